This is an optimization exercise on Yosys and OpenROAD, whose aim is small area, a short achievable clock period and few clock cycles per item, not a production implementation.
At most, simulation tests tie the RTL to the original design; equivalence was not proved.
Runs are listed by start time; runs that overlapped did not see each other's results, and the first one shown may already differ from the original design.
The series may have gaps, and a smaller design here may also do less where the tests do not look.
Function not checked in runs 3 to 11 and 21: the RTL went through the layout flow alone.
Power and IR drop assume default switching activity.

### flow/run.sh
#!/bin/bash
# synth_recipe.tcl (not shown) runs the flow's synth.tcl, then flattens the netlist and writes it again
# the make line also repeats each setting of config.mk as NAME=value (left out here)
make -C /OpenROAD-flow-scripts/flow DESIGN_CONFIG=/design/flow/config.mk WORK_HOME=/design/flow/orfs CLKGATE_MAP_FILE= SYNTH_SCRIPT=/design/flow/synth_recipe.tcl finish
### flow/config.mk
export PLATFORM = sky130hd
export DESIGN_NAME = rsa
export DESIGN_NICKNAME = rsa
export VERILOG_FILES = /design/flow/design.v
export SDC_FILE = /design/flow/constraint.sdc
export NUM_CORES = 4
export LEC_CHECK = 0
export ABC_CLOCK_PERIOD_IN_PS = 4000
export CAP_MARGIN = 20
export CORE_MARGIN = 2
export CORE_UTILIZATION = 40
export PLACE_DENSITY = 0.6
export SLEW_MARGIN = 20
### flow/constraint.sdc
create_clock -name core_clock -period 15.0 [get_ports {clk}]
set_input_delay 3.0000 -clock core_clock [delete_from_list [all_inputs] [get_ports {clk}]]
set_output_delay 3.0000 -clock core_clock [all_outputs]
set_load 0.01 [all_outputs]
### flow/design.v
module rsa #(
    parameter WIDTH = 32,
    parameter E_BITS = 32
)(
    input  wire                   clk,
    input  wire                   rst,
    input  wire                   start,
    input  wire [WIDTH-1:0]       M,
    input  wire [E_BITS-1:0]      E,
    input  wire [WIDTH-1:0]       N,
    input  wire [WIDTH-1:0]       N_INV,
    input  wire [WIDTH-1:0]       R2_MOD_N,
    output wire [WIDTH-1:0]       C,
    output reg                    done
);
    localparam K  = 4;           
    localparam W  = 38;          
    localparam AW = 34;          
    localparam PH_IDLE = 3'd0, PH_C1 = 3'd1, PH_C2 = 3'd2, PH_WAIT = 3'd3,
               PH_SQ = 3'd4, PH_MUL = 3'd5, PH_FIN = 3'd6;
    reg  [2:0]    ph;
    reg           it;          
    reg  [3:0]    j;           
    reg  [32:0]   res;         
    reg  [32:0]   mr;          
    reg  [AW-1:0] s, c;        
    reg           cin;         
    reg  [K-1:0]  a;           
    reg  [31:0]   er;          
    reg  [4:0]    cnt;         
    reg  [31:0]   nr;          
    reg           ez;          
    reg           isn;         
    assign C = res[31:0];
    reg  [3:0] np, npr;
    always @(*) begin
        case (N[3:1])
            3'd0: np = 4'd15;
            3'd1: np = 4'd5;
            3'd2: np = 4'd3;
            3'd3: np = 4'd9;
            3'd4: np = 4'd7;
            3'd5: np = 4'd13;
            3'd6: np = 4'd11;
            default: np = 4'd1;
        endcase
    end
    wire [3:0] u = s[3:0] + c[3:0] + {3'b0, cin} + (a * res[3:0]);
    wire [7:0] qm = u * npr;
    wire [3:0] q = qm[3:0];
    wire [W-1:0] b0 = a[0] ? {5'b0, res}        : {W{1'b0}};
    wire [W-1:0] b1 = a[1] ? {4'b0, res, cin}   : {{(W-1){1'b0}}, cin};
    wire [W-1:0] b2 = a[2] ? {3'b0, res, 2'b0}  : {W{1'b0}};
    wire [W-1:0] b3 = a[3] ? {2'b0, res, 3'b0}  : {W{1'b0}};
    wire [W-1:0] n0 = q[0] ? {6'b0, nr}         : {W{1'b0}};
    wire [W-1:0] n1 = q[1] ? {5'b0, nr, 1'b0}   : {W{1'b0}};
    wire [W-1:0] n2 = q[2] ? {4'b0, nr, 2'b0}   : {W{1'b0}};
    wire [W-1:0] n3 = q[3] ? {3'b0, nr, 3'b0}   : {W{1'b0}};
    wire [W-1:0] s0 = {4'b0, s};
    wire [W-1:0] c0 = {4'b0, c};
    wire [W-1:0] l1a_s = s0 ^ c0 ^ b0;
    wire [W-1:0] l1a_c = ((s0 & c0) | (s0 & b0) | (c0 & b0)) << 1;
    wire [W-1:0] l1b_s = b1 ^ b2 ^ b3;
    wire [W-1:0] l1b_c = ((b1 & b2) | (b1 & b3) | (b2 & b3)) << 1;
    wire [W-1:0] l2_s  = l1a_s ^ l1a_c ^ l1b_s;
    wire [W-1:0] l2_c  = ((l1a_s & l1a_c) | (l1a_s & l1b_s) | (l1a_c & l1b_s)) << 1;
    wire [W-1:0] l3_s  = l2_s ^ l2_c ^ l1b_c;
    wire [W-1:0] l3_c  = ((l2_s & l2_c) | (l2_s & l1b_c) | (l2_c & l1b_c)) << 1;
    wire [W-1:0] l4a_s = l3_s ^ l3_c ^ n0;
    wire [W-1:0] l4a_c = ((l3_s & l3_c) | (l3_s & n0) | (l3_c & n0)) << 1;
    wire [W-1:0] l4b_s = n1 ^ n2 ^ n3;
    wire [W-1:0] l4b_c = ((n1 & n2) | (n1 & n3) | (n2 & n3)) << 1;
    wire [W-1:0] l5_s  = l4a_s ^ l4a_c ^ l4b_s;
    wire [W-1:0] l5_c  = ((l4a_s & l4a_c) | (l4a_s & l4b_s) | (l4a_c & l4b_s)) << 1;
    wire [W-1:0] l6_s  = l5_s ^ l5_c ^ l4b_c;
    wire [W-1:0] l6_c  = ((l5_s & l5_c) | (l5_s & l4b_c) | (l5_c & l4b_c)) << 1;
    wire cin_n = |{l6_s[K-1:0], l6_c[K-1:0]};
    wire [AW-1:0] sum = s + c + {{(AW-1){1'b0}}, cin};
    wire [3:0] jn = it ? j + 4'd1 : 4'd0;    
    wire [35:0] res_w = {3'b0, res};
    wire [35:0] mr_w  = {3'b0, mr};
    reg  [3:0] res_d, mr_d;
    always @(*) begin
        case (jn)
            4'd0: begin res_d = res_w[3:0];   mr_d = mr_w[3:0];   end
            4'd1: begin res_d = res_w[7:4];   mr_d = mr_w[7:4];   end
            4'd2: begin res_d = res_w[11:8];  mr_d = mr_w[11:8];  end
            4'd3: begin res_d = res_w[15:12]; mr_d = mr_w[15:12]; end
            4'd4: begin res_d = res_w[19:16]; mr_d = mr_w[19:16]; end
            4'd5: begin res_d = res_w[23:20]; mr_d = mr_w[23:20]; end
            4'd6: begin res_d = res_w[27:24]; mr_d = mr_w[27:24]; end
            4'd7: begin res_d = res_w[31:28]; mr_d = mr_w[31:28]; end
            4'd8: begin res_d = res_w[35:32]; mr_d = mr_w[35:32]; end
            default: begin res_d = 4'd0; mr_d = 4'd0; end
        endcase
    end
    wire last = (ph == PH_C1) ? (j == 4'd13) : (j == 4'd8);
    wire norm = er[31] | (cnt == 5'd0);
    wire nshift = !norm;
    reg [2:0] ph_nx;
    always @(*) begin
        case (ph)
            PH_C1:   ph_nx = PH_C2;
            PH_C2:   ph_nx = ez ? PH_FIN : (!norm ? PH_WAIT : (cnt == 5'd0 ? PH_FIN : PH_SQ));
            PH_WAIT: ph_nx = !norm ? PH_WAIT : (cnt == 5'd0 ? PH_FIN : PH_SQ);
            PH_SQ:   ph_nx = er[30] ? PH_MUL : (cnt == 5'd1 ? PH_FIN : PH_SQ);
            PH_MUL:  ph_nx = (cnt == 5'd1) ? PH_FIN : PH_SQ;
            default: ph_nx = PH_IDLE;
        endcase
    end
    always @(posedge clk) begin
        nr  <= N;
        npr <= np;
        ez  <= ~|er;
        isn <= (res == {1'b0, nr});
        if (rst) begin
            ph   <= PH_IDLE;
            it   <= 1'b0;
            done <= 1'b0;
        end else begin
            done <= 1'b0;
            if (ph == PH_IDLE) begin
                if (start) begin
                    ph  <= PH_C1;
                    it  <= 1'b1;
                    j   <= 4'd0;
                    res <= {1'b0, R2_MOD_N};
                    er  <= E;
                    cnt <= 5'd31;
                    s   <= {AW{1'b0}};
                    c   <= {AW{1'b0}};
                    cin <= 1'b0;
                    a   <= R2_MOD_N[3:0];
                end
            end else begin
                if ((ph == PH_C1 || ph == PH_C2 || ph == PH_WAIT) && nshift) begin
                    er  <= {er[30:0], 1'b0};
                    cnt <= cnt - 5'd1;
                end
                if (ph == PH_WAIT) begin
                    if (norm) begin
                        ph <= ph_nx;
                        it <= 1'b1;
                        j  <= 4'd0;
                        a  <= (cnt == 5'd0) ? 4'd1 : res[3:0];
                    end
                end else if (it) begin
                    s   <= l6_s[W-1:K];
                    c   <= l6_c[W-1:K];
                    cin <= cin_n;
                    j   <= j + 4'd1;
                    if (last) it <= 1'b0;
                    case (ph)
                        PH_C1, PH_SQ: a <= res_d;
                        PH_C2:        a <= ez ? 4'd0 : mr_d;
                        PH_MUL:       a <= mr_d;
                        default:      a <= 4'd0;
                    endcase
                end else begin
                    s   <= {AW{1'b0}};
                    c   <= {AW{1'b0}};
                    cin <= 1'b0;
                    j   <= 4'd0;
                    ph  <= ph_nx;
                    it  <= (ph_nx != PH_WAIT) && (ph != PH_FIN);
                    case (ph)
                        PH_C1: begin
                            mr  <= sum[32:0];
                            res <= ez ? sum[32:0] : {1'b0, M};
                            a   <= ez ? 4'd1 : sum[3:0];
                        end
                        PH_C2: begin
                            res <= sum[32:0];
                            mr  <= sum[32:0];
                            a   <= (ph_nx == PH_FIN) ? 4'd1 : sum[3:0];
                        end
                        PH_SQ: begin
                            res <= sum[32:0];
                            if (er[30]) begin
                                a <= mr[3:0];
                            end else begin
                                er  <= {er[30:0], 1'b0};
                                cnt <= cnt - 5'd1;
                                a   <= (ph_nx == PH_FIN) ? 4'd1 : sum[3:0];
                            end
                        end
                        PH_MUL: begin
                            res <= sum[32:0];
                            er  <= {er[30:0], 1'b0};
                            cnt <= cnt - 5'd1;
                            a   <= (ph_nx == PH_FIN) ? 4'd1 : sum[3:0];
                        end
                        default: begin    
                            res  <= isn ? 33'd0 : sum[32:0];
                            done <= 1'b1;
                        end
                    endcase
                end
            end
        end
    end
endmodule
==> results.toml, run 1 <==
[global_route]
grt_pass1_vias = 16000
grt_usage = 0.231
grt_max_degree = 83
grt_pass1_wl_um = 93700
grt-ovfl-total = 0
antenna_found_initial = 3

[synth]
ys_types = 69
avgSynthCellArea_um2 = 10.1
syn-cell-area_um2 = 20200
yosysTopAreaCell = "edfxtp_1"
syn_inst = 1997
yosys_warnings = 1
synth_edf_count = 180
ys_ff_latch = 222
ys_seq_area_frac = 0.309
ys_async_sr_fraction = 0
synthTopCellsByArea = "edfxtp_1, fa_1, inv_1"
synth_top_area_frac = 0.268
synth_nets = 2489
synth_flop_cell = "edfxtp_1"

[timing]
worst_slew_pin_slew_ps = 1180
fmax_mhz = 139
setup_viol = 0
rsz0062_at_grt = "no"
clock_skew_ps = 13.1
final.setup.tns_ps = 0
min_period_ps = 7200
maxSlewViolCount = 0
slew_headroom = 0.213
hold_viol_final = 0
period_share = 0.480

[cells_and_area]
synthToLayoutAreaGrowth_pct = 15.0
regArea_um2 = 6250
multi_input_area_um2 = 12300
drive_gt1_frac = 0.0468
fillers = 4693
mostFrequentLayoutCells = "inv_1, fa_1, nand2_1"
final_common_cell = "inv_1"
final_net_count = 2583

[place]
dp_hpwl_um = 44500
place.gp.congestion = 0.905
io_buffers = 163

[critical_path]
crit_type = "reg -> reg"
path_common_cell = "ha_1"
crit_slowest_cell = "edfxtp_1"
start_kind = "flop"
critPathBufInv = 4
worstSetupEndpointType = "flop"
required_ps = 15330
crit_path_cell_trace = "buf_4 -> nand2_1 -> inv_1 -> ha_1 -> ha_1 -> fa_1 -> ha_1 -> ha_1 -> ha_1 -> xnor2_1 -> xnor2_1 -> xnor2_1 -> xnor2_1 -> xnor2_2 -> buf_4 -> nand2_1 -> fa_1 -> fa_1 -> inv_1 -> fa_1 -> or4_1 -> o21a_1"
cp_max_fo = 32
critical_path.top_delay_family = "adder cells"
arrival_ps = 7530
slowest_delay_ps = 850

[worst_hold_path]
min_path_type = "reg -> reg"

[outcome]
outcome = "timing/DRC/antenna clean"

[clock_tree]
cts.sinks = 222
htreeDepth = 1
post_cts_resize_count = 0
hold_buffers = 0
post_cts.repair.setup_buffers = 0
clk_pin_slew_ps = 60
cts_max_path_buffers = 3
cts_tree = "done"
cts_root_buffer = "clkbuf_16"
clock_latency_ps = 580
cts_buffers = 29

[drt]
drt_wl_total_um = 59600
drtIter0Drc = 1577
drc = 0
viasPerCell = 5.50
wl_per_cell_um = 21.4
ant_nets = 0
num_vias = 15300
drt_first_pass_iters = 5

[die]
rows = 82
fp.dieH_um = 229
start_util = 0.404
chipWidth_um = 229
core_um2 = 50000
io_pins = 196
die_area_um2 = 52300

[run]
cap_viol_max_count = 0
-- kinds of logic after synthesis --
kind of cell	after synthesis	synth area share
DFF	222	0.309
AOI/OAI and AO/OA	289	0.0994
muxes	17	0.0136
buffers and inverters	408	0.0822
and+or+nand+nor	649	0.158
adders and majority gates	329	0.301
xor gates and xnor gates	83	0.0360
-- state kept, by name, indices dropped and copies added (netlist names) --
register	flops
c	34
ez	1
ph	3
cin	1
res	33
j	4
er	32
mr	33
s	34
done	1
isn	1
cnt	5
nr	32
npr	3
it	1
a	4
-- Yosys cell counts, types with 3 or more instances --
library cell and n:
o22ai_1 3, a21o_1 19, nand2b_1 11, inv_1 282, a31oi_1 18, nand2_1 205
fa_1 262, a22o_1 7, and2_1 135, nor4_1 19, xnor2_1 55, mux2_2 4
clkbuf_1 82, dfxtp_1 42, or3_1 3, a222oi_1 12, nor3_1 22, nor3b_1 3
o21a_1 7, xor2_1 28, a311oi_1 3, nor2_1 133, nor2b_1 11, and3_1 74
mux2i_1 5, a21oi_1 66, buf_1 3, a221oi_1 36, nand4_1 12, o21ai_0 46
buf_4 32, a211oi_1 10, buf_2 7, ha_1 67, o31ai_1 6, o221ai_1 3
edfxtp_1 180, o211ai_1 9, a22oi_1 20, o21ai_1 4, mux4_2 8, nand3_1 11
-- tightest hold or removal path, delay by kind of cell (launching register included) --
family,cells,cell delay (ps)
DFF,1,340
and+or+nand+nor,1,80
AOI/OAI and AO/OA,1,80
-- cell type report --
class / instances / share of cell area
well taps: 672 / 0.0362
diodes: 3 / 0.000323
flip-flops and latches: 222 / 0.269
clock inverters: 16 / 0.00636
inverters: 284 / 0.0459
repair buffers: 187 / 0.0780
clock buffers: 38 / 0.0331
multi-input cells: 1367 / 0.531
-- per-layer routing --
layer | share of wire | vias to the layer above | global-route usage
met5 | 0 | - | 0
met4 | 0.023 | 0 | 0.0643
met3 | 0.076 | 85 | 0.0405
met2 | 0.49 | 558 | 0.391
met1 | 0.41 | 7889 | 0.306
li1 | - | 6807 | -
-- final timing paths --
check                            start                   end  slack [ps]  cells past startpoint
setup / recovery        a[0]$_DFFE_PP_     cin$_SDFFCE_PP0P_        7800                     22
hold reg to reg   cnt[4]$_SDFFCE_PP1P_  cnt[4]$_SDFFCE_PP1P_         610                      2
hold / removal    cnt[4]$_SDFFCE_PP1P_  cnt[4]$_SDFFCE_PP1P_         610                      2
setup reg to reg        a[0]$_DFFE_PP_     cin$_SDFFCE_PP0P_        7800                     22
-- through the flow --
stage	setup WS [ps]	cells	area, um2	hold WS (ps)	utilization
after global routing	7540	2788	23200	640	0.465
final	7800	2789	23200	613	0.465
after CTS	7860	2786	23200	605	0.465
after floorplan	6490	1997	20200	523	-
after detailed placement	7890	2732	22300	595	0.446
after global placement	8010	2732	22300	583	0.446
Testbench counts, summed over its fixed seeds: cycles 112,480, items 320.
Power of run 1 is left out: the tool's default activity adds up to more than one toggle a clock period on the data nets, which glitch-free logic cannot reach.
==> run 2: changes to the inputs <==
--- a/flow/config.mk
+++ b/flow/config.mk
@@ -5,7 +5,6 @@
 export SDC_FILE = /design/flow/constraint.sdc
 export NUM_CORES = 4
 export LEC_CHECK = 0
-export ABC_CLOCK_PERIOD_IN_PS = 4000
 export CAP_MARGIN = 20
 export CORE_MARGIN = 2
 export CORE_UTILIZATION = 40
==> results.toml, run 2 <==
[drt]
drtIter0Drc = 1577
drt_first_pass_iters = 5
ant_nets = 0
wl_per_cell_um = 21.4
viasPerCell = 5.50
drt_wl_total_um = 59600
num_vias = 15300
drc = 0

[timing]
worst_slew_pin_slew_ps = 1180
setup_viol = 0
fin_hold_ws_ps = 613
period_share = 0.480
rsz0062_at_grt = "no"
slew_headroom = 0.213
fmax_mhz = 139
maxSlewViolCount = 0
hold_viol_final = 0
min_period_ps = 7200
final.setup.tns_ps = 0
clock_skew_ps = 13.1

[global_route]
grt_most_used_layer = "met2"
grt_use_met2 = 0.391
antenna_found_initial = 3
grt_pass1_wl_um = 93700
grt_max_degree = 83
met1_usage = 0.306
grt_usage = 0.231
met3_usage = 0.0405
grt_pass1_vias = 16000
grt-ovfl-total = 0

[critical_path]
reg2reg_from = "a[0]$_DFFE_PP_"
reg2reg_depth = 22
required_ps = 15330
regToRegEndpoint = "cin$_SDFFCE_PP0P_"
worstSetupEndpointType = "flop"
crit_type = "reg -> reg"
arrival_ps = 7530
start_kind = "flop"
regToRegSetupSlack_ps = 7800
cp_max_fo = 32

[worst_hold_path]
hold_depth = 2
min_path_type = "reg -> reg"
hold-path-endpoint = "cnt[4]$_SDFFCE_PP1P_"
min-delay-start = "cnt[4]$_SDFFCE_PP1P_"

[synth]
synth_top_area_frac = 0.268
ys_types = 69
avgSynthCellArea_um2 = 10.1
synthTopCellsByArea = "edfxtp_1, fa_1, inv_1"
synth_nets = 2489
synth_flop_cell = "edfxtp_1"
syn_inst = 1997
synth_edf_count = 180
yosys_warnings = 1
yosysMostFrequentCell = "inv_1"
ys_ff_latch = 222
synthTopCellsByCount = "inv_1, fa_1, nand2_1"
ys_async_sr_fraction = 0
yosysTopAreaCell = "edfxtp_1"
ys_seq_area_frac = 0.309
syn-cell-area_um2 = 20200

[place]
dp_hpwl_um = 44500
io_buffers = 163
place.gp.congestion = 0.905

[clock_tree]
cts_buffers = 29
post_cts.repair.setup_buffers = 0
cts_root_buffer = "clkbuf_16"
cts_max_path_buffers = 3
cts_tree = "done"
htreeDepth = 1
hold_buffers = 0
post_cts_resize_count = 0
clk_pin_slew_ps = 60
cts.sinks = 222
clock_latency_ps = 580

[die]
chipWidth_um = 229
io_pins = 196
start_util = 0.404
fp.dieH_um = 229
die_area_um2 = 52300
core_um2 = 50000
rows = 82

[cells_and_area]
synthToLayoutAreaGrowth_pct = 15.0
post-route-util = 0.465
final_net_count = 2583
final_common_cell = "inv_1"
fillers = 4693
largestRegisters = "c x34, s x34"
multi_input_area_um2 = 12300
mostFrequentLayoutCells = "inv_1, fa_1, nand2_1"
drive_gt1_frac = 0.0468
regArea_um2 = 6250

[run]
cap_viol_max_count = 0

[outcome]
outcome = "timing/DRC/antenna clean"
==> run 2: cell counts in the layout (fill, tap and decap cells not counted) <==
No cell type changed its count.
==> run 2: layout make-up <==
class,count,share of cell area
inverters,284,0.0459
clock buffers,38,0.0331
flip-flops and latches,222,0.269
well taps,672,0.0362
clock inverters,16,0.00636
multi-input cells,1367,0.531
diodes,3,0.000323
repair buffers,187,0.0780
==> run 2: kinds of logic after synthesis <==
logic type | Yosys count | share of synthesized area
multiplexers | 17 | 0.0136
AND/OR/NAND/NOR | 649 | 0.158
buffers and inverters | 408 | 0.0822
XOR/XNOR | 83 | 0.0360
AO/OA/AOI/OAI | 289 | 0.0994
adder cells (fa/ha/maj) | 329 | 0.301
flip-flops | 222 | 0.309
==> run 2: worst max-delay path by stage <==
stage	from	endpoint	slack [ps]	cells after the start
6_report	a[0]$_DFFE_PP_	cin$_SDFFCE_PP0P_	7800	22
5_1_grt	a[0]$_DFFE_PP_	cin$_SDFFCE_PP0P_	7540	22
4_1_cts	a[0]$_DFFE_PP_	cin$_SDFFCE_PP0P_	7860	22
3_5_place_dp	a[0]$_DFFE_PP_	cin$_SDFFCE_PP0P_	7890	22
3_3_place_gp	a[0]$_DFFE_PP_	cin$_SDFFCE_PP0P_	8010	22
2_1_floorplan	rst	c[0]$_SDFFCE_PN0P_	6490	2
==> run 2: worst max-delay path, stage by stage (launching register included) <==
cell and delay, ps:
edfxtp_1 850, buf_4 380, nand2_1 130, inv_1 80
ha_1 220, ha_1 290, fa_1 440, ha_1 310
ha_1 280, ha_1 200, xnor2_1 200, xnor2_1 160
xnor2_1 100, xnor2_1 250, xnor2_2 150, buf_4 450
nand2_1 170, fa_1 530, fa_1 550, inv_1 50
fa_1 430, or4_1 540, o21a_1 180
==> run 2: per-stage QoR <==
stage               setup slack (ps)  area, um2  instances
floorplan                       6490      20200       1997
global placement                8010      22300       2732
detailed placement              7890      22300       2732
CTS                             7860      23200       2786
global route                    7540      23200       2788
finish                          7800      23200       2789
==> run 2: metal layers <==
metal	vias up	wire length, um
met3	85	4550
li1	6807	-
met1	7889	24700
met5	-	0
met4	0	1360
met2	558	29100
Power of run 2 is left out for the same reason.
==> run 3: changes to the inputs <==
==> flow/design.v (replaced) <==
module rsa #(
    parameter WIDTH = 32,
    parameter E_BITS = 32
)(
    input  wire                   clk,
    input  wire                   rst,
    input  wire                   start,
    input  wire [WIDTH-1:0]       M,
    input  wire [E_BITS-1:0]      E,
    input  wire [WIDTH-1:0]       N,
    input  wire [WIDTH-1:0]       N_INV,
    input  wire [WIDTH-1:0]       R2_MOD_N,
    output wire [WIDTH-1:0]       C,
    output reg                    done
);
    localparam K  = 4;           
    localparam W  = 38;          
    localparam AW = 34;          
    localparam PH_IDLE = 3'd0, PH_C1 = 3'd1, PH_C2 = 3'd2,
               PH_SQ = 3'd4, PH_MUL = 3'd5, PH_FIN = 3'd6;
    reg  [2:0]    ph;
    reg           it;          
    reg  [3:0]    j;           
    reg  [32:0]   res;         
    reg  [32:0]   mr;          
    reg  [AW-1:0] s, c;        
    reg           cin;         
    reg  [K-1:0]  a;           
    reg  [4:0]    idx;         
    reg           ebit;        
    reg           ez;          
    reg           isn;         
    reg  [3:0]    npr;         
    assign C = res[31:0];
    reg  [3:0] np;
    always @(*) begin
        case (N[3:1])
            3'd0: np = 4'd15;
            3'd1: np = 4'd5;
            3'd2: np = 4'd3;
            3'd3: np = 4'd9;
            3'd4: np = 4'd7;
            3'd5: np = 4'd13;
            3'd6: np = 4'd11;
            default: np = 4'd1;
        endcase
    end
    reg [4:0] lead;
    integer i;
    always @(*) begin
        lead = 5'd0;
        for (i = 0; i < 32; i = i + 1)
            if (E[i]) lead = i[4:0];
    end
    reg  [3:0] t;              
    wire [3:0] u = s[3:0] + c[3:0] + {3'b0, cin} + t;
    wire [3:0] q = u * npr;
    wire [W-1:0] b0 = a[0] ? {5'b0, res}        : {W{1'b0}};
    wire [W-1:0] b1 = a[1] ? {4'b0, res, cin}   : {{(W-1){1'b0}}, cin};
    wire [W-1:0] b2 = a[2] ? {3'b0, res, 2'b0}  : {W{1'b0}};
    wire [W-1:0] b3 = a[3] ? {2'b0, res, 3'b0}  : {W{1'b0}};
    wire [W-1:0] n0 = q[0] ? {6'b0, N}          : {W{1'b0}};
    wire [W-1:0] n1 = q[1] ? {5'b0, N, 1'b0}    : {W{1'b0}};
    wire [W-1:0] n2 = q[2] ? {4'b0, N, 2'b0}    : {W{1'b0}};
    wire [W-1:0] n3 = q[3] ? {3'b0, N, 3'b0}    : {W{1'b0}};
    wire [W-1:0] s0 = {4'b0, s};
    wire [W-1:0] c0 = {4'b0, c};
    wire [W-1:0] l1a_s = s0 ^ c0 ^ b0;
    wire [W-1:0] l1a_c = ((s0 & c0) | (s0 & b0) | (c0 & b0)) << 1;
    wire [W-1:0] l1b_s = b1 ^ b2 ^ b3;
    wire [W-1:0] l1b_c = ((b1 & b2) | (b1 & b3) | (b2 & b3)) << 1;
    wire [W-1:0] l2_s  = l1a_s ^ l1a_c ^ l1b_s;
    wire [W-1:0] l2_c  = ((l1a_s & l1a_c) | (l1a_s & l1b_s) | (l1a_c & l1b_s)) << 1;
    wire [W-1:0] l3_s  = l2_s ^ l2_c ^ l1b_c;
    wire [W-1:0] l3_c  = ((l2_s & l2_c) | (l2_s & l1b_c) | (l2_c & l1b_c)) << 1;
    wire [W-1:0] l4a_s = l3_s ^ l3_c ^ n0;
    wire [W-1:0] l4a_c = ((l3_s & l3_c) | (l3_s & n0) | (l3_c & n0)) << 1;
    wire [W-1:0] l4b_s = n1 ^ n2 ^ n3;
    wire [W-1:0] l4b_c = ((n1 & n2) | (n1 & n3) | (n2 & n3)) << 1;
    wire [W-1:0] l5_s  = l4a_s ^ l4a_c ^ l4b_s;
    wire [W-1:0] l5_c  = ((l4a_s & l4a_c) | (l4a_s & l4b_s) | (l4a_c & l4b_s)) << 1;
    wire [W-1:0] l6_s  = l5_s ^ l5_c ^ l4b_c;
    wire [W-1:0] l6_c  = ((l5_s & l5_c) | (l5_s & l4b_c) | (l5_c & l4b_c)) << 1;
    wire cin_n = |l6_c[K-1:1];
    wire [AW-1:0] sum = s + c + {{(AW-1){1'b0}}, cin};
    wire [3:0] jn = j + 4'd1;
    wire [35:0] res_w = {3'b0, res};
    wire [35:0] mr_w  = {3'b0, mr};
    reg  [3:0] res_d, mr_d;
    always @(*) begin
        case (jn)
            4'd1: begin res_d = res_w[7:4];   mr_d = mr_w[7:4];   end
            4'd2: begin res_d = res_w[11:8];  mr_d = mr_w[11:8];  end
            4'd3: begin res_d = res_w[15:12]; mr_d = mr_w[15:12]; end
            4'd4: begin res_d = res_w[19:16]; mr_d = mr_w[19:16]; end
            4'd5: begin res_d = res_w[23:20]; mr_d = mr_w[23:20]; end
            4'd6: begin res_d = res_w[27:24]; mr_d = mr_w[27:24]; end
            4'd7: begin res_d = res_w[31:28]; mr_d = mr_w[31:28]; end
            4'd8: begin res_d = res_w[35:32]; mr_d = mr_w[35:32]; end
            default: begin res_d = 4'd0; mr_d = 4'd0; end
        endcase
    end
    wire last = (ph == PH_C1) ? (j == 4'd13) : (j == 4'd8);
    wire idx0 = (idx == 5'd0);
    reg [2:0] ph_nx;
    always @(*) begin
        case (ph)
            PH_C1:   ph_nx = PH_C2;
            PH_C2:   ph_nx = (ez | idx0) ? PH_FIN : PH_SQ;
            PH_SQ:   ph_nx = ebit ? PH_MUL : (idx0 ? PH_FIN : PH_SQ);
            PH_MUL:  ph_nx = idx0 ? PH_FIN : PH_SQ;
            default: ph_nx = PH_IDLE;
        endcase
    end
    wire idx_dec = (ph == PH_C2 || ph == PH_MUL || (ph == PH_SQ && !ebit)) && !idx0;
    always @(posedge clk) begin
        if (rst) begin
            ph   <= PH_IDLE;
            it   <= 1'b0;
            done <= 1'b0;
        end else begin
            done <= 1'b0;
            if (ph == PH_IDLE) begin
                if (start) begin
                    ph <= PH_C1;
                    it <= 1'b1;
                end
            end else if (it) begin
                if (last) it <= 1'b0;
            end else begin
                ph   <= ph_nx;
                it   <= (ph != PH_FIN);
                done <= (ph == PH_FIN);
            end
        end
    end
    reg [3:0]  a_nx;
    reg [32:0] res_nx;
    always @(*) begin
        a_nx   = a;
        res_nx = res;
        if (ph == PH_IDLE) begin
            res_nx = {1'b0, R2_MOD_N};
            a_nx   = R2_MOD_N[3:0];
        end else if (it) begin
            case (ph)
                PH_C1, PH_SQ: a_nx = res_d;
                PH_C2:        a_nx = ez ? 4'd0 : mr_d;
                PH_MUL:       a_nx = mr_d;
                default:      a_nx = 4'd0;
            endcase
        end else begin
            case (ph)
                PH_C1: begin
                    res_nx = ez ? sum[32:0] : mr;
                    a_nx   = ez ? 4'd1 : sum[3:0];
                end
                PH_C2: begin
                    res_nx = sum[32:0];
                    a_nx   = (ph_nx == PH_FIN) ? 4'd1 : sum[3:0];
                end
                PH_SQ: begin
                    res_nx = sum[32:0];
                    a_nx   = ebit ? mr[3:0] : ((ph_nx == PH_FIN) ? 4'd1 : sum[3:0]);
                end
                PH_MUL: begin
                    res_nx = sum[32:0];
                    a_nx   = (ph_nx == PH_FIN) ? 4'd1 : sum[3:0];
                end
                default: begin    
                    res_nx = isn ? 33'd0 : sum[32:0];
                end
            endcase
        end
    end
    always @(posedge clk) begin
        npr  <= np;
        ebit <= E[idx];
        isn  <= (res == {1'b0, N});
        a    <= a_nx;
        res  <= res_nx;
        t    <= a_nx * res_nx[3:0];
        if (ph == PH_IDLE || !it) begin
            s   <= {AW{1'b0}};
            c   <= {AW{1'b0}};
            cin <= 1'b0;
            j   <= 4'd0;
        end else begin
            s   <= l6_s[W-1:K];
            c   <= l6_c[W-1:K];
            cin <= cin_n;
            j   <= jn;
        end
        if (ph == PH_IDLE) begin
            mr  <= {1'b0, M};
            idx <= lead;
            ez  <= ~|E;
        end else if (!it) begin
            if (idx_dec) idx <= idx - 5'd1;
            if (ph == PH_C1 || ph == PH_C2) mr <= sum[32:0];
        end
    end
endmodule
==> results.toml, run 3 <==
[timing]
rsz0062_at_grt = "no"
period_share = 0.400
min_period_ps = 6000
maxSlewViolCount = 0
final.setup.tns_ps = 0
clock_skew_ps = 12.2
hold_viol_final = 0
slew_headroom = 0.380
setup_viol = 0
fmax_mhz = 167
worst_slew_pin_slew_ps = 926

[cells_and_area]
synthToLayoutAreaGrowth_pct = 13.8
drive_gt1_frac = 0.0453
largestRegisters = "c x34, s x34"
final_common_cell = "inv_1"
final_net_count = 2488
mostFrequentLayoutCells = "inv_1, fa_1, and2_1"
finish.instance_area_um2 = 20600
instances_no_fill = 2603
n_antenna_cell = 0
post-route-util = 0.464

[clock_tree]
cts_max_path_buffers = 2
post_cts.repair.setup_buffers = 0
clk_pin_slew_ps = 70
hold_buffers = 0
cts_buffers = 17
htreeDepth = 4
cts_tree = "done"
post_cts_resize_count = 0
cts.sinks = 163
cts_root_buffer = "clkbuf_16"
clock_latency_ps = 450

[die]
core_um2 = 44500
die_area_um2 = 47000
start_util = 0.407
chipWidth_um = 217
io_pins = 196
fp.dieH_um = 217
rows = 77

[synth]
synth_top_area_frac = 0.287
yosysTopAreaCell = "fa_1"
ys_ff_latch = 163
syn-cell-area_um2 = 18100
avgSynthCellArea_um2 = 9.43
ys_seq_area_frac = 0.217
ys_async_sr_fraction = 0
synthTopCellsByCount = "inv_1, fa_1, and2_1"
ys_types = 83
synth_nets = 2412
synth_edf_count = 66
yosysMostFrequentCell = "inv_1"
yosys_warnings = 1
syn_inst = 1922
synth_flop_cell = "dfxtp_1"
synthTopCellsByArea = "fa_1, edfxtp_1, dfxtp_1"

[drt]
drt_first_pass_iters = 5
drt_wl_total_um = 54300
num_vias = 14000
wl_per_cell_um = 20.8
drtIter0Drc = 1002
viasPerCell = 5.38
ant_nets = 0
drc = 0

[place]
place.gp.congestion = 0.901
io_buffers = 163
dp.cells = 2570
dpl_cell_area_um2 = 20000
dp_hpwl_um = 42000

[outcome]
outcome = "timing/DRC/antenna clean"

[global_route]
grt_usage = 0.236
grt-ovfl-total = 0
grt_pass1_vias = 14600
grt_pass1_wl_um = 84300
grt_max_degree = 86
antenna_found_initial = 0

[critical_path]
cp_max_fo = 30
worstSetupEndpointType = "flop"
required_ps = 15340
reg2reg_from = "c[0]$_SDFF_PP0_"
critical_path.endpoint = "s[12]$_SDFF_PP0_"
startpoint = "c[0]$_SDFF_PP0_"
regToRegSetupSlack_ps = 9000
arrival_ps = 6340
start_kind = "flop"
reg2reg_depth = 21
regToRegEndpoint = "s[12]$_SDFF_PP0_"
crit_type = "reg -> reg"

[worst_hold_path]
min_path_type = "reg -> reg"

[run]
cap_viol_max_count = 0
[run 3: worst min path at each step]
stage | from | end | cells past startpoint
CTS | j[0]$_SDFF_PP0_ | j[0]$_SDFF_PP0_ | 1
floorplan | j[0]$_SDFF_PP0_ | j[0]$_SDFF_PP0_ | 1
detailed placement | j[0]$_SDFF_PP0_ | j[0]$_SDFF_PP0_ | 1
global route | j[0]$_SDFF_PP0_ | j[0]$_SDFF_PP0_ | 1
finish | j[0]$_SDFF_PP0_ | j[0]$_SDFF_PP0_ | 1
global placement | j[0]$_SDFF_PP0_ | j[0]$_SDFF_PP0_ | 1
[run 3: kinds of logic after synthesis]
logic type | Yosys count | share of synthesized area
AOI/OAI and AO/OA | 291 | 0.112
xor gates and xnor gates | 86 | 0.0416
adders and majority gates | 328 | 0.334
buffers and inverters | 403 | 0.0911
DFF | 163 | 0.217
muxes | 26 | 0.0226
and+or+nand+nor | 625 | 0.182
[run 3: area by class of cell]
cell class                      instances  area, um2
Timing Repair Buffer                  176       1750
Fill cell                            4343      23900
Tap cell                              592        741
Sequential cell                       163       3930
Clock buffer                           19        454
Inverter                              284       1070
Clock inverter                         13        111
Multi-Input combinational cell       1356      12600
[run 3: worst max-delay path, cell delays in order (launching register included)]
cell	delay (ps)
dfxtp_1	380
fa_1	550
ha_1	160
inv_1	60
fa_1	560
nor2b_1	60
ha_1	270
ha_1	290
ha_1	190
xnor2_1	170
xnor2_1	150
xnor2_1	110
xnor2_1	370
xnor2_4	160
buf_4	310
and2_1	250
fa_1	540
inv_1	60
fa_1	550
inv_1	60
fa_1	430
and3_1	170
[run 3: layer usage]
layer  share of wire  global-route usage
met3           0.060              0.0326
met2            0.46               0.382
met1            0.44               0.325
met5               0                   0
met4           0.032              0.0817
[run 3: per-stage QoR]
stage               hold slack, ps  setup slack (ps)
CTS                            544              8980
finish                         545              9000
detailed placement             530              9020
global placement               521              9040
global route                   583              8690
floorplan                      486              9690
Power of run 3 is left out for the same reason.
==> run 4: changes to the inputs <==
--- a/flow/design.v
+++ b/flow/design.v
@@ -16,7 +16,7 @@
     localparam K  = 4;           
     localparam W  = 38;          
     localparam AW = 34;          
-    localparam PH_IDLE = 3'd0, PH_C1 = 3'd1, PH_C2 = 3'd2,
+    localparam PH_IDLE = 3'd0, PH_C1 = 3'd1, PH_C2 = 3'd2, PH_PRE = 3'd3,
                PH_SQ = 3'd4, PH_MUL = 3'd5, PH_FIN = 3'd6;
     reg  [2:0]    ph;
     reg           it;          
@@ -26,11 +26,13 @@
     reg  [AW-1:0] s, c;        
     reg           cin;         
     reg  [K-1:0]  a;           
+    reg  [3:0]    q;           
     reg  [4:0]    idx;         
     reg           ebit;        
     reg           ez;          
     reg           isn;         
     reg  [3:0]    npr;         
+    reg  [31:0]   nr;          
     assign C = res[31:0];
     reg  [3:0] np;
     always @(*) begin
@@ -52,36 +54,33 @@
         for (i = 0; i < 32; i = i + 1)
             if (E[i]) lead = i[4:0];
     end
-    reg  [3:0] t;              
-    wire [3:0] u = s[3:0] + c[3:0] + {3'b0, cin} + t;
-    wire [3:0] q = u * npr;
+    wire [W-1:0] s0 = {4'b0, s};
+    wire [W-1:0] c0 = {4'b0, c};
     wire [W-1:0] b0 = a[0] ? {5'b0, res}        : {W{1'b0}};
     wire [W-1:0] b1 = a[1] ? {4'b0, res, cin}   : {{(W-1){1'b0}}, cin};
     wire [W-1:0] b2 = a[2] ? {3'b0, res, 2'b0}  : {W{1'b0}};
     wire [W-1:0] b3 = a[3] ? {2'b0, res, 3'b0}  : {W{1'b0}};
-    wire [W-1:0] n0 = q[0] ? {6'b0, N}          : {W{1'b0}};
-    wire [W-1:0] n1 = q[1] ? {5'b0, N, 1'b0}    : {W{1'b0}};
-    wire [W-1:0] n2 = q[2] ? {4'b0, N, 2'b0}    : {W{1'b0}};
-    wire [W-1:0] n3 = q[3] ? {3'b0, N, 3'b0}    : {W{1'b0}};
-    wire [W-1:0] s0 = {4'b0, s};
-    wire [W-1:0] c0 = {4'b0, c};
-    wire [W-1:0] l1a_s = s0 ^ c0 ^ b0;
-    wire [W-1:0] l1a_c = ((s0 & c0) | (s0 & b0) | (c0 & b0)) << 1;
-    wire [W-1:0] l1b_s = b1 ^ b2 ^ b3;
-    wire [W-1:0] l1b_c = ((b1 & b2) | (b1 & b3) | (b2 & b3)) << 1;
-    wire [W-1:0] l2_s  = l1a_s ^ l1a_c ^ l1b_s;
-    wire [W-1:0] l2_c  = ((l1a_s & l1a_c) | (l1a_s & l1b_s) | (l1a_c & l1b_s)) << 1;
-    wire [W-1:0] l3_s  = l2_s ^ l2_c ^ l1b_c;
-    wire [W-1:0] l3_c  = ((l2_s & l2_c) | (l2_s & l1b_c) | (l2_c & l1b_c)) << 1;
-    wire [W-1:0] l4a_s = l3_s ^ l3_c ^ n0;
-    wire [W-1:0] l4a_c = ((l3_s & l3_c) | (l3_s & n0) | (l3_c & n0)) << 1;
-    wire [W-1:0] l4b_s = n1 ^ n2 ^ n3;
-    wire [W-1:0] l4b_c = ((n1 & n2) | (n1 & n3) | (n2 & n3)) << 1;
-    wire [W-1:0] l5_s  = l4a_s ^ l4a_c ^ l4b_s;
-    wire [W-1:0] l5_c  = ((l4a_s & l4a_c) | (l4a_s & l4b_s) | (l4a_c & l4b_s)) << 1;
-    wire [W-1:0] l6_s  = l5_s ^ l5_c ^ l4b_c;
-    wire [W-1:0] l6_c  = ((l5_s & l5_c) | (l5_s & l4b_c) | (l5_c & l4b_c)) << 1;
-    wire cin_n = |l6_c[K-1:1];
+    wire [W-1:0] n0 = q[0] ? {6'b0, nr}         : {W{1'b0}};
+    wire [W-1:0] n1 = q[1] ? {5'b0, nr, 1'b0}   : {W{1'b0}};
+    wire [W-1:0] n2 = q[2] ? {4'b0, nr, 2'b0}   : {W{1'b0}};
+    wire [W-1:0] n3 = q[3] ? {3'b0, nr, 3'b0}   : {W{1'b0}};
+    wire [W-1:0] e1a_s = s0 ^ c0 ^ b0;
+    wire [W-1:0] e1a_c = ((s0 & c0) | (s0 & b0) | (c0 & b0)) << 1;
+    wire [W-1:0] e1b_s = b1 ^ b2 ^ b3;
+    wire [W-1:0] e1b_c = ((b1 & b2) | (b1 & b3) | (b2 & b3)) << 1;
+    wire [W-1:0] e2_s  = e1a_s ^ e1a_c ^ e1b_s;
+    wire [W-1:0] e2_c  = ((e1a_s & e1a_c) | (e1a_s & e1b_s) | (e1a_c & e1b_s)) << 1;
+    wire [W-1:0] e3_s  = e2_s ^ e2_c ^ e1b_c;
+    wire [W-1:0] e3_c  = ((e2_s & e2_c) | (e2_s & e1b_c) | (e2_c & e1b_c)) << 1;
+    wire [W-1:0] q1_s  = n0 ^ n1 ^ n2;
+    wire [W-1:0] q1_c  = ((n0 & n1) | (n0 & n2) | (n1 & n2)) << 1;
+    wire [W-1:0] q2_s  = q1_s ^ q1_c ^ n3;
+    wire [W-1:0] q2_c  = ((q1_s & q1_c) | (q1_s & n3) | (q1_c & n3)) << 1;
+    wire [W-1:0] m1_s  = e3_s ^ e3_c ^ q2_s;
+    wire [W-1:0] m1_c  = ((e3_s & e3_c) | (e3_s & q2_s) | (e3_c & q2_s)) << 1;
+    wire [W-1:0] r1    = m1_s ^ m1_c ^ q2_c;
+    wire [W-1:0] r2    = ((m1_s & m1_c) | (m1_s & q2_c) | (m1_c & q2_c)) << 1;
+    wire cin_n = |r2[3:1];
     wire [AW-1:0] sum = s + c + {{(AW-1){1'b0}}, cin};
     wire [3:0] jn = j + 4'd1;
     wire [35:0] res_w = {3'b0, res};
@@ -105,6 +104,7 @@
     reg [2:0] ph_nx;
     always @(*) begin
         case (ph)
+            PH_PRE:  ph_nx = PH_C1;
             PH_C1:   ph_nx = PH_C2;
             PH_C2:   ph_nx = (ez | idx0) ? PH_FIN : PH_SQ;
             PH_SQ:   ph_nx = ebit ? PH_MUL : (idx0 ? PH_FIN : PH_SQ);
@@ -121,10 +121,7 @@
         end else begin
             done <= 1'b0;
             if (ph == PH_IDLE) begin
-                if (start) begin
-                    ph <= PH_C1;
-                    it <= 1'b1;
-                end
+                if (start) ph <= PH_PRE;
             end else if (it) begin
                 if (last) it <= 1'b0;
             end else begin
@@ -135,14 +132,11 @@
         end
     end
     reg [3:0]  a_nx;
-    reg [32:0] res_nx;
+    reg [32:0] res_nx;         
     always @(*) begin
         a_nx   = a;
         res_nx = res;
-        if (ph == PH_IDLE) begin
-            res_nx = {1'b0, R2_MOD_N};
-            a_nx   = R2_MOD_N[3:0];
-        end else if (it) begin
+        if (it) begin
             case (ph)
                 PH_C1, PH_SQ: a_nx = res_d;
                 PH_C2:        a_nx = ez ? 4'd0 : mr_d;
@@ -151,6 +145,9 @@
             endcase
         end else begin
             case (ph)
+                PH_PRE: begin
+                    a_nx   = res[3:0];
+                end
                 PH_C1: begin
                     res_nx = ez ? sum[32:0] : mr;
                     a_nx   = ez ? 4'd1 : sum[3:0];
@@ -173,22 +170,177 @@
             endcase
         end
     end
+    function [3:0] qmul(input [3:0] y, input [2:0] n);
+        begin
+            case ({n, y})
+                7'd0: qmul = 4'd0;
+                7'd1: qmul = 4'd1;
+                7'd2: qmul = 4'd2;
+                7'd3: qmul = 4'd3;
+                7'd4: qmul = 4'd4;
+                7'd5: qmul = 4'd5;
+                7'd6: qmul = 4'd6;
+                7'd7: qmul = 4'd7;
+                7'd8: qmul = 4'd8;
+                7'd9: qmul = 4'd9;
+                7'd10: qmul = 4'd10;
+                7'd11: qmul = 4'd11;
+                7'd12: qmul = 4'd12;
+                7'd13: qmul = 4'd13;
+                7'd14: qmul = 4'd14;
+                7'd15: qmul = 4'd15;
+                7'd16: qmul = 4'd0;
+                7'd17: qmul = 4'd3;
+                7'd18: qmul = 4'd6;
+                7'd19: qmul = 4'd9;
+                7'd20: qmul = 4'd12;
+                7'd21: qmul = 4'd15;
+                7'd22: qmul = 4'd2;
+                7'd23: qmul = 4'd5;
+                7'd24: qmul = 4'd8;
+                7'd25: qmul = 4'd11;
+                7'd26: qmul = 4'd14;
+                7'd27: qmul = 4'd1;
+                7'd28: qmul = 4'd4;
+                7'd29: qmul = 4'd7;
+                7'd30: qmul = 4'd10;
+                7'd31: qmul = 4'd13;
+                7'd32: qmul = 4'd0;
+                7'd33: qmul = 4'd5;
+                7'd34: qmul = 4'd10;
+                7'd35: qmul = 4'd15;
+                7'd36: qmul = 4'd4;
+                7'd37: qmul = 4'd9;
+                7'd38: qmul = 4'd14;
+                7'd39: qmul = 4'd3;
+                7'd40: qmul = 4'd8;
+                7'd41: qmul = 4'd13;
+                7'd42: qmul = 4'd2;
+                7'd43: qmul = 4'd7;
+                7'd44: qmul = 4'd12;
+                7'd45: qmul = 4'd1;
+                7'd46: qmul = 4'd6;
+                7'd47: qmul = 4'd11;
+                7'd48: qmul = 4'd0;
+                7'd49: qmul = 4'd7;
+                7'd50: qmul = 4'd14;
+                7'd51: qmul = 4'd5;
+                7'd52: qmul = 4'd12;
+                7'd53: qmul = 4'd3;
+                7'd54: qmul = 4'd10;
+                7'd55: qmul = 4'd1;
+                7'd56: qmul = 4'd8;
+                7'd57: qmul = 4'd15;
+                7'd58: qmul = 4'd6;
+                7'd59: qmul = 4'd13;
+                7'd60: qmul = 4'd4;
+                7'd61: qmul = 4'd11;
+                7'd62: qmul = 4'd2;
+                7'd63: qmul = 4'd9;
+                7'd64: qmul = 4'd0;
+                7'd65: qmul = 4'd9;
+                7'd66: qmul = 4'd2;
+                7'd67: qmul = 4'd11;
+                7'd68: qmul = 4'd4;
+                7'd69: qmul = 4'd13;
+                7'd70: qmul = 4'd6;
+                7'd71: qmul = 4'd15;
+                7'd72: qmul = 4'd8;
+                7'd73: qmul = 4'd1;
+                7'd74: qmul = 4'd10;
+                7'd75: qmul = 4'd3;
+                7'd76: qmul = 4'd12;
+                7'd77: qmul = 4'd5;
+                7'd78: qmul = 4'd14;
+                7'd79: qmul = 4'd7;
+                7'd80: qmul = 4'd0;
+                7'd81: qmul = 4'd11;
+                7'd82: qmul = 4'd6;
+                7'd83: qmul = 4'd1;
+                7'd84: qmul = 4'd12;
+                7'd85: qmul = 4'd7;
+                7'd86: qmul = 4'd2;
+                7'd87: qmul = 4'd13;
+                7'd88: qmul = 4'd8;
+                7'd89: qmul = 4'd3;
+                7'd90: qmul = 4'd14;
+                7'd91: qmul = 4'd9;
+                7'd92: qmul = 4'd4;
+                7'd93: qmul = 4'd15;
+                7'd94: qmul = 4'd10;
+                7'd95: qmul = 4'd5;
+                7'd96: qmul = 4'd0;
+                7'd97: qmul = 4'd13;
+                7'd98: qmul = 4'd10;
+                7'd99: qmul = 4'd7;
+                7'd100: qmul = 4'd4;
+                7'd101: qmul = 4'd1;
+                7'd102: qmul = 4'd14;
+                7'd103: qmul = 4'd11;
+                7'd104: qmul = 4'd8;
+                7'd105: qmul = 4'd5;
+                7'd106: qmul = 4'd2;
+                7'd107: qmul = 4'd15;
+                7'd108: qmul = 4'd12;
+                7'd109: qmul = 4'd9;
+                7'd110: qmul = 4'd6;
+                7'd111: qmul = 4'd3;
+                7'd112: qmul = 4'd0;
+                7'd113: qmul = 4'd15;
+                7'd114: qmul = 4'd14;
+                7'd115: qmul = 4'd13;
+                7'd116: qmul = 4'd12;
+                7'd117: qmul = 4'd11;
+                7'd118: qmul = 4'd10;
+                7'd119: qmul = 4'd9;
+                7'd120: qmul = 4'd8;
+                7'd121: qmul = 4'd7;
+                7'd122: qmul = 4'd6;
+                7'd123: qmul = 4'd5;
+                7'd124: qmul = 4'd4;
+                7'd125: qmul = 4'd3;
+                7'd126: qmul = 4'd2;
+                7'd127: qmul = 4'd1;
+                default: qmul = 4'd0;
+            endcase
+        end
+    endfunction
+    wire [3:0] t_nx = a_nx * res_nx[3:0];
+    wire [3:0] x_p = r1[7:4] ^ r2[7:4];
+    wire [3:0] x_g = r1[7:4] & r2[7:4];
+    wire [3:0] x_c;
+    assign x_c[0] = cin_n;
+    assign x_c[1] = x_g[0] | (x_p[0] & cin_n);
+    assign x_c[2] = x_g[1] | (x_p[1] & x_g[0]) | (x_p[1] & x_p[0] & cin_n);
+    assign x_c[3] = x_g[2] | (x_p[2] & x_g[1]) | (x_p[2] & x_p[1] & x_g[0])
+                  | (x_p[2] & x_p[1] & x_p[0] & cin_n);
+    wire [3:0] x_s = x_p ^ x_c;
+    wire [3:0] y_p = x_s ^ t_nx;
+    wire [3:0] y_g = x_s & t_nx;
+    wire [3:0] y_c;
+    assign y_c[0] = 1'b0;
+    assign y_c[1] = y_g[0];
+    assign y_c[2] = y_g[1] | (y_p[1] & y_g[0]);
+    assign y_c[3] = y_g[2] | (y_p[2] & y_g[1]) | (y_p[2] & y_p[1] & y_g[0]);
+    wire [3:0] u_nx = y_p ^ y_c;
     always @(posedge clk) begin
         npr  <= np;
+        nr   <= N;
         ebit <= E[idx];
-        isn  <= (res == {1'b0, N});
+        isn  <= (res == {1'b0, nr});
         a    <= a_nx;
-        res  <= res_nx;
-        t    <= a_nx * res_nx[3:0];
+        res  <= (ph == PH_IDLE) ? {1'b0, R2_MOD_N} : res_nx;
         if (ph == PH_IDLE || !it) begin
             s   <= {AW{1'b0}};
             c   <= {AW{1'b0}};
             cin <= 1'b0;
+            q   <= qmul(t_nx, npr[3:1]);
             j   <= 4'd0;
         end else begin
-            s   <= l6_s[W-1:K];
-            c   <= l6_c[W-1:K];
+            s   <= r1[W-1:K];
+            c   <= r2[W-1:K];
             cin <= cin_n;
+            q   <= qmul(u_nx, npr[3:1]);
             j   <= jn;
         end
         if (ph == PH_IDLE) begin
==> results.toml, run 4 <==
[die]
start_util = 0.404
core_um2 = 48700
fp.dieH_um = 226
rows = 81
chipWidth_um = 226
io_pins = 196
die_area_um2 = 51000

[drt]
num_vias = 15300
viasPerCell = 5.39
ant_nets = 0
drt_wl_total_um = 59600
drtIter0Drc = 1222
wl_per_cell_um = 21.0
drt_first_pass_iters = 7
drc = 0

[cells_and_area]
n_antenna_cell = 0
synthToLayoutAreaGrowth_pct = 13.2
mostFrequentLayoutCells = "inv_1, fa_1, and2_1"
fillers = 4690
largest_register_ff_count = 34
final_common_cell = "inv_1"
regMostFlops = "c"
final_net_count = 2658
drive_gt1_frac = 0.0456

[clock_tree]
cts_buffers = 17
clk_pin_slew_ps = 80
clock_latency_ps = 500
cts_tree = "done"
cts_root_buffer = "clkbuf_16"
post_cts.repair.setup_buffers = 0
cts_max_path_buffers = 2
cts.sinks = 194
htreeDepth = 4
post_cts_resize_count = 0
hold_buffers = 0

[global_route]
antenna_found_initial = 1
grt_pass1_wl_um = 92900
grt_pass1_vias = 15800
grt-ovfl-total = 0
grt_max_degree = 82
grt_usage = 0.243

[place]
dp_hpwl_um = 45400
place.gp.congestion = 0.901
io_buffers = 163

[synth]
synth_nets = 2590
synth_edf_count = 66
syn-cell-area_um2 = 19700
avgSynthCellArea_um2 = 9.41
yosysTopAreaCell = "fa_1"
synth_flop_cell = "dfxtp_1"
yosysMostFrequentCell = "inv_1"
synthTopCellsByCount = "inv_1, fa_1, and2_1"
ys_types = 89
synthTopCellsByArea = "fa_1, dfxtp_1, edfxtp_1"
yosys_warnings = 1
ys_ff_latch = 194
ys_seq_area_frac = 0.231
synth_top_area_frac = 0.263
ys_async_sr_fraction = 0
syn_inst = 2092

[critical_path]
worstSetupEndpointType = "flop"
cp_max_fo = 77
critical_path.top_delay_family = "adder cells"
critPathBufInv = 3
required_ps = 15370
crit_type = "reg -> reg"
start_kind = "flop"
crit_path_cell_trace = "or3_4 -> buf_4 -> inv_2 -> buf_4 -> a21oi_1 -> o221ai_1 -> o21ai_0 -> nand2_1 -> and2_1 -> ha_1 -> ha_1 -> ha_1 -> ha_1 -> xnor2_1 -> nor2_1 -> a21oi_1 -> mux2i_1 -> xor2_1 -> a211oi_1 -> a211oi_2"
arrival_ps = 7200
slowest_delay_ps = 960
path_common_cell = "ha_1"
crit_slowest_cell = "dfxtp_1"

[timing]
period_share = 0.455
rsz0062_at_grt = "no"
worst_slew_pin_slew_ps = 1060
min_period_ps = 6830
final.setup.tns_ps = 0
hold_viol_final = 0
maxSlewViolCount = 0
setup_viol = 0
clock_skew_ps = 13.4
fmax_mhz = 146
slew_headroom = 0.290

[run]
cap_viol_max_count = 0

[worst_hold_path]
min_path_type = "reg -> reg"

[outcome]
outcome = "timing/DRC/antenna clean"
[run 4: cell types whose count changed in the layout (fill, tap and decap cells not counted), moves of 12 or more]
| cell | delta |
|---|---|
| dfxtp_1 | +25 |
| nand2_1 | +28 |
| a21oi_1 | +16 |
| mux2i_1 | +12 |
| a21o_1 | +12 |
| and2_1 | +23 |
[run 4: through the flow]
stage / util / area [um2] / hold slack (ps) / std cells / worst slack [ps]
2_1_floorplan: - / 19700 / 522 / 2092 / 9150
6_report: 0.457 / 22300 / 593 / 2837 / 8170
5_1_grt: 0.457 / 22300 / 629 / 2837 / 7570
3_3_place_gp: 0.444 / 21600 / 554 / 2805 / 8350
4_1_cts: 0.457 / 22300 / 599 / 2837 / 8250
3_5_place_dp: 0.444 / 21600 / 581 / 2805 / 8290
[run 4: worst paths after layout]
path                endpoint  cells after the start  slack [ps]                from
min reg2reg  j[0]$_SDFF_PP0_                      1         590     j[0]$_SDFF_PP0_
max reg2reg     q[3]$_DFF_P_                     20        8170  ph[2]$_SDFFE_PP0P_
max             q[3]$_DFF_P_                     20        8170  ph[2]$_SDFFE_PP0P_
min          j[0]$_SDFF_PP0_                      1         590     j[0]$_SDFF_PP0_
[run 4: cell families (layout without fill, tap and decap cells)]
group / count (synthesis) / count (layout) / synth area share
XOR/XNOR: 83 / 83 / 0.0413
buffers and inverters: 401 / 482 / 0.0839
AO/OA/AOI/OAI: 339 / 339 / 0.113
flip-flops: 194 / 194 / 0.231
AND/OR/NAND/NOR: 695 / 695 / 0.188
multiplexers: 44 / 44 / 0.0307
adder cells (fa/ha/maj): 336 / 336 / 0.312
[run 4: metal layers]
metal | vias up | global-route usage | routed length [um]
met5 | - | 0 | 0
met4 | 0 | 0.0940 | 1840
met3 | 89 | 0.0379 | 3360
met2 | 496 | 0.402 | 29000
met1 | 7734 | 0.320 | 25400
li1 | 6975 | - | -
[run 4: final cells by class]
cell class / instances / area, um2 / area share
inverter: 279 / 1050 / 0.0470
clock buffer: 19 / 464 / 0.0208
tap: 664 / 831 / 0.0373
multi-input combinational: 1497 / 13500 / 0.606
clock inverter: 13 / 193 / 0.00865
timing repair buffer: 171 / 1690 / 0.0759
sequential: 194 / 4550 / 0.204
[run 4: worst reg2reg max path: stages (launching register included)]
cell	delay, ps
dfxtp_1	960
or3_4	590
buf_4	730
inv_2	60
buf_4	360
a21oi_1	340
o221ai_1	170
o21ai_0	250
nand2_1	110
and2_1	180
ha_1	290
ha_1	270
ha_1	420
ha_1	400
xnor2_1	610
nor2_1	160
a21oi_1	160
mux2i_1	100
xor2_1	160
a211oi_1	290
a211oi_2	70
Power of run 4 is not shown: the default activity estimate is doubtful for this run.
==> run 5: changes to the inputs <==
==> flow/design.v (replaced) <==
module rsa #(
    parameter WIDTH = 32,
    parameter E_BITS = 32
)(
    input  wire                   clk,
    input  wire                   rst,
    input  wire                   start,
    input  wire [WIDTH-1:0]       M,
    input  wire [E_BITS-1:0]      E,
    input  wire [WIDTH-1:0]       N,
    input  wire [WIDTH-1:0]       N_INV,
    input  wire [WIDTH-1:0]       R2_MOD_N,
    output wire [WIDTH-1:0]       C,
    output reg                    done
);
    localparam W  = 38;          
    localparam PH_IDLE = 3'd0, PH_C1 = 3'd1, PH_C2 = 3'd2, PH_PRE = 3'd3,
               PH_SQ = 3'd4, PH_MUL = 3'd5, PH_FIN = 3'd6;
    reg  [2:0]    ph;          
    reg           it;          
    reg  [3:0]    j;           
    reg  [2:0]    phn;         
    reg  [32:0]   res;         
    reg  [32:0]   mr;          
    reg  [31:0]   nr;          
    reg  [3:0]    npr;         
    reg  [33:0]   s, c;        
    reg           cin;         
    reg  [36:0]   p1, p2;      
    reg  [3:0]    q;           
    reg  [3:0]    d;           
    reg  [4:0]    idx;         
    reg           ebit;        
    reg           ez;          
    reg           isn;         
    assign C = res[31:0];
    reg  [3:0] np;
    always @(*) begin
        case (N[3:1])
            3'd0: np = 4'd15;
            3'd1: np = 4'd5;
            3'd2: np = 4'd3;
            3'd3: np = 4'd9;
            3'd4: np = 4'd7;
            3'd5: np = 4'd13;
            3'd6: np = 4'd11;
            default: np = 4'd1;
        endcase
    end
    function [3:0] qmul(input [3:0] y, input [2:0] n);
        reg c2a, c2b, c2c, c2d;
        begin
            qmul[0] = y[0];
            qmul[1] = y[1] ^ (n[0] & y[0]);
            c2a = y[2]; c2b = n[0] & y[1]; c2c = n[1] & y[0]; c2d = n[0] & y[1] & y[0];
            qmul[2] = c2a ^ c2b ^ c2c ^ c2d;
            qmul[3] = y[3] ^ (n[0] & y[2]) ^ (n[1] & y[1]) ^ (n[2] & y[0])
                    ^ (c2a & c2b) ^ (c2a & c2c) ^ (c2a & c2d)
                    ^ (c2b & c2c) ^ (c2b & c2d) ^ (c2c & c2d);
        end
    endfunction
    reg [4:0] lead;
    integer i;
    always @(*) begin
        lead = 5'd0;
        for (i = 0; i < 32; i = i + 1)
            if (E[i]) lead = i[4:0];
    end
    wire [W-1:0] s0 = {4'b0, s};
    wire [W-1:0] c0 = {4'b0, c};
    wire [W-1:0] pa = {1'b0, p1};
    wire [W-1:0] pb = {1'b0, p2};
    wire [W-1:0] n0 = q[0] ? {6'b0, nr}         : {W{1'b0}};
    wire [W-1:0] n1 = q[1] ? {5'b0, nr, cin}    : {{(W-1){1'b0}}, cin};
    wire [W-1:0] n2 = q[2] ? {4'b0, nr, 2'b0}   : {W{1'b0}};
    wire [W-1:0] n3 = q[3] ? {3'b0, nr, 3'b0}   : {W{1'b0}};
    wire [W-1:0] e1_s = s0 ^ c0 ^ pa;
    wire [W-1:0] e1_c = ((s0 & c0) | (s0 & pa) | (c0 & pa)) << 1;
    wire [W-1:0] e2_s = e1_s ^ e1_c ^ pb;
    wire [W-1:0] e2_c = ((e1_s & e1_c) | (e1_s & pb) | (e1_c & pb)) << 1;
    wire [W-1:0] q1_s = n0 ^ n1 ^ n2;
    wire [W-1:0] q1_c = ((n0 & n1) | (n0 & n2) | (n1 & n2)) << 1;
    wire [W-1:0] q2_s = q1_s ^ q1_c ^ n3;
    wire [W-1:0] q2_c = ((q1_s & q1_c) | (q1_s & n3) | (q1_c & n3)) << 1;
    wire [W-1:0] m1_s = e2_s ^ e2_c ^ q2_s;
    wire [W-1:0] m1_c = ((e2_s & e2_c) | (e2_s & q2_s) | (e2_c & q2_s)) << 1;
    wire [W-1:0] r1   = m1_s ^ m1_c ^ q2_c;
    wire [W-1:0] r2   = ((m1_s & m1_c) | (m1_s & q2_c) | (m1_c & q2_c)) << 1;
    wire cin_n = |r2[3:1];
    wire [33:0] sum = s + c + {33'b0, cin};
    wire last = (ph == PH_C1) ? (j == 4'd13) : (j == 4'd8);
    wire idx0 = (idx == 5'd0);
    reg [2:0] ph_nx;
    always @(*) begin
        case (ph)
            PH_C1:   ph_nx = PH_C2;
            PH_C2:   ph_nx = (ez | idx0) ? PH_FIN : PH_SQ;
            PH_SQ:   ph_nx = ebit ? PH_MUL : (idx0 ? PH_FIN : PH_SQ);
            PH_MUL:  ph_nx = idx0 ? PH_FIN : PH_SQ;
            default: ph_nx = PH_IDLE;
        endcase
    end
    wire [2:0] ph_go = (ph == PH_PRE) ? PH_C1 : phn;
    wire idx_dec = (ph == PH_C2 || ph == PH_MUL || (ph == PH_SQ && !ebit)) && !idx0;
    always @(posedge clk) begin
        if (rst) begin
            ph   <= PH_IDLE;
            it   <= 1'b0;
            done <= 1'b0;
        end else begin
            done <= 1'b0;
            if (ph == PH_IDLE) begin
                if (start) ph <= PH_PRE;
            end else if (it) begin
                if (last) it <= 1'b0;
            end else begin
                ph   <= ph_go;
                it   <= (ph != PH_FIN);
                done <= (ph == PH_FIN);
            end
        end
    end
    wire [3:0]  j2 = j + 4'd2;
    wire [35:0] res_w = {3'b0, res};
    wire [35:0] mr_w  = {3'b0, mr};
    reg  [35:0] aw;
    reg  [3:0]  dig;
    always @(*) begin
        case (ph)
            PH_C1, PH_SQ: aw = res_w;
            PH_C2:        aw = ez ? 36'd0 : mr_w;
            PH_MUL:       aw = mr_w;
            default:      aw = 36'd0;
        endcase
        case (j2)
            4'd2: dig = aw[11:8];
            4'd3: dig = aw[15:12];
            4'd4: dig = aw[19:16];
            4'd5: dig = aw[23:20];
            4'd6: dig = aw[27:24];
            4'd7: dig = aw[31:28];
            4'd8: dig = aw[35:32];
            default: dig = 4'd0;
        endcase
    end
    reg [32:0] res_nx;
    reg [3:0]  a_use, d_nx;
    always @(*) begin
        res_nx = res;
        a_use  = d;
        d_nx   = dig;
        if (!it) begin
            case (ph)
                PH_PRE: begin
                    a_use = res[3:0];
                    d_nx  = res[7:4];
                end
                PH_C1: begin
                    res_nx = ez ? sum[32:0] : mr;
                    a_use  = ez ? 4'd1 : sum[3:0];
                    d_nx   = ez ? 4'd0 : sum[7:4];
                end
                PH_C2, PH_SQ, PH_MUL: begin
                    res_nx = sum[32:0];
                    if (ph_go == PH_MUL) begin
                        a_use = mr[3:0];
                        d_nx  = mr[7:4];
                    end else if (ph_go == PH_FIN) begin
                        a_use = 4'd1;
                        d_nx  = 4'd0;
                    end else begin
                        a_use = sum[3:0];
                        d_nx  = sum[7:4];
                    end
                end
                default: begin    
                    res_nx = isn ? 33'd0 : sum[32:0];
                end
            endcase
        end
    end
    wire [36:0] pb0 = a_use[0] ? {4'b0, res_nx}       : 37'd0;
    wire [36:0] pb1 = a_use[1] ? {3'b0, res_nx, 1'b0} : 37'd0;
    wire [36:0] pb2 = a_use[2] ? {2'b0, res_nx, 2'b0} : 37'd0;
    wire [36:0] pb3 = a_use[3] ? {1'b0, res_nx, 3'b0} : 37'd0;
    wire [36:0] pt_s = pb0 ^ pb1 ^ pb2;
    wire [36:0] pt_c = ((pb0 & pb1) | (pb0 & pb2) | (pb1 & pb2)) << 1;
    wire [36:0] p1_nx = pt_s ^ pt_c ^ pb3;
    wire [36:0] p2_nx = ((pt_s & pt_c) | (pt_s & pb3) | (pt_c & pb3)) << 1;
    wire [3:0] t_nx = a_use * res_nx[3:0];
    wire [3:0] y_s = r1[7:4] ^ r2[7:4] ^ t_nx;
    wire [3:0] y_k = {(r1[6:4] & r2[6:4]) | (r1[6:4] & t_nx[2:0]) | (r2[6:4] & t_nx[2:0]), 1'b0};
    wire [3:0] y_p = y_s ^ y_k;
    wire [3:0] y_g = y_s & y_k;
    wire [3:0] y_c;
    assign y_c[0] = cin_n;
    assign y_c[1] = y_g[0] | (y_p[0] & cin_n);
    assign y_c[2] = y_g[1] | (y_p[1] & y_g[0]) | (y_p[1] & y_p[0] & cin_n);
    assign y_c[3] = y_g[2] | (y_p[2] & y_g[1]) | (y_p[2] & y_p[1] & y_g[0])
                  | (y_p[2] & y_p[1] & y_p[0] & cin_n);
    wire [3:0] u_nx = y_p ^ y_c;
    always @(posedge clk) begin
        npr  <= np;
        nr   <= N;
        phn  <= ph_nx;
        ebit <= E[idx];
        isn  <= (res == {1'b0, nr});
        res  <= (ph == PH_IDLE) ? {1'b0, R2_MOD_N} : res_nx;
        d    <= d_nx;
        p1   <= p1_nx;
        p2   <= p2_nx;
        if (ph == PH_IDLE || !it) begin
            s   <= 34'd0;
            c   <= 34'd0;
            cin <= 1'b0;
            q   <= qmul(t_nx, npr[3:1]);
            j   <= 4'd0;
        end else begin
            s   <= r1[W-1:4];
            c   <= r2[W-1:4];
            cin <= cin_n;
            q   <= qmul(u_nx, npr[3:1]);
            j   <= j + 4'd1;
        end
        if (ph == PH_IDLE) begin
            mr  <= {1'b0, M};
            idx <= lead;
            ez  <= ~|E;
        end else if (!it) begin
            if (idx_dec) idx <= idx - 5'd1;
            if (ph == PH_C1 || ph == PH_C2) mr <= sum[32:0];
        end
    end
endmodule
--- a/flow/config.mk
+++ b/flow/config.mk
@@ -5,6 +5,7 @@
 export SDC_FILE = /design/flow/constraint.sdc
 export NUM_CORES = 4
 export LEC_CHECK = 0
+export ABC_CLOCK_PERIOD_IN_PS = 5000
 export CAP_MARGIN = 20
 export CORE_MARGIN = 2
 export CORE_UTILIZATION = 40
==> results.toml, run 5 <==
[timing]
hold_viol_final = 0
maxSlewViolCount = 0
min_period_ps = 6910
worst_slew_pin_slew_ps = 1110
clock_skew_ps = 24.0
final.setup.tns_ps = 0
setup_viol = 0
slew_headroom = 0.257
rsz0062_at_grt = "no"
period_share = 0.461
fmax_mhz = 145

[clock_tree]
cts.sinks = 266
clk_pin_slew_ps = 60
cts_tree = "done"
cts_root_buffer = "clkbuf_16"
htreeDepth = 2
hold_buffers = 0
clock_latency_ps = 550
cts_max_path_buffers = 3
post_cts_resize_count = 0
cts_buffers = 35
post_cts.repair.setup_buffers = 0

[synth]
syn-cell-area_um2 = 20400
yosys_warnings = 1
yosysTopAreaCell = "fa_1"
synthTopCellsByArea = "fa_1, dfxtp_1, edfxtp_1"
synth_top_area_frac = 0.254
ys_ff_latch = 266
synth_nets = 2631
synth_edf_count = 38
ys_async_sr_fraction = 0
avgSynthCellArea_um2 = 9.49
ys_seq_area_frac = 0.280
syn_inst = 2148
yosysMostFrequentCell = "inv_1"
synth_flop_cell = "dfxtp_1"
ys_types = 78
synthTopCellsByCount = "inv_1, fa_1, dfxtp_1"

[critical_path]
crit_path_cell_trace = "or3_4 -> inv_2 -> buf_4 -> nor3_4 -> mux2i_2 -> nor2_1 -> ha_1 -> inv_1 -> fa_1 -> inv_1 -> ha_1 -> xor2_1 -> and2_1 -> ha_1 -> xor2_1 -> xnor2_1 -> xnor2_1 -> xnor2_1 -> mux2i_1 -> xnor2_1"
path_common_cell = "xnor2_1"
worstSetupEndpointType = "flop"
start_kind = "flop"
crit_type = "reg -> reg"
cp_max_fo = 44
arrival_ps = 7340
slowest_delay_ps = 810
crit_slowest_cell = "mux2i_2"
critical_path.top_delay_family = "adder cells"
critPathBufInv = 4
required_ps = 15430

[pwr]
fin_total_pwr_w = 0.00432
peakVddDrop_mv = 0.0980
p_per_area_nw_per_um2 = 184
leakagePower_nw = 10.6

[global_route]
grt_max_degree = 82
grt_pass1_vias = 16600
grt_pass1_wl_um = 94100
antenna_found_initial = 2
grt_usage = 0.232
grt-ovfl-total = 0

[run]
cap_viol_max_count = 0

[die]
fp.dieH_um = 230
chipWidth_um = 230
die_area_um2 = 52800
start_util = 0.405
rows = 82
io_pins = 196
core_um2 = 50300

[drt]
num_vias = 15900
viasPerCell = 5.39
drc = 0
wl_per_cell_um = 20.4
drt_wl_total_um = 59900
ant_nets = 0
drt_first_pass_iters = 5
drtIter0Drc = 1210

[outcome]
outcome = "timing/DRC/antenna clean"

[place]
io_buffers = 163
dp_hpwl_um = 45300
place.gp.congestion = 0.894

[cells_and_area]
drive_gt1_frac = 0.0565
largest_register_ff_count = 36
final_net_count = 2724
final_common_cell = "inv_1"
fillers = 4786
regArea_um2 = 5710
largestRegisters = "p1 x36, c x34"
multi_input_area_um2 = 13000
mostFrequentLayoutCells = "inv_1, fa_1, dfxtp_1"
synthToLayoutAreaGrowth_pct = 15.6
n_antenna_cell = 0
regMostFlops = "p1"

[worst_hold_path]
min_path_type = "reg -> reg"
[run 5: changes by cell type after synthesis, moves of 15 or more]
| cell | delta |
|---|---|
| xnor2_1 | +22 |
| a22o_1 | +22 |
| inv_1 | +19 |
| ha_1 | -15 |
| edfxtp_1 | -28 |
| nor2_1 | +49 |
| and2_1 | -85 |
| dfxtp_1 | +100 |
[run 5: report_power, final]
group	total [W]	switching [W]	internal [W]
Clock	0.000838	0.000341	0.000497
Sequential	0.00118	0.000232	0.000945
Combinational	0.00231	0.00146	0.000853
[run 5: logic make-up (layout without fill, tap and decap cells)]
group                      after synthesis  after routing  share of synthesized area
xor gates and xnor gates                85             85                     0.0365
DFF                                    266            266                      0.280
muxes                                   30             30                     0.0217
AOI/OAI and AO/OA                      358            358                      0.120
adders and majority gates              322            322                      0.293
and+or+nand+nor                        664            664                      0.165
buffers and inverters                  423            542                     0.0845
[run 5: per-stage QoR]
stage	cells	setup slack, ps	hold slack [ps]	cell area (um2)	utilization
3_5_place_dp	2876	8280	465	22400	0.446
3_3_place_gp	2876	8390	466	22400	0.446
6_report	2939	8090	473	23600	0.468
4_1_cts	2939	8210	475	23500	0.468
2_1_floorplan	2148	9850	431	20400	-
5_1_grt	2939	7740	504	23600	0.468
[run 5: routing by layer]
| layer | GRT usage | share of wire | vias to the layer above |
|---|---|---|---|
| met5 | 0 | 0 | - |
| met4 | 0.0802 | 0.032 | 0 |
| met3 | 0.0403 | 0.068 | 117 |
| met2 | 0.372 | 0.46 | 552 |
| li1 | - | - | 7195 |
| met1 | 0.316 | 0.44 | 7986 |
[run 5: final cells by class]
type,count,area share
Inverter,299,0.0477
Tap cell,672,0.0357
Timing Repair Buffer,180,0.0747
Multi-Input combinational cell,1459,0.551
Sequential cell,266,0.242
Clock buffer,48,0.0436
Clock inverter,15,0.00473
[run 5: worst min-delay path, delay by kind of cell (launching register included)]
kind | cells | cell delay [ps]
flip-flops | 1 | 310
buffers and inverters | 1 | 70
AND/OR/NAND/NOR | 1 | 50
[run 5: final timing paths]
path                    end                from  slack [ps]  cells past startpoint
max reg2reg    q[3]$_DFF_P_  ph[1]$_SDFFE_PP0P_        8090                     20
min reg2reg  phn[0]$_DFF_P_        ebit$_DFF_P_         470                      2
max            q[3]$_DFF_P_  ph[1]$_SDFFE_PP0P_        8090                     20
min          phn[0]$_DFF_P_        ebit$_DFF_P_         470                      2
==> run 6: changes to the inputs <==
==> flow/flow/run.sh (new file) <==
#!/bin/bash
# Standard layout (standard.sh: standard synthesis, floorplan, place,
# CTS, route), with ORFS's repair_timing asked for 9 ns of setup margin
# instead of 0, so that it also works on paths that already meet the 15 ns
# clock. The SDC and clock period are the standard flow's.
set -euo pipefail
bash standard.sh SETUP_SLACK_MARGIN=9 finish > make_finish.log 2>&1
==> flow/standard.sh (new file) <==
#!/bin/bash
# synth_recipe.tcl (not shown) runs the flow's synth.tcl, then flattens the netlist and writes it again
# the make line also repeats each setting of config.mk as NAME=value (left out here)
make -C /OpenROAD-flow-scripts/flow DESIGN_CONFIG=/design/flow/config.mk WORK_HOME=/design/flow/orfs CLKGATE_MAP_FILE= SYNTH_SCRIPT=/design/flow/synth_recipe.tcl "${@:-finish}"
removed: flow/run.sh
==> results.toml, run 6 <==
[outcome]
outcome = "timing/DRC/antenna clean"

[synth]
yosys_warnings = 1
synth_nets = 2631
synth_top_area_frac = 0.254
synthTopCellsByArea = "fa_1, dfxtp_1, edfxtp_1"
ys_ff_latch = 266
syn-cell-area_um2 = 20400
synth_flop_cell = "dfxtp_1"
synth_edf_count = 38
avgSynthCellArea_um2 = 9.49
yosysMostFrequentCell = "inv_1"
yosysTopAreaCell = "fa_1"
ys_seq_area_frac = 0.280
synthTopCellsByCount = "inv_1, fa_1, dfxtp_1"
ys_types = 78
syn_inst = 2148
ys_async_sr_fraction = 0

[timing]
slew_headroom = 0.246
period_share = 0.380
clock_skew_ps = 24.0
fin_hold_ws_ps = 474
maxSlewViolCount = 0
hold_viol_final = 0
worst_slew_pin_slew_ps = 1130
fmax_mhz = 175
min_period_ps = 5700
final.setup.tns_ps = 0
rsz0062_at_grt = "no"
setup_viol = 0

[drt]
drt_first_pass_iters = 5
drtIter0Drc = 1258
num_vias = 15900
viasPerCell = 5.41
wl_per_cell_um = 20.7
drt_wl_total_um = 60900
ant_nets = 0
drc = 0

[critical_path]
crit_slowest_cell = "or3_4"
worstSetupEndpointType = "flop"
cp_max_fo = 28
required_ps = 15430
critPathBufInv = 3
slowest_delay_ps = 560
start_kind = "flop"
reg2reg_from = "ph[0]$_SDFFE_PP0P_"
startpoint = "ph[0]$_SDFFE_PP0P_"
path_common_cell = "xnor2_1"
crit_path_cell_trace = "or3_4 -> inv_4 -> buf_4 -> nor3_4 -> mux2i_4 -> or2_2 -> fa_1 -> inv_1 -> ha_1 -> fa_1 -> ha_1 -> xor2_1 -> ha_1 -> xor2_1 -> xnor2_1 -> xnor2_1 -> xnor2_1 -> mux2i_1 -> xnor2_1"
critical_path.top_delay_family = "adder cells"
crit_type = "reg -> reg"
arrival_ps = 6140

[global_route]
grt_max_degree = 82
grt_pass1_vias = 16600
grt_pass1_wl_um = 94900
antenna_found_initial = 2
grt-ovfl-total = 0
grt_usage = 0.234

[worst_hold_path]
min_path_type = "reg -> reg"
min-delay-start = "ebit$_DFF_P_"

[cells_and_area]
regArea_um2 = 5720
multi_input_area_um2 = 13000
synthToLayoutAreaGrowth_pct = 16.1
fillers = 4770
mostFrequentLayoutCells = "inv_1, fa_1, dfxtp_1"
n_antenna_cell = 0
regMostFlops = "p1"
largest_register_ff_count = 36
drive_gt1_frac = 0.0624
final_common_cell = "inv_1"
largestRegisters = "p1 x36, c x34"
final_net_count = 2733

[clock_tree]
cts_root_buffer = "clkbuf_16"
cts.sinks = 266
clock_latency_ps = 550
cts_tree = "done"
clk_pin_slew_ps = 60
htreeDepth = 2
hold_buffers = 0
cts_max_path_buffers = 3
cts_buffers = 35

[die]
die_area_um2 = 52800
core_um2 = 50300
start_util = 0.405
fp.dieH_um = 230
chipWidth_um = 230
io_pins = 196
rows = 82

[pwr]
p_per_area_nw_per_um2 = 185
leakagePower_nw = 10.6
peakVddDrop_mv = 0.0968

[place]
dp_hpwl_um = 45300
io_buffers = 163
place.gp.congestion = 0.894

[run]
cap_viol_max_count = 0
## run 6: changes by cell type in the layout (fill, tap and decap cells not counted), moves of 2 or more
cell / previous run / this run
dfxtp_2: 3 / 5
dfxtp_1: 225 / 222
or3_2: 0 / 2
buf_4: 17 / 24
## run 6: power by group
part	switching, W	internal, W	total [W]
combinational	0.00148	0.000878	0.00236
sequential	0.000240	0.000946	0.00119
clock	0.000342	0.000497	0.000839
total	0.00206	0.00232	0.00438
## run 6: kinds of logic after synthesis
group	after synthesis	synth area share
flops	266	0.280
buf+inv	423	0.0845
fa+ha+maj	322	0.293
simple gates	664	0.165
compound gates	358	0.120
xor+xnor	85	0.0365
mux	30	0.0217
## run 6: stage by stage
step / instance area [um2] / instances / setup slack [ps] / util / total power, W
floorplan: 20400 / 2148 / 9850 / - / 0.00268
global placement: 22400 / 2876 / 8390 / 0.446 / 0.00343
detailed placement: 22400 / 2876 / 8280 / 0.446 / 0.00347
CTS: 23600 / 2942 / 9030 / 0.469 / 0.00436
global route: 23700 / 2948 / 8990 / 0.471 / 0.00471
finish: 23700 / 2948 / 9300 / 0.471 / 0.00438
## run 6: path summary, 6_finish.rpt
path / to / depth (start not counted) / slack [ps]
setup reg to reg: q[3]$_DFF_P_ / 19 / 9300
hold / removal: phn[0]$_DFF_P_ / 2 / 470
setup / recovery: q[3]$_DFF_P_ / 19 / 9300
hold reg to reg: phn[0]$_DFF_P_ / 2 / 470
## run 6: repair_timing
item                                    4_1_cts  5_1_grt
pin swaps                                     2        3
buffers inserted                              2        5
endpoints found under the setup margin        2        1
gates cloned                                  1        1
gates resized for setup                       6        3
## run 6: per-layer routing
metal	track usage	part of all wire
met2	0.378	0.46
met5	0	0
met3	0.0340	0.069
met1	0.321	0.44
met4	0.0849	0.033
## run 6: layout make-up
class / instances / area share
sequential: 266 / 0.242
tap: 672 / 0.0355
timing repair buffer: 187 / 0.0766
clock inverter: 15 / 0.00471
multi-input combinational: 1461 / 0.551
clock buffer: 48 / 0.0434
inverter: 299 / 0.0476
## run 6: worst register-to-register path, cell delays in order, from the launching register on
cell and delay (ps):
dfxtp_2 450, or3_4 570, inv_4 340, buf_4 410, nor3_4 150, mux2i_4 270
or2_2 340, fa_1 480, inv_1 40, ha_1 410, fa_1 460, ha_1 330
xor2_1 180, ha_1 190, xor2_1 150, xnor2_1 220, xnor2_1 180, xnor2_1 160
mux2i_1 110, xnor2_1 150
==> run 7: changes to the inputs <==
==> flow/flow/run.sh (replaced) <==
#!/bin/bash
# Standard layout (standard.sh: standard synthesis, floorplan, place,
# CTS, route), with ORFS's repair_timing asked for 10 ns of setup margin
# instead of 0, so that it also works on paths that already meet the 15 ns
# clock. The SDC and clock period are the standard flow's.
set -euo pipefail
bash standard.sh SETUP_SLACK_MARGIN=10 finish > make_finish.log 2>&1
==> results.toml, run 7 <==
[cells_and_area]
synthToLayoutAreaGrowth_pct = 18.9
post-route-util = 0.482
drive_gt1_frac = 0.0856
finish.instance_area_um2 = 24200
mostFrequentLayoutCells = "inv_1, fa_1, dfxtp_1"
largestRegisters = "p1 x36, c x34"
largest_register_ff_count = 36
final_common_cell = "inv_1"
regMostFlops = "p1"
final_net_count = 2759

[critical_path]
required_ps = 15430
arrival_ps = 5530
startpoint = "q[2]$_DFF_P_"
crit_slowest_cell = "fa_1"
reg2reg_depth = 19
cp_max_fo = 6
critical_path.top_delay_family = "adder cells"
start_kind = "flop"
regToRegEndpoint = "q[3]$_DFF_P_"
regToRegSetupSlack_ps = 9900
reg2reg_from = "q[2]$_DFF_P_"
critPathBufInv = 3
slowest_delay_ps = 530
path_common_cell = "fa_1"
worstSetupEndpointType = "flop"
crit_path_cell_trace = "buf_12 -> and2_4 -> fa_1 -> fa_1 -> inv_1 -> fa_1 -> fa_1 -> fa_1 -> inv_2 -> ha_4 -> a31o_4 -> xor2_4 -> ha_4 -> xor2_1 -> xnor2_1 -> xnor2_1 -> xnor2_1 -> mux2i_1 -> xnor2_1"
crit_type = "reg -> reg"

[timing]
rsz0062_at_grt = "yes"
setup_viol = 0
min_period_ps = 5100
maxSlewViolCount = 0
final.setup.tns_ps = 0
fmax_mhz = 196
clock_skew_ps = 18.5
hold_viol_final = 0
worst_slew_pin_slew_ps = 1160
slew_headroom = 0.221
period_share = 0.340

[global_route]
grt_pass1_wl_um = 97300
grt_usage = 0.241
grt_max_degree = 85
grt-ovfl-total = 0
grt_pass1_vias = 16600
antenna_found_initial = 3

[pwr]
peakVddDrop_mv = 0.161
leakagePower_nw = 10.8
fin_total_pwr_w = 0.00459
p_per_area_nw_per_um2 = 189

[synth]
yosysTopAreaCell = "fa_1"
ys_async_sr_fraction = 0
synth_top_family_by_area = "adder cells"
ys_types = 78
synth-xor-area-share = 0.0365
synthTopCellsByCount = "inv_1, fa_1, dfxtp_1"
synth_edf_count = 38
ys_ff_latch = 266
muxShareOfSynthArea = 0.0217
synth-simple-area-share = 0.165
yosysMostFrequentCell = "inv_1"
synth_compound_area_frac = 0.120
synthTopCellsByArea = "fa_1, dfxtp_1, edfxtp_1"
avgSynthCellArea_um2 = 9.49
yosys_warnings = 1
synth_top_area_frac = 0.254
synth_flop_cell = "dfxtp_1"
syn-cell-area_um2 = 20400
synth_nets = 2631
ys_seq_area_frac = 0.280
syn_inst = 2148
synth-adder-area-share = 0.293

[die]
io_pins = 196
die_area_um2 = 52800
chipWidth_um = 230
fp.dieH_um = 230
rows = 82
start_util = 0.405
core_um2 = 50300

[place]
dp_hpwl_um = 45200
dpl_cell_area_um2 = 22500
place.gp.congestion = 0.886
io_buffers = 163

[worst_hold_path]
min-delay-start = "ebit$_DFF_P_"
hold_depth = 2
hold-path-endpoint = "phn[0]$_DFF_P_"
min_path_type = "reg -> reg"

[clock_tree]
cts.sinks = 266
htreeDepth = 2
cts_tree = "done"
cts_max_path_buffers = 3
clock_latency_ps = 550
clk_pin_slew_ps = 60
cts_buffers = 36
hold_buffers = 0
cts_root_buffer = "clkbuf_16"

[drt]
drt_wl_total_um = 62200
drt_first_pass_iters = 6
wl_per_cell_um = 20.9
num_vias = 15900
drtIter0Drc = 1271
ant_nets = 0
viasPerCell = 5.35
drc = 0

[outcome]
outcome = "timing/DRC/antenna clean"

[run]
cap_viol_max_count = 0
[run 7: kinds of logic after synthesis]
kind of cell / after synthesis
buf+inv: 423
mux: 30
fa+ha+maj: 322
flops: 266
simple gates: 664
compound gates: 358
xor+xnor: 85
[run 7: power by group]
group	total [W]	internal, W	leakage (nW)	switching (W)
Sequential	0.00117	0.000947	2.27	0.000221
Clock	0.000884	0.000541	0.594	0.000343
Combinational	0.00254	0.000993	7.98	0.00154
Total	0.00459	0.00248	10.8	0.00211
[run 7: worst max path at each step]
stage,end,slack [ps],cells past startpoint
floorplan,q[3]$_DFF_P_,10000,18
global placement,q[3]$_DFF_P_,8890,19
detailed placement,q[3]$_DFF_P_,8890,19
CTS,q[3]$_DFF_P_,9890,19
global route,q[3]$_DFF_P_,9670,22
finish,q[3]$_DFF_P_,9900,19
[run 7: layout make-up]
cell class                 instances  area [um2]
inverter                         299        1130
fill                            4808       26000
antenna                            1        2.50
timing repair buffer             213        2150
clock inverter                    11         109
sequential                       266        5730
multi-input combinational       1460       13200
tap                              672         841
clock buffer                      53        1100
[run 7: worst min-delay path: cells and delay by family, from the launching register on]
family / cells / cell delay [ps]
buffers and inverters: 1 / 60
flip-flops: 1 / 310
AND/OR/NAND/NOR: 1 / 50
[run 7: repair_timing]
| action | in CTS | in global routing |
|---|---|---|
| endpoints found under the setup margin | 9 | 9 |
| gates cloned | 4 | 0 |
| gates resized for setup | 55 | 10 |
| setup buffers | 22 | 4 |
| pin swaps | 28 | 6 |
[run 7: through the flow]
stage	instances	worst slack, ps	hold WS, ps
final	2975	9900	471
after global routing	2975	9670	497
after CTS	2969	9890	467
after detailed placement	2879	8890	459
after global placement	2879	8890	462
after floorplan	2148	10000	431
[run 7: layer usage]
layer / wire [um] / share of wire / vias to the layer above / track usage
li1: - / - / 7252 / -
met1: 27200 / 0.44 / 7956 / 0.335
met2: 29000 / 0.47 / 593 / 0.390
met3: 4190 / 0.067 / 106 / 0.0327
met4: 1810 / 0.029 / 0 / 0.0748
met5: 0 / 0 / - / 0
==> run 8: changes to the inputs <==
--- a/flow/design.v
+++ b/flow/design.v
@@ -143,40 +143,30 @@
             default: dig = 4'd0;
         endcase
     end
+    reg ld_sum, ld_mr, ld_zero, a_sum, a_mr, a_one, a_res;
+    always @(posedge clk) begin
+        ld_mr   <= (ph == PH_C1) && !ez;
+        ld_zero <= (ph == PH_FIN) && isn;
+        ld_sum  <= (ph == PH_C1 && ez) || ph == PH_C2 || ph == PH_SQ || ph == PH_MUL
+                || (ph == PH_FIN && !isn);
+        a_res   <= (ph == PH_IDLE) || (ph == PH_PRE);
+        a_mr    <= (ph != PH_C1 && ph_nx == PH_MUL);
+        a_one   <= (ph == PH_C1 && ez) || (ph != PH_C1 && ph_nx == PH_FIN);
+        a_sum   <= (ph == PH_C1 && !ez) || (ph != PH_C1 && ph_nx == PH_SQ);
+    end
     reg [32:0] res_nx;
     reg [3:0]  a_use, d_nx;
     always @(*) begin
-        res_nx = res;
-        a_use  = d;
-        d_nx   = dig;
-        if (!it) begin
-            case (ph)
-                PH_PRE: begin
-                    a_use = res[3:0];
-                    d_nx  = res[7:4];
-                end
-                PH_C1: begin
-                    res_nx = ez ? sum[32:0] : mr;
-                    a_use  = ez ? 4'd1 : sum[3:0];
-                    d_nx   = ez ? 4'd0 : sum[7:4];
-                end
-                PH_C2, PH_SQ, PH_MUL: begin
-                    res_nx = sum[32:0];
-                    if (ph_go == PH_MUL) begin
-                        a_use = mr[3:0];
-                        d_nx  = mr[7:4];
-                    end else if (ph_go == PH_FIN) begin
-                        a_use = 4'd1;
-                        d_nx  = 4'd0;
-                    end else begin
-                        a_use = sum[3:0];
-                        d_nx  = sum[7:4];
-                    end
-                end
-                default: begin    
-                    res_nx = isn ? 33'd0 : sum[32:0];
-                end
-            endcase
+        if (it) begin
+            res_nx = res;
+            a_use  = d;
+            d_nx   = dig;
+        end else begin
+            res_nx = ld_sum ? sum[32:0] : ld_mr ? mr : ld_zero ? 33'd0 : res;
+            a_use  = ({4{a_sum}} & sum[3:0]) | ({4{a_mr}} & mr[3:0])
+                   | ({3'b0, a_one}) | ({4{a_res}} & res[3:0]);
+            d_nx   = ({4{a_sum}} & sum[7:4]) | ({4{a_mr}} & mr[7:4])
+                   | ({4{a_res}} & res[7:4]);
         end
     end
     wire [36:0] pb0 = a_use[0] ? {4'b0, res_nx}       : 37'd0;
==> flow/flow/run.sh (replaced) <==
#!/bin/bash
# Standard layout (standard.sh: standard synthesis, floorplan, place,
# CTS, route), with ORFS's repair_timing asked for 10.5 ns of setup margin
# instead of 0, so that it also shortens paths that already meet the 15 ns
# clock. The SDC and clock period are the standard flow's.
set -euo pipefail
bash standard.sh SETUP_SLACK_MARGIN=10.5 finish > make_finish.log 2>&1
==> results.toml, run 8 <==
[drt]
drt_wl_total_um = 61900
viasPerCell = 5.27
wl_per_cell_um = 20.7
num_vias = 15800
drtIter0Drc = 1067
ant_nets = 0
drc = 0
drt_first_pass_iters = 5

[synth]
yosysMostFrequentCell = "fa_1"
synth-simple-area-share = 0.165
syn_inst = 2121
avgSynthCellArea_um2 = 9.47
synth_edf_count = 38
synth_flop_cell = "dfxtp_1"
ys_seq_area_frac = 0.291
synthTopCellsByArea = "fa_1, dfxtp_1, and2_1"
yosysTopAreaCell = "fa_1"
ys_types = 67
synth-xor-area-share = 0.0375
yosys_warnings = 1
synth_compound_area_frac = 0.117
muxShareOfSynthArea = 0.0167
synthTopCellsByCount = "fa_1, inv_1, dfxtp_1"
syn-cell-area_um2 = 20100
synth-adder-area-share = 0.298
synth_nets = 2604
ys_async_sr_fraction = 0
synth_top_area_frac = 0.258
synth_top_family_by_area = "adder cells"
ys_ff_latch = 273

[critical_path]
crit_slowest_cell = "fa_1"
start_kind = "flop"
slowest_delay_ps = 540
critPathBufInv = 1
worstSetupEndpointType = "flop"
path_common_cell = "fa_1"
crit_type = "reg -> reg"
critical_path.top_delay_family = "adder cells"
crit_path_cell_trace = "nand2_2 -> fa_1 -> fa_1 -> fa_1 -> fa_2 -> fa_1 -> inv_2 -> ha_4 -> xor2_4 -> mux2_4 -> a22oi_2 -> or2_4 -> maj3_2 -> nand2_1 -> xnor2_1 -> mux2i_1 -> xnor2_1"
regToRegSetupSlack_ps = 9980
cp_max_fo = 7
arrival_ps = 5450
required_ps = 15430

[timing]
maxSlewViolCount = 0
setup_viol = 0
clock_skew_ps = 26.7
rsz0062_at_grt = "yes"
period_share = 0.334
min_period_ps = 5020
final.setup.tns_ps = 0
fmax_mhz = 199
hold_viol_final = 0
worst_slew_pin_slew_ps = 1050
slew_headroom = 0.296

[clock_tree]
cts_root_buffer = "clkbuf_16"
clock_latency_ps = 550
cts.sinks = 273
cts_tree = "done"
cts_max_path_buffers = 3
clk_pin_slew_ps = 50
cts_buffers = 36
htreeDepth = 2

[cells_and_area]
mostFrequentLayoutCells = "inv_1, fa_1, and2_1"
synthToLayoutAreaGrowth_pct = 22.1
drive_gt1_frac = 0.135
largest_register_ff_count = 36
largestRegisters = "p1 x36, c x34"
fillers = 4704
final_net_count = 2774
final_common_cell = "inv_1"
regMostFlops = "p1"

[global_route]
grt-ovfl-total = 0
grt_pass1_wl_um = 95200
grt_usage = 0.238
grt_pass1_vias = 16400
grt_max_degree = 68
antenna_found_initial = 3

[die]
die_area_um2 = 52000
core_um2 = 49900
rows = 82
fp.dieH_um = 228
io_pins = 196
chipWidth_um = 228
start_util = 0.403

[place]
io_buffers = 163
place.gp.congestion = 0.947
dp_hpwl_um = 45900

[worst_hold_path]
min_path_type = "reg -> reg"

[run]
cap_viol_max_count = 0

[outcome]
outcome = "timing/DRC/antenna clean"
## run 8: worst reg2reg max path: stages (launching register included)
cell and delay, ps:
dfxtp_4 420, nand2_2 70, fa_1 540, fa_1 450
fa_1 540, fa_2 480, fa_1 530, inv_2 50
ha_4 310, xor2_4 210, mux2_4 180, a22oi_2 50
or2_4 270, maj3_2 310, nand2_1 90, xnor2_1 130
mux2i_1 110, xnor2_1 160
## run 8: cell type report
type | count | area [um2] | share of cell area
Multi-Input combinational cell | 1477 | 13300 | 0.542
Sequential cell | 273 | 5950 | 0.242
Timing Repair Buffer | 249 | 2310 | 0.0943
Clock buffer | 50 | 1040 | 0.0423
Inverter | 254 | 957 | 0.0390
Tap cell | 672 | 841 | 0.0343
Clock inverter | 14 | 116 | 0.00474
Antenna cell | 4 | 10.0 | 0.000408
## run 8: worst paths after layout
path | start | end | cells after the start
min | phn[0]$_DFF_P_ | ph[0]$_SDFFE_PP0P_ | 2
min reg2reg | phn[0]$_DFF_P_ | ph[0]$_SDFFE_PP0P_ | 2
max reg2reg | q[2]$_DFF_P_ | q[3]$_DFF_P_ | 17
max | q[2]$_DFF_P_ | q[3]$_DFF_P_ | 17
## run 8: per-stage QoR
stage	hold WS, ps	util	area, um2	cells	setup slack [ps]
CTS	440	0.480	23900	2960	10010
global placement	424	0.446	22200	2851	9020
detailed placement	432	0.446	22200	2851	8890
global route	447	0.492	24500	2990	9810
finish	437	0.492	24500	2993	9980
floorplan	411	-	20200	2121	10190
## run 8: layer usage
metal,part of all wire,global-route usage,up-vias
met1,0.42,0.312,7874
met4,0.036,0.0860,0
li1,-,-,7222
met2,0.47,0.395,570
met3,0.071,0.0429,104
met5,0,0,-
## run 8: cell families after synthesis
group                    after synthesis
adder cells (fa/ha/maj)              323
flip-flops                           273
buffers and inverters                371
XOR/XNOR                              86
multiplexers                          27
AO/OA/AOI/OAI                        362
AND/OR/NAND/NOR                      679
## run 8: timing repair
| action | CTS | global route |
|---|---|---|
| pin swaps | 27 | 49 |
| setup endpoints to repair | 77 | 46 |
| endpoints found under the hold margin | 0 | 0 |
| gates cloned | 0 | 1 |
| setup buffers | 45 | 28 |
| gates resized for setup | 140 | 99 |
| hold buffers | 0 | 0 |
Power of run 8 is not shown: the default activity estimate is doubtful for this run.
==> run 9: changes to the inputs <==
==> flow/design.v: back to that of run 3 <==
==> flow/flow/run.sh (replaced) <==
#!/bin/bash
# Standard layout (standard.sh: standard synthesis, floorplan, place,
# CTS, route), with ORFS's repair_timing asked for 10 ns of setup margin
# instead of 0, so that it also shortens paths that already meet the 15 ns
# clock. The SDC and clock period are the standard flow's.
set -euo pipefail
bash standard.sh SETUP_SLACK_MARGIN=10 finish > make_finish.log 2>&1
==> results.toml, run 9 <==
[outcome]
outcome = "timing/DRC/antenna clean"

[synth]
yosysMostFrequentCell = "inv_1"
ys_ff_latch = 163
synthTopCellsByCount = "inv_1, fa_1, and2_1"
synthTopCellsByArea = "fa_1, edfxtp_1, dfxtp_1"
ys_seq_area_frac = 0.217
synth_top_area_frac = 0.287
synth_flop_cell = "dfxtp_1"
yosys_warnings = 1
avgSynthCellArea_um2 = 9.43
syn_inst = 1922
yosysTopAreaCell = "fa_1"
synth_nets = 2412
ys_async_sr_fraction = 0
ys_types = 83
synth_edf_count = 66
syn-cell-area_um2 = 18100

[critical_path]
reg2reg_from = "t[0]$_DFF_P_"
arrival_ps = 5980
required_ps = 15330
regToRegSetupSlack_ps = 9350
worstSetupEndpointType = "flop"
cp_max_fo = 31
regToRegEndpoint = "s[20]$_SDFF_PP0_"
reg2reg_depth = 21
start_kind = "flop"
crit_type = "reg -> reg"

[clock_tree]
cts.sinks = 163
hold_buffers = 0
clock_latency_ps = 450
cts_buffers = 17
htreeDepth = 4
clk_pin_slew_ps = 70
cts_root_buffer = "clkbuf_16"
cts_tree = "done"
cts_max_path_buffers = 2

[drt]
drt_wl_total_um = 54500
ant_nets = 0
drc = 0
wl_per_cell_um = 20.9
drtIter0Drc = 1214
num_vias = 14000
viasPerCell = 5.38
drt_first_pass_iters = 7

[timing]
setup_viol = 0
hold_viol_final = 0
slew_headroom = 0.250
final.setup.tns_ps = 0
clock_skew_ps = 16.6
maxSlewViolCount = 0
rsz0062_at_grt = "yes"
min_period_ps = 5650
worst_slew_pin_slew_ps = 1120
period_share = 0.377
fmax_mhz = 177

[die]
fp.dieH_um = 217
chipWidth_um = 217
die_area_um2 = 47000
rows = 77
start_util = 0.407
io_pins = 196
core_um2 = 44500

[global_route]
grt_pass1_wl_um = 85300
grt_usage = 0.238
grt-ovfl-total = 0
grt_max_degree = 87
grt_pass1_vias = 14600
antenna_found_initial = 1

[place]
dp_hpwl_um = 41500
io_buffers = 163
place.gp.congestion = 0.876
dp.cells = 2568

[cells_and_area]
synthToLayoutAreaGrowth_pct = 14.9
final_net_count = 2489
mostFrequentLayoutCells = "inv_1, fa_1, and2_1"
post-route-util = 0.468
drive_gt1_frac = 0.0636
fillers = 4331
instances_no_fill = 2604
largestRegisters = "c x34, s x34"
n_antenna_cell = 0
final_common_cell = "inv_1"

[worst_hold_path]
hold_depth = 1
hold-path-endpoint = "j[0]$_SDFF_PP0_"
min_path_type = "reg -> reg"
min-delay-start = "j[0]$_SDFF_PP0_"

[run]
cap_viol_max_count = 0
run 9: cell count changes in the layout (fill, tap and decap cells not counted), sizes merged, moves of 31 or more:
| cell | delta |
|---|---|
| a21oi | -36 |
| and3 | +63 |
| buf | -75 |
| clkbuf | -31 |
| clkdlybuf4s50 | +37 |
| dfxtp | -138 |
| dlygate4sd2 | -32 |
| inv | +31 |
| nor2 | -126 |
run 9: how the worst max path moves through the flow:
stage,startpoint,slack [ps],depth (start not counted),to
after floorplan,s[0]$_SDFF_PP0_,9820,21,s[21]$_SDFF_PP0_
after global placement,s[0]$_SDFF_PP0_,9040,19,s[12]$_SDFF_PP0_
after detailed placement,s[0]$_SDFF_PP0_,8940,19,s[0]$_SDFF_PP0_
after CTS,t[0]$_DFF_P_,9330,21,s[20]$_SDFF_PP0_
after global routing,s[0]$_SDFF_PP0_,9200,21,s[18]$_SDFF_PP0_
final,t[0]$_DFF_P_,9350,21,s[20]$_SDFF_PP0_
run 9: kinds of logic after synthesis:
family          count (synthesis)  share of synthesized area
xor+xnor                       86                     0.0416
simple gates                  625                      0.182
compound gates                291                      0.112
mux                            26                     0.0226
fa+ha+maj                     328                      0.334
buf+inv                       403                     0.0911
flops                         163                      0.217
run 9: metrics by stage:
stage	setup WS (ps)	hold WS, ps	area, um2
detailed placement	8940	541	20100
global route	9200	592	20800
CTS	9330	553	20700
global placement	9040	522	20100
floorplan	9820	486	18200
finish	9350	552	20800
run 9: cell type report:
class / instances / area (um2) / area share
Multi-Input combinational cell: 1356 / 12700 / 0.611
Tap cell: 592 / 741 / 0.0356
Clock inverter: 12 / 155 / 0.00745
Timing Repair Buffer: 177 / 1750 / 0.0839
Clock buffer: 20 / 447 / 0.0215
Sequential cell: 163 / 3930 / 0.189
Inverter: 284 / 1070 / 0.0513
run 9: critical path: stages, from the launching register on:
cell	delay, ps
dfxtp_1	330
fa_1	590
ha_4	150
inv_1	40
fa_1	500
nor2b_1	50
ha_1	270
ha_1	280
ha_2	200
xnor2_2	160
xnor2_1	150
xnor2_1	120
xnor2_1	260
xnor2_2	180
buf_12	230
and2_1	200
fa_1	530
inv_1	60
fa_1	520
inv_1	50
fa_1	440
and3_1	190
run 9: repair_timing:
item | 4_1_cts | 5_1_grt
buffers inserted | 3 | 1
resized for setup | 11 | 16
pin swaps | 7 | 13
endpoints found under the setup margin | 65 | 66
run 9: layer usage:
layer  global-route usage  wire length, um
met1                0.329            23800
met2                0.387            25700
met3               0.0376             3570
met4               0.0696             1420
met5                    0                0
Power of run 9 is not shown: default switching activity piles up to over one toggle a cycle in this logic, so the estimate is an artifact.
==> run 10: changes to the inputs <==
==> flow/design.v: back to that of run 8 <==
==> flow/flow/run.sh (replaced) <==
#!/bin/bash
# Standard layout (standard.sh: standard synthesis, floorplan, place,
# CTS, route) with two changes to how it is made:
#  - ORFS's repair_timing is asked for 10.5 ns of setup margin instead of 0, so
#    that it also shortens paths that already meet the 15 ns clock;
#  - the port buffers that global placement inserts use sky130_fd_sc_hd__buf_2.
# The SDC and the clock period are the standard flow's. Make's output goes to make_finish.log.
set -euo pipefail
bash standard.sh SETUP_SLACK_MARGIN=10.5 'BUFFER_PORTS_ARGS=-buffer_cell sky130_fd_sc_hd__buf_2' finish > make_finish.log 2>&1
--- a/flow/config.mk
+++ b/flow/config.mk
@@ -8,6 +8,7 @@
 export ABC_CLOCK_PERIOD_IN_PS = 5000
 export CAP_MARGIN = 20
 export CORE_MARGIN = 2
-export CORE_UTILIZATION = 40
-export PLACE_DENSITY = 0.6
+export CORE_UTILIZATION = 60
+export CTS_BUF_LIST = sky130_fd_sc_hd__clkbuf_4 sky130_fd_sc_hd__clkbuf_8
+export PLACE_DENSITY = 0.7
 export SLEW_MARGIN = 20
==> results.toml, run 10 <==
[worst_hold_path]
hold-path-endpoint = "ph[0]$_SDFFE_PP0P_"
min_path_type = "reg -> reg"
hold_depth = 2
min-delay-start = "phn[0]$_DFF_P_"

[critical_path]
worstSetupEndpointType = "flop"
crit_path_cell_trace = "nand2_2 -> fa_1 -> fa_1 -> fa_2 -> inv_1 -> fa_1 -> inv_1 -> fa_1 -> inv_2 -> ha_4 -> xor2_4 -> and2_4 -> ha_1 -> xor2_1 -> xnor2_1 -> xnor2_1 -> xnor2_1 -> mux2i_1 -> xnor2_1"
regToRegEndpoint = "q[3]$_DFF_P_"
startpoint = "q[0]$_DFF_P_"
required_ps = 15490
slowest_delay_ps = 560
start_kind = "flop"
crit_type = "reg -> reg"
reg2reg_from = "q[0]$_DFF_P_"
crit_slowest_cell = "fa_1"
arrival_ps = 5660
reg2reg_depth = 19
cp_max_fo = 7
regToRegSetupSlack_ps = 9830

[clock_tree]
cts_root_buffer = "clkbuf_8"
clock_latency_ps = 630
htreeDepth = 2
cts_tree = "done"
cts_buffers = 49
cts.sinks = 273
cts_max_path_buffers = 3
clk_pin_slew_ps = 60
hold_buffers = 0

[global_route]
grt_max_degree = 81
grt_usage = 0.341
antenna_found_initial = 6
grt-ovfl-total = 0
grt_pass1_vias = 16500
grt_pass1_wl_um = 90900

[synth]
ys_seq_area_frac = 0.291
yosysTopAreaCell = "fa_1"
synthTopCellsByArea = "fa_1, dfxtp_1, and2_1"
synth_top_area_frac = 0.258
ys_async_sr_fraction = 0
syn-cell-area_um2 = 20100
syn_inst = 2121
synth_flop_cell = "dfxtp_1"
synthTopCellsByCount = "fa_1, inv_1, dfxtp_1"
ys_types = 67
yosys_warnings = 1
synth_nets = 2604
avgSynthCellArea_um2 = 9.47
synth_edf_count = 38
ys_ff_latch = 273
yosysMostFrequentCell = "fa_1"

[place]
io_buffers = 163
dp_hpwl_um = 42700
place.gp.congestion = 0.976

[drt]
drt_first_pass_iters = 9
drtIter0Drc = 1506
wl_per_cell_um = 21.5
drt_wl_total_um = 59100
ant_nets = 0
drc = 0
viasPerCell = 5.83
num_vias = 16100

[die]
io_pins = 196
fp.dieH_um = 187
start_util = 0.604
rows = 67
core_um2 = 33300
chipWidth_um = 187
die_area_um2 = 35000

[cells_and_area]
largestRegisters = "p1 x36, c x34"
drive_gt1_frac = 0.174
regArea_um2 = 5870
synthToLayoutAreaGrowth_pct = 13.6
final_net_count = 2752
final_common_cell = "fa_1"
multi_input_area_um2 = 13100
fillers = 2658
largest_register_ff_count = 36
mostFrequentLayoutCells = "fa_1, inv_1, dfxtp_1"
regMostFlops = "p1"

[timing]
setup_viol = 0
worst_slew_pin_slew_ps = 1020
clock_skew_ps = 25.8
hold_viol_final = 0
min_period_ps = 5170
rsz0062_at_grt = "yes"
period_share = 0.344
fmax_mhz = 194
slew_headroom = 0.320
final.setup.tns_ps = 0
maxSlewViolCount = 0

[outcome]
outcome = "timing/DRC/antenna clean"

[run]
cap_viol_max_count = 0
[run 10: cells by family after synthesis]
| family | count (synthesis) | synth area share |
|---|---|---|
| and+or+nand+nor | 679 | 0.165 |
| buffers and inverters | 371 | 0.0753 |
| AOI/OAI and AO/OA | 362 | 0.117 |
| adders and majority gates | 323 | 0.298 |
| DFF | 273 | 0.291 |
| xor gates and xnor gates | 86 | 0.0375 |
| muxes | 27 | 0.0167 |
[run 10: routing by layer]
metal  global-route usage  vias to the layer above  wire length, um
met1                0.450                     7996            23400
li1                     -                     7179                -
met5               0.0124                        -               95
met4                0.150                        6             2340
met3               0.0522                      150             4910
met2                0.562                      728            28400
[run 10: stage by stage]
| step | std cells | instance area (um2) | hold slack (ps) | setup WS, ps | utilization |
|---|---|---|---|---|---|
| floorplan | 2121 | 20200 | 411 | 10190 | - |
| global placement | 2626 | 21100 | 421 | 9280 | 0.635 |
| detailed placement | 2626 | 21100 | 430 | 9240 | 0.635 |
| CTS | 2739 | 22500 | 437 | 9940 | 0.677 |
| global route | 2749 | 22800 | 441 | 9710 | 0.685 |
| finish | 2754 | 22800 | 434 | 9830 | 0.686 |
[run 10: worst max-delay path by stage]
stage | cells past startpoint | endpoint
after floorplan | 18 | q[3]$_DFF_P_
after global placement | 17 | q[3]$_DFF_P_
after detailed placement | 17 | q[3]$_DFF_P_
after CTS | 21 | q[3]$_DFF_P_
after global routing | 21 | q[3]$_DFF_P_
final | 19 | q[3]$_DFF_P_
[run 10: timing repair]
item / CTS / global route
pin swaps: 12 / 27
endpoints found under the setup margin: 46 / 31
gates cloned: 0 / 1
setup buffers: 31 / 8
hold endpoints to repair: 0 / 0
resized for setup: 45 / 44
[run 10: critical path, delay by kind of cell, from the launching register on]
| family | cells | cell delay [ps] |
|---|---|---|
| xor gates and xnor gates | 6 | 1110 |
| DFF | 1 | 420 |
| muxes | 1 | 150 |
| buffers and inverters | 3 | 200 |
| adders and majority gates | 7 | 2890 |
| and+or+nand+nor | 2 | 250 |
[run 10: cell type report]
type,instances,area share
inverters,254,0.0419
multi-input cells,1477,0.576
repair buffers,214,0.0567
clock buffers,78,0.0410
diodes,6,0.000658
well taps,448,0.0246
clock inverters,4,0.00197
flip-flops and latches,273,0.257
Power of run 10 is not shown: the default activity estimate is doubtful for this run.
==> run 11: changes to the inputs <==
==> flow/design.v: back to that of run 3 <==
==> results.toml, run 11 <==
[critical_path]
path_common_cell = "fa_1"
crit_slowest_cell = "fa_1"
start_kind = "flop"
required_ps = 15370
critPathBufInv = 4
worstSetupEndpointType = "flop"
regToRegSetupSlack_ps = 9390
cp_max_fo = 25
reg2reg_from = "s[1]$_SDFF_PP0_"
critical_path.top_delay_family = "adder cells"
reg2reg_depth = 20
crit_type = "reg -> reg"
regToRegEndpoint = "s[6]$_SDFF_PP0_"
crit_path_cell_trace = "fa_1 -> inv_1 -> fa_1 -> nor2b_1 -> ha_1 -> ha_1 -> ha_4 -> xnor2_2 -> xnor2_1 -> xnor2_1 -> xnor2_2 -> xnor2_4 -> buf_12 -> and2_1 -> fa_1 -> inv_1 -> fa_1 -> inv_1 -> fa_1 -> and3_1"
slowest_delay_ps = 590
arrival_ps = 5980

[synth]
synth_flop_cell = "dfxtp_1"
synth_top_area_frac = 0.287
synth_edf_count = 66
synthTopCellsByCount = "inv_1, fa_1, and2_1"
ys_async_sr_fraction = 0
syn-cell-area_um2 = 18100
synth_compound_area_frac = 0.112
synthTopCellsByArea = "fa_1, edfxtp_1, dfxtp_1"
muxShareOfSynthArea = 0.0226
synth-simple-area-share = 0.182
avgSynthCellArea_um2 = 9.43
ys_ff_latch = 163
ys_seq_area_frac = 0.217
synth-xor-area-share = 0.0416
yosysTopAreaCell = "fa_1"
yosys_warnings = 1
synth-adder-area-share = 0.334
yosysMostFrequentCell = "inv_1"
ys_types = 83
synth_top_family_by_area = "adder cells"
synth_nets = 2412
syn_inst = 1922

[drt]
drt_first_pass_iters = 6
drc = 0
ant_nets = 0
drtIter0Drc = 1277
viasPerCell = 5.88
num_vias = 14100
drt_wl_total_um = 50000
wl_per_cell_um = 20.8

[cells_and_area]
drive_gt1_frac = 0.162
final_common_cell = "inv_1"
n_antenna_cell = 0
fillers = 2506
synthToLayoutAreaGrowth_pct = 8.61
mostFrequentLayoutCells = "inv_1, fa_1, and2_1"
final_net_count = 2494
largestRegisters = "c x34, s x34"

[timing]
worst_slew_pin_slew_ps = 1040
min_period_ps = 5610
setup_viol = 0
period_share = 0.374
rsz0062_at_grt = "yes"
final.setup.tns_ps = 0
slew_headroom = 0.305
clock_skew_ps = 23.3
fmax_mhz = 178
maxSlewViolCount = 0
hold_viol_final = 0

[clock_tree]
cts_root_buffer = "clkbuf_8"
cts_tree = "done"
clk_pin_slew_ps = 100
htreeDepth = 4
clock_latency_ps = 480
hold_buffers = 0
cts_max_path_buffers = 2
cts_buffers = 17
cts.sinks = 163

[worst_hold_path]
min-delay-start = "j[0]$_SDFF_PP0_"
min_path_type = "reg -> reg"
hold-path-endpoint = "j[0]$_SDFF_PP0_"
hold_depth = 1

[global_route]
grt_max_degree = 88
grt_usage = 0.333
grt_pass1_vias = 14300
grt-ovfl-total = 0
grt_pass1_wl_um = 79200
antenna_found_initial = 0

[place]
dp_hpwl_um = 37500
place.gp.congestion = 0.928
io_buffers = 163

[die]
start_util = 0.610
io_pins = 196
rows = 63
die_area_um2 = 31600
fp.dieH_um = 178
core_um2 = 29700
chipWidth_um = 178

[outcome]
outcome = "timing/DRC/antenna clean"

[run]
cap_viol_max_count = 0
[run 11: final cells by class]
cell class,count,area [um2],area share
Tap cell,390,488,0.0248
Multi-Input combinational cell,1356,12800,0.652
Clock inverter,11,82.6,0.00420
Clock buffer,21,270,0.0137
Inverter,284,1070,0.0544
Timing Repair Buffer,182,1010,0.0512
Sequential cell,163,3940,0.200
[run 11: kinds of logic after synthesis]
| group | Yosys count |
|---|---|
| buffers and inverters | 403 |
| AOI/OAI and AO/OA | 291 |
| and+or+nand+nor | 625 |
| xor gates and xnor gates | 86 |
| DFF | 163 |
| adders and majority gates | 328 |
| muxes | 26 |
[run 11: worst max-delay path by stage]
stage                         start          endpoint  slack (ps)  depth (start not counted)
finish              s[1]$_SDFF_PP0_   s[6]$_SDFF_PP0_        9390                         20
global route        s[0]$_SDFF_PP0_   s[7]$_SDFF_PP0_        9200                         21
global placement    s[0]$_SDFF_PP0_   s[0]$_SDFF_PP0_        8740                         19
detailed placement  s[0]$_SDFF_PP0_   s[0]$_SDFF_PP0_        8640                         19
CTS                 s[0]$_SDFF_PP0_   s[6]$_SDFF_PP0_        9420                         21
floorplan           s[0]$_SDFF_PP0_  s[21]$_SDFF_PP0_        9820                         21
[run 11: metal layers]
metal  vias up  track usage  part of all wire
li1       6387            -                 -
met1      7121        0.453              0.42
met2       541        0.540              0.47
met3        97       0.0497             0.076
met4         0        0.126             0.037
met5         -            0                 0
[run 11: repair_timing]
item	in CTS	in global routing
pin swaps	35	18
cloned	0	0
endpoints found under the setup margin	68	68
buffers inserted	8	0
gates resized for setup	46	10
endpoints found under the hold margin	0	0
[run 11: metrics by stage]
step,hold WS [ps],utilization,std cells,setup slack (ps),instance area [um2]
3_5_place_dp,531,0.641,2367,8640,19100
2_1_floorplan,486,-,1922,9820,18200
6_report,556,0.662,2407,9390,19700
3_3_place_gp,516,0.641,2367,8740,19100
4_1_cts,552,0.662,2407,9420,19700
5_1_grt,594,0.662,2407,9200,19700
Power of run 11 is not shown: default switching activity piles up to over one toggle a cycle in this logic, so the estimate is an artifact.
==> run 12: changes to the inputs <==
--- a/flow/design.v
+++ b/flow/design.v
@@ -30,6 +30,7 @@
     reg           ebit;        
     reg           ez;          
     reg           isn;         
+    reg  [31:0]   nr;          
     reg  [3:0]    npr;         
     assign C = res[31:0];
     reg  [3:0] np;
@@ -52,17 +53,39 @@
         for (i = 0; i < 32; i = i + 1)
             if (E[i]) lead = i[4:0];
     end
+    function [3:0] qmul(input [3:0] y, input [2:0] n);
+        reg c2a, c2b, c2c, c2d;
+        begin
+            qmul[0] = y[0];
+            qmul[1] = y[1] ^ (n[0] & y[0]);
+            c2a = y[2]; c2b = n[0] & y[1]; c2c = n[1] & y[0]; c2d = n[0] & y[1] & y[0];
+            qmul[2] = c2a ^ c2b ^ c2c ^ c2d;
+            qmul[3] = y[3] ^ (n[0] & y[2]) ^ (n[1] & y[1]) ^ (n[2] & y[0])
+                    ^ (c2a & c2b) ^ (c2a & c2c) ^ (c2a & c2d)
+                    ^ (c2b & c2c) ^ (c2b & c2d) ^ (c2c & c2d);
+        end
+    endfunction
     reg  [3:0] t;              
-    wire [3:0] u = s[3:0] + c[3:0] + {3'b0, cin} + t;
-    wire [3:0] q = u * npr;
+    wire [3:0] y_s = s[3:0] ^ c[3:0] ^ t;
+    wire [3:0] y_k = {(s[2:0] & c[2:0]) | (s[2:0] & t[2:0]) | (c[2:0] & t[2:0]), 1'b0};
+    wire [3:0] y_p = y_s ^ y_k;
+    wire [3:0] y_g = y_s & y_k;
+    wire [3:0] y_c;
+    assign y_c[0] = cin;
+    assign y_c[1] = y_g[0] | (y_p[0] & cin);
+    assign y_c[2] = y_g[1] | (y_p[1] & y_g[0]) | (y_p[1] & y_p[0] & cin);
+    assign y_c[3] = y_g[2] | (y_p[2] & y_g[1]) | (y_p[2] & y_p[1] & y_g[0])
+                  | (y_p[2] & y_p[1] & y_p[0] & cin);
+    wire [3:0] u = y_p ^ y_c;
+    wire [3:0] q = qmul(u, npr[3:1]);
     wire [W-1:0] b0 = a[0] ? {5'b0, res}        : {W{1'b0}};
     wire [W-1:0] b1 = a[1] ? {4'b0, res, cin}   : {{(W-1){1'b0}}, cin};
     wire [W-1:0] b2 = a[2] ? {3'b0, res, 2'b0}  : {W{1'b0}};
     wire [W-1:0] b3 = a[3] ? {2'b0, res, 3'b0}  : {W{1'b0}};
-    wire [W-1:0] n0 = q[0] ? {6'b0, N}          : {W{1'b0}};
-    wire [W-1:0] n1 = q[1] ? {5'b0, N, 1'b0}    : {W{1'b0}};
-    wire [W-1:0] n2 = q[2] ? {4'b0, N, 2'b0}    : {W{1'b0}};
-    wire [W-1:0] n3 = q[3] ? {3'b0, N, 3'b0}    : {W{1'b0}};
+    wire [W-1:0] n0 = q[0] ? {6'b0, nr}          : {W{1'b0}};
+    wire [W-1:0] n1 = q[1] ? {5'b0, nr, 1'b0}    : {W{1'b0}};
+    wire [W-1:0] n2 = q[2] ? {4'b0, nr, 2'b0}    : {W{1'b0}};
+    wire [W-1:0] n3 = q[3] ? {3'b0, nr, 3'b0}    : {W{1'b0}};
     wire [W-1:0] s0 = {4'b0, s};
     wire [W-1:0] c0 = {4'b0, c};
     wire [W-1:0] l1a_s = s0 ^ c0 ^ b0;
@@ -139,10 +162,7 @@
     always @(*) begin
         a_nx   = a;
         res_nx = res;
-        if (ph == PH_IDLE) begin
-            res_nx = {1'b0, R2_MOD_N};
-            a_nx   = R2_MOD_N[3:0];
-        end else if (it) begin
+        if (it) begin
             case (ph)
                 PH_C1, PH_SQ: a_nx = res_d;
                 PH_C2:        a_nx = ez ? 4'd0 : mr_d;
@@ -175,11 +195,12 @@
     end
     always @(posedge clk) begin
         npr  <= np;
+        nr   <= N;
         ebit <= E[idx];
-        isn  <= (res == {1'b0, N});
-        a    <= a_nx;
-        res  <= res_nx;
-        t    <= a_nx * res_nx[3:0];
+        isn  <= (res == {1'b0, nr});
+        a    <= (ph == PH_IDLE) ? R2_MOD_N[3:0] : a_nx;
+        res  <= (ph == PH_IDLE) ? {1'b0, R2_MOD_N} : res_nx;
+        t    <= (ph == PH_IDLE) ? R2_MOD_N[3:0] * R2_MOD_N[3:0] : a_nx * res_nx[3:0];
         if (ph == PH_IDLE || !it) begin
             s   <= {AW{1'b0}};
             c   <= {AW{1'b0}};
--- a/flow/config.mk
+++ b/flow/config.mk
@@ -9,6 +9,6 @@
 export CAP_MARGIN = 20
 export CORE_MARGIN = 2
 export CORE_UTILIZATION = 60
-export CTS_BUF_LIST = sky130_fd_sc_hd__clkbuf_4 sky130_fd_sc_hd__clkbuf_8
+export CTS_BUF_LIST = sky130_fd_sc_hd__clkbuf_8 sky130_fd_sc_hd__clkbuf_16
 export PLACE_DENSITY = 0.7
 export SLEW_MARGIN = 20
==> results.toml, run 12 <==
[global_route]
antenna_found_initial = 1
grt-ovfl-total = 0
grt_use_met2 = 0.556
met1_usage = 0.469
grt_usage = 0.339
grt_max_degree = 89
grt_most_used_layer = "met2"
grt_pass1_vias = 15600
met3_usage = 0.0441
grt_pass1_wl_um = 85800

[cells_and_area]
final_net_count = 2577
n_antenna_cell = 0
largestRegisters = "c x34, s x34"
mostFrequentLayoutCells = "inv_1, fa_1, nand2_1"
synthToLayoutAreaGrowth_pct = 10.0
final_common_cell = "inv_1"
drive_gt1_frac = 0.149

[place]
dp_hpwl_um = 39000
io_buffers = 163
place.gp.congestion = 0.924

[drt]
viasPerCell = 6.03
wl_per_cell_um = 21.5
drtIter0Drc = 1583
drt_wl_total_um = 53800
drc = 0
num_vias = 15100
ant_nets = 0
drt_first_pass_iters = 6

[critical_path]
required_ps = 15350
cp_max_fo = 22
slowest_delay_ps = 570
start_kind = "flop"
crit_slowest_cell = "fa_1"
crit_path_cell_trace = "fa_1 -> ha_4 -> a31o_4 -> xor2_2 -> ha_2 -> xnor2_2 -> xnor2_1 -> xnor2_1 -> xnor2_2 -> xnor2_4 -> buf_16 -> and2_1 -> fa_1 -> inv_1 -> fa_1 -> inv_1 -> fa_1 -> and3_1"
critPathBufInv = 3
path_common_cell = "fa_1"
worstSetupEndpointType = "flop"
arrival_ps = 5290
critical_path.top_delay_family = "adder cells"
crit_type = "reg -> reg"

[synth]
synth_top_area_frac = 0.275
syn-cell-area_um2 = 18900
synth_edf_count = 66
avgSynthCellArea_um2 = 9.42
ys_ff_latch = 195
synthTopCellsByCount = "inv_1, fa_1, nand2_1"
yosysMostFrequentCell = "inv_1"
yosysTopAreaCell = "fa_1"
ys_seq_area_frac = 0.242
synth_nets = 2491
synth_flop_cell = "dfxtp_1"
yosys_warnings = 1
synthTopCellsByArea = "fa_1, dfxtp_1, edfxtp_1"
ys_async_sr_fraction = 0
syn_inst = 2005
ys_types = 91

[timing]
maxSlewViolCount = 0
hold_viol_final = 0
slew_headroom = 0.289
final.setup.tns_ps = 0
rsz0062_at_grt = "yes"
setup_viol = 0
min_period_ps = 4940
fmax_mhz = 202
period_share = 0.330
worst_slew_pin_slew_ps = 1060
clock_skew_ps = 14.7

[worst_hold_path]
min_path_type = "reg -> reg"

[die]
chipWidth_um = 181
fp.dieH_um = 181
die_area_um2 = 32900
core_um2 = 30800
rows = 64
start_util = 0.613
io_pins = 196

[clock_tree]
htreeDepth = 4
cts.sinks = 195
cts_root_buffer = "clkbuf_16"
clk_pin_slew_ps = 70
cts_tree = "done"
clock_latency_ps = 460
cts_buffers = 17
cts_max_path_buffers = 2
hold_buffers = 0

[outcome]
outcome = "timing/DRC/antenna clean"

[run]
cap_viol_max_count = 0
==> run 12: cell type report <==
class / instances / area, um2
Clock inverter: 13 / 119
Inverter: 283 / 1060
Sequential cell: 195 / 4570
Clock buffer: 19 / 464
Timing Repair Buffer: 187 / 1130
Tap cell: 396 / 495
Multi-Input combinational cell: 1407 / 12900
Fill cell: 2534 / 10000
==> run 12: cells by family (layout without fill, tap and decap cells) <==
family,count (synthesis),in the layout,synth area share
AOI/OAI and AO/OA,314,314,0.114
buffers and inverters,403,502,0.0879
muxes,25,25,0.0164
adders and majority gates,324,324,0.317
and+or+nand+nor,659,659,0.182
xor gates and xnor gates,85,85,0.0405
DFF,195,195,0.242
==> run 12: repair_timing <==
action	CTS	global route
buffers inserted	10	2
endpoints found under the setup margin	66	65
hold endpoints to repair	0	0
pin swaps	24	7
resized for setup	44	16
gates cloned	1	0
==> run 12: final timing paths <==
| check | to | startpoint | slack [ps] | cells after the start |
|---|---|---|---|---|
| hold reg to reg | j[0]$_SDFF_PP0_ | j[0]$_SDFF_PP0_ | 530 | 1 |
| setup reg to reg | s[6]$_SDFF_PP0_ | c[1]$_SDFF_PP0_ | 10060 | 18 |
| setup / recovery | s[6]$_SDFF_PP0_ | c[1]$_SDFF_PP0_ | 10060 | 18 |
| hold / removal | j[0]$_SDFF_PP0_ | j[0]$_SDFF_PP0_ | 530 | 1 |
==> run 12: metal layers <==
metal	vias to the layer above	share of wire
li1	6695	-
met1	7656	0.42
met4	0	0.034
met2	621	0.48
met5	-	0
met3	102	0.068
==> run 12: metrics by stage <==
step                hold slack, ps  std cells  area (um2)  utilization  worst slack, ps
floorplan                      489       2005       18900            -            10450
global placement               551       2453       19800        0.642             9100
detailed placement             557       2455       19800        0.644             9190
CTS                            566       2498       20700        0.672            10050
global route                   570       2500       20800        0.674             9900
finish                         529       2500       20800        0.674            10060
Testbench counts for the RTL of run 12, summed over its fixed seeds: cycles 112,410, items 320.
Power of run 12 is left out for the same reason.
==> run 13: changes to the inputs <==
==> flow/flow/run.sh (replaced) <==
#!/bin/bash
# Standard layout (standard.sh: standard synthesis, floorplan, place,
# CTS, route) with two changes to how it is made:
#  - ORFS's repair_timing is asked for 11 ns of setup margin instead of 0, so
#    that it also shortens paths that already meet the 15 ns clock;
#  - the port buffers that global placement inserts use sky130_fd_sc_hd__buf_2.
# The SDC and the clock period are the standard flow's. Make's output goes to make_finish.log.
set -euo pipefail
bash standard.sh SETUP_SLACK_MARGIN=11 'BUFFER_PORTS_ARGS=-buffer_cell sky130_fd_sc_hd__buf_2' finish > make_finish.log 2>&1
==> results.toml, run 13 <==
[cells_and_area]
final_net_count = 2676
multi_input_area_um2 = 13200
drive_gt1_frac = 0.201
fillers = 2390
mostFrequentLayoutCells = "inv_1, fa_1, nand2_1"
final_common_cell = "inv_1"
synthToLayoutAreaGrowth_pct = 16.0
largestRegisters = "c x34, s x34"
regArea_um2 = 4610

[synth]
ys_seq_area_frac = 0.242
synthTopCellsByCount = "inv_1, fa_1, nand2_1"
synth_compound_area_frac = 0.114
yosysTopAreaCell = "fa_1"
ys_async_sr_fraction = 0
avgSynthCellArea_um2 = 9.42
synth-adder-area-share = 0.317
yosys_warnings = 1
synth_top_area_frac = 0.275
syn-cell-area_um2 = 18900
synth-xor-area-share = 0.0405
synth_top_family_by_area = "adder cells"
synth_edf_count = 66
muxShareOfSynthArea = 0.0164
synthTopCellsByArea = "fa_1, dfxtp_1, edfxtp_1"
ys_ff_latch = 195
ys_types = 91
synth-simple-area-share = 0.182
synth_nets = 2491
syn_inst = 2005
yosysMostFrequentCell = "inv_1"
synth_flop_cell = "dfxtp_1"

[die]
rows = 64
chipWidth_um = 181
die_area_um2 = 32900
fp.dieH_um = 181
start_util = 0.613
io_pins = 196
core_um2 = 30800

[critical_path]
worstSetupEndpointType = "flop"
start_kind = "flop"
required_ps = 15360
cp_max_fo = 12
arrival_ps = 5340
crit_type = "reg -> reg"

[timing]
maxSlewViolCount = 0
rsz0062_at_grt = "yes"
final.setup.tns_ps = 0
clock_skew_ps = 15.0
period_share = 0.332
worst_slew_pin_slew_ps = 1040
slew_headroom = 0.303
setup_viol = 0
min_period_ps = 4980
fmax_mhz = 201
hold_viol_final = 0

[global_route]
grt_usage = 0.347
antenna_found_initial = 0
grt_max_degree = 89
grt-ovfl-total = 0
grt_pass1_vias = 16000
grt_pass1_wl_um = 87000

[run]
cap_viol_max_count = 0

[clock_tree]
htreeDepth = 4
cts_buffers = 17
cts.sinks = 195
cts_max_path_buffers = 2
clk_pin_slew_ps = 70
cts_root_buffer = "clkbuf_16"
cts_tree = "done"
hold_buffers = 0
clock_latency_ps = 470

[drt]
num_vias = 15500
drt_first_pass_iters = 17
drtIter0Drc = 1432
drt_wl_total_um = 57300
wl_per_cell_um = 22.0
drc = 0
viasPerCell = 5.98
ant_nets = 0

[place]
place.gp.congestion = 0.928
io_buffers = 163
dp_hpwl_um = 39200

[outcome]
outcome = "timing/DRC/antenna clean"

[worst_hold_path]
min_path_type = "reg -> reg"
==> run 13: cell counts after synthesis <==
Identical to the previous run, type by type.
==> run 13: metal layers <==
| layer | track usage | part of all wire | up-vias |
|---|---|---|---|
| met1 | 0.456 | 0.40 | 7776 |
| li1 | - | - | 6912 |
| met2 | 0.543 | 0.47 | 703 |
| met4 | 0.184 | 0.046 | 0 |
| met5 | 0 | 0 | - |
| met3 | 0.0754 | 0.089 | 152 |
==> run 13: cell type report <==
class | instances | share of cell area
timing repair buffer | 284 | 0.0895
tap | 396 | 0.0226
multi-input combinational | 1409 | 0.602
antenna | 1 | 0.000114
clock inverter | 15 | 0.00726
inverter | 283 | 0.0486
sequential | 195 | 0.210
clock buffer | 17 | 0.0194
==> run 13: worst max-delay path: stages (launching register included) <==
cell,delay [ps]
dfxtp_4,360
fa_1,550
ha_4,230
a31o_4,270
xor2_4,160
ha_4,170
xnor2_2,140
xnor2_2,160
xnor2_2,160
xnor2_2,280
xnor2_4,130
clkbuf_16,190
and2_1,180
fa_1,540
inv_1,60
fa_1,570
inv_1,70
fa_1,450
and3_1,180
==> run 13: cells by family (layout without fill, tap and decap cells) <==
| family | after synthesis | after routing |
|---|---|---|
| and+or+nand+nor | 659 | 661 |
| buffers and inverters | 403 | 599 |
| adders and majority gates | 324 | 324 |
| AOI/OAI and AO/OA | 314 | 314 |
| DFF | 195 | 195 |
| xor gates and xnor gates | 85 | 85 |
| muxes | 25 | 25 |
| other | 0 | 1 |
==> run 13: final timing paths <==
path | cells past startpoint | to | start | slack (ps)
min | 1 | ebit$_DFF_P_ | idx[4]$_DFFE_PP_ | 570
max reg2reg | 18 | s[1]$_SDFF_PP0_ | s[1]$_SDFF_PP0_ | 10020
max | 18 | s[1]$_SDFF_PP0_ | s[1]$_SDFF_PP0_ | 10020
min reg2reg | 1 | ebit$_DFF_P_ | idx[4]$_DFFE_PP_ | 570
==> run 13: timing repair <==
item | in CTS | in global routing
endpoints found under the setup margin | 100 | 110
pin swaps | 6 | 43
setup buffers | 64 | 41
cloned | 0 | 6
gates resized for setup | 22 | 106
==> run 13: stage by stage <==
| stage | cells | cell area, um2 | utilization | hold WS, ps | worst slack, ps |
|---|---|---|---|---|---|
| 6_report | 2600 | 21900 | 0.710 | 570 | 10020 |
| 3_3_place_gp | 2454 | 19800 | 0.643 | 551 | 9100 |
| 2_1_floorplan | 2005 | 19000 | - | 489 | 10450 |
| 3_5_place_dp | 2456 | 19900 | 0.644 | 559 | 9120 |
| 5_1_grt | 2599 | 21900 | 0.710 | 585 | 9890 |
| 4_1_cts | 2552 | 21000 | 0.682 | 522 | 9970 |
Power of run 13 is left out for the same reason.
==> run 14: changes to the inputs <==
==> flow/flow/run.sh (replaced) <==
#!/bin/bash
# Standard layout (standard.sh: standard synthesis, floorplan, place,
# CTS, route) with three changes to how it is made:
#  - before floorplanning, flow/fixpol.tcl (with flow/fixpol.py) flips full
#    adders to remove inverters around them (FA(~a,~b,~c) = ~FA(a,b,c)); the
#    registers and the logic function are unchanged;
#  - ORFS's repair_timing is asked for 10.5 ns of setup margin instead of 0, so
#    that it also shortens paths that already meet the 15 ns clock;
#  - the port buffers that global placement inserts are sky130_fd_sc_hd__buf_2.
# The SDC and the clock period are the standard flow's. Make's output goes to
# make_finish.log; fixpol writes fixpol_in.txt and fixpol_ops.txt here.
set -euo pipefail
bash standard.sh SETUP_SLACK_MARGIN=10.5 'BUFFER_PORTS_ARGS=-buffer_cell sky130_fd_sc_hd__buf_2' "PRE_FLOORPLAN_TCL=$(pwd)/flow/fixpol.tcl" finish > make_finish.log 2>&1
==> flow/flow/fixpol.py (new file) <==
#!/usr/bin/env python3
"""Remove inverters around full adders by flipping full adders.

A full adder is self-dual: FA(~a, ~b, ~c) = (~sum, ~cout). Flipping one
(feeding it complemented inputs, so that its outputs carry complemented
values) changes which signals need an inverter. This picks flips greedily to
reduce the number of inverters, then lists the netlist edits.

Input (from fixpol.tcl): lines
  I <inst> <master>
  P <inst> <pin> <net> <INPUT|OUTPUT|INOUT>
  B <port> <net>
Output: lines
  NEWINV <inst> <in_net> <out_net>     (create net out_net and an inverter)
  MOVE <inst> <pin> <net>              (reconnect a pin)
  DEL <inst>                           (delete an inverter)
  DELNET <net>
"""
import sys
from collections import defaultdict

FA_IN = ("A", "B", "CIN")
FA_OUT = ("SUM", "COUT")


def main(src, dst):
    master = {}
    pins = defaultdict(dict)          # inst -> pin -> net
    driver = {}                       # net -> (inst, pin) or ("<port>", name)
    loads = defaultdict(list)         # net -> [(inst, pin)]
    port_nets = set()
    for line in open(src):
        f = line.split()
        if not f:
            continue
        if f[0] == "I":
            master[f[1]] = f[2]
        elif f[0] == "P":
            inst, pin, net, io = f[1], f[2], f[3], f[4]
            pins[inst][pin] = net
            if io == "OUTPUT":
                driver[net] = (inst, pin)
            else:
                loads[net].append((inst, pin))
        elif f[0] == "B":
            port_nets.add(f[2])

    def is_inv(i):
        m = master.get(i, "")
        return m.startswith("sky130_fd_sc_hd__inv_")

    def is_fa(i):
        m = master.get(i, "")
        return m.startswith("sky130_fd_sc_hd__fa_")

    # root and phase of every net through chains of inverters
    memo = {}

    def root(net, depth=0):
        if net in memo:
            return memo[net]
        d = driver.get(net)
        if d is None or depth > 50:
            r = (net, 0)
        elif is_inv(d[0]) and pins[d[0]].get("A") is not None:
            rr, p = root(pins[d[0]]["A"], depth + 1)
            r = (rr, p ^ 1)
        else:
            r = (net, 0)
        memo[net] = r
        return r

    # the inverter tree of each root: inverters and the nets they drive
    tree_invs = defaultdict(list)
    tree_nets = defaultdict(set)
    for i, m in master.items():
        if is_inv(i) and "Y" in pins[i] and "A" in pins[i]:
            r, _ = root(pins[i]["A"])
            tree_invs[r].append(i)
            tree_nets[r].add(pins[i]["Y"])
    for net in list(driver) + list(loads):
        r, _ = root(net)
        tree_nets[r].add(net)

    # consumers of each root: every load pin that is not an inverter input
    cons = defaultdict(list)          # root -> [(inst, pin, phase)]
    for r, nets in tree_nets.items():
        for n in nets:
            _, p = root(n)
            for (i, pin) in loads[n]:
                if is_inv(i) and pin == "A":
                    continue
                cons[r].append((i, pin, p))

    # roots we may rewire: a cell drives them, no port or undriven net in the
    # tree, and every inverter in the tree has exactly A and Y
    fixed = set()
    for r, nets in tree_nets.items():
        d = driver.get(r)
        if d is None or any(n in port_nets for n in nets):
            fixed.add(r)
            continue
        for i in tree_invs[r]:
            if set(pins[i]) - {"A", "Y"}:
                fixed.add(r)

    fas = [i for i in master if is_fa(i)]
    # a full adder may flip only if all its input and output roots may change
    flippable = set()
    for i in fas:
        ok = all(p in pins[i] for p in FA_IN + FA_OUT)
        if ok:
            rs = [root(pins[i][p])[0] for p in FA_IN] + [pins[i][p] for p in FA_OUT]
            ok = all(r not in fixed for r in rs)
        if ok:
            flippable.add(i)

    flip = {i: 0 for i in fas}

    def drv_flip(r):
        d = driver.get(r)
        return flip.get(d[0], 0) if d else 0

    def need(r):
        """phases needed at the physical driver output of root r"""
        df = drv_flip(r)
        ph = set()
        for (i, pin, p) in cons[r]:
            cf = flip.get(i, 0) if pin in FA_IN else 0
            ph.add(p ^ cf ^ df)
        return ph

    def cost(r):
        return 1 if 1 in need(r) else 0

    def touched(i):
        rs = set(root(pins[i][p])[0] for p in FA_IN)
        rs |= set(pins[i][p] for p in FA_OUT)
        return rs

    before = sum(cost(r) for r in cons if r not in fixed)
    improved = True
    rounds = 0
    while improved and rounds < 50:
        improved = False
        rounds += 1
        for i in sorted(flippable):
            rs = touched(i)
            c0 = sum(cost(r) for r in rs)
            flip[i] ^= 1
            c1 = sum(cost(r) for r in rs)
            if c1 < c0:
                improved = True
            else:
                flip[i] ^= 1
    after = sum(cost(r) for r in cons if r not in fixed)

    ops = []
    k = 0
    changed = set()
    for i in fas:
        if flip[i]:
            changed |= touched(i)
    for r in sorted(changed):
        if r in fixed:
            continue
        df = drv_flip(r)
        inv_net = None
        moves = []
        for (i, pin, p) in cons[r]:
            cf = flip.get(i, 0) if pin in FA_IN else 0
            want = p ^ cf ^ df
            if want:
                if inv_net is None:
                    k += 1
                    inv_net = "polfix_n%d" % k
                    ops.append("NEWINV polfix_i%d %s %s" % (k, r, inv_net))
                moves.append((i, pin, inv_net))
            else:
                moves.append((i, pin, r))
        for (i, pin, net) in moves:
            if pins[i][pin] != net:
                ops.append("MOVE %s %s %s" % (i, pin, net))
        for inv in tree_invs[r]:
            ops.append("DEL %s" % inv)
            ops.append("DELNET %s" % pins[inv]["Y"])
    with open(dst, "w") as g:
        g.write("\n".join(ops) + "\n")
    print("fixpol: %d full adders, %d flippable, %d flipped; inverted roots %d -> %d"
          % (len(fas), len(flippable), sum(flip.values()), before, after))


if __name__ == "__main__":
    main(sys.argv[1], sys.argv[2])
==> flow/flow/fixpol.tcl (new file) <==
# PRE_FLOORPLAN_TCL: flip full adders to remove inverters (see fixpol.py).
# Writes fixpol_in.txt and fixpol_ops.txt in the flow's work folder (the
# parent of flow/), then returns to the folder it was called from.
set fixpol_dir [file dirname [file normalize [info script]]]
set fixpol_cwd [pwd]
cd [file dirname $fixpol_dir]
set block [ord::get_db_block]

set f [open fixpol_in.txt w]
foreach inst [$block getInsts] {
  puts $f "I [$inst getName] [[$inst getMaster] getName]"
  foreach it [$inst getITerms] {
    set net [$it getNet]
    if { $net eq "NULL" } { continue }
    if { [$net isSpecial] } { continue }
    set st [$net getSigType]
    if { $st eq "POWER" || $st eq "GROUND" } { continue }
    puts $f "P [$inst getName] [[$it getMTerm] getName] [$net getName] [$it getIoType]"
  }
}
foreach bt [$block getBTerms] {
  set net [$bt getNet]
  if { $net ne "NULL" } { puts $f "B [$bt getName] [$net getName]" }
}
close $f

set msg [exec python3 [file join $fixpol_dir fixpol.py] fixpol_in.txt fixpol_ops.txt]
puts $msg

set inv_master [[ord::get_db] findMaster sky130_fd_sc_hd__inv_1]
set f [open fixpol_ops.txt r]
set nops 0
while { [gets $f line] >= 0 } {
  set w [split [string trim $line] " "]
  if { [llength $w] == 0 } { continue }
  set op [lindex $w 0]
  incr nops
  if { $op eq "NEWINV" } {
    set out [odb::dbNet_create $block [lindex $w 3]]
    set inst [odb::dbInst_create $block $inv_master [lindex $w 1]]
    [$inst findITerm A] connect [$block findNet [lindex $w 2]]
    [$inst findITerm Y] connect $out
  } elseif { $op eq "MOVE" } {
    set it [[$block findInst [lindex $w 1]] findITerm [lindex $w 2]]
    $it disconnect
    $it connect [$block findNet [lindex $w 3]]
  } elseif { $op eq "DEL" } {
    odb::dbInst_destroy [$block findInst [lindex $w 1]]
  } elseif { $op eq "DELNET" } {
    set n [$block findNet [lindex $w 1]]
    if { $n ne "NULL" && [llength [$n getITerms]] == 0 && [llength [$n getBTerms]] == 0 } {
      odb::dbNet_destroy $n
    }
  }
}
close $f
puts "fixpol: applied $nops edits"
cd $fixpol_cwd
==> results.toml, run 14 <==
[place]
dp_hpwl_um = 37800
place.gp.congestion = 0.938
dp.cells = 2260
io_buffers = 163

[critical_path]
cp_max_fo = 8
start_kind = "flop"
reg2reg_from = "c[1]$_SDFF_PP0_"
reg2reg_depth = 18
startpoint = "c[1]$_SDFF_PP0_"
arrival_ps = 5340
crit_type = "reg -> reg"
worstSetupEndpointType = "flop"
required_ps = 15350
regToRegSetupSlack_ps = 10010

[die]
chipWidth_um = 178
core_um2 = 29700
start_util = 0.612
io_pins = 196
die_area_um2 = 31700
rows = 63
fp.dieH_um = 178

[clock_tree]
cts_root_buffer = "clkbuf_16"
clk_pin_slew_ps = 80
cts_tree = "done"
clock_latency_ps = 460
cts_buffers = 17
htreeDepth = 4
hold_buffers = 0
cts.sinks = 195
cts_max_path_buffers = 2

[timing]
period_share = 0.333
clock_skew_ps = 16.4
fmax_mhz = 200
hold_viol_final = 0
slew_headroom = 0.290
maxSlewViolCount = 0
final.setup.tns_ps = 0
min_period_ps = 4990
setup_viol = 0
rsz0062_at_grt = "yes"
worst_slew_pin_slew_ps = 1070

[global_route]
grt_max_degree = 89
antenna_found_initial = 2
grt_pass1_wl_um = 81500
grt_pass1_vias = 14600
grt-ovfl-total = 0
grt_usage = 0.344

[drt]
dr.max_layer_used = "met4"
wl_per_cell_um = 23.3
drc = 0
wl_met2_um = 25400
viasPerCell = 6.21
drt_first_pass_iters = 7
drtIter0Drc = 1508
wl_met1_um = 21800
num_vias = 14400
wl_met3_um = 4770
drt_wl_total_um = 53900
ant_nets = 0

[worst_hold_path]
min-delay-start = "j[0]$_SDFF_PP0_"
min_path_type = "reg -> reg"
hold_depth = 1

[outcome]
outcome = "timing/DRC/antenna clean"

[cells_and_area]
instances_no_fill = 2314
mostFrequentLayoutCells = "fa_1, nand2_1, buf_2"
drive_gt1_frac = 0.186
multi_input_area_um2 = 13200
final_common_cell = "fa_1"
fillers = 2366
regArea_um2 = 4580
largestRegisters = "c x34, s x34"
final_net_count = 2396
synthToLayoutAreaGrowth_pct = 11.6

[synth]
syn-cell-area_um2 = 18200
yosys_warnings = 1
syn_inst = 1818
avgSynthCellArea_um2 = 10.0
synth_nets = 2304

[run]
cap_viol_max_count = 0
-- run 14: cell type report --
| cell class | count | area share |
|---|---|---|
| well taps | 390 | 0.0241 |
| clock inverters | 15 | 0.00672 |
| multi-input cells | 1409 | 0.648 |
| repair buffers | 191 | 0.0562 |
| diodes | 1 | 0.000123 |
| inverters | 96 | 0.0178 |
| flip-flops and latches | 195 | 0.226 |
| clock buffers | 17 | 0.0210 |
-- run 14: worst paths after layout --
check / end
setup / recovery: s[3]$_SDFF_PP0_
hold reg to reg: j[0]$_SDFF_PP0_
setup reg to reg: s[3]$_SDFF_PP0_
hold / removal: j[0]$_SDFF_PP0_
-- run 14: per-stage QoR --
step / hold WS [ps] / utilization / instance area, um2 / worst slack (ps)
2_1_floorplan: 488 / - / 18200 / 10490
3_3_place_gp: 545 / 0.640 / 19000 / 9180
3_5_place_dp: 539 / 0.640 / 19000 / 9100
4_1_cts: 532 / 0.671 / 19900 / 10150
5_1_grt: 558 / 0.683 / 20300 / 9900
6_report: 532 / 0.683 / 20300 / 10010
-- run 14: critical path: stages, from the launching register on --
cell and delay, ps:
dfxtp_4 350, fa_1 570, ha_4 230, a31o_4 270, xor2_4 170, ha_4 190, xnor2_4 140, xnor2_2 160
xnor2_2 280, xnor2_4 110, buf_6 150, xnor2_4 230, buf_12 150, buf_16 130, and2_1 140, fa_1 440
fa_1 540, fa_2 450, and3_1 170
-- run 14: timing repair --
| item | 4_1_cts | 5_1_grt |
|---|---|---|
| gates cloned | 2 | 2 |
| setup endpoints to repair | 67 | 65 |
| setup buffers | 11 | 6 |
| pin swaps | 8 | 23 |
| resized for setup | 41 | 72 |
-- run 14: metal layers --
metal | track usage | vias to the layer above
met5 | 0 | -
met4 | 0.133 | 0
met3 | 0.0763 | 101
met2 | 0.546 | 667
met1 | 0.462 | 7270
li1 | - | 6332
Power of run 14 is left out for the same reason.
==> run 15: changes to the inputs <==
==> flow/flow/run.sh (replaced) <==
#!/bin/bash
# Standard layout (standard.sh: standard synthesis, floorplan, place,
# CTS, route) with three changes to how it is made:
#  - before floorplanning, flow/fixpol.tcl (with flow/fixpol.py) flips full
#    adders to remove inverters around them (FA(~a,~b,~c) = ~FA(a,b,c)); the
#    registers and the logic function are unchanged;
#  - ORFS's repair_timing is asked for 10 ns of setup margin instead of 0, so
#    that it also shortens paths that already meet the 15 ns clock;
#  - the port buffers that global placement inserts are sky130_fd_sc_hd__buf_2.
# The SDC and the clock period are the standard flow's. Make's output goes to
# make_finish.log; fixpol writes fixpol_in.txt and fixpol_ops.txt here.
set -euo pipefail
bash standard.sh SETUP_SLACK_MARGIN=10 'BUFFER_PORTS_ARGS=-buffer_cell sky130_fd_sc_hd__buf_2' "PRE_FLOORPLAN_TCL=$(pwd)/flow/fixpol.tcl" finish > make_finish.log 2>&1
==> results.toml, run 15 <==
[outcome]
outcome = "timing/DRC/antenna clean"

[die]
rows = 63
fp.dieH_um = 178
io_pins = 196
core_um2 = 29700
start_util = 0.612
die_area_um2 = 31700
chipWidth_um = 178

[run]
cap_viol_max_count = 0

[drt]
drt_first_pass_iters = 8
viasPerCell = 6.14
drt_wl_total_um = 52400
wl_met2_um = 25000
drc = 0
dr.max_layer_used = "met4"
wl_met1_um = 21400
ant_nets = 0
drtIter0Drc = 1508
wl_per_cell_um = 22.7
num_vias = 14200
wl_met3_um = 4610

[clock_tree]
hold_buffers = 0
clk_pin_slew_ps = 80
cts_tree = "done"
cts_buffers = 17
cts.sinks = 195
clock_latency_ps = 470
cts_max_path_buffers = 2
cts_root_buffer = "clkbuf_16"
htreeDepth = 4

[place]
io_buffers = 163
place.gp.congestion = 0.960
dpl_cell_area_um2 = 19000
dp_hpwl_um = 37800

[global_route]
grt_usage = 0.342
antenna_found_initial = 0
grt_pass1_wl_um = 81300
grt-ovfl-total = 0
grt_pass1_vias = 14700
grt_max_degree = 89

[critical_path]
critical_path.top_delay_family = "adder cells"
critPathBufInv = 3
crit_path_cell_trace = "fa_1 -> ha_4 -> a31o_4 -> xor2_2 -> ha_2 -> xnor2_2 -> xnor2_1 -> xnor2_1 -> xnor2_2 -> buf_4 -> xnor2_4 -> buf_4 -> clkbuf_16 -> and2_4 -> fa_1 -> fa_2 -> fa_1 -> and3_1"
arrival_ps = 5340
start_kind = "flop"
path_common_cell = "fa_1"
cp_max_fo = 8
crit_slowest_cell = "fa_1"
required_ps = 15360
crit_type = "reg -> reg"
slowest_delay_ps = 580
worstSetupEndpointType = "flop"

[timing]
maxSlewViolCount = 0
final.setup.tns_ps = 0
setup_viol = 0
min_period_ps = 4980
clock_skew_ps = 11.7
slew_headroom = 0.273
hold_viol_final = 0
worst_slew_pin_slew_ps = 1090
period_share = 0.332
rsz0062_at_grt = "yes"
fmax_mhz = 201

[cells_and_area]
final_net_count = 2391
finish.instance_area_um2 = 19900
final_common_cell = "fa_1"
mostFrequentLayoutCells = "fa_1, nand2_1, and2_1"
largestRegisters = "c x34, s x34"
synthToLayoutAreaGrowth_pct = 9.37
drive_gt1_frac = 0.141

[synth]
synth_nets = 2304
syn-cell-area_um2 = 18200
avgSynthCellArea_um2 = 10.0
syn_inst = 1818
yosys_warnings = 1

[worst_hold_path]
min_path_type = "reg -> reg"
## run 15: final cells by class
cell class	count	area, um2
multi-input cells	1408	12800
fillers	2415	9830
flip-flops and latches	195	4580
repair buffers	187	1070
well taps	390	488
clock buffers	17	425
inverters	96	360
clock inverters	15	124
diodes	1	2.50
## run 15: final timing paths
check,slack (ps),cells past startpoint,startpoint,to
worst max-delay path,10020,18,t[1]$_DFF_P_,s[0]$_SDFF_PP0_
worst min-delay path,570,1,nr[0]$_DFF_P_,cin$_SDFF_PP0_
worst max register to register,10020,18,t[1]$_DFF_P_,s[0]$_SDFF_PP0_
worst min register to register,570,1,nr[0]$_DFF_P_,cin$_SDFF_PP0_
## run 15: what timing repair did
item	CTS	global route
setup endpoints to repair	63	60
pin swaps	4	51
gates resized for setup	9	22
cloned	1	2
setup buffers	7	5
## run 15: per-layer routing
layer,up-vias,global-route usage
li1,6341,-
met1,7146,0.459
met2,607,0.555
met3,83,0.0703
met4,0,0.117
met5,-,0
## run 15: stage by stage
step	cells	util	worst slack [ps]	hold WS, ps
after floorplan	1818	-	10380	488
after global placement	2261	0.640	9220	553
after global routing	2308	0.669	9950	585
after detailed placement	2261	0.640	9140	552
final	2309	0.669	10020	566
after CTS	2301	0.664	10030	564
Power of run 15 is left out for the same reason.
==> run 16: changes to the inputs <==
--- a/flow/design.v
+++ b/flow/design.v
@@ -66,6 +66,7 @@
         end
     endfunction
     reg  [3:0] t;              
+    reg  [3:0] mlo;            
     wire [3:0] y_s = s[3:0] ^ c[3:0] ^ t;
     wire [3:0] y_k = {(s[2:0] & c[2:0]) | (s[2:0] & t[2:0]) | (c[2:0] & t[2:0]), 1'b0};
     wire [3:0] y_p = y_s ^ y_k;
@@ -172,7 +173,7 @@
         end else begin
             case (ph)
                 PH_C1: begin
-                    res_nx = ez ? sum[32:0] : mr;
+                    res_nx = ez ? sum[32:0] : {1'b0, M};
                     a_nx   = ez ? 4'd1 : sum[3:0];
                 end
                 PH_C2: begin
@@ -200,7 +201,9 @@
         isn  <= (res == {1'b0, nr});
         a    <= (ph == PH_IDLE) ? R2_MOD_N[3:0] : a_nx;
         res  <= (ph == PH_IDLE) ? {1'b0, R2_MOD_N} : res_nx;
-        t    <= (ph == PH_IDLE) ? R2_MOD_N[3:0] * R2_MOD_N[3:0] : a_nx * res_nx[3:0];
+        t    <= (ph == PH_IDLE) ? R2_MOD_N[3:0] * R2_MOD_N[3:0]
+              : a_nx * ((!it && ph == PH_C1 && !ez) ? mlo : res_nx[3:0]);
+        if (ph == PH_IDLE) mlo <= M[3:0];
         if (ph == PH_IDLE || !it) begin
             s   <= {AW{1'b0}};
             c   <= {AW{1'b0}};
@@ -213,7 +216,6 @@
             j   <= jn;
         end
         if (ph == PH_IDLE) begin
-            mr  <= {1'b0, M};
             idx <= lead;
             ez  <= ~|E;
         end else if (!it) begin
==> flow/flow/run.sh (replaced) <==
#!/bin/bash
# Standard layout (standard.sh: standard synthesis, floorplan, place,
# CTS, route) with three changes to how it is made:
#  - before floorplanning, flow/fixpol.tcl (with flow/fixpol.py) flips full
#    adders to remove inverters around them (FA(~a,~b,~c) = ~FA(a,b,c)); the
#    registers and the logic function are unchanged;
#  - ORFS's repair_timing is asked for 10 ns of setup margin instead of 0, so
#    that it also shortens paths that already meet the 15 ns clock;
#  - the port buffers that global placement inserts are sky130_fd_sc_hd__buf_1.
# The SDC and the clock period are the standard flow's. Make's output goes to
# make_finish.log; fixpol writes fixpol_in.txt and fixpol_ops.txt here.
set -euo pipefail
bash standard.sh SETUP_SLACK_MARGIN=10 'BUFFER_PORTS_ARGS=-buffer_cell sky130_fd_sc_hd__buf_1' "PRE_FLOORPLAN_TCL=$(pwd)/flow/fixpol.tcl" finish > make_finish.log 2>&1
--- a/flow/config.mk
+++ b/flow/config.mk
@@ -9,6 +9,8 @@
 export CAP_MARGIN = 20
 export CORE_MARGIN = 2
 export CORE_UTILIZATION = 60
-export CTS_BUF_LIST = sky130_fd_sc_hd__clkbuf_8 sky130_fd_sc_hd__clkbuf_16
+export CTS_BUF_LIST = sky130_fd_sc_hd__clkbuf_16
+export CTS_CLUSTER_DIAMETER = 150
+export CTS_CLUSTER_SIZE = 40
 export PLACE_DENSITY = 0.7
 export SLEW_MARGIN = 20
==> results.toml, run 16 <==
[clock_tree]
cts.sinks = 199
cts_tree = "done"
hold_buffers = 0
clk_pin_slew_ps = 80
cts_root_buffer = "clkbuf_16"
cts_buffers = 17
cts_max_path_buffers = 2
clock_latency_ps = 460
htreeDepth = 4

[die]
core_um2 = 29600
chipWidth_um = 177
start_util = 0.608
rows = 63
io_pins = 196
die_area_um2 = 31500
fp.dieH_um = 177

[global_route]
antenna_found_initial = 1
grt_usage = 0.343
grt_max_degree = 91
grt_pass1_wl_um = 80700
grt-ovfl-total = 0
grt_pass1_vias = 14100

[critical_path]
reg2reg_from = "t[1]$_DFF_P_"
cp_max_fo = 7
regToRegSetupSlack_ps = 9960
worstSetupEndpointType = "flop"
crit_type = "reg -> reg"
start_kind = "flop"
crit_slowest_cell = "fa_1"
reg2reg_depth = 18
crit_path_cell_trace = "fa_1 -> ha_4 -> a31o_4 -> xor2_2 -> ha_2 -> xnor2_2 -> xnor2_2 -> xnor2_2 -> xnor2_4 -> buf_6 -> xnor2_4 -> buf_6 -> clkbuf_16 -> and2_4 -> fa_1 -> fa_1 -> fa_1 -> and3_1"
arrival_ps = 5390
slowest_delay_ps = 590
regToRegEndpoint = "s[0]$_SDFF_PP0_"
path_common_cell = "fa_1"
required_ps = 15340

[worst_hold_path]
min-delay-start = "j[0]$_SDFF_PP0_"
min_path_type = "reg -> reg"
hold-path-endpoint = "j[0]$_SDFF_PP0_"
hold_depth = 1

[timing]
clock_skew_ps = 13.7
min_period_ps = 5040
fmax_mhz = 198
hold_viol_final = 0
slew_headroom = 0.355
period_share = 0.336
setup_viol = 0
final.setup.tns_ps = 0
rsz0062_at_grt = "yes"
worst_slew_pin_slew_ps = 965
maxSlewViolCount = 0

[cells_and_area]
largestRegisters = "c x34, s x34"
post-route-util = 0.664
mostFrequentLayoutCells = "fa_1, and2_1, buf_1"
fillers = 2420
drive_gt1_frac = 0.0612
synthToLayoutAreaGrowth_pct = 9.19
final_net_count = 2336
final_common_cell = "fa_1"

[synth]
syn-cell-area_um2 = 18000
syn_inst = 1756
yosys_warnings = 1
avgSynthCellArea_um2 = 10.3
synth_nets = 2242

[run]
cap_viol_max_count = 0

[drt]
drtIter0Drc = 1494
drt_wl_total_um = 52300
wl_per_cell_um = 23.2
ant_nets = 0
viasPerCell = 6.18
drc = 0
num_vias = 13900
drt_first_pass_iters = 6

[place]
dp_hpwl_um = 38200
io_buffers = 163
place.gp.congestion = 0.942

[outcome]
outcome = "timing/DRC/antenna clean"
## run 16: cell count changes in the layout (fill, tap and decap cells not counted), sizes merged, moves of 6 or more
cell	before	now
and2	170	177
o21ai	74	50
a22oi	30	21
nand4	14	8
or3	3	9
a221oi	5	15
a21oi	64	75
o221ai	3	9
o21bai	5	11
nand2	199	149
nor2	77	70
## run 16: what timing repair did
action | in CTS | in global routing
gates resized for setup | 12 | 21
pin swaps | 6 | 52
cloned | 1 | 1
setup buffers | 8 | 3
setup endpoints to repair | 64 | 64
hold endpoints to repair | 0 | 0
## run 16: how the worst max path moves through the flow
stage                          startpoint  cells after the start                to  slack (ps)
after floorplan           s[1]$_SDFF_PP0_                     16  s[21]$_SDFF_PP0_       10350
after global placement    s[1]$_SDFF_PP0_                     15  s[11]$_SDFF_PP0_        9370
after detailed placement  s[1]$_SDFF_PP0_                     15  s[10]$_SDFF_PP0_        9210
after CTS                 c[1]$_SDFF_PP0_                     17  s[10]$_SDFF_PP0_       10010
after global routing      s[1]$_SDFF_PP0_                     18   s[0]$_SDFF_PP0_        9830
final                        t[1]$_DFF_P_                     18   s[0]$_SDFF_PP0_        9960
## run 16: area by class of cell
type | instances | area [um2] | area share
Antenna cell | 2 | 5.00 | 0.000254
Clock buffer | 17 | 425 | 0.0216
Clock inverter | 15 | 213 | 0.0108
Inverter | 97 | 364 | 0.0185
Multi-Input combinational cell | 1345 | 12600 | 0.639
Sequential cell | 199 | 4710 | 0.239
Tap cell | 390 | 488 | 0.0248
Timing Repair Buffer | 190 | 908 | 0.0461
## run 16: critical path, delay by kind of cell, from the launching register on
family | cells | cell delay [ps]
adder cells (fa/ha/maj) | 6 | 2510
XOR/XNOR | 6 | 1010
buffers and inverters | 3 | 470
AND/OR/NAND/NOR | 2 | 350
flip-flops | 1 | 330
AO/OA/AOI/OAI | 1 | 250
## run 16: metrics by stage
step | worst slack, ps | cells | hold slack (ps) | cell area [um2]
6_report | 9960 | 2255 | 564 | 19700
3_5_place_dp | 9210 | 2207 | 549 | 18700
3_3_place_gp | 9370 | 2207 | 525 | 18700
2_1_floorplan | 10350 | 1756 | 505 | 18000
4_1_cts | 10010 | 2248 | 567 | 19500
5_1_grt | 9830 | 2254 | 599 | 19700
## run 16: routing by layer
metal | wire length, um | up-vias | track usage
li1 | - | 6153 | -
met1 | 21000 | 7034 | 0.470
met2 | 24900 | 645 | 0.547
met3 | 4400 | 109 | 0.0617
met4 | 1930 | 0 | 0.132
met5 | 0 | - | 0
Testbench counts for the RTL of run 16, summed over its fixed seeds: cycles 112,410, items 320.
Power of run 16 is not shown: the default activity estimate is doubtful for this run.
==> run 17: changes to the inputs <==
==> flow/flow/run.sh (replaced) <==
#!/bin/bash
# Standard layout (standard.sh: standard synthesis, floorplan, place,
# CTS, route) with three changes to how it is made:
#  - before floorplanning, flow/fixpol.tcl (with flow/fixpol.py) flips full
#    adders to remove inverters around them (FA(~a,~b,~c) = ~FA(a,b,c)); the
#    registers and the logic function are unchanged;
#  - ORFS's repair_timing is asked for 10 ns of setup margin instead of 0, so
#    that it also shortens paths that already meet the 15 ns clock;
#  - the port buffers that global placement inserts are sky130_fd_sc_hd__buf_2.
# The SDC and the clock period are the standard flow's. Make's output goes to
# make_finish.log; fixpol writes fixpol_in.txt and fixpol_ops.txt here.
set -euo pipefail
bash standard.sh SETUP_SLACK_MARGIN=10 'BUFFER_PORTS_ARGS=-buffer_cell sky130_fd_sc_hd__buf_2' "PRE_FLOORPLAN_TCL=$(pwd)/flow/fixpol.tcl" finish > make_finish.log 2>&1
==> flow/config.mk (replaced) <==
export PLATFORM = sky130hd
export DESIGN_NAME = rsa
export DESIGN_NICKNAME = rsa
export VERILOG_FILES = /design/flow/design.v
export SDC_FILE = /design/flow/constraint.sdc
export NUM_CORES = 4
export LEC_CHECK = 0
export ABC_CLOCK_PERIOD_IN_PS = 5000
export CAP_MARGIN = 20
export CORE_MARGIN = 2
export CORE_UTILIZATION = 70
export CTS_BUF_LIST = sky130_fd_sc_hd__clkbuf_8 sky130_fd_sc_hd__clkbuf_16
export PLACE_DENSITY = 0.8
export SLEW_MARGIN = 20
==> results.toml, run 17 <==
[timing]
final.setup.tns_ps = 0
clock_skew_ps = 18.8
worst_slew_pin_slew_ps = 1030
period_share = 0.338
min_period_ps = 5070
fmax_mhz = 197
setup_viol = 0
slew_headroom = 0.313
maxSlewViolCount = 0
rsz0062_at_grt = "yes"
setup_ws_ps = 9930
hold_viol_final = 0

[cells_and_area]
largestRegisters = "c x34, s x34"
final_net_count = 2336
final_common_cell = "fa_1"
synthToLayoutAreaGrowth_pct = 9.95
finish.instance_area_um2 = 19800
mostFrequentLayoutCells = "fa_1, and2_1, buf_2"
n_antenna_cell = 0
drive_gt1_frac = 0.161

[global_route]
grt_pass1_vias = 14500
met1_usage = 0.526
grt_max_degree = 69
met3_usage = 0.0889
grt-ovfl-total = 0
grt_pass1_wl_um = 80200
grt_most_used_layer = "met2"
grt_use_met2 = 0.635
antenna_found_initial = 1
grt_usage = 0.399

[critical_path]
crit_slowest_cell = "fa_1"
worstSetupEndpointType = "flop"
start_kind = "flop"
regToRegEndpoint = "s[28]$_SDFF_PP0_"
required_ps = 15380
slowest_delay_ps = 590
cp_max_fo = 8
regToRegSetupSlack_ps = 9930
arrival_ps = 5460
reg2reg_depth = 18
crit_path_cell_trace = "fa_1 -> ha_4 -> a31o_4 -> xor2_4 -> ha_4 -> xnor2_2 -> xnor2_2 -> xnor2_2 -> xnor2_4 -> buf_12 -> xnor2_4 -> buf_6 -> buf_16 -> and2_4 -> fa_1 -> fa_1 -> fa_2 -> and3_1"
crit_type = "reg -> reg"
reg2reg_from = "t[1]$_DFF_P_"

[worst_hold_path]
min-delay-start = "j[0]$_SDFF_PP0_"
hold_depth = 1
hold-path-endpoint = "j[0]$_SDFF_PP0_"
min_path_type = "reg -> reg"

[die]
core_um2 = 25300
chipWidth_um = 164
die_area_um2 = 27100
start_util = 0.714
fp.dieH_um = 164
rows = 58
io_pins = 196

[place]
dp_slack_ps = 9180
dp_hpwl_um = 37600
dpl_cell_area_um2 = 18800
place.gp.congestion = 0.985
io_buffers = 163

[drt]
drc = 0
viasPerCell = 6.46
drt_first_pass_iters = 8
drt_wl_total_um = 52100
drtIter0Drc = 1390
wl_per_cell_um = 23.8
num_vias = 14200
ant_nets = 0

[clock_tree]
cts_buffers = 17
hold_buffers = 0
cts_root_buffer = "clkbuf_16"
clock_latency_ps = 450
clk_pin_slew_ps = 80
cts.sinks = 199
cts_max_path_buffers = 2
htreeDepth = 4
cts_tree = "done"

[run]
cap_viol_max_count = 0

[synth]
syn_inst = 1756
syn-cell-area_um2 = 18000
synth_nets = 2242
avgSynthCellArea_um2 = 10.3
yosys_warnings = 1

[outcome]
outcome = "timing/DRC/antenna clean"
## run 17: area by class of cell
cell class / count / area [um2]
clock buffer: 17 / 425
tap: 330 / 413
inverter: 97 / 364
fill: 1723 / 5430
multi-input combinational: 1345 / 12700
timing repair buffer: 190 / 1110
sequential: 199 / 4710
clock inverter: 15 / 140
## run 17: how the worst max path moves through the flow
stage,from,end,slack [ps],depth (start not counted)
floorplan,s[1]$_SDFF_PP0_,s[21]$_SDFF_PP0_,10350,16
global placement,c[1]$_SDFF_PP0_,s[12]$_SDFF_PP0_,9310,15
detailed placement,c[1]$_SDFF_PP0_,s[20]$_SDFF_PP0_,9180,15
CTS,s[1]$_SDFF_PP0_,s[10]$_SDFF_PP0_,9920,18
global route,t[1]$_DFF_P_,s[0]$_SDFF_PP0_,9820,18
finish,t[1]$_DFF_P_,s[28]$_SDFF_PP0_,9930,18
## run 17: what timing repair did
item                                    in CTS  in global routing
endpoints found under the setup margin      64                 54
pin swaps                                   25                 54
setup buffers                                8                  4
endpoints found under the hold margin        0                  0
resized for setup                           22                 38
cloned                                       2                  1
## run 17: metrics by stage
stage,cells,hold slack (ps),utilization
final,2193,572,0.785
after detailed placement,2146,552,0.745
after global routing,2193,611,0.785
after floorplan,1756,505,-
after global placement,2146,537,0.745
after CTS,2188,575,0.778
## run 17: worst max-delay path: cells and delay by family (launching register included)
kind	cells	cell delay, ps
simple gates	2	320
compound gates	1	280
fa+ha+maj	6	2570
flops	1	330
buf+inv	3	500
xor+xnor	6	1000
## run 17: metal layers
layer,vias up,wire (um)
met1,7007,19900
met4,2,2480
met2,845,24600
met5,-,13
met3,158,5200
li1,6154,-
Power of run 17 is not shown: the default activity estimate is doubtful for this run.
==> run 18: changes to the inputs <==
--- a/flow/config.mk
+++ b/flow/config.mk
@@ -8,7 +8,7 @@
 export ABC_CLOCK_PERIOD_IN_PS = 5000
 export CAP_MARGIN = 20
 export CORE_MARGIN = 2
-export CORE_UTILIZATION = 70
+export CORE_UTILIZATION = 60
 export CTS_BUF_LIST = sky130_fd_sc_hd__clkbuf_8 sky130_fd_sc_hd__clkbuf_16
-export PLACE_DENSITY = 0.8
+export PLACE_DENSITY = 0.7
 export SLEW_MARGIN = 20
==> results.toml, run 18 <==
[place]
io_buffers = 163
place.gp.congestion = 0.928
dp_hpwl_um = 37800

[critical_path]
arrival_ps = 5270
crit_slowest_cell = "fa_1"
critical_path.endpoint = "s[11]$_SDFF_PP0_"
reg2reg_from = "s[1]$_SDFF_PP0_"
regToRegEndpoint = "s[11]$_SDFF_PP0_"
required_ps = 15340
crit_type = "reg -> reg"
crit_path_cell_trace = "fa_1 -> ha_4 -> a31o_4 -> xor2_2 -> ha_2 -> xnor2_2 -> xnor2_2 -> xnor2_2 -> xnor2_4 -> buf_12 -> xnor2_4 -> buf_12 -> and2_1 -> fa_1 -> fa_1 -> fa_1 -> and3_1"
slowest_delay_ps = 560
start_kind = "flop"
regToRegSetupSlack_ps = 10080
cp_max_fo = 16
worstSetupEndpointType = "flop"
reg2reg_depth = 17
startpoint = "s[1]$_SDFF_PP0_"
path_common_cell = "fa_1"

[synth]
avgSynthCellArea_um2 = 10.3
yosys_warnings = 1
syn-cell-area_um2 = 18000
synth_nets = 2242
syn_inst = 1756

[run]
cap_viol_max_count = 0

[drt]
drtIter0Drc = 1323
ant_nets = 0
drt_wl_total_um = 51300
drt_first_pass_iters = 7
num_vias = 13900
viasPerCell = 6.17
drc = 0
wl_per_cell_um = 22.8

[timing]
rsz0062_at_grt = "yes"
fmax_mhz = 203
final.setup.tns_ps = 0
period_share = 0.328
clock_skew_ps = 16.8
slew_headroom = 0.291
hold_viol_final = 0
setup_viol = 0
maxSlewViolCount = 0
fin_hold_ws_ps = 566
min_period_ps = 4920
worst_slew_pin_slew_ps = 1060

[clock_tree]
cts_max_path_buffers = 2
cts_buffers = 17
clk_pin_slew_ps = 70
hold_buffers = 0
clock_latency_ps = 460
cts_tree = "done"
cts.sinks = 199
cts_root_buffer = "clkbuf_16"
htreeDepth = 4

[cells_and_area]
n_antenna_cell = 0
final_net_count = 2330
mostFrequentLayoutCells = "fa_1, and2_1, buf_2"
fillers = 2394
largestRegisters = "c x34, s x34"
synthToLayoutAreaGrowth_pct = 9.66
final_common_cell = "fa_1"
drive_gt1_frac = 0.143

[die]
start_util = 0.608
die_area_um2 = 31500
core_um2 = 29600
rows = 63
fp.dieH_um = 177
chipWidth_um = 177
io_pins = 196

[global_route]
grt_pass1_vias = 14300
grt_usage = 0.341
grt_pass1_wl_um = 80200
antenna_found_initial = 0
grt-ovfl-total = 0
grt_max_degree = 91

[worst_hold_path]
min_path_type = "reg -> reg"

[outcome]
outcome = "timing/DRC/antenna clean"
==> run 18: worst min path at each step <==
stage / from / end / cells past startpoint
floorplan: j[0]$_SDFF_PP0_ / j[0]$_SDFF_PP0_ / 1
global placement: j[0]$_SDFF_PP0_ / j[0]$_SDFF_PP0_ / 1
detailed placement: j[0]$_SDFF_PP0_ / j[0]$_SDFF_PP0_ / 1
CTS: j[0]$_SDFF_PP0_ / j[0]$_SDFF_PP0_ / 1
global route: nr[0]$_DFF_P_ / cin$_SDFF_PP0_ / 1
finish: j[0]$_SDFF_PP0_ / j[0]$_SDFF_PP0_ / 1
==> run 18: through the flow <==
| step | instance area, um2 | setup slack, ps | utilization | std cells |
|---|---|---|---|---|
| after global routing | 19800 | 9950 | 0.667 | 2247 |
| after floorplan | 18000 | 10350 | - | 1756 |
| after CTS | 19700 | 9980 | 0.665 | 2245 |
| after detailed placement | 18900 | 9220 | 0.638 | 2206 |
| final | 19800 | 10080 | 0.667 | 2247 |
| after global placement | 18900 | 9270 | 0.638 | 2206 |
==> run 18: worst max-delay path: cells and delay by family (launching register included) <==
family,cells,cell delay (ps)
AO/OA/AOI/OAI,1,250
XOR/XNOR,6,1010
adder cells (fa/ha/maj),6,2470
buffers and inverters,2,360
flip-flops,1,370
AND/OR/NAND/NOR,2,370
==> run 18: layout make-up <==
type                       instances  area (um2)  share of cell area
multi-input combinational       1345       12600               0.636
sequential                       199        4710               0.238
timing repair buffer             184        1030              0.0521
tap                              390         488              0.0247
clock buffer                      17         425              0.0215
inverter                          97         364              0.0184
clock inverter                    15         185             0.00937
==> run 18: routing by layer <==
| metal | global-route usage | up-vias | wire length [um] |
|---|---|---|---|
| met5 | 0 | - | 0 |
| met4 | 0.136 | 0 | 2060 |
| met3 | 0.0790 | 117 | 4420 |
| met2 | 0.547 | 629 | 23900 |
| met1 | 0.451 | 6959 | 20900 |
| li1 | - | 6148 | - |
==> run 18: what timing repair did <==
item                                    4_1_cts  5_1_grt
endpoints found under the setup margin       64       64
cloned                                        1        0
gates resized for setup                      13       13
pin swaps                                     7       31
buffers inserted                              6        2
Power of run 18 is not shown: the default activity estimate is doubtful for this run.
==> run 19: changes to the inputs <==
--- a/flow/design.v
+++ b/flow/design.v
@@ -30,7 +30,6 @@
     reg           ebit;        
     reg           ez;          
     reg           isn;         
-    reg  [31:0]   nr;          
     reg  [3:0]    npr;         
     assign C = res[31:0];
     reg  [3:0] np;
@@ -83,10 +82,10 @@
     wire [W-1:0] b1 = a[1] ? {4'b0, res, cin}   : {{(W-1){1'b0}}, cin};
     wire [W-1:0] b2 = a[2] ? {3'b0, res, 2'b0}  : {W{1'b0}};
     wire [W-1:0] b3 = a[3] ? {2'b0, res, 3'b0}  : {W{1'b0}};
-    wire [W-1:0] n0 = q[0] ? {6'b0, nr}          : {W{1'b0}};
-    wire [W-1:0] n1 = q[1] ? {5'b0, nr, 1'b0}    : {W{1'b0}};
-    wire [W-1:0] n2 = q[2] ? {4'b0, nr, 2'b0}    : {W{1'b0}};
-    wire [W-1:0] n3 = q[3] ? {3'b0, nr, 3'b0}    : {W{1'b0}};
+    wire [W-1:0] n0 = q[0] ? {6'b0, N}          : {W{1'b0}};
+    wire [W-1:0] n1 = q[1] ? {5'b0, N, 1'b0}    : {W{1'b0}};
+    wire [W-1:0] n2 = q[2] ? {4'b0, N, 2'b0}    : {W{1'b0}};
+    wire [W-1:0] n3 = q[3] ? {3'b0, N, 3'b0}    : {W{1'b0}};
     wire [W-1:0] s0 = {4'b0, s};
     wire [W-1:0] c0 = {4'b0, c};
     wire [W-1:0] l1a_s = s0 ^ c0 ^ b0;
@@ -196,9 +195,8 @@
     end
     always @(posedge clk) begin
         npr  <= np;
-        nr   <= N;
         ebit <= E[idx];
-        isn  <= (res == {1'b0, nr});
+        isn  <= (res == {1'b0, N});
         a    <= (ph == PH_IDLE) ? R2_MOD_N[3:0] : a_nx;
         res  <= (ph == PH_IDLE) ? {1'b0, R2_MOD_N} : res_nx;
         t    <= (ph == PH_IDLE) ? R2_MOD_N[3:0] * R2_MOD_N[3:0]
==> results.toml, run 19 <==
[outcome]
outcome = "timing/DRC/antenna clean"

[cells_and_area]
final_net_count = 2298
finish.instance_area_um2 = 19200
mostFrequentLayoutCells = "fa_1, and2_1, buf_2"
final_common_cell = "fa_1"
synthToLayoutAreaGrowth_pct = 10.0
largestRegisters = "c x34, s x34"
fillers = 2318
drive_gt1_frac = 0.155

[critical_path]
start_kind = "flop"
slowest_delay_ps = 570
critical_path.top_delay_family = "adder cells"
required_ps = 15320
crit_path_cell_trace = "fa_1 -> ha_4 -> a31o_4 -> xor2_2 -> ha_2 -> xnor2_2 -> xnor2_2 -> xnor2_2 -> xnor2_4 -> buf_4 -> xnor2_4 -> buf_12 -> and2_1 -> fa_1 -> fa_1 -> fa_1 -> and3_1"
crit_slowest_cell = "fa_1"
critPathBufInv = 2
worstSetupEndpointType = "flop"
crit_type = "reg -> reg"
path_common_cell = "fa_1"
arrival_ps = 5250
cp_max_fo = 18

[clock_tree]
cts_tree = "done"
cts_root_buffer = "clkbuf_16"
htreeDepth = 4
cts_buffers = 17
clock_latency_ps = 440
hold_buffers = 0
cts.sinks = 167
cts_max_path_buffers = 2
clk_pin_slew_ps = 70

[die]
io_pins = 196
rows = 62
chipWidth_um = 175
fp.dieH_um = 175
die_area_um2 = 30500
start_util = 0.609
core_um2 = 28700

[timing]
clock_skew_ps = 14.3
rsz0062_at_grt = "yes"
setup_viol = 0
min_period_ps = 4930
maxSlewViolCount = 0
slew_headroom = 0.288
period_share = 0.329
worst_slew_pin_slew_ps = 1060
fmax_mhz = 203
final.setup.tns_ps = 0
hold_viol_final = 0

[global_route]
grt_usage = 0.338
grt-ovfl-total = 0
grt_most_used_layer = "met2"
antenna_found_initial = 2
met1_usage = 0.472
grt_max_degree = 89
met3_usage = 0.0583
grt_pass1_vias = 14000
grt_pass1_wl_um = 79000
grt_use_met2 = 0.551

[drt]
viasPerCell = 6.20
drt_first_pass_iters = 5
drtIter0Drc = 1355
drc = 0
num_vias = 13700
ant_nets = 0
drt_wl_total_um = 49900
wl_per_cell_um = 22.6

[place]
dp_hpwl_um = 36000
place.gp.congestion = 0.910
dpl_cell_area_um2 = 18300
io_buffers = 163

[synth]
avgSynthCellArea_um2 = 10.1
syn-cell-area_um2 = 17500
synth_nets = 2219
syn_inst = 1733
yosys_warnings = 1

[worst_hold_path]
min_path_type = "reg -> reg"

[run]
cap_viol_max_count = 0
[run 19: final cells by class]
type | instances | area (um2) | area share
timing repair buffer | 187 | 1070 | 0.0559
multi-input combinational | 1341 | 12600 | 0.657
antenna | 3 | 7.51 | 0.000391
clock inverter | 8 | 50.0 | 0.00260
sequential | 167 | 4070 | 0.212
tap | 384 | 480 | 0.0250
inverter | 98 | 368 | 0.0191
clock buffer | 23 | 553 | 0.0288
[run 19: routing by layer]
| layer | vias to the layer above | wire (um) |
|---|---|---|
| li1 | 6066 | - |
| met1 | 6933 | 20600 |
| met2 | 624 | 23700 |
| met3 | 79 | 4210 |
| met4 | 0 | 1360 |
| met5 | - | 0 |
[run 19: final timing paths]
| path | startpoint | endpoint | slack (ps) | cells after the start |
|---|---|---|---|---|
| setup / recovery | c[1]$_SDFF_PP0_ | s[7]$_SDFF_PP0_ | 10070 | 17 |
| hold / removal | j[0]$_SDFF_PP0_ | j[0]$_SDFF_PP0_ | 540 | 1 |
| setup reg to reg | c[1]$_SDFF_PP0_ | s[7]$_SDFF_PP0_ | 10070 | 17 |
| hold reg to reg | j[0]$_SDFF_PP0_ | j[0]$_SDFF_PP0_ | 540 | 1 |
[run 19: what timing repair did]
item / 4_1_cts / 5_1_grt
resized for setup: 12 / 21
cloned: 1 / 0
pin swaps: 6 / 22
setup endpoints to repair: 63 / 63
setup buffers: 5 / 5
hold endpoints to repair: 0 / 0
[run 19: through the flow]
step | util | cells | hold slack (ps) | setup slack (ps)
global route | 0.670 | 2210 | 567 | 9930
CTS | 0.664 | 2202 | 538 | 10000
global placement | 0.637 | 2165 | 513 | 9290
floorplan | - | 1733 | 490 | 10140
detailed placement | 0.637 | 2165 | 522 | 9230
finish | 0.670 | 2211 | 537 | 10070
Testbench counts for the RTL of run 19, summed over its fixed seeds: cycles 112,410, items 320.
Power of run 19 is not shown: the default activity estimate is doubtful for this run.
==> run 20: changes to the inputs <==
==> flow/flow/run.sh (replaced) <==
#!/bin/bash
# Standard layout (standard.sh: standard synthesis, floorplan, place,
# CTS, route) with three changes to how it is made:
#  - before floorplanning, flow/fixpol.tcl (with flow/fixpol.py) flips full
#    adders to remove inverters around them (FA(~a,~b,~c) = ~FA(a,b,c)); the
#    registers and the logic function are unchanged;
#  - ORFS's repair_timing is asked for 10 ns of setup margin instead of 0, so
#    that it also shortens paths that already meet the 15 ns clock;
#  - the port buffers that global placement inserts are sky130_fd_sc_hd__buf_1.
# The SDC and the clock period are the standard flow's. Make's output goes to
# make_finish.log; fixpol writes fixpol_in.txt and fixpol_ops.txt here.
set -euo pipefail
bash standard.sh SETUP_SLACK_MARGIN=10 'BUFFER_PORTS_ARGS=-buffer_cell sky130_fd_sc_hd__buf_1' "PRE_FLOORPLAN_TCL=$(pwd)/flow/fixpol.tcl" finish > make_finish.log 2>&1
==> results.toml, run 20 <==
[outcome]
outcome = "timing/DRC/antenna clean"

[critical_path]
arrival_ps = 5240
worstSetupEndpointType = "flop"
slowest_delay_ps = 580
crit_type = "in -> reg"
crit_path_cell_trace = "buf_1 -> xor2_1 -> nor4_2 -> nand4_1 -> or4_1 -> nor4_1"
cp_max_fo = 6
required_ps = 15330
crit_slowest_cell = "or4_1"
start_kind = "input port"

[synth]
yosys_warnings = 1
avgSynthCellArea_um2 = 10.1
syn-cell-area_um2 = 17500
synth_nets = 2219
syn_inst = 1733

[timing]
slew_headroom = 0.294
rsz0062_at_grt = "yes"
clock_skew_ps = 17.2
fmax_mhz = 204
setup_viol = 0
min_period_ps = 4910
period_share = 0.327
maxSlewViolCount = 0
final.setup.tns_ps = 0
hold_viol_final = 0
worst_slew_pin_slew_ps = 1060

[clock_tree]
cts_buffers = 17
cts.sinks = 167
clk_pin_slew_ps = 80
cts_tree = "done"
htreeDepth = 4
cts_root_buffer = "clkbuf_16"
cts_max_path_buffers = 2
clock_latency_ps = 450
hold_buffers = 0

[cells_and_area]
final_net_count = 2297
mostFrequentLayoutCells = "fa_1, and2_1, buf_1"
largestRegisters = "c x34, s x34"
final_common_cell = "fa_1"
synthToLayoutAreaGrowth_pct = 8.70
regArea_um2 = 4070
multi_input_area_um2 = 12600
fillers = 2359
drive_gt1_frac = 0.0636

[place]
io_buffers = 163
place.gp.congestion = 0.937
dp_hpwl_um = 37000

[die]
io_pins = 196
core_um2 = 28700
start_util = 0.609
fp.dieH_um = 175
die_area_um2 = 30500
chipWidth_um = 175
rows = 62

[drt]
drt_first_pass_iters = 5
ant_nets = 0
viasPerCell = 6.21
drt_wl_total_um = 50100
drtIter0Drc = 1293
wl_per_cell_um = 22.7
num_vias = 13700
drc = 0

[global_route]
grt_usage = 0.342
grt_most_used_layer = "met2"
met3_usage = 0.0470
grt-ovfl-total = 0
grt_use_met2 = 0.563
grt_max_degree = 89
met1_usage = 0.480
antenna_found_initial = 1
grt_pass1_vias = 14300
grt_pass1_wl_um = 80200

[worst_hold_path]
min_path_type = "reg -> reg"

[run]
cap_viol_max_count = 0
## run 20: final timing paths
check / start / endpoint / slack, ps / depth (start not counted)
max: N[1] / isn$_DFF_P_ / 10090 / 6
min: j[0]$_SDFF_PP0_ / j[0]$_SDFF_PP0_ / 550 / 1
max reg2reg: c[1]$_SDFF_PP0_ / s[8]$_SDFF_PP0_ / 10110 / 17
min reg2reg: j[0]$_SDFF_PP0_ / j[0]$_SDFF_PP0_ / 550 / 1
## run 20: timing repair
action                                 CTS  global route
cloned                                   1             1
endpoints found under the hold margin    0             0
setup buffers                            5             2
setup endpoints to repair               64            62
pin swaps                               17            31
resized for setup                       15            14
## run 20: routing by layer
layer  vias to the layer above  part of all wire  wire [um]
met5                         -                 0          0
met3                       106             0.078       3910
met2                       629              0.48      24200
li1                       6057                 -          -
met4                         0             0.031       1540
met1                      6922              0.41      20500
## run 20: final cells by class
class	count	area share
Multi-Input combinational cell	1341	0.665
Antenna cell	1	0.000132
Sequential cell	167	0.214
Tap cell	384	0.0253
Inverter	98	0.0194
Timing Repair Buffer	186	0.0465
Clock inverter	15	0.00751
Clock buffer	17	0.0224
## run 20: per-stage QoR
stage               cell area (um2)  cells  utilization  hold WS, ps  setup slack (ps)
finish                        19000   2209        0.661          546             10090
global route                  19000   2208        0.661          572              9940
CTS                           18900   2204        0.657          549             10020
detailed placement            18100   2166        0.631          526              9210
global placement              18100   2166        0.631          514              9290
floorplan                     17500   1733            -          490             10140
## run 20: critical path, delay by kind of cell
family,cells,cell delay [ps]
simple gates,4,1680
xor+xnor,1,270
buf+inv,1,280
Power of run 20 is not shown: the default activity estimate is doubtful for this run.
==> run 21: changes to the inputs <==
--- a/flow/design.v
+++ b/flow/design.v
@@ -30,6 +30,7 @@
     reg           ebit;        
     reg           ez;          
     reg           isn;         
+    reg  [3:0]    iseq;        
     reg  [3:0]    npr;         
     assign C = res[31:0];
     reg  [3:0] np;
@@ -196,7 +197,9 @@
     always @(posedge clk) begin
         npr  <= np;
         ebit <= E[idx];
-        isn  <= (res == {1'b0, N});
+        iseq <= {res[31:24] == N[31:24], res[23:16] == N[23:16],
+                 res[15:8] == N[15:8], res[7:0] == N[7:0]};
+        isn  <= (&iseq) & ~res[32];
         a    <= (ph == PH_IDLE) ? R2_MOD_N[3:0] : a_nx;
         res  <= (ph == PH_IDLE) ? {1'b0, R2_MOD_N} : res_nx;
         t    <= (ph == PH_IDLE) ? R2_MOD_N[3:0] * R2_MOD_N[3:0]
==> results.toml, run 21 <==
[die]
start_util = 0.609
chipWidth_um = 177
die_area_um2 = 31500
fp.dieH_um = 177
io_pins = 196
core_um2 = 29600
rows = 63

[timing]
maxSlewViolCount = 0
period_share = 0.327
final.setup.tns_ps = 0
hold_viol_final = 0
rsz0062_at_grt = "no"
slew_headroom = 0.287
clock_skew_ps = 21.3
fmax_mhz = 204
setup_viol = 0
worst_slew_pin_slew_ps = 1070
min_period_ps = 4900

[clock_tree]
cts_tree = "done"
clock_latency_ps = 450
cts_max_path_buffers = 2
clk_pin_slew_ps = 70
cts_buffers = 17
cts_root_buffer = "clkbuf_16"
htreeDepth = 4
cts.sinks = 171

[critical_path]
arrival_ps = 5230
regToRegSetupSlack_ps = 10100
start_kind = "flop"
cp_max_fo = 16
crit_type = "reg -> reg"
worstSetupEndpointType = "flop"
reg2reg_depth = 16
regToRegEndpoint = "s[4]$_SDFF_PP0_"
required_ps = 15330
reg2reg_from = "c[1]$_SDFF_PP0_"

[synth]
yosys_warnings = 1
syn-cell-area_um2 = 18000
syn_inst = 1792
synth_nets = 2278
avgSynthCellArea_um2 = 10.1

[cells_and_area]
drive_gt1_frac = 0.0684
synthToLayoutAreaGrowth_pct = 8.45
final_net_count = 2360
final_common_cell = "fa_1"
largestRegisters = "c x34, s x34"
instances_no_fill = 2278
mostFrequentLayoutCells = "fa_1, and2_1, buf_1"
post-route-util = 0.660

[drt]
num_vias = 14200
viasPerCell = 6.25
ant_nets = 0
wl_per_cell_um = 22.3
drc = 0
drtIter0Drc = 1536
drt_first_pass_iters = 6
drt_wl_total_um = 50800

[worst_hold_path]
min_path_type = "reg -> reg"
hold-path-endpoint = "isn$_DFF_P_"
hold_depth = 2
min-delay-start = "iseq[2]$_DFF_P_"

[global_route]
grt_usage = 0.334
grt_pass1_wl_um = 80700
antenna_found_initial = 0
grt-ovfl-total = 0
grt_pass1_vias = 14500
grt_max_degree = 96

[outcome]
outcome = "timing/DRC/antenna clean"

[run]
cap_viol_max_count = 0

[place]
io_buffers = 163
dp.cells = 2236
dp_hpwl_um = 37000
place.gp.congestion = 0.935
## run 21: changes by cell type in the layout (fill, tap and decap cells not counted), moves of 9 or more
cell / previous run / this run
nand3_1: 13 / 25
xnor2_1: 50 / 59
xor2_1: 33 / 13
a221oi_1: 26 / 17
o21a_1: 4 / 13
mux2i_1: 18 / 8
nor2_1: 65 / 87
o21ai_0: 46 / 55
a22oi_1: 9 / 21
## run 21: layout make-up
type / instances / area (um2)
timing repair buffer: 186 / 840
sequential: 171 / 4140
multi-input combinational: 1402 / 13100
inverter: 96 / 360
clock inverter: 10 / 82.6
clock buffer: 22 / 528
antenna: 1 / 2.50
tap: 390 / 488
fill: 2475 / 10100
## run 21: what timing repair did
item / CTS / global route
endpoints found under the setup margin: 64 / 63
setup buffers: 6 / 1
endpoints found under the hold margin: 0 / 0
resized for setup: 11 / 15
hold buffers: 0 / 0
cloned: 1 / 1
pin swaps: 3 / 4
## run 21: worst max path at each step
stage | cells after the start | slack [ps] | to | startpoint
2_1_floorplan | 6 | 10140 | s[0]$_SDFF_PP0_ | N[2]
5_1_grt | 17 | 9980 | s[4]$_SDFF_PP0_ | c[0]$_SDFF_PP0_
3_5_place_dp | 15 | 9420 | s[4]$_SDFF_PP0_ | c[1]$_SDFF_PP0_
3_3_place_gp | 15 | 9460 | s[1]$_SDFF_PP0_ | c[1]$_SDFF_PP0_
6_report | 16 | 10100 | s[4]$_SDFF_PP0_ | c[1]$_SDFF_PP0_
4_1_cts | 17 | 10010 | s[4]$_SDFF_PP0_ | c[0]$_SDFF_PP0_
## run 21: layer usage
layer  GRT usage  share of wire
met1       0.473           0.42
met4      0.0956          0.028
met2       0.546           0.49
met5           0              0
met3      0.0375          0.063
## run 21: worst max-delay path: stages (launching register included)
cell and delay [ps]:
dfxtp_2 360, fa_1 580, ha_4 230, a31o_2 260, xor2_1 150, ha_1 210
xnor2_2 160, xnor2_2 290, xnor2_4 120, buf_12 160, xnor2_4 140, buf_12 170
and2_1 190, fa_1 530, fa_1 600, fa_1 450, and3_1 180
## run 21: per-stage QoR
| stage | cell area (um2) | hold slack, ps | setup WS (ps) |
|---|---|---|---|
| detailed placement | 18700 | 556 | 9420 |
| finish | 19600 | 585 | 10100 |
| global placement | 18700 | 543 | 9460 |
| CTS | 19500 | 582 | 10010 |
| global route | 19600 | 611 | 9980 |
| floorplan | 18000 | 410 | 10140 |
Power of run 21 is not shown: default switching activity piles up to over one toggle a cycle in this logic, so the estimate is an artifact.
==> run 22: changes to the inputs <==
--- a/flow/design.v
+++ b/flow/design.v
@@ -30,7 +30,6 @@
     reg           ebit;        
     reg           ez;          
     reg           isn;         
-    reg  [3:0]    iseq;        
     reg  [3:0]    npr;         
     assign C = res[31:0];
     reg  [3:0] np;
@@ -197,9 +196,7 @@
     always @(posedge clk) begin
         npr  <= np;
         ebit <= E[idx];
-        iseq <= {res[31:24] == N[31:24], res[23:16] == N[23:16],
-                 res[15:8] == N[15:8], res[7:0] == N[7:0]};
-        isn  <= (&iseq) & ~res[32];
+        isn  <= (res == {1'b0, N});
         a    <= (ph == PH_IDLE) ? R2_MOD_N[3:0] : a_nx;
         res  <= (ph == PH_IDLE) ? {1'b0, R2_MOD_N} : res_nx;
         t    <= (ph == PH_IDLE) ? R2_MOD_N[3:0] * R2_MOD_N[3:0]
==> flow/flow/run.sh (replaced) <==
#!/bin/bash
# Standard layout (standard.sh: standard synthesis, floorplan, place,
# CTS, route) with three changes to how it is made:
#  - before floorplanning, flow/fixpol.tcl (with flow/fixpol.py) flips full
#    adders to remove inverters around them (FA(~a,~b,~c) = ~FA(a,b,c)); the
#    registers and the logic function are unchanged;
#  - ORFS's repair_timing is asked for 10.25 ns of setup margin instead of 0, so
#    that it also shortens paths that already meet the 15 ns clock;
#  - the port buffers that global placement inserts are sky130_fd_sc_hd__buf_1.
# The SDC and the clock period are the standard flow's. Make's output goes to
# make_finish.log; fixpol writes fixpol_in.txt and fixpol_ops.txt here.
set -euo pipefail
bash standard.sh SETUP_SLACK_MARGIN=10.25 'BUFFER_PORTS_ARGS=-buffer_cell sky130_fd_sc_hd__buf_1' "PRE_FLOORPLAN_TCL=$(pwd)/flow/fixpol.tcl" finish > make_finish.log 2>&1
==> results.toml, run 22 <==
[worst_hold_path]
min_path_type = "reg -> reg"
min-delay-start = "j[0]$_SDFF_PP0_"

[cells_and_area]
final_common_cell = "fa_1"
post-route-util = 0.668
drive_gt1_frac = 0.0810
n_antenna_cell = 0
instances_no_fill = 2211
fillers = 2350
final_net_count = 2300
largestRegisters = "c x34, s x34"
mostFrequentLayoutCells = "fa_1, and2_1, buf_1"
synthToLayoutAreaGrowth_pct = 9.74

[timing]
slew_headroom = 0.338
setup_viol = 0
rsz0062_at_grt = "yes"
fmax_mhz = 204
final.setup.tns_ps = 0
maxSlewViolCount = 0
clock_skew_ps = 11.9
min_period_ps = 4900
hold_viol_final = 0
worst_slew_pin_slew_ps = 990
period_share = 0.327

[synth]
avgSynthCellArea_um2 = 10.1
yosys_warnings = 1
synth_nets = 2219
syn_inst = 1733
syn-cell-area_um2 = 17500

[global_route]
met3_usage = 0.0448
grt_most_used_layer = "met2"
met1_usage = 0.464
grt_use_met2 = 0.553
grt_max_degree = 89
grt_pass1_wl_um = 78700
grt-ovfl-total = 0
grt_pass1_vias = 14200
grt_usage = 0.336
antenna_found_initial = 1

[clock_tree]
cts_buffers = 17
clk_pin_slew_ps = 70
cts_tree = "done"
clock_latency_ps = 430
cts_max_path_buffers = 2
hold_buffers = 0
cts.sinks = 167
htreeDepth = 4
cts_root_buffer = "clkbuf_16"

[drt]
drc = 0
ant_nets = 0
wl_per_cell_um = 22.5
viasPerCell = 6.21
drtIter0Drc = 1396
num_vias = 13700
drt_first_pass_iters = 6
drt_wl_total_um = 49700

[place]
dp.cells = 2165
io_buffers = 163
place.gp.congestion = 0.894
dp_hpwl_um = 36100

[critical_path]
required_ps = 15320
crit_type = "reg -> reg"
regToRegSetupSlack_ps = 10100
startpoint = "s[1]$_SDFF_PP0_"
worstSetupEndpointType = "flop"
cp_max_fo = 8
arrival_ps = 5220
reg2reg_from = "s[1]$_SDFF_PP0_"
start_kind = "flop"

[run]
cap_viol_max_count = 0

[die]
chipWidth_um = 175
io_pins = 196
rows = 62
fp.dieH_um = 175
start_util = 0.609
core_um2 = 28700
die_area_um2 = 30500

[outcome]
outcome = "timing/DRC/antenna clean"
-- run 22: final timing paths --
kind         depth (start not counted)              end
min                                  1  j[0]$_SDFF_PP0_
max                                 18  s[7]$_SDFF_PP0_
min reg2reg                          1  j[0]$_SDFF_PP0_
max reg2reg                         18  s[7]$_SDFF_PP0_
-- run 22: per-layer routing --
metal  part of all wire  routed length (um)
met1               0.41               20300
met2               0.48               23800
met3              0.080                3970
met4              0.033                1650
met5                  0                   0
-- run 22: area by class of cell --
type                            count  area [um2]  share of cell area
Multi-Input combinational cell   1341       12700               0.663
Sequential cell                   167        4070               0.212
Timing Repair Buffer              189         898              0.0469
Clock buffer                       22         528              0.0275
Tap cell                          384         480              0.0251
Inverter                           98         368              0.0192
Clock inverter                     10         108             0.00561
-- run 22: through the flow --
| stage | hold slack (ps) | cell area, um2 | worst slack, ps |
|---|---|---|---|
| 6_report | 553 | 19200 | 10100 |
| 5_1_grt | 606 | 19200 | 9970 |
| 4_1_cts | 550 | 19100 | 10090 |
| 3_5_place_dp | 534 | 18100 | 9260 |
| 3_3_place_gp | 514 | 18100 | 9330 |
| 2_1_floorplan | 490 | 17500 | 10150 |
-- run 22: critical path, cell delays in order (launching register included) --
cell     delay [ps]
dfxtp_4         350
fa_1            550
ha_4            240
a31o_4          250
xor2_2          160
ha_2            200
xnor2_2         140
xnor2_2         160
xnor2_2         250
xnor2_4          90
buf_6           140
xnor2_4         130
buf_12          160
buf_16          150
and2_4          160
fa_1            460
fa_1            550
fa_2            470
and3_1          180
-- run 22: repair_timing --
action	in CTS	in global routing
cloned	2	0
gates resized for setup	37	24
setup endpoints to repair	65	65
pin swaps	54	5
buffers inserted	11	1
Testbench counts for the RTL of run 22, summed over its fixed seeds: cycles 112,410, items 320.
Power of run 22 is not shown: the default activity estimate is doubtful for this run.
==> run 23: changes to the inputs <==
--- a/flow/config.mk
+++ b/flow/config.mk
@@ -5,6 +5,7 @@
 export SDC_FILE = /design/flow/constraint.sdc
 export NUM_CORES = 4
 export LEC_CHECK = 0
+export ABC_AREA = 1
 export ABC_CLOCK_PERIOD_IN_PS = 5000
 export CAP_MARGIN = 20
 export CORE_MARGIN = 2
==> results.toml, run 23 <==
[run]
cap_viol_max_count = 0

[cells_and_area]
n_antenna_cell = 0
drive_gt1_frac = 0.131
final_net_count = 2597
largestRegisters = "c x34, s x34"
fillers = 2242
synthToLayoutAreaGrowth_pct = 14.4
mostFrequentLayoutCells = "nand2_1, inv_1, fa_1"
final_common_cell = "nand2_1"
instances_no_fill = 2502

[synth]
avgSynthCellArea_um2 = 8.64
syn-cell-area_um2 = 17200
syn_inst = 1986
synth_nets = 2472
yosys_warnings = 1

[drt]
num_vias = 14400
drt_wl_total_um = 50300
drt_first_pass_iters = 7
viasPerCell = 5.76
drtIter0Drc = 1063
wl_per_cell_um = 20.1
ant_nets = 0
drc = 0

[outcome]
outcome = "timing/DRC/antenna clean"

[timing]
slew_headroom = 0.235
setup_viol = 0
period_share = 0.336
worst_slew_pin_slew_ps = 1140
min_period_ps = 5040
maxSlewViolCount = 0
clock_skew_ps = 14.3
setup_ws_ps = 9960
rsz0062_at_grt = "yes"
fmax_mhz = 198
final.setup.tns_ps = 0
fin_hold_ws_ps = 559
hold_viol_final = 0

[die]
die_area_um2 = 30000
core_um2 = 27900
fp.dieH_um = 173
chipWidth_um = 173
io_pins = 196
rows = 61
start_util = 0.614

[place]
dp.cells = 2445
dp_slack_ps = 9530
io_buffers = 163
place.gp.congestion = 0.902
dp_hpwl_um = 36500

[clock_tree]
hold_buffers = 0
cts_max_path_buffers = 2
cts_tree = "done"
clock_latency_ps = 440
htreeDepth = 4
cts_buffers = 17
cts.sinks = 167
cts_root_buffer = "clkbuf_16"
clk_pin_slew_ps = 70

[global_route]
grt_pass1_vias = 14900
grt-ovfl-total = 0
antenna_found_initial = 0
grt_usage = 0.340
grt_max_degree = 76
grt_pass1_wl_um = 78300

[critical_path]
crit_type = "in -> reg"
arrival_ps = 5370
cp_max_fo = 2
worstSetupEndpointType = "flop"
required_ps = 15330
start_kind = "input port"

[worst_hold_path]
min_path_type = "reg -> reg"
## run 23: worst max-delay path: stages
cell	delay, ps
clkbuf_2	100
nand2_1	60
o21ai_1	60
a31oi_1	220
or2_1	170
o21ai_2	60
inv_1	80
nor2_1	50
ha_1	320
ha_4	240
ha_4	170
xnor2_4	210
xor2_2	180
xor2_1	190
nand3_1	110
nand2_1	70
o21ai_1	70
## run 23: area by class of cell
type	count	area [um2]	share of cell area
inverters	339	1500	0.0762
multi-input cells	1387	11900	0.608
clock inverters	13	130	0.00663
well taps	378	473	0.0241
clock buffers	19	464	0.0237
repair buffers	199	1060	0.0541
flip-flops and latches	167	4060	0.207
## run 23: worst paths after layout
check	start	end	slack (ps)	cells after the start
hold reg to reg	j[0]$_SDFF_PP0_	j[0]$_SDFF_PP0_	560	1
setup reg to reg	s[1]$_SDFF_PP0_	s[9]$_SDFF_PP0_	10190	20
setup / recovery	M[1]	t[3]$_DFF_P_	9960	17
hold / removal	j[0]$_SDFF_PP0_	j[0]$_SDFF_PP0_	560	1
## run 23: repair_timing
action,CTS,global route
resized for setup,97,49
buffers inserted,14,6
endpoints found under the setup margin,63,65
pin swaps,44,44
gates cloned,3,1
## run 23: per-layer routing
metal	share of wire	routed length, um	global-route usage
met3	0.082	4130	0.0712
met4	0.040	1990	0.143
met1	0.39	19600	0.428
met2	0.49	24500	0.573
met5	0	0	0
## run 23: stage by stage
| step | area (um2) | utilization |
|---|---|---|
| after floorplan | 17500 | - |
| after global placement | 18300 | 0.654 |
| after detailed placement | 18300 | 0.654 |
| after CTS | 19400 | 0.693 |
| after global routing | 19600 | 0.703 |
| final | 19600 | 0.703 |
Power of run 23 is not shown: the default activity estimate is doubtful for this run.
==> run 24: changes to the inputs <==
==> flow/flow/run.sh (replaced) <==
#!/bin/bash
# Standard layout (standard.sh: standard synthesis, floorplan, place,
# CTS, route) with three changes to how it is made:
#  - before floorplanning, flow/fixpol.tcl (with flow/fixpol.py) flips full
#    adders to remove inverters around them (FA(~a,~b,~c) = ~FA(a,b,c)); the
#    registers and the logic function are unchanged;
#  - ORFS's repair_timing is asked for 10.5 ns of setup margin instead of 0, so
#    that it also shortens paths that already meet the 15 ns clock;
#  - the port buffers that global placement inserts are sky130_fd_sc_hd__buf_1.
# The SDC and the clock period are the standard flow's. Make's output goes to
# make_finish.log; fixpol writes fixpol_in.txt and fixpol_ops.txt here.
set -euo pipefail
bash standard.sh SETUP_SLACK_MARGIN=10.5 'BUFFER_PORTS_ARGS=-buffer_cell sky130_fd_sc_hd__buf_1' "PRE_FLOORPLAN_TCL=$(pwd)/flow/fixpol.tcl" finish > make_finish.log 2>&1
==> results.toml, run 24 <==
[synth]
avgSynthCellArea_um2 = 8.64
synth_nets = 2472
yosys_warnings = 1
syn-cell-area_um2 = 17200
syn_inst = 1986

[critical_path]
cp_max_fo = 2
worstSetupEndpointType = "flop"
required_ps = 15350
start_kind = "input port"
slowest_delay_ps = 310
crit_path_cell_trace = "buf_2 -> nand2_4 -> o21ai_1 -> a31oi_1 -> or2_1 -> o21ai_2 -> inv_1 -> nor2_1 -> ha_1 -> ha_4 -> ha_4 -> xnor2_2 -> xor2_1 -> xor2_1 -> nand3_1 -> nand2_1 -> o21ai_1"
crit_type = "in -> reg"
arrival_ps = 5260
critPathBufInv = 2
critical_path.top_delay_family = "adder cells"
crit_slowest_cell = "ha_1"

[run]
cap_viol_max_count = 0

[place]
io_buffers = 163
dp_hpwl_um = 37000
place.gp.congestion = 0.927
dp.cells = 2441

[cells_and_area]
mostFrequentLayoutCells = "nand2_1, inv_1, fa_1"
synthToLayoutAreaGrowth_pct = 16.2
n_antenna_cell = 0
drive_gt1_frac = 0.165
largestRegisters = "c x34, s x34"
instances_no_fill = 2491
final_net_count = 2586
final_common_cell = "nand2_1"

[die]
chipWidth_um = 173
core_um2 = 27900
rows = 61
fp.dieH_um = 173
die_area_um2 = 30000
start_util = 0.614
io_pins = 196

[worst_hold_path]
min_path_type = "reg -> reg"

[clock_tree]
htreeDepth = 4
clock_latency_ps = 460
cts_buffers = 17
cts_max_path_buffers = 2
clk_pin_slew_ps = 80
cts_root_buffer = "clkbuf_16"
cts_tree = "done"
cts.sinks = 167

[drt]
num_vias = 14400
drt_wl_total_um = 50100
drt_first_pass_iters = 6
ant_nets = 0
drtIter0Drc = 1271
viasPerCell = 5.79
wl_per_cell_um = 20.1
drc = 0

[outcome]
outcome = "timing/DRC/antenna clean"

[timing]
setup_viol = 0
worst_slew_pin_slew_ps = 1050
slew_headroom = 0.300
maxSlewViolCount = 0
period_share = 0.328
clock_skew_ps = 17.1
min_period_ps = 4920
final.setup.tns_ps = 0
rsz0062_at_grt = "yes"
fmax_mhz = 203
hold_viol_final = 0

[global_route]
antenna_found_initial = 0
grt_pass1_wl_um = 80400
grt_pass1_vias = 15000
grt_max_degree = 67
grt-ovfl-total = 0
grt_usage = 0.347
## run 24: worst min-delay path, delay by kind of cell, from the launching register on
family | cells | cell delay, ps
DFF | 1 | 300
AOI/OAI and AO/OA | 1 | 80
and+or+nand+nor | 1 | 100
## run 24: metal layers
| layer | GRT usage | share of wire | vias up |
|---|---|---|---|
| li1 | - | - | 6483 |
| met1 | 0.462 | 0.41 | 7213 |
| met2 | 0.557 | 0.47 | 609 |
| met3 | 0.0754 | 0.078 | 121 |
| met4 | 0.142 | 0.039 | 0 |
| met5 | 0 | 0 | - |
## run 24: cell type report
type | count | area (um2)
sequential | 167 | 4070
fill | 2252 | 8000
multi-input combinational | 1387 | 12100
clock inverter | 15 | 178
inverter | 339 | 1600
timing repair buffer | 188 | 1050
tap | 378 | 473
clock buffer | 17 | 425
## run 24: repair_timing
item	in CTS	in global routing
gates cloned	4	0
hold buffers	0	0
setup buffers	10	3
setup endpoints to repair	66	65
pin swaps	57	52
gates resized for setup	117	37
## run 24: final timing paths
path                        start            endpoint  slack, ps  depth (start not counted)
setup / recovery             M[1]        t[3]$_DFF_P_      10080                         17
hold / removal       ebit$_DFF_P_  ph[0]$_SDFFE_PP0P_        530                          2
setup reg to reg  s[1]$_SDFF_PP0_    s[20]$_SDFF_PP0_      10160                         20
hold reg to reg      ebit$_DFF_P_  ph[0]$_SDFFE_PP0P_        530                          2
## run 24: per-stage QoR
stage                     utilization  setup WS, ps  hold WS (ps)  instance area, um2
final                           0.713         10080           533               19900
after global routing            0.713          9890           579               19900
after CTS                       0.709         10130           536               19800
after detailed placement        0.667          9290           524               18600
after global placement          0.667          9340           520               18600
after floorplan                     -          9980           484               17900
Power of run 24 is not shown: the default activity estimate is doubtful for this run.
==> run 25: changes to the inputs <==
==> flow/flow/run.sh (replaced) <==
#!/bin/bash
# Standard layout (standard.sh: standard synthesis, floorplan, place,
# CTS, route) with three changes to how it is made:
#  - before floorplanning, flow/fixpol.tcl (with flow/fixpol.py) flips full
#    adders to remove inverters around them (FA(~a,~b,~c) = ~FA(a,b,c)); the
#    registers and the logic function are unchanged;
#  - ORFS's repair_timing is asked for 10 ns of setup margin instead of 0, so
#    that it also shortens paths that already meet the 15 ns clock;
#  - the port buffers that global placement inserts are sky130_fd_sc_hd__buf_1.
# The SDC and the clock period are the standard flow's. Make's output goes to
# make_finish.log; fixpol writes fixpol_in.txt and fixpol_ops.txt here.
set -euo pipefail
bash standard.sh SETUP_SLACK_MARGIN=10 'BUFFER_PORTS_ARGS=-buffer_cell sky130_fd_sc_hd__buf_1' "PRE_FLOORPLAN_TCL=$(pwd)/flow/fixpol.tcl" finish > make_finish.log 2>&1
==> results.toml, run 25 <==
[synth]
synth_nets = 2472
syn_inst = 1986
syn-cell-area_um2 = 17200
avgSynthCellArea_um2 = 8.64
yosys_warnings = 1

[cells_and_area]
n_antenna_cell = 0
final_net_count = 2587
synthToLayoutAreaGrowth_pct = 9.56
final_common_cell = "nand2_1"
mostFrequentLayoutCells = "nand2_1, inv_1, fa_1"
largestRegisters = "c x34, s x34"
drive_gt1_frac = 0.0672

[place]
io_buffers = 163
place.gp.congestion = 0.917
dp_hpwl_um = 36000

[timing]
period_share = 0.329
worst_slew_pin_slew_ps = 1120
maxSlewViolCount = 0
final.setup.tns_ps = 0
rsz0062_at_grt = "yes"
hold_viol_final = 0
slew_headroom = 0.246
fmax_mhz = 202
clock_skew_ps = 12.3
setup_viol = 0
min_period_ps = 4940

[drt]
drt_first_pass_iters = 7
wl_per_cell_um = 19.7
num_vias = 14200
ant_nets = 0
drt_wl_total_um = 49100
drc = 0
viasPerCell = 5.71
drtIter0Drc = 1138

[critical_path]
required_ps = 15340
regToRegSetupSlack_ps = 10160
start_kind = "input port"
crit_type = "in -> reg"
worstSetupEndpointType = "flop"
cp_max_fo = 2
arrival_ps = 5280

[outcome]
outcome = "timing/DRC/antenna clean"

[clock_tree]
clk_pin_slew_ps = 70
cts_buffers = 17
cts_root_buffer = "clkbuf_16"
cts_tree = "done"
hold_buffers = 0
cts.sinks = 167
cts_max_path_buffers = 2
clock_latency_ps = 450
htreeDepth = 4

[die]
io_pins = 196
rows = 61
fp.dieH_um = 173
chipWidth_um = 173
die_area_um2 = 30000
start_util = 0.614
core_um2 = 27900

[global_route]
grt-ovfl-total = 0
grt_pass1_vias = 14800
grt_pass1_wl_um = 76500
antenna_found_initial = 0
grt_usage = 0.327
grt_max_degree = 63

[run]
cap_viol_max_count = 0

[worst_hold_path]
min_path_type = "reg -> reg"
-- run 25: cell types whose count changed in the layout (fill, tap and decap cells not counted), sizes merged --
cell      before  now
clkinvlp       1    2
bufbuf         1    0
clkbuf        17   19
inv          346  345
-- run 25: cell type report --
class	count	area [um2]
multi-input cells	1387	11500
repair buffers	189	931
clock buffers	17	425
clock inverters	15	123
flip-flops and latches	167	4070
well taps	378	473
fillers	2361	9140
inverters	339	1280
-- run 25: worst max-delay path, stage by stage --
cell and delay (ps):
buf_6 100, a22oi_2 160, nor2_1 80, a21oi_2 180
nand2_1 90, o21ai_2 70, nor2_1 60, ha_1 300
ha_1 300, ha_2 190, xnor2_2 140, xor2_1 190
xor2_1 200, nand3_1 90, nand2_1 70, o21ai_1 80
-- run 25: per-layer routing --
metal | vias to the layer above | global-route usage | wire, um
met3 | 124 | 0.0558 | 3870
li1 | 6460 | - | -
met5 | - | 0 | 0
met1 | 7017 | 0.426 | 19700
met4 | 0 | 0.125 | 1690
met2 | 626 | 0.551 | 23900
-- run 25: timing repair --
action | CTS | global route
resized for setup | 3 | 50
buffers inserted | 1 | 11
cloned | 0 | 2
endpoints found under the setup margin | 37 | 52
pin swaps | 0 | 23
-- run 25: through the flow --
| stage | hold WS (ps) | utilization | instances | area (um2) | setup WS, ps |
|---|---|---|---|---|---|
| 4_1_cts | 552 | 0.660 | 2478 | 18400 | 10010 |
| 2_1_floorplan | 484 | - | 1986 | 17200 | 9910 |
| 5_1_grt | 598 | 0.673 | 2492 | 18800 | 9860 |
| 3_3_place_gp | 527 | 0.640 | 2445 | 17900 | 9600 |
| 6_report | 553 | 0.673 | 2492 | 18800 | 10060 |
| 3_5_place_dp | 538 | 0.640 | 2445 | 17900 | 9560 |
-- run 25: final timing paths --
kind / from / end / cells past startpoint
worst max-delay path: M[2] / t[3]$_DFF_P_ / 16
worst min-delay path: j[0]$_SDFF_PP0_ / j[0]$_SDFF_PP0_ / 1
worst max register to register: s[1]$_SDFF_PP0_ / s[16]$_SDFF_PP0_ / 20
worst min register to register: j[0]$_SDFF_PP0_ / j[0]$_SDFF_PP0_ / 1
Power of run 25 is not shown: the default activity estimate is doubtful for this run.
==> run 26: changes to the inputs <==
==> flow/flow/run.sh (replaced) <==
#!/bin/bash
# Standard layout (standard.sh: standard synthesis, floorplan, place,
# CTS, route) with three changes to how it is made:
#  - before floorplanning, flow/fixpol.tcl (with flow/fixpol.py) flips full
#    adders to remove inverters around them (FA(~a,~b,~c) = ~FA(a,b,c)); the
#    registers and the logic function are unchanged;
#  - ORFS's repair_timing is asked for 9.8 ns of setup margin instead of 0, so
#    that it also shortens paths that already meet the 15 ns clock;
#  - the port buffers that global placement inserts are sky130_fd_sc_hd__buf_1.
# The SDC and the clock period are the standard flow's. Make's output goes to
# make_finish.log; fixpol writes fixpol_in.txt and fixpol_ops.txt here.
set -euo pipefail
bash standard.sh SETUP_SLACK_MARGIN=9.8 'BUFFER_PORTS_ARGS=-buffer_cell sky130_fd_sc_hd__buf_1' "PRE_FLOORPLAN_TCL=$(pwd)/flow/fixpol.tcl" finish > make_finish.log 2>&1
==> results.toml, run 26 <==
[global_route]
grt_usage = 0.330
grt_max_degree = 78
grt_pass1_wl_um = 77200
grt_pass1_vias = 14700
grt-ovfl-total = 0
antenna_found_initial = 0

[cells_and_area]
largestRegisters = "c x34, s x34"
final_net_count = 2576
fillers = 2400
drive_gt1_frac = 0.0456
final_common_cell = "nand2_1"
mostFrequentLayoutCells = "nand2_1, inv_1, fa_1"
synthToLayoutAreaGrowth_pct = 7.78
n_antenna_cell = 0

[die]
core_um2 = 27900
rows = 61
start_util = 0.614
fp.dieH_um = 173
die_area_um2 = 30000
chipWidth_um = 173
io_pins = 196

[synth]
syn_inst = 1986
avgSynthCellArea_um2 = 8.64
syn-cell-area_um2 = 17200
synth_nets = 2472
yosys_warnings = 1

[drt]
wl_met2_um = 23400
viasPerCell = 5.69
wl_per_cell_um = 19.2
wl_met3_um = 3780
dr.max_layer_used = "met4"
wl_met1_um = 19000
drtIter0Drc = 1072
drt_wl_total_um = 47600
ant_nets = 0
drc = 0
num_vias = 14100
drt_first_pass_iters = 5

[critical_path]
arrival_ps = 5310
startpoint = "c[1]$_SDFF_PP0_"
worstSetupEndpointType = "flop"
required_ps = 15300
start_kind = "flop"
crit_type = "reg -> reg"
cp_max_fo = 31
reg2reg_from = "c[1]$_SDFF_PP0_"

[outcome]
outcome = "timing/DRC/antenna clean"

[timing]
worst_slew_pin_slew_ps = 1040
rsz0062_at_grt = "no"
min_period_ps = 5010
maxSlewViolCount = 0
fmax_mhz = 200
clock_skew_ps = 13.3
final.setup.tns_ps = 0
period_share = 0.334
setup_viol = 0
hold_viol_final = 0
slew_headroom = 0.303

[clock_tree]
cts_tree = "done"
htreeDepth = 4
cts_root_buffer = "clkbuf_16"
cts_max_path_buffers = 2
clk_pin_slew_ps = 70
cts_buffers = 17
cts.sinks = 167
clock_latency_ps = 440

[worst_hold_path]
min_path_type = "reg -> reg"
min-delay-start = "j[0]$_SDFF_PP0_"

[place]
dp_hpwl_um = 36400
place.gp.congestion = 0.924
io_buffers = 163

[run]
cap_viol_max_count = 0
run 26: changes by cell type in the layout (fill, tap and decap cells not counted), sizes merged:
cell    previous run  this run
bufinv             0         1
clkinv             7        10
inv              345       340
clkbuf            19        18
buf              187       178
run 26: final timing paths:
kind / slack (ps) / to / cells past startpoint
hold / removal: 550 / j[0]$_SDFF_PP0_ / 1
hold reg to reg: 550 / j[0]$_SDFF_PP0_ / 1
setup reg to reg: 9990 / s[28]$_SDFF_PP0_ / 18
setup / recovery: 9990 / s[28]$_SDFF_PP0_ / 18
run 26: critical path: stages (launching register included):
cell and delay [ps]:
dfxtp_2 360, fa_1 490, ha_1 320, or2_2 280, nand2_1 140, nor2_1 80, ha_1 220, xor2_1 200
xor2_1 190, xor2_1 210, xor2_1 260, inv_1 80, buf_6 220, nor2_1 200, fa_1 450, fa_1 580
inv_1 60, fa_1 470, nor2_1 40
run 26: layout make-up:
type	count	area (um2)	area share
Multi-Input combinational cell	1387	11400	0.616
Sequential cell	167	4060	0.219
Inverter	339	1270	0.0689
Timing Repair Buffer	178	752	0.0407
Tap cell	378	473	0.0256
Clock buffer	18	439	0.0238
Clock inverter	14	110	0.00596
run 26: through the flow:
| step | hold slack (ps) | area [um2] | util | instances | worst slack [ps] |
|---|---|---|---|---|---|
| final | 554 | 18500 | 0.662 | 2481 | 9990 |
| after global routing | 599 | 18500 | 0.662 | 2481 | 9800 |
| after CTS | 548 | 18400 | 0.660 | 2480 | 9830 |
| after detailed placement | 532 | 17900 | 0.640 | 2447 | 9600 |
| after global placement | 531 | 17900 | 0.640 | 2447 | 9640 |
| after floorplan | 484 | 17200 | - | 1986 | 9910 |
run 26: per-layer routing:
metal,track usage,vias to the layer above
met5,0,-
met4,0.109,0
met3,0.0486,105
met2,0.564,583
met1,0.434,6999
li1,-,6432
run 26: what timing repair did:
item	4_1_cts	5_1_grt
gates resized for setup	0	6
hold buffers	0	0
endpoints found under the setup margin	1	57
buffers inserted	1	0
pin swaps	1	2
cloned	0	0
Power of run 26 is not shown: the default activity estimate is doubtful for this run.
==> run 27: changes to the inputs <==
==> flow/flow/run.sh (replaced) <==
#!/bin/bash
# Standard layout (standard.sh: standard synthesis, floorplan, place,
# CTS, route) with three changes to how it is made:
#  - before floorplanning, flow/fixpol.tcl (with flow/fixpol.py) flips full
#    adders to remove inverters around them (FA(~a,~b,~c) = ~FA(a,b,c)); the
#    registers and the logic function are unchanged;
#  - ORFS's repair_timing is asked for 10 ns of setup margin instead of 0, so
#    that it also shortens paths that already meet the 15 ns clock;
#  - the port buffers that global placement inserts are sky130_fd_sc_hd__buf_1.
# The SDC and the clock period are the standard flow's. Make's output goes to
# make_finish.log; fixpol writes fixpol_in.txt and fixpol_ops.txt here.
set -euo pipefail
bash standard.sh SETUP_SLACK_MARGIN=10 'BUFFER_PORTS_ARGS=-buffer_cell sky130_fd_sc_hd__buf_1' "PRE_FLOORPLAN_TCL=$(pwd)/flow/fixpol.tcl" finish > make_finish.log 2>&1
--- a/flow/config.mk
+++ b/flow/config.mk
@@ -9,7 +9,7 @@
 export ABC_CLOCK_PERIOD_IN_PS = 5000
 export CAP_MARGIN = 20
 export CORE_MARGIN = 2
-export CORE_UTILIZATION = 60
+export CORE_UTILIZATION = 50
 export CTS_BUF_LIST = sky130_fd_sc_hd__clkbuf_8 sky130_fd_sc_hd__clkbuf_16
-export PLACE_DENSITY = 0.7
+export PLACE_DENSITY = 0.6
 export SLEW_MARGIN = 20
==> results.toml, run 27 <==
[critical_path]
start_kind = "input port"
required_ps = 15340
crit_type = "in -> reg"
cp_max_fo = 2
worstSetupEndpointType = "flop"
arrival_ps = 5260

[outcome]
outcome = "timing/DRC/antenna clean"

[timing]
clock_skew_ps = 14.8
setup_viol = 0
maxSlewViolCount = 0
rsz0062_at_grt = "yes"
fmax_mhz = 204
period_share = 0.327
final.setup.tns_ps = 0
worst_slew_pin_slew_ps = 1100
hold_viol_final = 0
slew_headroom = 0.267
min_period_ps = 4910

[place]
place.gp.congestion = 0.972
io_buffers = 163
dp_hpwl_um = 38000

[global_route]
grt_pass1_wl_um = 79500
grt-ovfl-total = 0
grt_usage = 0.290
grt_max_degree = 85
antenna_found_initial = 0
grt_pass1_vias = 14700

[die]
start_util = 0.510
io_pins = 196
fp.dieH_um = 189
core_um2 = 33600
chipWidth_um = 189
rows = 67
die_area_um2 = 35800

[drt]
drc = 0
num_vias = 14100
viasPerCell = 5.52
drt_wl_total_um = 51600
drt_first_pass_iters = 5
ant_nets = 0
wl_per_cell_um = 20.2
drtIter0Drc = 897

[worst_hold_path]
min_path_type = "reg -> reg"

[cells_and_area]
mostFrequentLayoutCells = "nand2_1, inv_1, fa_1"
final_common_cell = "nand2_1"
synthToLayoutAreaGrowth_pct = 10.5
largestRegisters = "c x34, s x34"
final_net_count = 2584
drive_gt1_frac = 0.0682
n_antenna_cell = 0

[synth]
syn_inst = 1986
avgSynthCellArea_um2 = 8.64
syn-cell-area_um2 = 17200
yosys_warnings = 1
synth_nets = 2472

[run]
cap_viol_max_count = 0

[clock_tree]
clk_pin_slew_ps = 70
cts_tree = "done"
cts_buffers = 17
hold_buffers = 0
cts_max_path_buffers = 2
clock_latency_ps = 460
cts_root_buffer = "clkbuf_16"
cts.sinks = 167
htreeDepth = 4
-- run 27: path summary, 6_finish.rpt --
kind	from	endpoint	slack [ps]	depth (start not counted)
max	M[2]	t[3]$_DFF_P_	10090	16
min	ebit$_DFF_P_	ph[0]$_SDFFE_PP0P_	560	2
max reg2reg	s[1]$_SDFF_PP0_	s[28]$_SDFF_PP0_	10130	18
min reg2reg	ebit$_DFF_P_	ph[0]$_SDFFE_PP0P_	560	2
-- run 27: metrics by stage --
stage | worst slack (ps) | area, um2 | util | hold WS (ps) | instances
2_1_floorplan | 9910 | 17200 | - | 484 | 1986
3_3_place_gp | 9610 | 18000 | 0.535 | 517 | 2516
3_5_place_dp | 9560 | 18000 | 0.535 | 549 | 2516
4_1_cts | 10000 | 18600 | 0.553 | 555 | 2548
5_1_grt | 9920 | 18900 | 0.564 | 592 | 2559
6_report | 10090 | 18900 | 0.564 | 558 | 2559
-- run 27: final cells by class --
| type | count | area [um2] |
|---|---|---|
| clock buffer | 21 | 503 |
| clock inverter | 11 | 118 |
| fill | 3134 | 14700 |
| inverter | 339 | 1270 |
| multi-input combinational | 1387 | 11500 |
| sequential | 167 | 4060 |
| tap | 448 | 561 |
| timing repair buffer | 186 | 898 |
-- run 27: repair_timing --
item                                    4_1_cts  5_1_grt
endpoints found under the setup margin       51       61
resized for setup                             4       55
pin swaps                                     0       19
cloned                                        0        4
buffers inserted                              0        6
-- run 27: critical path, cell delays in order --
cell	delay (ps)
clkbuf_2	110
a22oi_2	150
nor2_1	80
a21oi_2	180
nand2_1	80
o21ai_2	80
nor2_1	60
ha_1	290
ha_1	300
ha_2	190
xnor2_2	130
xor2_1	180
xor2_1	190
nand3_1	90
nand2_1	80
o21ai_2	70
-- run 27: layer usage --
layer | wire (um) | track usage | vias up | share of wire
li1 | - | - | 6458 | -
met1 | 21300 | 0.379 | 7074 | 0.41
met2 | 25800 | 0.512 | 525 | 0.50
met3 | 3190 | 0.0348 | 80 | 0.062
met4 | 1360 | 0.0784 | 0 | 0.026
met5 | 0 | 0 | - | 0
Power of run 27 is not shown: the default activity estimate is doubtful for this run.
==> run 28: changes to the inputs <==
--- a/flow/config.mk
+++ b/flow/config.mk
@@ -9,7 +9,9 @@
 export ABC_CLOCK_PERIOD_IN_PS = 5000
 export CAP_MARGIN = 20
 export CORE_MARGIN = 2
-export CORE_UTILIZATION = 50
-export CTS_BUF_LIST = sky130_fd_sc_hd__clkbuf_8 sky130_fd_sc_hd__clkbuf_16
-export PLACE_DENSITY = 0.6
+export CORE_UTILIZATION = 60
+export CTS_BUF_LIST = sky130_fd_sc_hd__clkbuf_16
+export CTS_CLUSTER_DIAMETER = 250
+export CTS_CLUSTER_SIZE = 60
+export PLACE_DENSITY = 0.7
 export SLEW_MARGIN = 20
==> results.toml, run 28 <==
[outcome]
outcome = "timing/DRC/antenna clean"

[clock_tree]
cts_root_buffer = "clkbuf_16"
clk_pin_slew_ps = 70
cts_buffers = 17
hold_buffers = 0
cts_tree = "done"
cts.sinks = 167
htreeDepth = 4
clock_latency_ps = 450
cts_max_path_buffers = 2

[timing]
min_period_ps = 4940
final.setup.tns_ps = 0
clock_skew_ps = 12.3
hold_viol_final = 0
worst_slew_pin_slew_ps = 1120
setup_viol = 0
period_share = 0.329
rsz0062_at_grt = "yes"
fmax_mhz = 202
slew_headroom = 0.246
maxSlewViolCount = 0

[critical_path]
crit_path_cell_trace = "buf_6 -> a22oi_2 -> nor2_1 -> a21oi_2 -> nand2_1 -> o21ai_2 -> nor2_1 -> ha_1 -> ha_1 -> ha_2 -> xnor2_2 -> xor2_1 -> xor2_1 -> nand3_1 -> nand2_1 -> o21ai_1"
crit_type = "in -> reg"
cp.depth = 16
required_ps = 15340
slowest_delay_ps = 300
reg2reg_from = "s[1]$_SDFF_PP0_"
regToRegEndpoint = "s[16]$_SDFF_PP0_"
critical_path.endpoint = "t[3]$_DFF_P_"
cp_max_fo = 2
start_kind = "input port"
crit_slowest_cell = "ha_1"
regToRegSetupSlack_ps = 10160
startpoint = "M[2]"
reg2reg_depth = 20
worstSetupEndpointType = "flop"
arrival_ps = 5280
critPathBufInv = 1
critical_path.top_delay_family = "adder cells"

[drt]
ant_nets = 0
drt_first_pass_iters = 7
dr.max_layer_used = "met4"
drtIter0Drc = 1138
drt_wl_total_um = 49100
num_vias = 14200
wl_met1_um = 19700
wl_met2_um = 23900
wl_met3_um = 3870
drc = 0
viasPerCell = 5.71
wl_per_cell_um = 19.7

[place]
dp_hpwl_um = 36000
io_buffers = 163
place.gp.congestion = 0.917

[global_route]
grt_pass1_vias = 14800
antenna_found_initial = 0
grt-ovfl-total = 0
grt_max_degree = 63
grt_pass1_wl_um = 76500
grt_usage = 0.327

[cells_and_area]
mostFrequentLayoutCells = "nand2_1, inv_1, fa_1"
largestRegisters = "c x34, s x34"
n_antenna_cell = 0
multi_input_area_um2 = 11500
drive_gt1_frac = 0.0672
regArea_um2 = 4070
final_common_cell = "nand2_1"
synthToLayoutAreaGrowth_pct = 9.56
final_net_count = 2587
fillers = 2361

[worst_hold_path]
min_path_type = "reg -> reg"
min-delay-start = "j[0]$_SDFF_PP0_"

[die]
rows = 61
core_um2 = 27900
chipWidth_um = 173
start_util = 0.614
die_area_um2 = 30000
io_pins = 196
fp.dieH_um = 173

[synth]
syn-cell-area_um2 = 17200
avgSynthCellArea_um2 = 8.64
yosys_warnings = 1
synth_nets = 2472
syn_inst = 1986

[run]
cap_viol_max_count = 0
-- run 28: cell count changes in the layout (fill, tap and decap cells not counted), sizes merged --
cell | previous run | this run
buf | 182 | 187
bufinv | 2 | 0
clkbuf | 25 | 19
clkinvlp | 0 | 2
inv | 341 | 345
-- run 28: how the worst min path moves through the flow --
| stage | to | cells after the start |
|---|---|---|
| 6_report | j[0]$_SDFF_PP0_ | 1 |
| 5_1_grt | ebit$_DFF_P_ | 1 |
| 3_5_place_dp | j[0]$_SDFF_PP0_ | 1 |
| 3_3_place_gp | j[0]$_SDFF_PP0_ | 1 |
| 4_1_cts | j[0]$_SDFF_PP0_ | 1 |
| 2_1_floorplan | ph[0]$_SDFFE_PP0P_ | 2 |
-- run 28: metal layers --
| metal | track usage | vias to the layer above |
|---|---|---|
| met2 | 0.551 | 626 |
| met3 | 0.0558 | 124 |
| met1 | 0.426 | 7017 |
| met4 | 0.125 | 0 |
| li1 | - | 6460 |
| met5 | 0 | - |
-- run 28: worst reg2reg max path, delay by kind of cell, from the launching register on --
family / cells / cell delay, ps
fa+ha+maj: 6 / 2470
xor+xnor: 5 / 810
buf+inv: 6 / 690
flops: 1 / 360
compound gates: 1 / 250
simple gates: 2 / 120
-- run 28: per-stage QoR --
step | util | instance area (um2) | setup WS (ps) | hold slack [ps] | instances
after floorplan | - | 17200 | 9910 | 484 | 1986
after global placement | 0.640 | 17900 | 9600 | 527 | 2445
after detailed placement | 0.640 | 17900 | 9560 | 538 | 2445
after CTS | 0.660 | 18400 | 10010 | 552 | 2478
after global routing | 0.673 | 18800 | 9860 | 598 | 2492
final | 0.673 | 18800 | 10060 | 553 | 2492
-- run 28: final cells by class --
cell class,instances,area share
Multi-Input combinational cell,1387,0.612
Sequential cell,167,0.216
Inverter,339,0.0682
Timing Repair Buffer,189,0.0495
Tap cell,378,0.0252
Clock buffer,17,0.0226
Clock inverter,15,0.00653
-- run 28: repair_timing --
item / in CTS / in global routing
pin swaps: 0 / 23
gates resized for setup: 3 / 50
setup endpoints to repair: 37 / 52
gates cloned: 0 / 2
setup buffers: 1 / 11
Power of run 28 is not shown: the default activity estimate is doubtful for this run.

static timing again, ports no longer ideal:
Ports are ideal in the flow. The routed layouts listed here were re-timed in OpenROAD.
Step 1 sets driving cells, clkbuf_16 on the clock port and buf_2 on the other inputs (assumed; they add their load-dependent delay and slew).
Step 2, shift: input delay + t, output delay - t, t = (earliest + latest rising clock arrival at the registers) / 2. This alone moves slack from input paths to output paths.
Slacks: ideal ports / drivers / drivers and shift; pairs: ideal ports / drivers.
run | t, ns | setup slack, ns | worst setup path at the end | clock arrival spread, ns | worst register clock-pin slew, ns
run 1 | 0.629 | 7.801 / 7.801 / 7.801 | register to register | 0.013 / 0.014 | 0.07 / 0.07
run 2 | 0.629 | 7.801 / 7.801 / 7.801 | register to register | 0.013 / 0.014 | 0.07 / 0.07
run 3 | 0.497 | 9.001 / 9.001 / 9.001 | register to register | 0.014 / 0.013 | 0.08 / 0.08
run 4 | 0.548 | 8.173 / 8.173 / 8.173 | register to register | 0.014 / 0.014 | 0.08 / 0.08
run 5 | 0.596 | 8.088 / 8.088 / 8.088 | register to register | 0.024 / 0.024 | 0.06 / 0.06
run 6 | 0.597 | 9.297 / 9.297 / 9.297 | register to register | 0.024 / 0.024 | 0.06 / 0.06
run 7 | 0.601 | 9.898 / 9.898 / 9.696 | input to register | 0.019 / 0.019 | 0.06 / 0.06
run 8 | 0.599 | 9.984 / 9.984 / 9.984 | register to register | 0.026 / 0.027 | 0.06 / 0.06
run 9 | 0.490 | 9.346 / 9.346 / 9.289 | input to register | 0.016 / 0.017 | 0.08 / 0.08
run 10 | 0.663 | 9.834 / 9.834 / 9.834 | register to register | 0.027 / 0.027 | 0.06 / 0.06
run 11 | 0.519 | 9.390 / 9.390 / 9.390 | register to register | 0.023 / 0.024 | 0.11 / 0.11
run 12 | 0.510 | 10.056 / 10.056 / 10.056 | register to register | 0.015 / 0.015 | 0.08 / 0.08
run 13 | 0.516 | 10.019 / 10.019 / 10.019 | register to register | 0.015 / 0.015 | 0.08 / 0.08
run 14 | 0.507 | 10.009 / 10.009 / 10.009 | register to register | 0.017 / 0.016 | 0.09 / 0.09
run 15 | 0.516 | 10.018 / 10.018 / 10.018 | register to register | 0.012 / 0.012 | 0.08 / 0.08
run 16 | 0.507 | 9.959 / 9.959 / 9.959 | register to register | 0.013 / 0.014 | 0.08 / 0.08
run 17 | 0.492 | 9.928 / 9.928 / 9.928 | register to register | 0.020 / 0.020 | 0.08 / 0.08
run 18 | 0.503 | 10.077 / 10.077 / 10.077 | register to register | 0.017 / 0.016 | 0.08 / 0.08
run 19 | 0.483 | 10.067 / 10.067 / 9.623 | input to register | 0.018 / 0.018 | 0.08 / 0.08
run 20 | 0.488 | 10.090 / 10.106 / 9.630 | input to register | 0.017 / 0.017 | 0.08 / 0.08
run 21 | 0.490 | 10.097 / 10.097 / 9.713 | input to register | 0.022 / 0.022 | 0.08 / 0.08
run 22 | 0.480 | 10.101 / 10.101 / 9.726 | input to register | 0.012 / 0.012 | 0.07 / 0.07
run 23 | 0.489 | 9.957 / 9.988 / 9.499 | input to register | 0.014 / 0.014 | 0.07 / 0.07
run 24 | 0.500 | 10.083 / 10.108 / 9.608 | input to register | 0.018 / 0.018 | 0.08 / 0.08
run 25 | 0.495 | 10.060 / 10.076 / 9.581 | input to register | 0.013 / 0.013 | 0.08 / 0.08
run 26 | 0.482 | 9.988 / 9.988 / 9.586 | input to register | 0.013 / 0.014 | 0.07 / 0.07
run 27 | 0.503 | 10.088 / 10.118 / 9.615 | input to register | 0.015 / 0.014 | 0.08 / 0.08
run 28 | 0.495 | 10.060 / 10.076 / 9.581 | input to register | 0.013 / 0.013 | 0.08 / 0.08
After both steps every run listed still meets setup and hold.
